Source: an optimization exercise on an open RTL-to-GDS flow (aim: small area). Production flows keep margins and buffers that such runs may drop. The RTL was checked by simulation tests, not by an equivalence proof against the original design. Order is by start time. A run may have started before the one above it ended, and the first run may already hold edits. Some runs may be left out. An edit can pass the tests and still lose a function that they never use.

===== design/flow/run.sh =====
#!/bin/bash
# synth_recipe.tcl (not shown) runs the flow's synth.tcl, then flattens the netlist and writes it again
# the make line also repeats each setting of config.mk as NAME=value (left out here)
make -C /OpenROAD-flow-scripts/flow DESIGN_CONFIG=/design/flow/config.mk WORK_HOME=/design/flow/orfs CLKGATE_MAP_FILE= SYNTH_SCRIPT=/design/flow/synth_recipe.tcl finish

===== design/flow/constraint.sdc =====
create_clock -name core_clock -period 6.5 [get_ports {sys_clk}]
set_input_delay 1.3000 -clock core_clock [delete_from_list [all_inputs] [get_ports {sys_clk}]]
set_output_delay 1.3000 -clock core_clock [all_outputs]
set_load 0.01 [all_outputs]

===== design/flow/design.v =====
module apb_slave (
	input  wire sys_clk,
	input  wire sys_rst_n,
	input  wire tim_psel,
	input  wire tim_penable,
	input  wire tim_pwrite,
	output wire tim_pready,
	output wire wr_en,
	output wire rd_en
);
	reg  apb_access;
	wire apb_access_pre;
	assign wr_en          = tim_pready  & tim_pwrite;
	assign rd_en          = tim_pready  & ~tim_pwrite;
	assign tim_pready     = apb_access  & tim_penable;
	assign apb_access_pre = tim_penable & tim_psel;
	always @(posedge sys_clk, negedge sys_rst_n) begin
		if (!sys_rst_n) begin
			apb_access <= 1'b0;
		end else begin
			apb_access <= apb_access_pre;
		end
	end
endmodule
module counter (
	input  wire sys_clk,
	input  wire sys_rst_n,
	input  wire timer_en,
	input  wire div_en,
	input  wire [3:0]  div_val,
	input  wire [63:0] cnt_tdr,
	input  wire cnt_tdr_en,
	input  wire cnt_clr,
	input  wire timer_en_nedge,
	input  wire halt_en,
	output reg  [63:0] count,
	output reg  cnt_update
);
	reg  [63:0] cnt_pre;
	wire cnt_en;
	wire pulse;
	reg  [7:0]  sub_cnt;
	wire [7:0]  sub_cnt_pre;
	reg  [7:0]  sub_cnt_cmp;
	wire sub_cnt_clr;
	wire sub_cnt_en;
	assign cnt_en = ~halt_en && timer_en && (!div_en || (div_val==0) || pulse );
	always @(posedge sys_clk, negedge sys_rst_n) begin
		if (!sys_rst_n) begin
			cnt_update <= 1'b0;
		end else begin
			cnt_update <= cnt_en;
		end
	end
	always @(*) begin
		if( ((cnt_clr & cnt_en) | timer_en_nedge) & (~halt_en) ) begin
			cnt_pre = 64'h0;
		end else begin
			if (cnt_tdr_en) begin
				cnt_pre = cnt_tdr;
			end else begin
				if (cnt_en) begin
					cnt_pre = count + 1;
				end else begin
					cnt_pre = count;
				end
			end
		end
	end
	always @(posedge sys_clk, negedge sys_rst_n) begin
		if (!sys_rst_n) begin
			count <= 64'b0;
		end else begin
			count <= cnt_pre;
		end
	end
	always @(*) begin
		case (div_val)
			4'h0: sub_cnt_cmp = 8'd0;
			4'h2: sub_cnt_cmp = 8'd3;
			4'h3: sub_cnt_cmp = 8'd7;
			4'h4: sub_cnt_cmp = 8'd15;
			4'h5: sub_cnt_cmp = 8'd31;
			4'h6: sub_cnt_cmp = 8'd63;
			4'h7: sub_cnt_cmp = 8'd127;
			4'h8: sub_cnt_cmp = 8'd255;
			default: sub_cnt_cmp = 8'd1;
		endcase
	end
	assign pulse       = sub_cnt == sub_cnt_cmp;
	assign sub_cnt_pre = sub_cnt_clr ? 8'h0 : sub_cnt_en ? sub_cnt+1 : sub_cnt;
	assign sub_cnt_clr = ~halt_en & (~timer_en | ~div_en | pulse);
	assign sub_cnt_en  = ~halt_en & timer_en & div_en & (div_val!=0);
	always @(posedge sys_clk, negedge sys_rst_n) begin
		if (!sys_rst_n) begin
			sub_cnt <= 8'b0;
		end else begin
			sub_cnt <= sub_cnt_pre;
		end
	end
endmodule
module register (
	input  wire sys_clk,
	input  wire sys_rst_n,
	input  wire wr_en,
	input  wire rd_en,
	input  wire [11:0] tim_paddr,
	input  wire [31:0] tim_pwdata,
	input  wire [3:0]  tim_pstrb,
	output reg  [31:0] tim_prdata,
	output wire tim_pslverr,
	output wire tim_int,
	input  wire dbg_mode,
	input  wire cnt_update,
	input  wire [63:0] count,
	output wire timer_en,
	output wire div_en,
	output wire [3:0]  div_val,
	output wire [63:0] cnt_tdr,
	output wire cnt_tdr_en,
	output wire cnt_clr,
	output wire timer_en_nedge,
	output wire halt_en
);
	reg  [31:0] TCR_reg;
	reg  [31:0] TDR0_reg;
	reg  [31:0] TDR1_reg;
	reg  [31:0] TCMP0_reg;
	reg  [31:0] TCMP1_reg;
	reg  [31:0] TIER_reg;
	reg  [31:0] TISR_reg;
	reg  [31:0] THCSR_reg;
	wire [5:0]  TCR_pre;
	reg  [31:0] TDR0_pre;
	reg  [31:0] TDR1_pre;
	wire [31:0] TCMP0_pre;
	wire [31:0] TCMP1_pre;
	wire THCSR_pre;
	wire TIER_pre;
	wire TISR_pre;
	wire TCR_sel0;
	wire TCR_sel1;
	wire TDR0_sel;
	wire TDR1_sel;
	wire TCMP0_sel;
	wire TCMP1_sel;
	wire TIER_sel;
	wire TISR_clr;
	wire TISR_set;
	wire THCSR_sel;
	wire prohibit_err;
	wire div_en_err;
	wire div_val_err;
	reg  timer_en_next;
	function [31:0] strobe_merge;
		input [3:0]  pstrb;
		input [31:0] pwdata;
		input [31:0] data_reg;
		reg   [31:0] mask;
		begin
			mask = {{8{pstrb[3]}},
				{8{pstrb[2]}},
				{8{pstrb[1]}},
				{8{pstrb[0]}}};
			strobe_merge = (pwdata & mask) | (data_reg & (~mask));
		end
	endfunction
	assign timer_en    = TCR_reg[0];
	assign div_en      = TCR_reg[1];
	assign div_val     = TCR_reg[11:8];
	assign cnt_tdr     = {TDR1_pre,TDR0_pre};
	assign cnt_tdr_en  = TDR0_sel | TDR1_sel;
	assign cnt_clr     = TISR_set;
	assign halt_en     = dbg_mode & THCSR_reg[0];
	assign tim_int     = TIER_reg[0] & TISR_reg[0];
	assign div_en_err  = TCR_sel0 & TCR_reg[0] & (TCR_reg[1] !== tim_pwdata[1]);
	assign div_val_err = TCR_sel1 & TCR_reg[0] & (TCR_reg[11:8] !== tim_pwdata[11:8]);
	assign prohibit_err= TCR_sel1 & (tim_pwdata[11:8]>4'h8);
	assign tim_pslverr = div_en_err | div_val_err | prohibit_err;
	assign TCR_sel0     = wr_en & (tim_paddr === 12'h0) & tim_pstrb[0];
	assign TCR_sel1     = wr_en & (tim_paddr === 12'h0) & tim_pstrb[1];
	assign TCR_pre[1:0] = TCR_sel0 & ~tim_pslverr ? tim_pwdata[1:0]  : TCR_reg[1:0];
	assign TCR_pre[5:2] = TCR_sel1 & ~tim_pslverr ? tim_pwdata[11:8] : TCR_reg[11:8];
	assign timer_en_nedge = timer_en_next & (~timer_en);
	always @(posedge sys_clk, negedge sys_rst_n) begin
		if (!sys_rst_n) begin
			timer_en_next <= 1'b0;
		end else begin
			timer_en_next <= timer_en;
		end
	end
	assign TDR0_sel = wr_en & (tim_paddr === 12'h4);
	always @(*) begin
		if(TDR0_sel) begin
			TDR0_pre = strobe_merge(tim_pstrb,tim_pwdata,TDR0_reg);
		end else begin
			if (timer_en_nedge) begin
				TDR0_pre = 32'h0;
			end else begin
				if (cnt_update) begin
					TDR0_pre = count[31:0];
				end else begin
					TDR0_pre = TDR0_reg;
				end
			end
		end
	end
	assign TDR1_sel  = wr_en & (tim_paddr === 12'h8);
	always @(*) begin
		if(TDR1_sel) begin
			TDR1_pre = strobe_merge(tim_pstrb,tim_pwdata,TDR1_reg);
		end else begin
			if (timer_en_nedge) begin
				TDR1_pre = 32'h0;
			end else begin
				if (cnt_update) begin
					TDR1_pre = count[63:32];
				end else begin
					TDR1_pre = TDR1_reg;
				end
			end
		end
	end
	assign TCMP0_sel = wr_en & (tim_paddr === 12'hC);
	assign TCMP0_pre = TCMP0_sel ? strobe_merge(tim_pstrb,tim_pwdata,TCMP0_reg) : TCMP0_reg;
	assign TCMP1_sel = wr_en & (tim_paddr === 12'h10);
	assign TCMP1_pre = TCMP1_sel ? strobe_merge(tim_pstrb,tim_pwdata,TCMP1_reg) : TCMP1_reg;
	assign TIER_sel  = wr_en & tim_pstrb[0] & (tim_paddr === 12'h14);
	assign TIER_pre  = TIER_sel ? tim_pwdata[0] : TIER_reg[0];
	assign TISR_clr  = wr_en & tim_pstrb[0] & tim_pwdata[0] & (tim_paddr === 12'h18);
	assign TISR_set  = count === {TCMP1_reg,TCMP0_reg};
	assign TISR_pre  = TISR_clr ? 1'b0 : ( TISR_set ? 1'b1 : TISR_reg[0]);
	assign THCSR_sel    = wr_en & tim_pstrb[0] & (tim_paddr === 12'h1C);
	assign THCSR_pre    = THCSR_sel ? tim_pwdata[0] : THCSR_reg[0];
	always @(*) begin
		if (rd_en) begin
			case (tim_paddr)
				12'h00: tim_prdata = TCR_reg;
				12'h04: tim_prdata = TDR0_reg;
				12'h08: tim_prdata = TDR1_reg;
				12'h0C: tim_prdata = TCMP0_reg;
				12'h10: tim_prdata = TCMP1_reg;
				12'h14: tim_prdata = TIER_reg;
				12'h18: tim_prdata = TISR_reg;
				12'h1C: tim_prdata = THCSR_reg;
				default: tim_prdata = 32'h0;
			endcase
		end else begin
			tim_prdata = 32'h0;
		end
	end
	always @(posedge sys_clk, negedge sys_rst_n) begin
		if (!sys_rst_n) begin
			TCR_reg <= 32'h0000_0100;
		end else begin
			TCR_reg[1:0]  <= TCR_pre[1:0];
			TCR_reg[11:8] <= TCR_pre[5:2];
		end
	end
	always @(posedge sys_clk, negedge sys_rst_n) begin
		if (!sys_rst_n) begin
			TDR0_reg <= 32'h0;
		end else begin
			TDR0_reg <= TDR0_pre;
		end
	end
	always @(posedge sys_clk, negedge sys_rst_n) begin
		if (!sys_rst_n) begin
			TDR1_reg <= 32'h0;
		end else begin
			TDR1_reg <= TDR1_pre;
		end
	end
	always @(posedge sys_clk, negedge sys_rst_n) begin
		if (!sys_rst_n) begin
			TCMP0_reg <= 32'hFFFF_FFFF;
		end else begin
			TCMP0_reg <= TCMP0_pre;
		end
	end
	always @(posedge sys_clk, negedge sys_rst_n) begin
		if (!sys_rst_n) begin
			TCMP1_reg <= 32'hFFFF_FFFF;
		end else begin
			TCMP1_reg <= TCMP1_pre;
		end
	end
	always @(posedge sys_clk, negedge sys_rst_n) begin
		if (!sys_rst_n) begin
			TIER_reg <= 32'h0;
		end else begin
			TIER_reg[0] <= TIER_pre;
		end
	end
	always @(posedge sys_clk, negedge sys_rst_n) begin
		if (!sys_rst_n) begin
			TISR_reg <= 32'h0;
		end else begin
			TISR_reg[0] <= TISR_pre;
		end
	end
	always @(posedge sys_clk, negedge sys_rst_n) begin
		if (!sys_rst_n) begin
			THCSR_reg <= 32'h0;
		end else begin
			THCSR_reg[0] <= THCSR_pre;
			THCSR_reg[1] <= dbg_mode & THCSR_reg[0];
		end
	end
endmodule
module timer_top (
	input  wire sys_clk,
	input  wire sys_rst_n,
	input  wire tim_psel,
	input  wire tim_penable,
	input  wire tim_pwrite,
	input  wire [11:0] tim_paddr,
	input  wire [31:0] tim_pwdata,
	input  wire [3:0]  tim_pstrb,
	output wire [31:0] tim_prdata,
	output wire tim_pslverr,
	output wire tim_pready,
	output wire tim_int,
	input  wire dbg_mode
);
	wire wr_en;
	wire rd_en;
	wire timer_en;
	wire div_en;
	wire [3:0]  div_val;
	wire [63:0] cnt_tdr;
	wire cnt_tdr_en;
	wire cnt_clr;
	wire timer_en_nedge;
	wire [63:0] count;
	wire cnt_update;
	wire halt_en;
	apb_slave apb_slave_u(
		.sys_clk        (sys_clk        ),
		.sys_rst_n      (sys_rst_n      ),
		.tim_psel       (tim_psel       ),
		.tim_penable    (tim_penable    ),
		.tim_pwrite     (tim_pwrite     ),
		.tim_pready     (tim_pready     ),
		.wr_en          (wr_en          ),
		.rd_en          (rd_en          )
	);	
	register register_u (
		.sys_clk        (sys_clk        ),
		.sys_rst_n      (sys_rst_n      ),
		.wr_en          (wr_en          ),
		.rd_en          (rd_en          ),
		.tim_paddr      (tim_paddr      ),
		.tim_pwdata     (tim_pwdata     ),
		.tim_prdata     (tim_prdata     ),
		.tim_pstrb      (tim_pstrb      ),
		.tim_pslverr    (tim_pslverr    ),
		.tim_int        (tim_int        ),
		.dbg_mode       (dbg_mode       ),
		.timer_en       (timer_en       ),
		.div_en         (div_en         ),
		.div_val        (div_val        ),
		.cnt_tdr        (cnt_tdr        ),
		.cnt_tdr_en     (cnt_tdr_en     ),	
		.cnt_clr        (cnt_clr        ),
		.timer_en_nedge (timer_en_nedge ),
		.count          (count          ),
		.cnt_update     (cnt_update     ),
		.halt_en        (halt_en        )
	);
	counter counter_u (
		.sys_clk        (sys_clk        ),
		.sys_rst_n      (sys_rst_n      ),
		.timer_en       (timer_en       ),
		.div_en         (div_en         ),
		.div_val        (div_val        ),
		.cnt_tdr        (cnt_tdr        ),
		.cnt_tdr_en     (cnt_tdr_en     ),	
		.timer_en_nedge (timer_en_nedge ),
		.cnt_clr        (cnt_clr        ),
		.count          (count          ),
		.cnt_update     (cnt_update     ),
		.halt_en        (halt_en        )
	);
endmodule

===== design/flow/config.mk =====
export PLATFORM = sky130hd
export DESIGN_NAME = timer_top
export DESIGN_NICKNAME = timer_top
export VERILOG_FILES = /design/flow/design.v
export SDC_FILE = /design/flow/constraint.sdc
export NUM_CORES = 4
export LEC_CHECK = 0
export CAP_MARGIN = 20
export CORE_MARGIN = 2
export CORE_UTILIZATION = 40
export PLACE_DENSITY = 0.6
export SLEW_MARGIN = 20

==> summary.txt, run 1 <==
- Status: complete, no violations
- Arrival @ worst endpoint: 4.35 ns
- First-pass GRT wire length: approximately 65000 microns
- Worst path bufs/invs: 2
- Synth top area share: 27.8%
- CP required: 5.20 ns
- DR WL met2: between 15000 and 20000 microns
- WL met3: 2740 microns
- Clock sinks: ~210
- Fin. max-slew vios: 0
- Num rows: 66
- Min-Delay Startpoint: register_u.TIER_reg[0]
- Hold Crit Depth: 1
- Asr flop ratio synth: between 90% and 100%
- Syn Std Cell Area: 13300 sq um
- Beginning of the critical path: tim_paddr[7]
- Hold Vio Cnt, Final: 0
- Min Tclk post-route: 5.65 ns
- Detail Route Antenna Nets: 0
- FF-to-FF setup slack: ~2.5 ns
- Port bufs: a little under 90
- Setup violations, final: 0
- Synth Register Bits: roughly 210
- RSZ-0062 raised after global routing: no
- Yosys Warn Count: 3
- Initial Util: 40.7%
- Cell family with most CP delay: simple AND/OR/NAND/NOR gates
- R2R cell count: 8
- MaxCap Viol Count: 0
- Chip height: 186 microns
- Top cell type by total area after synthesis: dfrtp_1
- TritonRoute pass-1 iters: 5
- CTS Buf Count: 25
- Clock Pin Slew Worst Setup and Hold Paths: 0.06 ns
- Final worst path period share: 86.9%
- DRC errors left: 0
- Critical Setup Path Class: input port to output port
- Most used cell, CP: clkdlybuf4s50_1
- Worst path max stage delay: 0.95 ns
- Min-delay worst type: flip-flop to flip-flop
- Vias: 10581
- Initial antenna violation count: 0
- I/O pin count: slightly below 90
- Number of diodes: 0
- Relative slew slack: 27.4%
- Gr ovfl total: 0
- Setup crit end kind: output port
- Post-DP HPWL: 26800 microns
- Hold path endpoint: register_u.TIER_reg[0]
- Setup Fix Bufs, Post-CTS: 0
- Main synth FF type: dfrtp_1
- Avg Inst Size Synth: around 10 sq um
- Total Routing Usage GR: 23.4%
- FMAX: 177 MHz
- Routed vias/inst: 5.86
- Fill count: roughly 3100
- Clk latency of the worst-skew pair: 0.53 ns
- Maximum fanout along the worst path: 32
- Synth cell types: 68
- Final Wtd Congestion: 0.833
- Largest net degree at the start of global routing: approximately 140
- Max H-tree Level: 1
- Core Box Area: 32700 sq um
- Synth area leaders: dfrtp_1, dfstp_2, mux2_2
- Count leader, synth: dfrtp_1
- Layout Nets: 1403
- Top Layer Used: met4
- R2r endpoint: counter_u.count[12]
- Footprint of the multi-input gates: 7490 sq um
- Final setup TNS: 0 ns
- EDFF count, synth: 0
- Post-Synthesis Cells: 1310
- M1 wire length: 18800 microns
- Root Buffer: clkbuf_16
- Die width: 186 microns
- Wire per inst: approximately 23 microns
- Max Clock Skew: 0.0125 ns
- CTS tree: done
- Max clock buf depth: 3
- Initial detailed-routing violation count: 920
- Post-Route WL: between 40000 and 50000 microns
- Syn_nets: 1366
- Crit path max-delay cell type: or3b_2
- Cell Chain, Critical Path: clkdlybuf4s50_1, nor4_1, nand3_1, or3b_2, a21oi_1, clkdlybuf4s50_1
- Full die area: 34800 sq um
- CTS hold repair buffers: 0
- Layout cell share with drive strength beyond 1: between 20% and 30%
- Number of global-route vias before repair: about 10000
- Actual slew at the worst max-slew pin: approximately 1.1 ns
- Area growth from synthesis to layout: 15.4%
- Most frequent cells after synthesis: dfrtp_1, a21oi_1, mux2_2
- Startpoint Class: input port
- Register area: 5410 sq um
- CTS resizes: 0
- Sequential share of the synthesized area: around two fifths
==> worst max-delay path by stage <==
stage | end | slack (ns) | depth (start not counted)
final | tim_prdata[21] | 0.85 | 6
after global routing | tim_prdata[22] | 0.55 | 6
after global placement | tim_prdata[29] | 0.96 | 6
after detailed placement | tim_prdata[22] | 0.86 | 6
after floorplan | tim_prdata[25] | 2.09 | 6
after CTS | tim_prdata[22] | 0.84 | 6
==> cell families (layout without fill, tap and decap cells) <==
family                   after synthesis  count (layout)  synth area share (%)
XOR/XNOR                             138             138                  9.07
AO/OA/AOI/OAI                        294             294                  13.8
AND/OR/NAND/NOR                      342             342                  15.2
buffers and inverters                111             165                  3.63
flip-flops                           213             213                  40.6
adder cells (fa/ha/maj)                2               2                 0.188
multiplexers                         210             210                  17.4
==> worst register-to-register path: cells and delay by family, from the launching register on <==
kind | cells | cell delay [ns]
buffers and inverters | 1 | 0.49
XOR/XNOR | 1 | 0.20
flip-flops | 1 | 0.56
AND/OR/NAND/NOR | 4 | 1.86
AO/OA/AOI/OAI | 2 | 0.75
==> layout by cell type, fill, tap and decap left out, types with 6 or more instances in the layout <==
| master | count |
|---|---|
| inv_1 | 10 |
| a21oi_1 | 109 |
| and4_1 | 6 |
| clkbuf_8 | 9 |
| nand2_1 | 54 |
| mux2_1 | 27 |
| dfstp_2 | 65 |
| xnor2_1 | 58 |
| nor4_2 | 18 |
| o21ai_0 | 45 |
| mux2i_1 | 70 |
| clkbuf_1 | 8 |
| clkbuf_16 | 25 |
| a211oi_1 | 35 |
| and2_1 | 6 |
| nor3_2 | 19 |
| nor3_1 | 14 |
| nand4_1 | 12 |
| mux2_2 | 109 |
| buf_4 | 18 |
| nor2_1 | 78 |
| nor4_1 | 24 |
| o21ai_1 | 15 |
| a211oi_2 | 6 |
| nor3b_1 | 7 |
| a22oi_1 | 57 |
| xor2_1 | 80 |
| and3_1 | 15 |
| nand3_1 | 54 |
| dfrtp_1 | 147 |
| clkdlybuf4s50_1 | 87 |
==> stage by stage <==
stage / setup slack (ns) / std cells / area (sq um) / hold WS [ns] / util, %
after detailed placement: 0.860 / 1761 / 14500 / 0.510 / 44.5
final: 0.853 / 1806 / 15400 / 0.522 / 47.0
after floorplan: 2.09 / 1310 / 13300 / 0.352 / -
after CTS: 0.841 / 1805 / 15400 / 0.524 / 47.0
after global placement: 0.961 / 1761 / 14500 / 0.506 / 44.5
after global routing: 0.555 / 1806 / 15400 / 0.546 / 47.0
==> layout make-up <==
class                   instances  share of cell area [%]
well taps                     442                    3.60
clock inverters                 2                   0.228
flip-flops and latches        213                    35.2
multi-input cells             986                    48.7
repair buffers                108                    6.87
clock buffers                  42                    5.07
inverters                      13                   0.317
==> routing by layer <==
layer | vias to the layer above | GRT usage, %
met5 | - | 0
met4 | 0 | 5.65
met3 | 49 | 4.44
met2 | 330 | 36.8
met1 | 5309 | 33.3
li1 | 4893 | -
Power of run 1 is not shown: the default activity estimate is doubtful for this run.
==> inputs of run 2 (changes only) <==
==> design/flow/design.v (replaced) <==
module timer_top (
	input  wire sys_clk,
	input  wire sys_rst_n,
	input  wire tim_psel,
	input  wire tim_penable,
	input  wire tim_pwrite,
	input  wire [11:0] tim_paddr,
	input  wire [31:0] tim_pwdata,
	input  wire [3:0]  tim_pstrb,
	output wire [31:0] tim_prdata,
	output wire tim_pslverr,
	output wire tim_pready,
	output wire tim_int,
	input  wire dbg_mode
);
	reg         apb_access;
	reg         timer_en, div_en;
	reg  [3:0]  div_val;
	reg         timer_en_prev;
	reg         cnt_update;
	reg  [7:0]  sub_cnt;
	reg  [63:0] r;
	reg         inc, z, y;
	reg  [63:0] tcmp;
	reg         tier, tisr, halt_req, halt_ack;
	assign tim_pready = apb_access & tim_penable;
	wire wr_en  = tim_pready & tim_pwrite;
	wire a_ok   = (tim_paddr[11:5] == 7'd0) & (tim_paddr[1:0] == 2'd0);
	wire [2:0] idx = tim_paddr[4:2];
	wire wsel   = wr_en & a_ok;
	wire tcr_w  = wsel & (idx == 3'd0);
	wire tdr0_w = wsel & (idx == 3'd1);
	wire tdr1_w = wsel & (idx == 3'd2);
	wire cmp0_w = wsel & (idx == 3'd3);
	wire cmp1_w = wsel & (idx == 3'd4);
	wire tier_w = wsel & (idx == 3'd5) & tim_pstrb[0];
	wire tisr_w = wsel & (idx == 3'd6) & tim_pstrb[0];
	wire hcsr_w = wsel & (idx == 3'd7) & tim_pstrb[0];
	wire tdr_w  = tdr0_w | tdr1_w;
	wire [31:0] mask = {{8{tim_pstrb[3]}}, {8{tim_pstrb[2]}}, {8{tim_pstrb[1]}}, {8{tim_pstrb[0]}}};
	wire tcr_w0 = tcr_w & tim_pstrb[0];
	wire tcr_w1 = tcr_w & tim_pstrb[1];
	assign tim_pslverr = (tcr_w0 & timer_en & (div_en != tim_pwdata[1])) |
	                     (tcr_w1 & ((timer_en & (div_val != tim_pwdata[11:8])) | (tim_pwdata[11:8] > 4'h8)));
	always @(posedge sys_clk, negedge sys_rst_n) begin
		if (!sys_rst_n) begin
			apb_access    <= 1'b0;
			timer_en      <= 1'b0;
			div_en        <= 1'b0;
			div_val       <= 4'h1;
			timer_en_prev <= 1'b0;
			tier          <= 1'b0;
			halt_req      <= 1'b0;
			halt_ack      <= 1'b0;
		end else begin
			apb_access    <= tim_penable & tim_psel;
			timer_en_prev <= timer_en;
			if (tcr_w0 & ~tim_pslverr) begin
				timer_en <= tim_pwdata[0];
				div_en   <= tim_pwdata[1];
			end
			if (tcr_w1 & ~tim_pslverr)
				div_val  <= tim_pwdata[11:8];
			if (tier_w)
				tier <= tim_pwdata[0];
			if (hcsr_w)
				halt_req <= tim_pwdata[0];
			halt_ack <= dbg_mode & halt_req;
		end
	end
	wire halt  = dbg_mode & halt_req;
	wire nedge = timer_en_prev & ~timer_en;
	reg [7:0] sub_cmp;
	always @(*) begin
		case (div_val)
			4'h0: sub_cmp = 8'd0;
			4'h2: sub_cmp = 8'd3;
			4'h3: sub_cmp = 8'd7;
			4'h4: sub_cmp = 8'd15;
			4'h5: sub_cmp = 8'd31;
			4'h6: sub_cmp = 8'd63;
			4'h7: sub_cmp = 8'd127;
			4'h8: sub_cmp = 8'd255;
			default: sub_cmp = 8'd1;
		endcase
	end
	wire pulse  = sub_cnt == sub_cmp;
	wire cnt_en = ~halt & timer_en & (~div_en | (div_val == 4'h0) | pulse);
	always @(posedge sys_clk, negedge sys_rst_n) begin
		if (!sys_rst_n)
			sub_cnt <= 8'h0;
		else if (~halt) begin
			if (~timer_en | ~div_en | pulse)
				sub_cnt <= 8'h0;
			else if (div_val != 4'h0)
				sub_cnt <= sub_cnt + 8'd1;
		end
	end
	wire [63:0] s    = r + {63'b0, inc};
	wire [63:0] cnt  = z ? {63'b0, inc} : s;
	wire [63:0] tdr  = y ? 64'b0 : r;
	wire match = cnt == tcmp;
	wire clr   = (match & cnt_en) | (nedge & ~halt);
	wire [31:0] tn0 = tdr0_w ? ((tim_pwdata & mask) | (tdr[31:0] & ~mask)) :
	                  nedge ? 32'h0 : cnt_update ? cnt[31:0] : tdr[31:0];
	wire [31:0] tn1 = tdr1_w ? ((tim_pwdata & mask) | (tdr[63:32] & ~mask)) :
	                  nedge ? 32'h0 : cnt_update ? cnt[63:32] : tdr[63:32];
	always @(posedge sys_clk, negedge sys_rst_n) begin
		if (!sys_rst_n) begin
			r          <= 64'h0;
			inc        <= 1'b0;
			z          <= 1'b0;
			y          <= 1'b0;
			cnt_update <= 1'b0;
		end else begin
			cnt_update <= cnt_en;
			if (clr | tdr_w)
				r <= {tn1, tn0};
			else if (nedge | cnt_update)
				r <= cnt;
			inc <= ~clr & ~tdr_w & cnt_en;
			z   <= clr | (z & ~tdr_w & ~cnt_update & ~nedge);
			y   <= ~clr & ~tdr_w & (nedge | (y & ~cnt_update));
		end
	end
	always @(posedge sys_clk, negedge sys_rst_n) begin
		if (!sys_rst_n) begin
			tcmp <= 64'hFFFF_FFFF_FFFF_FFFF;
			tisr <= 1'b0;
		end else begin
			if (cmp0_w)
				tcmp[31:0]  <= (tim_pwdata & mask) | (tcmp[31:0] & ~mask);
			if (cmp1_w)
				tcmp[63:32] <= (tim_pwdata & mask) | (tcmp[63:32] & ~mask);
			if (tisr_w & tim_pwdata[0])
				tisr <= 1'b0;
			else if (match)
				tisr <= 1'b1;
		end
	end
	assign tim_int = tier & tisr;
	reg [31:0] rdata;
	always @(*) begin
		case (idx)
			3'd0: rdata = {20'h0, div_val, 6'h0, div_en, timer_en};
			3'd1: rdata = tdr[31:0];
			3'd2: rdata = tdr[63:32];
			3'd3: rdata = tcmp[31:0];
			3'd4: rdata = tcmp[63:32];
			3'd5: rdata = {31'h0, tier};
			3'd6: rdata = {31'h0, tisr};
			default: rdata = {30'h0, halt_ack, halt_req};
		endcase
	end
	assign tim_prdata = a_ok ? rdata : 32'h0;
endmodule
==> run 2 against run 1 <==
Effect of this change: still clean on timing, DRC and antenna; die area up 3.6%; final area rose by 0.83%; worst hold slack improved by 0.042 ns; largest cell class unchanged; highest routed layer unchanged; count of clock-buffer cells in the layout is 19 lower; final cell count up 24%; synthesized cell count grew 36%; clock skew down 0.0013 ns.
==> summary.txt, run 2 <==
- Area growth from synthesis to layout: 12.3%
- FF-to-FF setup slack: 1.08 ns
- Clk latency of the worst-skew pair: ~0.45 ns
- Routed vias/inst: 6.81
- Post-Synthesis Cells: 1785
- Worst setup margin: 0.969 ns
- Synth area leaders: dfrtp_1, dfstp_2, mux2_2
- Arrival @ worst endpoint: 4.23 ns
- R2r endpoint: r[18]
- Total Routing Usage GR: approximately a third
- Final worst path period share: 85.1%
- Hold Crit Depth: 1
- Max H-tree Level: 4
- Initial antenna violation count: 0
- FMAX: 181 MHz
- Initial Util: 40.3%
- Clock Pin Slew Worst Setup and Hold Paths: approximately 0.07 ns
- Status: complete, no violations
- Relative slew slack: 25.6%
- Setup Fix Bufs, Post-CTS: 0
- Port bufs: 88
- Synth top area share: 15.8%
- Beginning of the critical path: tim_paddr[2]
- Layout cell share with drive strength beyond 1: roughly 15%
- Maximum fanout along the worst path: 19
- CTS resizes: 0
- Max clock buf depth: 2
- Commonest non-fill, non-tap cell in the layout: nand2_1
- RSZ-0062 raised after global routing: no
- Syn Std Cell Area: between 10000 and 15000 sq um
- Top cell type by total area after synthesis: dfrtp_1
- Root Buffer: clkbuf_16
- CP required: 5.20 ns
- Avg Inst Size Synth: 7.74 sq um
- Number of global-route vias before repair: between 10000 and 15000
- Syn_nets: 1843
- Wire per inst: about 27 microns
- Gr ovfl total: 0
- Final Wtd Congestion: 1.07
- I/O pin count: 89
- Detail Route Antenna Nets: 0
- Largest net degree at the start of global routing: 94
- Yosys Warn Count: 1
- Most frequent cells after synthesis: nand2_1, a21oi_1, clkbuf_1
- Actual slew at the worst max-slew pin: 1.11 ns
- Post-DP HPWL: 43500 microns
- Core Box Area: 34300 sq um
- Min-delay worst type: flip-flop to flip-flop
- TritonRoute pass-1 iters: 6
- Die width: about 190 microns
- Setup crit end kind: output port
- Layout Nets: 1821
- Synth Register Bits: 152
- Min Tclk post-route: roughly 5.5 ns
- Synth cell types: ~70
- First-pass GRT wire length: 92300 microns
- Num rows: 68
- Critical Setup Path Class: input port to output port
- Asr flop ratio synth: 100%
- DRC errors left: 0
- Initial detailed-routing violation count: 2068
- EDFF count, synth: 0
- Number of diodes: 0
- Clock sinks: 152
- Setup violations, final: 0
- Full die area: 36000 sq um
- MaxCap Viol Count: 0
- Fin. max-slew vios: 0
- Hold path endpoint: halt_req
- Startpoint Class: input port
- Sequential share of the synthesized area: between 20% and 30%
- R2R cell count: 13
- Fill count: around 3500
- Max Clock Skew: 0.0112 ns
- Count leader, synth: nand2_1
- Pre-CTS WS: 1.06 ns
- Hold Vio Cnt, Final: 0
- CTS hold repair buffers: 0
- Main synth FF type: dfrtp_1
- Most frequent cells in the layout: nand2_1, a21oi_1, nor2_1
- Final setup TNS: 0 ns
- Chip height: 190 microns
- CTS tree: done
- Post-Route WL: 61000 microns
- Vias: 15191
- Min-Delay Startpoint: halt_req
- Worst r2r src: r[19]
- CTS Buf Count: 17
-- run 2: worst max-delay path by stage --
stage	slack, ns	endpoint	cells after the start
global placement	1.12	tim_prdata[23]	7
CTS	1.06	tim_prdata[6]	7
finish	0.97	tim_prdata[29]	8
detailed placement	1.06	tim_prdata[6]	7
global route	0.86	tim_prdata[29]	8
floorplan	2.28	r[55]	15
-- run 2: cells by family (layout without fill, tap and decap cells) --
logic type / after synthesis / in the layout / share of synthesized area (%)
AND/OR/NAND/NOR: 671 / 671 / 24.1
AO/OA/AOI/OAI: 517 / 517 / 23.9
buffers and inverters: 203 / 194 / 5.91
multiplexers: 159 / 159 / 12.5
flip-flops: 152 / 152 / 28.1
XOR/XNOR: 79 / 79 / 5.01
adder cells (fa/ha/maj): 4 / 4 / 0.362
-- run 2: cell type report --
type	count	area (sq um)	area share, %
Clock inverter	9	70.1	0.452
Timing Repair Buffer	137	1270	8.22
Multi-Input combinational cell	1430	9140	58.9
Inverter	25	93.8	0.605
Sequential cell	152	3890	25.1
Tap cell	455	569	3.67
Clock buffer	23	469	3.03
-- run 2: metrics by stage --
stage / utilization (%) / area (sq um) / hold slack [ns] / cells
global placement: 43.6 / 15000 / 0.530 / 2199
detailed placement: 43.6 / 15000 / 0.547 / 2199
floorplan: - / 13800 / 0.469 / 1785
CTS: 45.2 / 15500 / 0.559 / 2231
finish: 45.2 / 15500 / 0.564 / 2231
global route: 45.2 / 15500 / 0.571 / 2231
-- run 2: critical path, cell delays in order --
cell             delay, ns
clkdlybuf4s50_1       0.45
buf_4                 0.19
nor2b_1               0.37
and2_1                0.85
buf_4                 0.29
a221oi_1              0.10
nor2_1                0.12
clkdlybuf4s50_1       0.54
-- run 2: metal layers --
layer  up-vias  global-route usage [%]  wire length [microns]
met4         0                    17.1                   3220
met1      7364                    46.5                  24400
met3       188                    8.02                   7230
met2      1045                    49.7                  26100
met5         -                       0                      0
li1       6594                       -                      -
Power of run 2 is not shown: the default activity estimate is doubtful for this run.
==> inputs of run 3 (changes only) <==
--- a/design/flow/config.mk
+++ b/design/flow/config.mk
@@ -5,6 +5,7 @@
 export SDC_FILE = /design/flow/constraint.sdc
 export NUM_CORES = 4
 export LEC_CHECK = 0
+export ABC_AREA = 1
 export CAP_MARGIN = 20
 export CORE_MARGIN = 2
 export CORE_UTILIZATION = 40
==> run 3 against run 2 <==
Effect of this change: still clean on timing, DRC and antenna; setup slack improved by 0.20 ns; register-to-register slack better by 0.58 ns; first-iteration DRC count is 21% higher; clock skew is 0.0015 ns higher; critical path depth rose by 3; non-clock buffer count is 26 lower; count of clock-buffer cells in the layout shrank 5; wire length up 7.0%; sequential share of layout area is 0.65 points lower; global-route usage rose by 1.8 points; synthesized cell count up 34%; area after synthesis is 2.1% higher.
==> summary.txt, run 3 <==
- Status: complete, no violations
- Post-Route WL: between 60000 and 70000 microns
- Max H-tree Level: 4
- Die width: 192 microns
- Count leader, synth: nand2_1
- Clock Pin Slew Worst Setup and Hold Paths: 0.07 ns
- MaxCap Viol Count: 0
- Sequential share of the synthesized area: 27.6%
- Startpoint Class: input port
- Initial detailed-routing violation count: 2495
- Arrival @ worst endpoint: roughly 4 ns
- Cell Chain, Critical Path: clkdlybuf4s50_1, nor2_1, and3_1, nand2_1, inv_1, nand3_1, inv_1, nand2_1, or4_1, o41ai_1, clkdlybuf4s50_1
- Max clock buf depth: 2
- Hold Vio Cnt, Final: 0
- FF-to-FF setup slack: 1.66 ns
- Root Buffer: clkbuf_16
- First-pass GRT wire length: 97800 microns
- CTS Buf Count: 17
- Post-Synthesis Cells: 2393
- Cell family with most CP delay: buffers and inverters
- Most frequent cells in the layout: nand2_1, nor2_1, inv_1
- Vias: 17216
- Setup Fix Bufs, Post-CTS: 0
- Synth Register Bits: 152
- Worst r2r src: r[6]
- Final setup TNS: 0 ns
- Clk latency of the worst-skew pair: 0.46 ns
- Syn Std Cell Area: 14100 sq um
- Routed vias/inst: 6.01
- Fin. max-slew vios: 0
- Total Routing Usage GR: 35.8%
- TritonRoute pass-1 iters: 6
- Setup violations, final: 0
- Main synth FF type: dfrtp_1
- RSZ-0062 raised after global routing: no
- Detail Route Antenna Nets: 0
- Largest net degree at the start of global routing: approximately 100
- Layout cell share with drive strength beyond 1: 7.06%
- R2R cell count: 18
- Yosys Warn Count: 1
- Crit path max-delay cell type: clkdlybuf4s50_1
- Syn_nets: roughly 2500
- Chip height: about 190 microns
- I/O pin count: just under 90
- Initial antenna violation count: 0
- Worst path max stage delay: 0.66 ns
- Setup crit end kind: output port
- Top cell type by total area after synthesis: nand2_1
- Avg Inst Size Synth: 5.89 sq um
- DRC errors left: 0
- Wire per inst: 22.8 microns
- Final worst path period share: 82.0%
- Most frequent cells after synthesis: nand2_1, nor2_1, inv_1
- Area growth from synthesis to layout: 12.9%
- Synth top area share: 21.9%
- CTS tree: done
- Gr ovfl total: 0
- Min-delay worst type: flip-flop to flip-flop
- Initial Util: 40.7%
- CTS resizes: 0
- Synth area leaders: nand2_1, dfrtp_1, dfstp_2
- Number of diodes: 0
- CP required: 5.20 ns
- Relative slew slack: 24.6%
- Clock sinks: between 150 and 200
- Beginning of the critical path: tim_paddr[10]
- Maximum fanout along the worst path: 8
- EDFF count, synth: 0
- Number of global-route vias before repair: between 15000 and 20000
- Synth cell types: 46
- Critical path depth: 11
- Post-DP HPWL: 47900 microns
- Num rows: 68
- Full die area: 36800 sq um
- Worst path bufs/invs: 4
- Worst setup endpoint: tim_pslverr
- Commonest non-fill, non-tap cell in the layout: nand2_1
- Critical Setup Path Class: input port to output port
- FMAX: 188 MHz
- Actual slew at the worst max-slew pin: 1.13 ns
- Fill count: between 3000 and 4000
- CTS hold repair buffers: 0
- Min Tclk post-route: roughly 5.3 ns
- Asr flop ratio synth: between 90% and 100%
- Port bufs: 88
- Final Wtd Congestion: 0.988
- Layout Nets: 2454
- Max Clock Skew: 0.0127 ns
- Core Box Area: 34600 sq um
- R2r endpoint: r[49]
## run 3: stage by stage
stage / hold WS (ns) / worst slack (ns) / instances / utilization (%) / area (sq um)
2_1_floorplan: 0.413 / 2.51 / 2393 / - / 14100
3_3_place_gp: 0.489 / 1.33 / 2831 / 44.0 / 15200
3_5_place_dp: 0.495 / 1.25 / 2831 / 44.0 / 15200
4_1_cts: 0.506 / 1.21 / 2863 / 45.9 / 15900
5_1_grt: 0.531 / 0.951 / 2864 / 46.0 / 15900
6_report: 0.506 / 1.17 / 2864 / 46.0 / 15900
## run 3: worst min path at each step
stage / start / end / depth (start not counted)
after floorplan: timer_en / timer_en_prev / 0
after global placement: flip-flop / flip-flop / 2
after detailed placement: flip-flop / flip-flop / 2
after CTS: flip-flop / flip-flop / 2
after global routing: timer_en / timer_en_prev / 0
final: flip-flop / flip-flop / 2
## run 3: tightest hold or removal path, stage by stage, from the launching register on
cell and delay [ns]:
dfstp_2 0.38, nand2_1 0.05, o21ai_0 0.07
## run 3: routing by layer
| layer | GRT usage [%] | up-vias | routed length [microns] | part of all wire [%] |
|---|---|---|---|---|
| li1 | - | 7933 | - | - |
| met1 | 52.4 | 8040 | 28400 | 44 |
| met2 | 50.3 | 1119 | 26100 | 40 |
| met3 | 9.70 | 124 | 8750 | 13 |
| met4 | 11.5 | 0 | 2010 | 3.1 |
| met5 | 0 | - | 0 | 0 |
## run 3: cell type report
class	instances	area [sq um]	share of cell area, %
multi-input cells	1858	8740	54.9
clock buffers	18	439	2.76
well taps	455	569	3.58
clock inverters	14	220	1.38
inverters	256	963	6.05
repair buffers	111	1090	6.88
flip-flops and latches	152	3890	24.4
## run 3: logic make-up (layout without fill, tap and decap cells)
| family | count (synthesis) | after routing | share of synthesized area [%] |
|---|---|---|---|
| muxes | 2 | 2 | 0.142 |
| buffers and inverters | 383 | 399 | 10.6 |
| adders and majority gates | 4 | 4 | 0.355 |
| xor gates and xnor gates | 30 | 30 | 1.86 |
| AOI/OAI and AO/OA | 399 | 399 | 16.3 |
| and+or+nand+nor | 1423 | 1423 | 43.1 |
| DFF | 152 | 152 | 27.6 |
Power of run 3 is not shown: the default activity estimate is doubtful for this run.
==> inputs of run 4 (changes only) <==
--- a/design/flow/design.v
+++ b/design/flow/design.v
@@ -37,7 +37,6 @@
 	wire tisr_w = wsel & (idx == 3'd6) & tim_pstrb[0];
 	wire hcsr_w = wsel & (idx == 3'd7) & tim_pstrb[0];
 	wire tdr_w  = tdr0_w | tdr1_w;
-	wire [31:0] mask = {{8{tim_pstrb[3]}}, {8{tim_pstrb[2]}}, {8{tim_pstrb[1]}}, {8{tim_pstrb[0]}}};
 	wire tcr_w0 = tcr_w & tim_pstrb[0];
 	wire tcr_w1 = tcr_w & tim_pstrb[1];
 	assign tim_pslverr = (tcr_w0 & timer_en & (div_en != tim_pwdata[1])) |
@@ -96,15 +95,48 @@
 				sub_cnt <= sub_cnt + 8'd1;
 		end
 	end
-	wire [63:0] s    = r + {63'b0, inc};
-	wire [63:0] cnt  = z ? {63'b0, inc} : s;
-	wire [63:0] tdr  = y ? 64'b0 : r;
-	wire match = cnt == tcmp;
+	wire [7:0] allone;
+	wire [8:0] bc;
+	wire [63:0] carry;
+	genvar gb, gi;
+	generate
+		for (gb = 0; gb < 8; gb = gb + 1) begin : g_byte
+			assign allone[gb] = &r[8*gb+7:8*gb];
+			assign carry[8*gb] = bc[gb];
+			for (gi = 1; gi < 8; gi = gi + 1) begin : g_bit
+				assign carry[8*gb+gi] = carry[8*gb+gi-1] & r[8*gb+gi-1];
+			end
+		end
+		for (gb = 0; gb < 9; gb = gb + 1) begin : g_bc
+			if (gb == 0) begin : g_first
+				assign bc[gb] = inc;
+			end else begin : g_rest
+				assign bc[gb] = inc & (&allone[gb-1:0]);
+			end
+		end
+	endgenerate
+	wire [63:0] s = r ^ carry;
+	wire [63:0] cnt = z ? {63'b0, inc} : s;
+	wire match = z ? ((tcmp[63:1] == 63'd0) & (tcmp[0] == inc)) : (s == tcmp);
 	wire clr   = (match & cnt_en) | (nedge & ~halt);
-	wire [31:0] tn0 = tdr0_w ? ((tim_pwdata & mask) | (tdr[31:0] & ~mask)) :
-	                  nedge ? 32'h0 : cnt_update ? cnt[31:0] : tdr[31:0];
-	wire [31:0] tn1 = tdr1_w ? ((tim_pwdata & mask) | (tdr[63:32] & ~mask)) :
-	                  nedge ? 32'h0 : cnt_update ? cnt[63:32] : tdr[63:32];
+	wire load = clr | tdr_w;
+	wire [7:0] bw;
+	assign bw[3:0] = {4{tdr0_w}} & tim_pstrb;
+	assign bw[7:4] = {4{tdr1_w}} & tim_pstrb;
+	wire sel_cnt_nw = load ? (~nedge & cnt_update) : (nedge | cnt_update);
+	wire sel_r_nw   = load ? (~nedge & ~cnt_update & ~y) : (~nedge & ~cnt_update);
+	wire [63:0] rn;
+	generate
+		for (gb = 0; gb < 8; gb = gb + 1) begin : g_sel
+			wire wsel_b = (gb < 4) ? tdr0_w : tdr1_w;
+			wire sp = bw[gb];
+			wire sc = ~wsel_b & sel_cnt_nw;
+			wire sr = wsel_b ? (~bw[gb] & ~y) : sel_r_nw;
+			assign rn[8*gb+7:8*gb] = ({8{sp}} & tim_pwdata[8*(gb%4)+7:8*(gb%4)]) |
+			                         ({8{sc}} & cnt[8*gb+7:8*gb]) |
+			                         ({8{sr}} & r[8*gb+7:8*gb]);
+		end
+	endgenerate
 	always @(posedge sys_clk, negedge sys_rst_n) begin
 		if (!sys_rst_n) begin
 			r          <= 64'h0;
@@ -114,15 +146,13 @@
 			cnt_update <= 1'b0;
 		end else begin
 			cnt_update <= cnt_en;
-			if (clr | tdr_w)
-				r <= {tn1, tn0};
-			else if (nedge | cnt_update)
-				r <= cnt;
-			inc <= ~clr & ~tdr_w & cnt_en;
+			r   <= rn;
+			inc <= ~load & cnt_en;
 			z   <= clr | (z & ~tdr_w & ~cnt_update & ~nedge);
-			y   <= ~clr & ~tdr_w & (nedge | (y & ~cnt_update));
+			y   <= ~load & (nedge | (y & ~cnt_update));
 		end
 	end
+	wire [31:0] mask = {{8{tim_pstrb[3]}}, {8{tim_pstrb[2]}}, {8{tim_pstrb[1]}}, {8{tim_pstrb[0]}}};
 	always @(posedge sys_clk, negedge sys_rst_n) begin
 		if (!sys_rst_n) begin
 			tcmp <= 64'hFFFF_FFFF_FFFF_FFFF;
@@ -139,18 +169,18 @@
 		end
 	end
 	assign tim_int = tier & tisr;
-	reg [31:0] rdata;
-	always @(*) begin
-		case (idx)
-			3'd0: rdata = {20'h0, div_val, 6'h0, div_en, timer_en};
-			3'd1: rdata = tdr[31:0];
-			3'd2: rdata = tdr[63:32];
-			3'd3: rdata = tcmp[31:0];
-			3'd4: rdata = tcmp[63:32];
-			3'd5: rdata = {31'h0, tier};
-			3'd6: rdata = {31'h0, tisr};
-			default: rdata = {30'h0, halt_ack, halt_req};
-		endcase
-	end
-	assign tim_prdata = a_ok ? rdata : 32'h0;
+	wire rs_tdr0 = a_ok & (idx == 3'd1) & ~y;
+	wire rs_tdr1 = a_ok & (idx == 3'd2) & ~y;
+	wire rs_cmp0 = a_ok & (idx == 3'd3);
+	wire rs_cmp1 = a_ok & (idx == 3'd4);
+	wire rs_tcr  = a_ok & (idx == 3'd0);
+	wire rs_tier = a_ok & (idx == 3'd5);
+	wire rs_tisr = a_ok & (idx == 3'd6);
+	wire rs_hcsr = a_ok & (idx == 3'd7);
+	assign tim_prdata = ({32{rs_tdr0}} & r[31:0]) | ({32{rs_tdr1}} & r[63:32]) |
+	                    ({32{rs_cmp0}} & tcmp[31:0]) | ({32{rs_cmp1}} & tcmp[63:32]) |
+	                    ({32{rs_tcr}}  & {20'h0, div_val, 6'h0, div_en, timer_en}) |
+	                    ({32{rs_tier}} & {31'h0, tier}) |
+	                    ({32{rs_tisr}} & {31'h0, tisr}) |
+	                    ({32{rs_hcsr}} & {30'h0, halt_ack, halt_req});
 endmodule
==> design/flow/config.mk (replaced) <==
export PLATFORM = sky130hd
export DESIGN_NAME = timer_top
export DESIGN_NICKNAME = timer_top
export VERILOG_FILES = /design/flow/design.v
export SDC_FILE = /design/flow/constraint.sdc
export NUM_CORES = 4
export LEC_CHECK = 0
export CAP_MARGIN = 20
export CORE_MARGIN = 2
export CORE_UTILIZATION = 65
export PLACE_DENSITY = 0.75
export SLEW_MARGIN = 20
==> run 4 against run 3 <==
Effect of this change: final area down 30%; maximum frequency down 2.0%; non-clock buffer count down 10; synthesized cell count down 60%; wire length down 52%; global-route usage up 4.6 points; critical path depth down 3; worst hold slack worse by 0.0088 ns; clock skew down 0.0014 ns; area after synthesis down 32%; highest routed layer unchanged.
==> summary.txt, run 4 <==
- Layout Nets: 1146
- Min-delay worst type: flip-flop to flip-flop
- M1 wire length: 12100 microns
- Cell Chain, Critical Path: clkdlybuf4s50_1, nor4_1, nand3_1, nor4_2, buf_4, a22oi_1, o21ai_0, clkdlybuf4s50_1
- Hold Vio Cnt, Final: 0
- R2r endpoint: r[42]
- WL met3: around 4000 microns
- Sequential share of the synthesized area: 40.8%
- Gr ovfl total: 0
- Footprint of the multi-input gates: around 5400 sq um
- Chip height: 125 microns
- R2R cell count: 22
- Final Non-Filler Cells: 1232
- Asr flop ratio synth: 100%
- Synth top area share: between 20% and 30%
- Main synth FF type: dfrtp_1
- RSZ-0062 raised after global routing: no
- Count leader, synth: nand2_1
- Port bufs: between 80 and 90
- Startpoint Class: input port
- CTS hold repair buffers: 0
- FMAX: 184 MHz
- Clk latency of the worst-skew pair: 0.43 ns
- Hold Crit Depth: 0
- Crit path max-delay cell type: clkdlybuf4s50_1
- Clock Pin Slew Worst Setup and Hold Paths: about 0.060 ns
- Actual slew at the worst max-slew pin: 1.10 ns
- Most used cell, CP: clkdlybuf4s50_1
- FF-to-FF setup slack: 1.35 ns
- Die width: 125 microns
- Top cell type by total area after synthesis: dfrtp_1
- Worst r2r src: r[19]
- Critical Setup Path Class: input port to output port
- Critical path depth: 8
- Maximum fanout along the worst path: 32
- Synth area leaders: dfrtp_1, dfstp_2, mux2_2
- Fin. max-slew vios: 0
- Number of global-route vias before repair: 8573
- Setup Fix Bufs, Post-CTS: 0
- Synth cell types: 62
- Full die area: around 16000 sq um
- Post-Synthesis Cells: 964
- Routed vias/inst: 7.24
- Status: complete, no violations
- Total Routing Usage GR: about two fifths
- Max H-tree Level: 4
- Fill count: 1002
- First-pass GRT wire length: 49200 microns
- Relative slew slack: 25.1%
- Clock sinks: approximately 150
- CP required: 5.20 ns
- CTS tree: done
- Post-Route WL: ~31000 microns
- Vias: 8915
- Top Layer Used: met4
- CTS Buf Count: 17
- WHS: 0.497 ns
- Syn_nets: 1075
- DRC errors left: 0
- Final worst path period share: 83.7%
- Final Wtd Congestion: slightly above 1
- Wire per inst: 25.5 microns
- Avg Inst Size Synth: 9.88 sq um
- Yosys Warn Count: 1
- Largest net degree at the start of global routing: 98
- Max Clock Skew: 0.0112 ns
- Worst path max stage delay: 0.58 ns
- Syn Std Cell Area: between 9000 and 10000 sq um
- Post-DP HPWL: roughly 22000 microns
- Final setup TNS: 0 ns
- Number of diodes: 0
- Root Buffer: clkbuf_16
- MaxCap Viol Count: 0
- Initial Util: between 60% and 70%
- Placed cells: 1200
- Initial antenna violation count: 0
- EDFF count, synth: 0
- Num rows: 44
- Layout cell share with drive strength beyond 1: between 10% and 20%
- Commonest non-fill, non-tap cell in the layout: nand2_1
- Detail Route Antenna Nets: 0
- Register area: between 3000 and 4000 sq um
- TritonRoute pass-1 iters: 12
- DR WL met2: 13700 microns
- Synth Register Bits: around 150
- Worst path bufs/invs: 3
- Initial detailed-routing violation count: 1659
- CTS resizes: 0
- Max clock buf depth: 2
- Min Tclk post-route: between 5 and 6 ns
- Cell family with most CP delay: buffers and inverters
- Beginning of the critical path: tim_paddr[1]
- Most frequent cells after synthesis: nand2_1, dfrtp_1, o21ai_0
- Arrival @ worst endpoint: roughly 4.1 ns
- Worst setup endpoint: tim_prdata[0]
- Most frequent cells in the layout: nand2_1, dfrtp_1, clkdlybuf4s50_1
- Core Box Area: about 14000 sq um
- Setup crit end kind: output port
- Area growth from synthesis to layout: 17.8%
- Setup violations, final: 0
- I/O pin count: 89
-- run 4: cell types whose count changed after synthesis, moves of 44 or more --
| cell | change |
|---|---|
| xor2_1 | +44 |
| mux2_2 | +69 |
| o21ai_0 | -77 |
| inv_1 | -222 |
| clkbuf_1 | -58 |
| a21oi_1 | -109 |
| ha_1 | +53 |
| a22oi_1 | +47 |
| nand2_1 | -691 |
| nor2_1 | -238 |
| nand3_1 | -88 |
| nand4_1 | -148 |
-- run 4: metal layers --
layer,vias to the layer above,track usage [%]
met5,-,0
li1,3775,-
met2,716,58.5
met4,0,19.7
met3,138,10.6
met1,4286,56.5
-- run 4: worst min-delay path by stage --
stage | startpoint | endpoint
after floorplan | timer_en | timer_en_prev
after global placement | timer_en | timer_en_prev
after detailed placement | timer_en | timer_en_prev
after CTS | timer_en | timer_en_prev
after global routing | timer_en | timer_en_prev
final | timer_en | timer_en_prev
-- run 4: cell type report --
class                           count  area share [%]
Timing Repair Buffer              101            8.74
Clock inverter                     14            1.84
Tap cell                          184            2.05
Inverter                           15           0.502
Multi-Input combinational cell    748            48.4
Sequential cell                   152            34.6
Clock buffer                       18            3.83
-- run 4: kinds of logic after synthesis --
family,count (synthesis),synth area share (%)
buffers and inverters,64,2.64
AO/OA/AOI/OAI,215,16.2
multiplexers,72,8.48
XOR/XNOR,86,7.91
adder cells (fa/ha/maj),57,7.49
flip-flops,152,40.8
AND/OR/NAND/NOR,318,16.5
-- run 4: stage by stage --
stage | utilization, % | area [sq um] | worst slack [ns]
CTS | 77.7 | 11200 | 1.08
finish | 77.7 | 11200 | 1.06
global route | 77.7 | 11200 | 0.898
global placement | 73.3 | 10600 | 1.08
floorplan | - | 9520 | 2.26
detailed placement | 73.3 | 10600 | 1.09
Power of run 4 is not shown: the default activity estimate is doubtful for this run.
==> inputs of run 5 (changes only) <==
--- a/design/flow/config.mk
+++ b/design/flow/config.mk
@@ -7,6 +7,6 @@
 export LEC_CHECK = 0
 export CAP_MARGIN = 20
 export CORE_MARGIN = 2
-export CORE_UTILIZATION = 65
-export PLACE_DENSITY = 0.75
+export CORE_UTILIZATION = 40
+export PLACE_DENSITY = 0.6
 export SLEW_MARGIN = 20
==> run 5 against run 4 <==
Effect of this change: final cell count increased by 11%; worst hold slack worse by 0.0037 ns; non-clock buffer count is 1 lower; sequential share of layout area fell by 0.33 points; final area is 0.95% higher; area after synthesis unchanged; flip-flop and latch count is the same; highest routed layer unchanged; maximum frequency up 0.28%.
==> summary.txt, run 5 <==
- Status: complete, no violations
- Min-delay worst type: flip-flop to flip-flop
- Layout Nets: ~1100
- Avg Inst Size Synth: 9.88 sq um
- Root Buffer: clkbuf_16
- Max H-tree Level: 4
- First-pass GRT wire length: 50100 microns
- I/O pin count: 89
- Post-Synthesis Cells: 964
- Hold Crit Depth: 0
- Gr ovfl total: 0
- Relative slew slack: 28.3%
- Total Routing Usage GR: 26.8%
- Yosys Warn Count: 1
- RSZ-0062 raised after global routing: no
- MaxCap Viol Count: 0
- Initial detailed-routing violation count: 989
- Detail Route Antenna Nets: 0
- Asr flop ratio synth: 100%
- Count leader, synth: nand2_1
- Full die area: 25100 sq um
- Core Box Area: 23400 sq um
- Chip height: 158 microns
- Synth Register Bits: 152
- Min-Delay Startpoint: timer_en
- Final worst path period share: between 80% and 90%
- Fill count: around 2200
- FMAX: 184 MHz
- Startpoint Class: input port
- Synth cell types: 62
- Register area: 3880 sq um
- Setup crit end kind: output port
- CTS resizes: 0
- Synth top area share: 22.9%
- Commonest non-fill, non-tap cell in the layout: nand2_1
- Number of global-route vias before repair: 8293
- Wire per inst: between 20 and 25 microns
- Max Clock Skew: about 0.018 ns
- CTS Buf Count: 17
- Num rows: 56
- Largest net degree at the start of global routing: 88
- Footprint of the multi-input gates: 5430 sq um
- Maximum fanout along the worst path: 32
- Die width: 158 microns
- TritonRoute pass-1 iters: 6
- DRC errors left: 0
- CP required: 5.20 ns
- Hold Vio Cnt, Final: 0
- Actual slew at the worst max-slew pin: roughly 1.1 ns
- Post-Route WL: 32200 microns
- R2r endpoint: r[45]
- Final Wtd Congestion: 0.950
- Syn Std Cell Area: 9520 sq um
- Sequential share of the synthesized area: 40.8%
- Layout cell share with drive strength beyond 1: 18.7%
- Min Tclk post-route: ~5.4 ns
- Clk latency of the worst-skew pair: around 0.44 ns
- Clock Pin Slew Worst Setup and Hold Paths: 0.05 ns
- Critical Setup Path Class: input port to output port
- R2R cell count: 21
- Top cell type by total area after synthesis: dfrtp_1
- Arrival @ worst endpoint: 4.13 ns
- Hold path endpoint: timer_en_prev
- Setup Fix Bufs, Post-CTS: 0
- Final setup TNS: 0 ns
- CTS tree: done
- Most frequent cells in the layout: nand2_1, dfrtp_1, clkdlybuf4s50_1
- EDFF count, synth: 0
- Main synth FF type: dfrtp_1
- Fin. max-slew vios: 0
- Initial Util: between 40% and 50%
- Most frequent cells after synthesis: nand2_1, dfrtp_1, o21ai_0
- Max clock buf depth: 2
- Synth area leaders: dfrtp_1, dfstp_2, mux2_2
- Initial antenna violation count: 1
- Clock sinks: 152
- Beginning of the critical path: tim_paddr[1]
- FF-to-FF setup slack: 1.42 ns
- Port bufs: 88
- Vias: 8431
- Routed vias/inst: 6.17
- Post-DP HPWL: roughly 23000 microns
- Setup violations, final: 0
- Worst r2r src: inc
- CTS hold repair buffers: 0
- Area growth from synthesis to layout: 18.9%
- Syn_nets: about 1100
[run 5: cell counts after synthesis]
No cell type changed its count.
[run 5: stage by stage]
step / std cells / hold WS (ns) / util (%) / instance area (sq um) / setup WS [ns]
6_report: 1367 / 0.493 / 48.4 / 11300 / 1.07
5_1_grt: 1366 / 0.512 / 48.4 / 11300 / 0.773
2_1_floorplan: 964 / 0.435 / - / 9520 / 2.26
3_5_place_dp: 1334 / 0.478 / 45.9 / 10700 / 1.03
4_1_cts: 1366 / 0.491 / 48.3 / 11300 / 1.02
3_3_place_gp: 1334 / 0.482 / 45.9 / 10700 / 1.04
[run 5: cell families (layout without fill, tap and decap cells)]
logic type	after synthesis	in the layout	synth area share, %
AND/OR/NAND/NOR	318	318	16.5
AO/OA/AOI/OAI	215	215	16.2
flip-flops	152	152	40.8
XOR/XNOR	86	86	7.91
multiplexers	72	72	8.48
buffers and inverters	64	147	2.64
adder cells (fa/ha/maj)	57	57	7.49
other	0	1	0
[run 5: worst max-delay path, cell delays in order]
cell             delay [ns]
clkdlybuf4s50_1        0.39
nor4_1                 0.37
nand3_1                0.41
nor4_2                 0.32
buf_4                  0.43
a22oi_1                0.17
o21ai_0                0.15
clkdlybuf4s50_1        0.58
[run 5: worst max-delay path by stage]
stage / endpoint / slack [ns] / depth (start not counted)
2_1_floorplan: tim_prdata[0] / 2.26 / 6
4_1_cts: tim_prdata[1] / 1.02 / 8
3_5_place_dp: tim_prdata[1] / 1.03 / 8
6_report: tim_prdata[1] / 1.07 / 8
5_1_grt: tim_prdata[5] / 0.77 / 8
3_3_place_gp: tim_prdata[1] / 1.04 / 8
[run 5: area by class of cell]
cell class,count,area share (%)
clock buffers,20,4.03
flip-flops and latches,152,34.3
diodes,1,0.0221
repair buffers,100,8.59
multi-input cells,748,48.0
clock inverters,12,1.03
well taps,319,3.53
inverters,15,0.497
[run 5: routing by layer]
metal	vias up	wire length, microns	GRT usage [%]
li1	3772	-	-
met1	4160	14200	38.3
met2	427	14100	38.8
met3	72	2680	5.66
met4	0	1200	12.3
met5	-	0	0
Power of run 5 is not shown: the default activity estimate is doubtful for this run.
==> inputs of run 6 (changes only) <==
--- a/design/flow/design.v
+++ b/design/flow/design.v
@@ -21,7 +21,7 @@
 	reg  [7:0]  sub_cnt;
 	reg  [63:0] r;
 	reg         inc, z, y;
-	reg  [63:0] tcmp;
+	reg  [63:0] tcmp_n;    
 	reg         tier, tisr, halt_req, halt_ack;
 	assign tim_pready = apb_access & tim_penable;
 	wire wr_en  = tim_pready & tim_pwrite;
@@ -69,29 +69,24 @@
 	end
 	wire halt  = dbg_mode & halt_req;
 	wire nedge = timer_en_prev & ~timer_en;
-	reg [7:0] sub_cmp;
-	always @(*) begin
-		case (div_val)
-			4'h0: sub_cmp = 8'd0;
-			4'h2: sub_cmp = 8'd3;
-			4'h3: sub_cmp = 8'd7;
-			4'h4: sub_cmp = 8'd15;
-			4'h5: sub_cmp = 8'd31;
-			4'h6: sub_cmp = 8'd63;
-			4'h7: sub_cmp = 8'd127;
-			4'h8: sub_cmp = 8'd255;
-			default: sub_cmp = 8'd1;
-		endcase
-	end
+	wire [7:0] sub_cmp;
+	assign sub_cmp[0] = div_val[3] | div_val[2] | div_val[1] | div_val[0];
+	assign sub_cmp[1] = div_val[3] | div_val[2] | div_val[1];
+	assign sub_cmp[2] = div_val[3] | div_val[2] | (div_val[1] & div_val[0]);
+	assign sub_cmp[3] = div_val[3] | div_val[2];
+	assign sub_cmp[4] = div_val[3] | (div_val[2] & (div_val[1] | div_val[0]));
+	assign sub_cmp[5] = div_val[3] | (div_val[2] & div_val[1]);
+	assign sub_cmp[6] = div_val[3] | (div_val[2] & div_val[1] & div_val[0]);
+	assign sub_cmp[7] = div_val[3];
 	wire pulse  = sub_cnt == sub_cmp;
-	wire cnt_en = ~halt & timer_en & (~div_en | (div_val == 4'h0) | pulse);
+	wire cnt_en = ~halt & timer_en & (~div_en | ~sub_cmp[0] | pulse);
 	always @(posedge sys_clk, negedge sys_rst_n) begin
 		if (!sys_rst_n)
 			sub_cnt <= 8'h0;
 		else if (~halt) begin
 			if (~timer_en | ~div_en | pulse)
 				sub_cnt <= 8'h0;
-			else if (div_val != 4'h0)
+			else if (sub_cmp[0])
 				sub_cnt <= sub_cnt + 8'd1;
 		end
 	end
@@ -117,7 +112,7 @@
 	endgenerate
 	wire [63:0] s = r ^ carry;
 	wire [63:0] cnt = z ? {63'b0, inc} : s;
-	wire match = z ? ((tcmp[63:1] == 63'd0) & (tcmp[0] == inc)) : (s == tcmp);
+	wire match = z ? ((&tcmp_n[63:1]) & (tcmp_n[0] != inc)) : ((s ^ tcmp_n) == 64'hFFFF_FFFF_FFFF_FFFF);
 	wire clr   = (match & cnt_en) | (nedge & ~halt);
 	wire load = clr | tdr_w;
 	wire [7:0] bw;
@@ -155,19 +150,26 @@
 	wire [31:0] mask = {{8{tim_pstrb[3]}}, {8{tim_pstrb[2]}}, {8{tim_pstrb[1]}}, {8{tim_pstrb[0]}}};
 	always @(posedge sys_clk, negedge sys_rst_n) begin
 		if (!sys_rst_n) begin
-			tcmp <= 64'hFFFF_FFFF_FFFF_FFFF;
 			tisr <= 1'b0;
 		end else begin
-			if (cmp0_w)
-				tcmp[31:0]  <= (tim_pwdata & mask) | (tcmp[31:0] & ~mask);
-			if (cmp1_w)
-				tcmp[63:32] <= (tim_pwdata & mask) | (tcmp[63:32] & ~mask);
 			if (tisr_w & tim_pwdata[0])
 				tisr <= 1'b0;
 			else if (match)
 				tisr <= 1'b1;
 		end
 	end
+	genvar gc;
+	generate
+		for (gc = 0; gc < 8; gc = gc + 1) begin : g_cmp
+			wire we = ((gc < 4) ? cmp0_w : cmp1_w) & tim_pstrb[gc % 4];
+			always @(posedge sys_clk, negedge sys_rst_n) begin
+				if (!sys_rst_n)
+					tcmp_n[8*gc+7:8*gc] <= 8'h0;
+				else if (we)
+					tcmp_n[8*gc+7:8*gc] <= ~tim_pwdata[8*(gc%4)+7:8*(gc%4)];
+			end
+		end
+	endgenerate
 	assign tim_int = tier & tisr;
 	wire rs_tdr0 = a_ok & (idx == 3'd1) & ~y;
 	wire rs_tdr1 = a_ok & (idx == 3'd2) & ~y;
@@ -178,7 +180,7 @@
 	wire rs_tisr = a_ok & (idx == 3'd6);
 	wire rs_hcsr = a_ok & (idx == 3'd7);
 	assign tim_prdata = ({32{rs_tdr0}} & r[31:0]) | ({32{rs_tdr1}} & r[63:32]) |
-	                    ({32{rs_cmp0}} & tcmp[31:0]) | ({32{rs_cmp1}} & tcmp[63:32]) |
+	                    ({32{rs_cmp0}} & ~tcmp_n[31:0]) | ({32{rs_cmp1}} & ~tcmp_n[63:32]) |
 	                    ({32{rs_tcr}}  & {20'h0, div_val, 6'h0, div_en, timer_en}) |
 	                    ({32{rs_tier}} & {31'h0, tier}) |
 	                    ({32{rs_tisr}} & {31'h0, tisr}) |
==> design/flow/flow/run.sh (new file) <==
#!/bin/bash
# Standard ORFS layout (standard.sh) with these changes:
#  - synthesis maps with flow/abc_map.script, an area-oriented ABC script, in place
#    of ORFS's speed script (same synthesis script otherwise, same registers)
#  - the port buffers that global placement inserts are buf_1 cells
#  - CTS inserts no dummy loads and uses the buffers named in CTS_BUFS
set -euo pipefail
W=$PWD
CTS_BUFS="-buf_list sky130_fd_sc_hd__clkbuf_8"
rm -rf "$W/scripts"
cp -r "$FLOW_HOME/scripts" "$W/scripts"
cp "$W/flow/abc_map.script" "$W/scripts/abc_speed.script"
bash standard.sh SCRIPTS_DIR="$W/scripts" synth > synth.log 2>&1
export BUFFER_PORTS_ARGS="-buffer_cell sky130_fd_sc_hd__buf_1"
export CTS_ARGS="-sink_clustering_enable -repair_clock_nets -dont_use_dummy_load $CTS_BUFS"
bash standard.sh finish > layout.log 2>&1
==> design/flow/flow/abc_map.script (new file) <==
&get -n
&st
&syn2
&dch -f
&nf -R 1000 -p
&put
topo
stime -c
==> design/flow/standard.sh (new file) <==
#!/bin/bash
# synth_recipe.tcl (not shown) runs the flow's synth.tcl, then flattens the netlist and writes it again
# the make line also repeats each setting of config.mk as NAME=value (left out here)
make -C /OpenROAD-flow-scripts/flow DESIGN_CONFIG=/design/flow/config.mk WORK_HOME=/design/flow/orfs CLKGATE_MAP_FILE= SYNTH_SCRIPT=/design/flow/synth_recipe.tcl "${@:-finish}"
removed: design/flow/run.sh
==> run 6 against run 5 <==
Effect of this change: final cell count grew 0.44%; setup slack got worse by 0.64 ns; sequential share of layout area rose by 4.1 points; die area decreased by 7.6%.
==> summary.txt, run 6 <==
- Fill count: 2163
- Startpoint Class: flip-flop
- Max Clock Skew: 0.0318 ns
- CP required: 6.84 ns
- Top cell type by total area after synthesis: dfrtp_1
- Layout cell share with drive strength beyond 1: under 10%
- Min Tclk post-route: 6.07 ns
- Setup violations, final: 0
- Worst setup margin: 0.435 ns
- Post-Route WL: 29100 microns
- Detail Route Antenna Nets: 0
- First-pass GRT wire length: 45800 microns
- Full die area: 23100 sq um
- Synth top area share: roughly 43%
- Avg Inst Size Synth: 9.06 sq um
- FMAX: 165 MHz
- Max clock buf depth: 2
- DRC errors left: 0
- Core Box Area: roughly 22000 sq um
- Initial Util: between 40% and 50%
- Setup crit end kind: flip-flop
- Maximum fanout along the worst path: 21
- Gr ovfl total: 0
- CTS hold repair buffers: 0
- Number of diodes: 0
- Clk latency of the worst-skew pair: 0.46 ns
- TritonRoute pass-1 iters: 6
- EDFF count, synth: 0
- I/O pin count: 89
- Initial detailed-routing violation count: 677
- MaxCap Viol Count: 0
- Routed vias/inst: 5.89
- Main synth FF type: dfrtp_1
- Actual slew at the worst max-slew pin: between 0.9 and 1 ns
- Largest regs: r: 64 flops, tcmp_n: 64 flops, sub_cnt: 8 flops
- Min-delay worst type: flip-flop to flip-flop
- Chip height: 152 microns
- Post-DP HPWL: between 20000 and 25000 microns
- Final Wtd Congestion: 0.913
- Asr flop ratio synth: 100%
- Critical Setup Path Class: flip-flop to flip-flop
- Number of global-route vias before repair: 8003
- Port bufs: 88
- Pre-CTS WS: 0.00986 ns
- Most frequent cells in the layout: nand2_1, dfrtp_1, o21ai_0
- Yosys Warn Count: 1
- Clock Pin Slew Worst Setup and Hold Paths: 0.08 ns
- Initial antenna violation count: 0
- Synth Register Bits: 152
- Final worst path period share: 93.3%
- Syn_nets: around 1100
- CTS tree: done
- Syn Std Cell Area: around 8800 sq um
- Relative slew slack: roughly 34%
- Status: complete, no violations
- Synth area leaders: dfrtp_1, nand2_1, ha_1
- Clock sinks: between 150 and 200
- Commonest non-fill, non-tap cell in the layout: nand2_1
- Sequential share of the synthesized area: 43.4%
- Root Buffer: clkbuf_8
- Arrival @ worst endpoint: 6.41 ns
- RSZ-0062 raised after global routing: no
- Fin. max-slew vios: 0
- CTS Buf Count: 17
- Synth cell types: 38
- Num rows: 54
- Layout Nets: about 1200
- Largest net degree at the start of global routing: 87
- Most frequent cells after synthesis: nand2_1, dfrtp_1, o21ai_0
- Wire per inst: 21.2 microns
- Vias: 8082
- Total Routing Usage GR: ~25%
- Die width: 152 microns
- Final setup TNS: 0 ns
- Max H-tree Level: 4
- Area growth from synthesis to layout: 13.0%
- Count leader, synth: nand2_1
- Post-Synthesis Cells: 969
- Hold Vio Cnt, Final: 0
==> run 6: changes by cell type after synthesis, moves of 37 or more <==
| cell | before | now |
|---|---|---|
| mux2_2 | 69 | 0 |
| nand2_1 | 130 | 233 |
| clkbuf_1 | 37 | 0 |
| o21ai_0 | 71 | 110 |
| dfstp_2 | 65 | 1 |
| dfrtp_1 | 87 | 151 |
==> run 6: worst max-delay path, stage by stage (launching register included) <==
cell,delay (ns)
dfrtp_1,0.40
nand3_1,0.12
nor3_2,0.24
nand2_1,0.11
or3_1,0.40
or3_1,0.44
nor3_2,0.28
nor3b_4,0.28
ha_1,0.19
ha_1,0.17
ha_1,0.17
ha_1,0.15
ha_1,0.14
ha_1,0.17
ha_1,0.25
xnor2_1,0.15
nor4_1,0.24
buf_4,0.16
nand4_1,0.08
nor4_1,0.25
a31oi_1,0.19
o21ai_0,0.22
nand2b_1,0.19
a21o_1,0.22
nor3_2,0.07
buf_4,0.26
a22oi_1,0.31
nand2_1,0.09
==> run 6: timing repair <==
item / in CTS / in global routing
pin swaps: 0 / 2
setup buffers: 0 / 1
setup endpoints to repair: 4 / 64
resized for setup: 1 / 5
==> run 6: path summary, 6_finish.rpt <==
| check | start | to | slack (ns) | depth (start not counted) |
|---|---|---|---|---|
| setup / recovery | r[5] | r[55] | 0.43 | 27 |
| hold / removal | sub_cnt[7] | sub_cnt[7] | 0.51 | 1 |
| setup reg to reg | r[5] | r[55] | 0.43 | 27 |
| hold reg to reg | sub_cnt[7] | sub_cnt[7] | 0.51 | 1 |
| max in group asynchronous | sys_rst_n | r[34] | 4.45 | 2 |
| min in group asynchronous | sys_rst_n | tcmp_n[23] | 1.01 | 1 |
==> run 6: layer usage <==
metal	vias up	share of wire [%]	track usage [%]
met4	0	2.6	8.77
met1	3891	46	36.3
met5	-	0	0
met2	331	45	38.7
met3	47	6.9	4.91
li1	3813	-	-
==> run 6: cell families after synthesis <==
| family | share of synthesized area (%) |
|---|---|
| flops | 43.4 |
| compound gates | 18.3 |
| mux | 1.14 |
| xor+xnor | 7.68 |
| buf+inv | 0.470 |
| simple gates | 20.9 |
| fa+ha+maj | 8.13 |
==> run 6: metrics by stage <==
stage	std cells	area (sq um)	hold WS, ns	utilization [%]
after CTS	1372	9880	0.513	45.5
final	1373	9920	0.515	45.7
after global placement	1355	9640	0.496	44.4
after global routing	1373	9920	0.541	45.7
after floorplan	969	8780	0.467	-
after detailed placement	1355	9640	0.499	44.4
==> run 6: area by class of cell <==
type                       count  area [sq um]  share of cell area (%)
sequential                   152          3800                    38.4
clock buffer                  17           234                    2.36
timing repair buffer         107           502                    5.06
inverter                      11          41.3                   0.416
multi-input combinational    806          4980                    50.3
tap                          280           350                    3.53
Power of run 6 is not shown: the default activity estimate is doubtful for this run.
==> inputs of run 7 (changes only) <==
==> design/flow/flow/abc_map.script (replaced) <==
&get -n
&st
&dc2
&syn2
&dc2
&dch -f
&nf -R 1000 -p
&put
topo
stime -c
==> run 7 against run 6 <==
Effect of this change: final area decreased by 2.3%; clock skew grew 0.0018 ns; setup slack better by 0.21 ns; wire length rose by 6.8%.
==> summary.txt, run 7 <==
- Post-Route WL: 31000 microns
- Routed vias/inst: between 6 and 7
- Setup Fix Bufs, Post-CTS: 0
- Initial detailed-routing violation count: roughly 750
- Actual slew at the worst max-slew pin: 1.06 ns
- Cell family with most CP delay: simple AND/OR/NAND/NOR gates
- Hold Crit Depth: 0
- Die width: 150 microns
- Asr flop ratio synth: 100%
- Worst path max stage delay: 0.41 ns
- Critical path depth: 29
- Synth cell types: 46
- Synth top area share: 44.3%
- Cell Area, Placed: roughly 9400 sq um
- Root Buffer: clkbuf_8
- Port bufs: just under 90
- Top cell type by total area after synthesis: dfrtp_1
- Number of global-route vias before repair: 7867
- Count leader, synth: nand2_1
- CTS tree: done
- Startpoint Class: flip-flop
- R2R cell count: 29
- Fill count: 2110
- Core Box Area: 21000 sq um
- Hold path endpoint: timer_en_prev
- Max clock buf depth: 2
- TritonRoute pass-1 iters: 9
- Detail Route Antenna Nets: 0
- Syn_nets: between 1000 and 1500
- Maximum fanout along the worst path: 8
- Initial Util: 40.7%
- Sequential share of the synthesized area: 44.6%
- Largest regs: r: 64 flops, tcmp_n: 64 flops, sub_cnt: 8 flops
- Min-Delay Startpoint: timer_en
- Max Clock Skew: 0.0335 ns
- Most frequent cells in the layout: nand2_1, dfrtp_1, buf_1
- Clk latency of the worst-skew pair: 0.47 ns
- Synth area leaders: dfrtp_1, ha_1, nand2_1
- Total Routing Usage GR: 28.5%
- CP required: slightly below 7 ns
- Util after Layout: 46.2%
- FF-to-FF setup slack: 0.64 ns
- Avg Inst Size Synth: 9.45 sq um
- Final worst path period share: between 90% and 100%
- Yosys Warn Count: 1
- Arrival @ worst endpoint: 6.19 ns
- CTS Buf Count: 17
- I/O pin count: 89
- First-pass GRT wire length: 48100 microns
- Largest net degree at the start of global routing: 58
- Num rows: 53
- Crit path max-delay cell type: dfrtp_1
- Worst path bufs/invs: 1
- Most used cell, CP: ha_1
- FMAX: 171 MHz
- Post-Synthesis Cells: 903
- Worst r2r src: r[5]
- Area growth from synthesis to layout: 13.5%
- Chip height: about 150 microns
- Relative slew slack: 29.3%
- Most frequent cells after synthesis: nand2_1, dfrtp_1, nor2_1
- Final Wtd Congestion: 0.971
- Hold Vio Cnt, Final: 0
- Vias: 8183
- Number of diodes: 0
- DRC errors left: 0
- Clock sinks: 152
- Setup crit end kind: flip-flop
- Post-DP HPWL: 23200 microns
- R2r endpoint: r[40]
- Layout Nets: 1139
- Layout cell share with drive strength beyond 1: 5.07%
- Fin. max-slew vios: 0
- Syn Std Cell Area: 8540 sq um
- Status: complete, no violations
- Wire per inst: 23.8 microns
- MaxCap Viol Count: 0
- Main synth FF type: dfrtp_1
- Gr ovfl total: 0
- Min-delay worst type: flip-flop to flip-flop
- Max H-tree Level: 4
- Synth Register Bits: between 150 and 200
- Min Tclk post-route: 5.86 ns
- Final instance area: 9690 sq um
- RSZ-0062 raised after global routing: no
- EDFF count, synth: 0
- Commonest non-fill, non-tap cell in the layout: nand2_1
- Initial antenna violation count: 0
- Clock Pin Slew Worst Setup and Hold Paths: ~0.08 ns
- Setup violations, final: 0
- Full die area: 22500 sq um
- Critical Setup Path Class: flip-flop to flip-flop
==> run 7: changes by cell type in the layout (fill, tap and decap cells not counted), moves of 21 or more <==
cell	change
xnor2_1	-22
o22ai_1	+36
a21oi_1	+30
nor2_1	+28
o21ai_0	-67
nand2_1	-79
a221o_1	+30
clkinv_1	+21
a222oi_1	+25
==> run 7: worst max path at each step <==
| stage | end | start |
|---|---|---|
| floorplan | r[40] | r[6] |
| global placement | r[55] | r[5] |
| detailed placement | r[55] | r[5] |
| CTS | r[60] | r[5] |
| global route | r[19] | r[5] |
| finish | r[40] | r[5] |
==> run 7: what timing repair did <==
item                                   CTS  global route
resized for setup                        5             9
cloned                                   0             0
hold buffers                             0             0
setup endpoints to repair               30            64
endpoints found under the hold margin    0             0
==> run 7: metrics by stage <==
| stage | hold WS (ns) | std cells | setup slack [ns] | TNS, ns |
|---|---|---|---|---|
| floorplan | 0.457 | 903 | 0.636 | 0 |
| global placement | 0.509 | 1282 | 0.150 | 0 |
| detailed placement | 0.509 | 1282 | -0.121 | -1.72 |
| CTS | 0.525 | 1299 | 0.105 | 0 |
| global route | 0.544 | 1301 | 0.0355 | 0 |
| finish | 0.524 | 1301 | 0.643 | 0 |
==> run 7: cell type report <==
cell class | instances | area [sq um] | area share [%]
Inverter | 32 | 120 | 1.24
Tap cell | 275 | 344 | 3.55
Clock buffer | 17 | 234 | 2.41
Timing Repair Buffer | 106 | 494 | 5.10
Multi-Input combinational cell | 719 | 4690 | 48.4
Sequential cell | 152 | 3800 | 39.3
==> run 7: logic make-up (layout without fill, tap and decap cells) <==
group | count (synthesis) | after routing | share of synthesized area, %
simple gates | 342 | 342 | 18.0
compound gates | 272 | 272 | 22.6
xor+xnor | 41 | 41 | 4.21
buf+inv | 32 | 155 | 1.41
mux | 7 | 7 | 0.909
fa+ha+maj | 57 | 57 | 8.35
flops | 152 | 152 | 44.6
==> run 7: metal layers <==
layer | vias to the layer above | GRT usage [%] | wire length (microns)
li1 | 3717 | - | -
met1 | 4033 | 40.3 | 13500
met2 | 386 | 45.3 | 14600
met5 | - | 0 | 0
met3 | 47 | 3.91 | 2270
met4 | 0 | 9.10 | 701
Power of run 7 is not shown: the default activity estimate is doubtful for this run.
==> inputs of run 8 (changes only) <==
--- a/design/flow/flow/run.sh
+++ b/design/flow/flow/run.sh
@@ -6,7 +6,7 @@
 #  - CTS inserts no dummy loads and uses the buffers named in CTS_BUFS
 set -euo pipefail
 W=$PWD
-CTS_BUFS="-buf_list sky130_fd_sc_hd__clkbuf_8"
+CTS_BUFS="-buf_list \"sky130_fd_sc_hd__clkbuf_2 sky130_fd_sc_hd__clkbuf_4 sky130_fd_sc_hd__clkbuf_8\""
 rm -rf "$W/scripts"
 cp -r "$FLOW_HOME/scripts" "$W/scripts"
 cp "$W/flow/abc_map.script" "$W/scripts/abc_speed.script"
==> run 8 against run 7 <==
Effect of this change: critical endpoint unchanged; critical path type unchanged; global-route usage did not move; highest routed layer unchanged; count of clock-buffer cells in the layout did not move; first-iteration DRC count did not move; still clean; core utilization did not move.
==> summary.txt, run 8 <==
- CTS Buf Count: 17
- Most frequent cells in the layout: nand2_1, dfrtp_1, buf_1
- Die width: 150 microns
- Status: complete, no violations
- Max H-tree Level: 4
- RSZ-0062 raised after global routing: no
- Layout Nets: 1139
- Cell family with most CP delay: simple AND/OR/NAND/NOR gates
- FMAX: 171 MHz
- Arrival @ worst endpoint: 6.19 ns
- Hold path endpoint: timer_en_prev
- Met3 track demand over resource: under 10%
- Maximum fanout along the worst path: 8
- Setup Fix Bufs, Post-CTS: 0
- Root Buffer: clkbuf_8
- Layout cell share with drive strength beyond 1: just over 5%
- Initial antenna violation count: 0
- Chip height: approximately 150 microns
- Critical Setup Path Class: flip-flop to flip-flop
- Post-DP HPWL: 23200 microns
- Crit path max-delay cell type: dfrtp_1
- Simple-gate area share of the yosys netlist: 18.0%
- Critical path depth: 29
- Avg Inst Size Synth: 9.45 sq um
- Clock Pin Slew Worst Setup and Hold Paths: 0.08 ns
- Vias: between 8000 and 9000
- Initial Util: 40.7%
- DRC errors left: 0
- Gr ovfl total: 0
- Asr flop ratio synth: 100%
- Startpoint Class: flip-flop
- Complex-gate fraction of the synthesized area: 22.6%
- Placed cells: 1282
- Post-synthesis adder-cell area fraction: 8.35%
- Worst path max stage delay: 0.41 ns
- Full die area: between 20000 and 25000 sq um
- Port bufs: 88
- Syn_nets: 1014
- Global routing met1 resource utilization: between 40% and 50%
- Largest net degree at the start of global routing: 58
- Routed vias/inst: 6.29
- Clk latency of the worst-skew pair: about 0.47 ns
- Sequential share of the synthesized area: 44.6%
- Synth cell types: 46
- Wire per inst: about 24 microns
- Setup violations, final: 0
- Final worst path period share: 90.1%
- Post-Route WL: 31000 microns
- Relative slew slack: around 29%
- Fin. max-slew vios: 0
- Most frequent cells after synthesis: nand2_1, dfrtp_1, nor2_1
- Final Non-Filler Cells: approximately 1300
- Detail Route Antenna Nets: 0
- Count leader, synth: nand2_1
- Cell Area, Placed: approximately 9400 sq um
- Hold Vio Cnt, Final: 0
- EDFF count, synth: 0
- Yosys Warn Count: 1
- Total Routing Usage GR: 28.5%
- Max Clock Skew: 0.0335 ns
- Min-delay worst type: flip-flop to flip-flop
- Largest regs: r: 64 flops, tcmp_n: 64 flops, sub_cnt: 8 flops
- Final setup TNS: 0 ns
- Mux cell area share after synthesis: 0.909%
- Worst path bufs/invs: 1
- CP required: ~6.8 ns
- Synth area leaders: dfrtp_1, ha_1, nand2_1
- First-pass GRT wire length: 48100 microns
- Fill count: 2110
- Most used cell, CP: ha_1
- Num rows: 53
- R2r endpoint: r[40]
- Syn Std Cell Area: between 8000 and 9000 sq um
- Met2 usage: 45.3%
- Final instance area: between 9000 and 10000 sq um
- Number of diodes: 0
- R2R cell count: 29
- TritonRoute pass-1 iters: 9
- Hold Crit Depth: 0
- Core Box Area: 21000 sq um
- Busiest grt layer: met2
- Largest family of logic cells by synthesized area: compound AO/OA/AOI/OAI gates
- Xor and xnor fraction of the mapped netlist area: 4.21%
- Max clock buf depth: 2
- Initial detailed-routing violation count: approximately 750
- Synth Register Bits: 152
- Min-Delay Startpoint: timer_en
- Clock sinks: about 150
- CTS tree: done
- Top cell type by total area after synthesis: dfrtp_1
- Synth top area share: 44.3%
- Commonest non-fill, non-tap cell in the layout: nand2_1
- Main synth FF type: dfrtp_1
- MaxCap Viol Count: 0
- Setup crit end kind: flip-flop
- Min Tclk post-route: 5.86 ns
- Actual slew at the worst max-slew pin: 1.06 ns
- Area growth from synthesis to layout: 13.5%
- Worst r2r src: r[5]
- I/O pin count: 89
- Post-Synthesis Cells: about 900
- Final Wtd Congestion: 0.971
- FF-to-FF setup slack: about 0.64 ns
- Number of global-route vias before repair: a little under 8000
[run 8: cell counts after synthesis]
No cell type changed its count.
[run 8: stage by stage]
| step | hold WS, ns | utilization [%] | setup slack (ns) |
|---|---|---|---|
| 2_1_floorplan | 0.457 | - | 0.636 |
| 3_3_place_gp | 0.509 | 44.8 | 0.150 |
| 3_5_place_dp | 0.509 | 44.8 | -0.121 |
| 4_1_cts | 0.525 | 46.0 | 0.105 |
| 5_1_grt | 0.544 | 46.2 | 0.0355 |
| 6_report | 0.524 | 46.2 | 0.643 |
[run 8: cells by family after synthesis]
kind of cell	after synthesis
AO/OA/AOI/OAI	272
XOR/XNOR	41
adder cells (fa/ha/maj)	57
buffers and inverters	32
flip-flops	152
multiplexers	7
AND/OR/NAND/NOR	342
[run 8: final cells by class]
type	count	area [sq um]	area share, %
Tap cell	275	344	3.55
Sequential cell	152	3800	39.3
Inverter	32	120	1.24
Timing Repair Buffer	106	494	5.10
Clock buffer	17	234	2.41
Multi-Input combinational cell	719	4690	48.4
[run 8: worst max path at each step]
stage	to	slack (ns)	startpoint
final	r[40]	0.64	r[5]
after global routing	r[19]	0.04	r[5]
after CTS	r[60]	0.11	r[5]
after detailed placement	r[55]	-0.12	r[5]
after global placement	r[55]	0.15	r[5]
after floorplan	r[40]	0.64	r[6]
[run 8: routing by layer]
layer	up-vias	share of wire, %
met4	0	2.3
met1	4033	43
met3	47	7.3
met2	386	47
li1	3717	-
met5	-	0
[run 8: what timing repair did]
| item | in CTS | in global routing |
|---|---|---|
| endpoints found under the setup margin | 30 | 64 |
| hold buffers | 0 | 0 |
| gates resized for setup | 5 | 9 |
| pin swaps | 0 | 0 |
Power of run 8 is not shown: the default activity estimate is doubtful for this run.
==> inputs of run 9 (changes only) <==
--- a/design/flow/flow/run.sh
+++ b/design/flow/flow/run.sh
@@ -6,7 +6,7 @@
 #  - CTS inserts no dummy loads and uses the buffers named in CTS_BUFS
 set -euo pipefail
 W=$PWD
-CTS_BUFS="-buf_list \"sky130_fd_sc_hd__clkbuf_2 sky130_fd_sc_hd__clkbuf_4 sky130_fd_sc_hd__clkbuf_8\""
+CTS_BUFS="-buf_list sky130_fd_sc_hd__clkbuf_8"
 rm -rf "$W/scripts"
 cp -r "$FLOW_HOME/scripts" "$W/scripts"
 cp "$W/flow/abc_map.script" "$W/scripts/abc_speed.script"
--- a/design/flow/config.mk
+++ b/design/flow/config.mk
@@ -5,8 +5,8 @@
 export SDC_FILE = /design/flow/constraint.sdc
 export NUM_CORES = 4
 export LEC_CHECK = 0
-export CAP_MARGIN = 20
+export CAP_MARGIN = 0
 export CORE_MARGIN = 2
 export CORE_UTILIZATION = 40
 export PLACE_DENSITY = 0.6
-export SLEW_MARGIN = 20
+export SLEW_MARGIN = 0
==> run 9 against run 8 <==
Effect of this change: still clean; worst hold slack improved by 0.0015 ns; die area unchanged; count of clock-buffer cells in the layout unchanged; via count about the same; wire length about the same; clock skew decreased by 0.0012 ns; flip-flop and latch count unchanged; critical path depth unchanged; register-to-register slack got worse by 0.03 ns.
==> summary.txt, run 9 <==
- Complex-gate fraction of the synthesized area: 22.6%
- CP required: around 6.9 ns
- R2r endpoint: r[47]
- Initial antenna violation count: 0
- Post-Synthesis Cells: 903
- FMAX: between 150 and 200 MHz
- Chip height: ~150 microns
- Full die area: 22500 sq um
- WHS: 0.526 ns
- Worst r2r src: r[14]
- Total Routing Usage GR: 28.5%
- Setup crit end kind: flip-flop
- Actual slew at the worst max-slew pin: 1.15 ns
- Min Tclk post-route: 5.89 ns
- FF-to-FF setup slack: approximately 0.61 ns
- Count leader, synth: nand2_1
- Gr ovfl total: 0
- Max clock buf depth: 2
- Fin. max-slew vios: 0
- Root Buffer: clkbuf_8
- Main synth FF type: dfrtp_1
- Most used cell, CP: ha_1
- DRC errors left: 0
- Max H-tree Level: 4
- Post-DP HPWL: 23200 microns
- EDFF count, synth: 0
- Number of global-route vias before repair: about 7900
- RSZ-0062 raised after global routing: no
- Crit path max-delay cell type: dfrtp_1
- Core Box Area: around 21000 sq um
- CTS tree: done
- Detail Route Antenna Nets: 0
- Synth cell types: 46
- Clock sinks: 152
- Hold Vio Cnt, Final: 0
- First-pass GRT wire length: 48100 microns
- Min-delay worst type: flip-flop to flip-flop
- I/O pin count: 89
- Status: complete, no violations
- Layout cell share with drive strength beyond 1: 4.88%
- Largest family of logic cells by synthesized area: compound AO/OA/AOI/OAI gates
- Synth area leaders: dfrtp_1, ha_1, nand2_1
- Xor and xnor fraction of the mapped netlist area: 4.21%
- Post-Route WL: between 30000 and 40000 microns
- Relative slew slack: 23.0%
- Synth top area share: 44.3%
- TritonRoute pass-1 iters: 7
- Die width: about 150 microns
- Clock Pin Slew Worst Setup and Hold Paths: about 0.090 ns
- Post-synthesis adder-cell area fraction: 8.35%
- Setup violations, final: 0
- Final worst path period share: 90.6%
- Initial Util: 40.7%
- Number of diodes: 0
- Avg Inst Size Synth: 9.45 sq um
- MaxCap Viol Count: 0
- Beginning of the critical path: r[14]
- Initial detailed-routing violation count: approximately 800
- Syn_nets: 1014
- Worst setup endpoint: r[47]
- CTS hold repair buffers: 0
- Wire per inst: 23.9 microns
- Vias: ~8200
- Most frequent cells in the layout: nand2_1, dfrtp_1, buf_1
- Area growth from synthesis to layout: 13.5%
- Sequential share of the synthesized area: 44.6%
- Max Clock Skew: roughly 0.032 ns
- Most frequent cells after synthesis: nand2_1, dfrtp_1, nor2_1
- Num rows: 53
- Commonest non-fill, non-tap cell in the layout: nand2_1
- Routed vias/inst: approximately 6.3
- Arrival @ worst endpoint: approximately 6.2 ns
- Largest net degree at the start of global routing: 58
- Startpoint Class: flip-flop
- Clk latency of the worst-skew pair: 0.47 ns
- Mux cell area share after synthesis: 0.909%
- Asr flop ratio synth: 100%
- Critical Setup Path Class: flip-flop to flip-flop
- Port bufs: 88
- Synth Register Bits: approximately 150
- Worst path max stage delay: 0.44 ns
- R2R cell count: 29
- Largest regs: r: 64 flops, tcmp_n: 64 flops, sub_cnt: 8 flops
- Util after Layout: between 40% and 50%
- Simple-gate area share of the yosys netlist: 18.0%
- Top cell type by total area after synthesis: dfrtp_1
- CTS Buf Count: 17
- Final Wtd Congestion: about 0.97
- Maximum fanout along the worst path: 8
- Yosys Warn Count: 1
- Layout Nets: 1138
- Syn Std Cell Area: around 8500 sq um
-- run 9: changes by cell type in the layout (fill, tap and decap cells not counted), sizes merged --
cell  change
buf       -1
-- run 9: kinds of logic (layout without fill, tap and decap cells) --
logic type	Yosys count	in the layout
XOR/XNOR	41	41
AND/OR/NAND/NOR	342	342
buffers and inverters	32	154
flip-flops	152	152
adder cells (fa/ha/maj)	57	57
multiplexers	7	7
AO/OA/AOI/OAI	272	272
-- run 9: critical path: cells and delay by family (launching register included) --
family / cells / cell delay [ns]
xor+xnor: 1 / 0.17
simple gates: 14 / 2.59
compound gates: 6 / 1.31
buf+inv: 1 / 0.12
fa+ha+maj: 7 / 1.15
flops: 1 / 0.44
-- run 9: repair_timing --
action,in CTS,in global routing
gates resized for setup,5,9
setup endpoints to repair,30,64
pin swaps,0,1
setup buffers,0,1
-- run 9: layout make-up --
class / count / area, sq um
clock buffers: 17 / 234
fillers: 2108 / 11300
inverters: 32 / 120
multi-input cells: 719 / 4690
flip-flops and latches: 152 / 3800
well taps: 275 / 344
repair buffers: 105 / 499
-- run 9: stage by stage --
stage	cells	area [sq um]	setup slack [ns]	setup TNS [ns]
3_3_place_gp	1282	9390	0.150	0
3_5_place_dp	1282	9390	-0.121	-1.72
4_1_cts	1299	9640	0.105	0
5_1_grt	1300	9690	0.0116	0
2_1_floorplan	903	8540	0.636	0
6_report	1300	9690	0.614	0
-- run 9: worst min-delay path by stage --
stage / cells after the start / to / startpoint / slack (ns)
final: 0 / timer_en_prev / timer_en / 0.53
after CTS: 0 / timer_en_prev / timer_en / 0.52
after detailed placement: 0 / timer_en_prev / timer_en / 0.51
after global placement: 0 / timer_en_prev / timer_en / 0.51
after floorplan: 0 / timer_en_prev / timer_en / 0.46
after global routing: 1 / halt_req / halt_req / 0.54
-- run 9: metal layers --
layer / routed length [microns] / global-route usage, %
met2: 14500 / 45.3
met1: 13500 / 40.3
met3: 2250 / 3.91
met5: 0 / 0
met4: 771 / 9.10
Power of run 9 is not shown: the default activity estimate is doubtful for this run.
==> inputs of run 10 (changes only) <==
--- a/design/flow/flow/run.sh
+++ b/design/flow/flow/run.sh
@@ -6,7 +6,7 @@
 #  - CTS inserts no dummy loads and uses the buffers named in CTS_BUFS
 set -euo pipefail
 W=$PWD
-CTS_BUFS="-buf_list sky130_fd_sc_hd__clkbuf_8"
+CTS_BUFS="-buf_list sky130_fd_sc_hd__clkbuf_8 -sink_clustering_size 25 -sink_clustering_max_diameter 100"
 rm -rf "$W/scripts"
 cp -r "$FLOW_HOME/scripts" "$W/scripts"
 cp "$W/flow/abc_map.script" "$W/scripts/abc_speed.script"
--- a/design/flow/config.mk
+++ b/design/flow/config.mk
@@ -5,8 +5,8 @@
 export SDC_FILE = /design/flow/constraint.sdc
 export NUM_CORES = 4
 export LEC_CHECK = 0
-export CAP_MARGIN = 0
+export CAP_MARGIN = 20
 export CORE_MARGIN = 2
 export CORE_UTILIZATION = 40
 export PLACE_DENSITY = 0.6
-export SLEW_MARGIN = 0
+export SLEW_MARGIN = 20
==> run 10 against run 9 <==
Effect of this change: register-to-register slack gained 0.03 ns; highest routed layer unchanged; flip-flop and latch count is the same; largest cell class unchanged; critical endpoint is now r[40]; final cell count about the same; maximum frequency up 0.49%; first-iteration DRC count fell by 7.5%; critical path depth stayed put; setup slack better by 0.029 ns; still clean.
==> summary.txt, run 10 <==
- FF-to-FF setup slack: around 0.64 ns
- Setup Fix Bufs, Post-CTS: 0
- Detail Route Antenna Nets: 0
- Post-Synthesis Cells: ~900
- Asr flop ratio synth: 100%
- Hold Crit Depth: 0
- Synth top area share: roughly 44%
- Avg Inst Size Synth: 9.45 sq um
- CTS Buf Count: 17
- Min Tclk post-route: a little under 6 ns
- Wire per inst: 23.8 microns
- Most frequent cells after synthesis: nand2_1, dfrtp_1, nor2_1
- Hold path endpoint: timer_en_prev
- Global routing met1 resource utilization: 40.3%
- FMAX: ~170 MHz
- CTS tree: done
- Layout cell share with drive strength beyond 1: approximately 5%
- Sequential share of the synthesized area: 44.6%
- Initial antenna violation count: 0
- Count leader, synth: nand2_1
- Synth Register Bits: 152
- Min-Delay Startpoint: timer_en
- Largest regs: r: 64 flops, tcmp_n: 64 flops, sub_cnt: 8 flops
- I/O pin count: 89
- Core Box Area: about 21000 sq um
- Synth cell types: 46
- Max clock buf depth: 2
- Main synth FF type: dfrtp_1
- Number of global-route vias before repair: 7867
- Syn Std Cell Area: 8540 sq um
- Setup crit end kind: flip-flop
- MaxCap Viol Count: 0
- Busiest grt layer: met2
- Worst r2r src: r[5]
- Worst path max stage delay: 0.41 ns
- Placed cells: between 1000 and 1500
- Post-Route WL: 31000 microns
- Met3 track demand over resource: 3.91%
- Fill count: 2110
- Num rows: 53
- Most frequent cells in the layout: nand2_1, dfrtp_1, buf_1
- Largest net degree at the start of global routing: 58
- Clock sinks: between 150 and 200
- Yosys Warn Count: 1
- R2r endpoint: r[40]
- Synth area leaders: dfrtp_1, ha_1, nand2_1
- Actual slew at the worst max-slew pin: 1.06 ns
- CTS hold repair buffers: 0
- Worst path bufs/invs: 1
- Layout Nets: ~1100
- RSZ-0062 raised after global routing: no
- WHS: 0.524 ns
- Initial Util: 40.7%
- Clock Pin Slew Worst Setup and Hold Paths: 0.08 ns
- Area growth from synthesis to layout: 13.5%
- Final worst path period share: 90.1%
- Max Clock Skew: 0.0335 ns
- Critical Setup Path Class: flip-flop to flip-flop
- First-pass GRT wire length: 48100 microns
- Port bufs: 88
- Final Wtd Congestion: slightly below 1
- Die width: 150 microns
- Pre-CTS WS: -0.121 ns
- Startpoint Class: flip-flop
- Min-delay worst type: flip-flop to flip-flop
- Vias: 8183
- Post-DP HPWL: 23200 microns
- R2R cell count: 29
- Cell family with most CP delay: simple AND/OR/NAND/NOR gates
- Most used cell, CP: ha_1
- Relative slew slack: 29.3%
- Number of diodes: 0
- Max H-tree Level: 4
- Top cell type by total area after synthesis: dfrtp_1
- Full die area: 22500 sq um
- TritonRoute pass-1 iters: 9
- CP required: 6.83 ns
- Gr ovfl total: 0
- Arrival @ worst endpoint: 6.19 ns
- Root Buffer: clkbuf_8
- EDFF count, synth: 0
- DRC errors left: 0
- Total Routing Usage GR: 28.5%
- Initial detailed-routing violation count: about 750
- Commonest non-fill, non-tap cell in the layout: nand2_1
- Status: complete, no violations
- Worst setup margin: 0.643 ns
- Met2 usage: approximately 45%
- Setup violations, final: 0
- Routed vias/inst: 6.29
- Chip height: 150 microns
- Syn_nets: between 1000 and 1500
- Clk latency of the worst-skew pair: about 0.47 ns
- Hold Vio Cnt, Final: 0
- Fin. max-slew vios: 0
- Crit path max-delay cell type: dfrtp_1
- Maximum fanout along the worst path: 8
- Final Non-Filler Cells: 1301
-- run 10: cell counts after synthesis --
No cell type changed its count.
-- run 10: stage by stage --
stage	setup TNS (ns)	util, %	area (sq um)
6_report	0	46.2	9690
5_1_grt	0	46.2	9690
4_1_cts	0	46.0	9640
3_5_place_dp	-1.72	44.8	9390
3_3_place_gp	0	44.8	9390
2_1_floorplan	0	-	8540
-- run 10: final cells by class --
cell class                      count  area [sq um]  share of cell area [%]
Timing Repair Buffer              106           494                    5.10
Inverter                           32           120                    1.24
Multi-Input combinational cell    719          4690                    48.4
Tap cell                          275           344                    3.55
Sequential cell                   152          3800                    39.3
Clock buffer                       17           234                    2.41
-- run 10: worst max-delay path by stage --
stage / slack [ns] / endpoint / from / depth (start not counted)
6_report: 0.64 / r[40] / r[5] / 29
4_1_cts: 0.11 / r[60] / r[5] / 28
5_1_grt: 0.04 / r[19] / r[5] / 30
3_3_place_gp: 0.15 / r[55] / r[5] / 29
3_5_place_dp: -0.12 / r[55] / r[5] / 29
2_1_floorplan: 0.64 / r[40] / r[6] / 27
-- run 10: repair_timing --
action | in CTS | in global routing
gates resized for setup | 5 | 9
cloned | 0 | 0
endpoints found under the setup margin | 30 | 64
-- run 10: routing by layer --
metal | wire (microns) | part of all wire [%]
met4 | 701 | 2.3
met2 | 14600 | 47
met1 | 13500 | 43
met3 | 2270 | 7.3
met5 | 0 | 0
-- run 10: cell families (layout without fill, tap and decap cells) --
group | Yosys count | count (layout) | synth area share, %
fa+ha+maj | 57 | 57 | 8.35
simple gates | 342 | 342 | 18.0
flops | 152 | 152 | 44.6
mux | 7 | 7 | 0.909
buf+inv | 32 | 155 | 1.41
xor+xnor | 41 | 41 | 4.21
compound gates | 272 | 272 | 22.6
Power of run 10 is not shown: the default activity estimate is doubtful for this run.
==> inputs of run 11 (changes only) <==
--- a/design/flow/flow/run.sh
+++ b/design/flow/flow/run.sh
@@ -6,7 +6,7 @@
 #  - CTS inserts no dummy loads and uses the buffers named in CTS_BUFS
 set -euo pipefail
 W=$PWD
-CTS_BUFS="-buf_list sky130_fd_sc_hd__clkbuf_8 -sink_clustering_size 25 -sink_clustering_max_diameter 100"
+CTS_BUFS="-buf_list sky130_fd_sc_hd__clkbuf_16 -sink_clustering_size 30 -sink_clustering_max_diameter 120"
 rm -rf "$W/scripts"
 cp -r "$FLOW_HOME/scripts" "$W/scripts"
 cp "$W/flow/abc_map.script" "$W/scripts/abc_speed.script"
==> run 11 against run 10 <==
Effect of this change: still clean; die area did not move; synthesized cell count did not move; register-to-register slack worse by 0.05 ns; wire length fell by 0.18%; critical path type unchanged.
==> summary.txt, run 11 <==
- Status: complete, no violations
- Pre-CTS WS: -0.121 ns
- Routed vias/inst: 6.28
- Top cell type by total area after synthesis: dfrtp_1
- Die width: 150 microns
- Footprint of the multi-input gates: 4690 sq um
- RSZ-0062 raised after global routing: no
- Post-DP HPWL: 23200 microns
- Max clock buf depth: 2
- Clk latency of the worst-skew pair: between 0.4 and 0.5 ns
- Critical Setup Path Class: flip-flop to flip-flop
- Final Non-Filler Cells: ~1300
- Initial detailed-routing violation count: 847
- Port bufs: 88
- Startpoint Class: flip-flop
- Synth area leaders: dfrtp_1, ha_1, nand2_1
- Syn Std Cell Area: 8540 sq um
- Final Wtd Congestion: 0.971
- Fin. max-slew vios: 0
- Detail Route Antenna Nets: 0
- Synth cell types: 46
- Post-Synthesis Cells: approximately 900
- Chip height: 150 microns
- Most used cell, CP: ha_1
- Wire per inst: roughly 24 microns
- Asr flop ratio synth: 100%
- Most frequent cells in the layout: nand2_1, dfrtp_1, buf_1
- Synth Register Bits: 152
- Setup Fix Bufs, Post-CTS: 0
- CP required: 6.81 ns
- Worst setup margin: 0.597 ns
- Post-Route WL: between 30000 and 40000 microns
- MaxCap Viol Count: 0
- Layout cell share with drive strength beyond 1: 4.97%
- FMAX: around 170 MHz
- Largest net degree at the start of global routing: a little under 60
- CTS Buf Count: 17
- Most frequent cells after synthesis: nand2_1, dfrtp_1, nor2_1
- Yosys Warn Count: 1
- Hold path endpoint: tier
- Clock sinks: around 150
- R2r endpoint: r[47]
- DRC errors left: 0
- CTS tree: done
- Commonest non-fill, non-tap cell in the layout: nand2_1
- FF-to-FF setup slack: 0.60 ns
- Min-delay worst type: flip-flop to flip-flop
- Number of global-route vias before repair: about 7900
- Maximum fanout along the worst path: 8
- Max H-tree Level: 4
- Root Buffer: clkbuf_16
- Crit path max-delay cell type: dfrtp_1
- Full die area: 22500 sq um
- Sequential share of the synthesized area: between 40% and 50%
- Setup violations, final: 0
- Worst path max stage delay: 0.41 ns
- Number of diodes: 0
- Setup crit end kind: flip-flop
- Largest regs: r: 64 flops, tcmp_n: 64 flops, sub_cnt: 8 flops
- Core Box Area: approximately 21000 sq um
- Initial antenna violation count: 0
- Gr ovfl total: 0
- Area growth from synthesis to layout: 15.7%
- Hold Crit Depth: 1
- Num rows: 53
- First-pass GRT wire length: 48000 microns
- Avg Inst Size Synth: 9.45 sq um
- Hold Vio Cnt, Final: 0
- Actual slew at the worst max-slew pin: around 1.0 ns
- TritonRoute pass-1 iters: 8
- Clock Pin Slew Worst Setup and Hold Paths: approximately 0.070 ns
- Min-Delay Startpoint: tier
- Vias: 8168
- Layout Nets: around 1100
- Placed cells: 1282
- Arrival @ worst endpoint: 6.21 ns
- R2R cell count: 29
- Worst r2r src: r[5]
- Min Tclk post-route: slightly below 6 ns
- Main synth FF type: dfrtp_1
- Max Clock Skew: 0.0209 ns
- Syn_nets: approximately 1000
- EDFF count, synth: 0
- Initial Util: 40.7%
- Fill count: about 2100
- Relative slew slack: roughly 30%
- Count leader, synth: nand2_1
- I/O pin count: 89
- Register area: 3800 sq um
- Synth top area share: 44.3%
- Final worst path period share: about 90%
- Total Routing Usage GR: 28.4%
- Beginning of the critical path: r[5]
-- run 11: cell counts after synthesis --
Identical to the previous run, type by type.
-- run 11: per-stage QoR --
step	hold slack (ns)	util [%]	area (sq um)	setup TNS [ns]
global route	0.539	47.1	9880	0
finish	0.521	47.1	9880	0
global placement	0.509	44.8	9390	0
detailed placement	0.509	44.8	9390	-1.72
floorplan	0.457	-	8540	0
CTS	0.521	46.9	9830	0
-- run 11: layer usage --
layer | part of all wire, % | vias up | wire, microns | GRT usage, %
met1 | 44 | 3974 | 13500 | 40.2
met3 | 7.3 | 56 | 2260 | 4.67
met5 | 0 | - | 0 | 0
li1 | - | 3730 | - | -
met2 | 46 | 408 | 14400 | 45.1
met4 | 2.6 | 0 | 790 | 8.44
-- run 11: worst max path at each step --
stage	endpoint	slack, ns
final	r[47]	0.60
after floorplan	r[40]	0.64
after CTS	r[60]	0.12
after global routing	r[19]	0.003
after detailed placement	r[55]	-0.12
after global placement	r[55]	0.15
-- run 11: kinds of logic (layout without fill, tap and decap cells) --
group           after synthesis  count (layout)  share of synthesized area [%]
fa+ha+maj                    57              57                           8.35
buf+inv                      32             155                           1.41
flops                       152             152                           44.6
mux                           7               7                          0.909
simple gates                342             342                           18.0
compound gates              272             272                           22.6
xor+xnor                     41              41                           4.21
-- run 11: final cells by class --
cell class | instances | area share, %
flip-flops and latches | 152 | 38.5
clock buffers | 17 | 4.31
repair buffers | 106 | 5.00
multi-input cells | 719 | 47.5
well taps | 275 | 3.48
inverters | 32 | 1.22
-- run 11: timing repair --
action,in CTS,in global routing
endpoints found under the setup margin,30,64
hold buffers,0,0
gates resized for setup,5,8
-- run 11: critical path: cells and delay by family, from the launching register on --
kind | cells | cell delay [ns]
fa+ha+maj | 7 | 1.14
simple gates | 14 | 2.69
buf+inv | 1 | 0.10
compound gates | 6 | 1.29
xor+xnor | 1 | 0.17
flops | 1 | 0.41
Power of run 11 is not shown: the default activity estimate is doubtful for this run.
==> inputs of run 12 (changes only) <==
--- a/design/flow/flow/run.sh
+++ b/design/flow/flow/run.sh
@@ -6,7 +6,7 @@
 #  - CTS inserts no dummy loads and uses the buffers named in CTS_BUFS
 set -euo pipefail
 W=$PWD
-CTS_BUFS="-buf_list sky130_fd_sc_hd__clkbuf_16 -sink_clustering_size 30 -sink_clustering_max_diameter 120"
+CTS_BUFS="-buf_list sky130_fd_sc_hd__clkbuf_16 -sink_buffer_max_cap_derate 0.1"
 rm -rf "$W/scripts"
 cp -r "$FLOW_HOME/scripts" "$W/scripts"
 cp "$W/flow/abc_map.script" "$W/scripts/abc_speed.script"
==> run 12 against run 11 <==
Effect of this change: final cell count unchanged; global-route usage unchanged; critical path depth unchanged; synthesized cell count unchanged; final area unchanged; largest cell class unchanged; first-iteration DRC count unchanged; sequential share of layout area is the same; count of clock-buffer cells in the layout unchanged; worst hold slack is the same; critical endpoint unchanged; still clean on timing, DRC and antenna.
==> summary.txt, run 12 <==
- Number of global-route vias before repair: between 7000 and 8000
- Layout cell share with drive strength beyond 1: under 10%
- Sequential share of the synthesized area: 44.6%
- Arrival @ worst endpoint: 6.21 ns
- Status: complete, no violations
- Hold Crit Depth: 1
- Vias: just over 8000
- Most frequent cells in the layout: nand2_1, dfrtp_1, buf_1
- Fin. max-slew vios: 0
- Total Routing Usage GR: 28.4%
- Final Wtd Congestion: just under 1
- Num rows: 53
- Clk latency of the worst-skew pair: 0.43 ns
- FMAX: 169 MHz
- Worst path bufs/invs: 1
- Hold path endpoint: tier
- MaxCap Viol Count: 0
- FF-to-FF setup slack: about 0.60 ns
- Number of diodes: 0
- First-pass GRT wire length: 48000 microns
- Post-DP HPWL: 23200 microns
- Post-Synthesis Cells: 903
- Root Buffer: clkbuf_16
- Cell family with most CP delay: simple AND/OR/NAND/NOR gates
- Setup violations, final: 0
- Largest family of logic cells by synthesized area: compound AO/OA/AOI/OAI gates
- Synth top area share: approximately 44%
- Actual slew at the worst max-slew pin: 1.05 ns
- Clock sinks: 152
- CP required: 6.81 ns
- Final worst path period share: 90.8%
- Most frequent cells after synthesis: nand2_1, dfrtp_1, nor2_1
- Chip height: 150 microns
- Critical Setup Path Class: flip-flop to flip-flop
- Post-Route WL: 31000 microns
- Post-synthesis adder-cell area fraction: around 8.4%
- RSZ-0062 raised after global routing: no
- Port bufs: 88
- Synth area leaders: dfrtp_1, ha_1, nand2_1
- Simple-gate area share of the yosys netlist: between 15 and 20%
- Count leader, synth: nand2_1
- Most used cell, CP: ha_1
- Initial Util: roughly two fifths
- EDFF count, synth: 0
- TritonRoute pass-1 iters: 8
- Main synth FF type: dfrtp_1
- Initial detailed-routing violation count: 847
- Clock Pin Slew Worst Setup and Hold Paths: 0.07 ns
- Largest net degree at the start of global routing: 58
- Largest regs: r: 64 flops, tcmp_n: 64 flops, sub_cnt: 8 flops
- Routed vias/inst: about 6.3
- Syn_nets: 1014
- R2R cell count: 29
- Maximum fanout along the worst path: 8
- Setup Fix Bufs, Post-CTS: 0
- Worst r2r src: r[5]
- Max H-tree Level: 4
- Max clock buf depth: 2
- Min Tclk post-route: 5.90 ns
- Complex-gate fraction of the synthesized area: 22.6%
- CTS tree: done
- Startpoint Class: flip-flop
- Worst setup margin: 0.597 ns
- Die width: 150 microns
- Yosys Warn Count: 1
- Min-Delay Startpoint: tier
- Synth Register Bits: 152
- CTS hold repair buffers: 0
- Mux cell area share after synthesis: 0.909%
- Gr ovfl total: 0
- Avg Inst Size Synth: 9.45 sq um
- Syn Std Cell Area: 8540 sq um
- Wire per inst: 23.8 microns
- Top cell type by total area after synthesis: dfrtp_1
- Worst path max stage delay: 0.41 ns
- Commonest non-fill, non-tap cell in the layout: nand2_1
- Beginning of the critical path: r[5]
- Setup crit end kind: flip-flop
- R2r endpoint: r[47]
- Max Clock Skew: 0.0209 ns
- Hold Vio Cnt, Final: 0
- Min-delay worst type: flip-flop to flip-flop
- Relative slew slack: 29.9%
- I/O pin count: 89
- Full die area: 22500 sq um
- Core Box Area: roughly 21000 sq um
- Area growth from synthesis to layout: 15.7%
- Pre-CTS WS: -0.121 ns
- Asr flop ratio synth: 100%
- Synth cell types: 46
- Crit path max-delay cell type: dfrtp_1
- Xor and xnor fraction of the mapped netlist area: 4.21%
- DRC errors left: 0
- Layout Nets: approximately 1100
- Initial antenna violation count: 0
- CTS Buf Count: 17
- Detail Route Antenna Nets: 0
## run 12: layout make-up
cell class | count | area, sq um
clock buffer | 17 | 425
fill | 2095 | 11100
inverter | 32 | 120
multi-input combinational | 719 | 4690
sequential | 152 | 3800
tap | 275 | 344
timing repair buffer | 106 | 494
## run 12: kinds of logic (layout without fill, tap and decap cells)
logic type / after synthesis / in the layout
adders and majority gates: 57 / 57
buffers and inverters: 32 / 155
AOI/OAI and AO/OA: 272 / 272
muxes: 7 / 7
and+or+nand+nor: 342 / 342
DFF: 152 / 152
xor gates and xnor gates: 41 / 41
## run 12: worst max path at each step
stage                        to  cells past startpoint  slack [ns]
after global placement    r[55]                     29        0.15
after floorplan           r[40]                     27        0.64
final                     r[47]                     29        0.60
after CTS                 r[60]                     28        0.12
after global routing      r[19]                     30       0.003
after detailed placement  r[55]                     29       -0.12
## run 12: stage by stage
step / instance area [sq um] / utilization, % / cells / hold WS [ns] / TNS [ns]
2_1_floorplan: 8540 / - / 903 / 0.457 / 0
3_5_place_dp: 9390 / 44.8 / 1282 / 0.509 / -1.72
5_1_grt: 9880 / 47.1 / 1301 / 0.539 / 0
6_report: 9880 / 47.1 / 1301 / 0.521 / 0
3_3_place_gp: 9390 / 44.8 / 1282 / 0.509 / 0
4_1_cts: 9830 / 46.9 / 1299 / 0.521 / 0
## run 12: timing repair
item	4_1_cts	5_1_grt
setup endpoints to repair	30	64
pin swaps	0	0
resized for setup	5	8
## run 12: routing by layer
layer	share of wire, %	up-vias	GRT usage (%)
met5	0	-	0
met4	2.6	0	8.44
met1	44	3974	40.2
met2	46	408	45.1
met3	7.3	56	4.67
li1	-	3730	-
Power of run 12 is not shown: the default activity estimate is doubtful for this run.
==> inputs of run 13 (changes only) <==
--- a/design/flow/flow/run.sh
+++ b/design/flow/flow/run.sh
@@ -6,7 +6,7 @@
 #  - CTS inserts no dummy loads and uses the buffers named in CTS_BUFS
 set -euo pipefail
 W=$PWD
-CTS_BUFS="-buf_list sky130_fd_sc_hd__clkbuf_16 -sink_buffer_max_cap_derate 0.1"
+CTS_BUFS="-buf_list sky130_fd_sc_hd__clkbuf_8 -sink_buffer_max_cap_derate 0.05"
 rm -rf "$W/scripts"
 cp -r "$FLOW_HOME/scripts" "$W/scripts"
 cp "$W/flow/abc_map.script" "$W/scripts/abc_speed.script"
==> run 13 against run 12 <==
Effect of this change: still clean on timing, DRC and antenna; via count rose by 0.18%; synthesized cell count unchanged; wire length rose by 0.18%; die area unchanged; sequential share of layout area up 0.74 points; largest cell class unchanged.
==> summary.txt, run 13 <==
- Status: complete, no violations
- Most frequent cells after synthesis: nand2_1, dfrtp_1, nor2_1
- CTS Buf Count: 17
- Min-delay worst type: flip-flop to flip-flop
- Initial Util: between 40% and 50%
- Simple-gate area share of the yosys netlist: 18.0%
- Num rows: 53
- Full die area: 22500 sq um
- Clock sinks: about 150
- Setup violations, final: 0
- Maximum fanout along the worst path: 8
- Final Non-Filler Cells: between 1000 and 1500
- Relative slew slack: 29.3%
- Wire per inst: 23.8 microns
- Number of global-route vias before repair: 7867
- Total Routing Usage GR: 28.5%
- Final setup TNS: 0 ns
- Synth Register Bits: 152
- Max H-tree Level: 4
- CTS tree: done
- Fill count: 2110
- First-pass GRT wire length: 48100 microns
- Largest family of logic cells by synthesized area: compound AO/OA/AOI/OAI gates
- Main synth FF type: dfrtp_1
- Largest net degree at the start of global routing: a little under 60
- Post-synthesis adder-cell area fraction: 8.35%
- Arrival @ worst endpoint: between 6 and 7 ns
- Post-DP HPWL: 23200 microns
- Vias: 8183
- Final Wtd Congestion: 0.971
- Complex-gate fraction of the synthesized area: 22.6%
- Most used cell, CP: ha_1
- Synth area leaders: dfrtp_1, ha_1, nand2_1
- Top cell type by total area after synthesis: dfrtp_1
- Worst path max stage delay: 0.41 ns
- Xor and xnor fraction of the mapped netlist area: 4.21%
- Count leader, synth: nand2_1
- Post-Route WL: 31000 microns
- Clk latency of the worst-skew pair: 0.47 ns
- Avg Inst Size Synth: 9.45 sq um
- Port bufs: 88
- FF-to-FF setup slack: approximately 0.64 ns
- FMAX: roughly 170 MHz
- RSZ-0062 raised after global routing: no
- Core Box Area: 21000 sq um
- Post-Synthesis Cells: 903
- Asr flop ratio synth: 100%
- Syn_nets: just over 1000
- Sequential share of the synthesized area: 44.6%
- Final worst path period share: 90.1%
- Setup Fix Bufs, Post-CTS: 0
- Initial antenna violation count: 0
- Mux cell area share after synthesis: 0.909%
- Largest regs: r: 64 flops, tcmp_n: 64 flops, sub_cnt: 8 flops
- Max clock buf depth: 2
- Layout cell share with drive strength beyond 1: 5.07%
- Placed cells: 1282
- TritonRoute pass-1 iters: 9
- R2R cell count: 29
- Gr ovfl total: 0
- Syn Std Cell Area: 8540 sq um
- Most frequent cells in the layout: nand2_1, dfrtp_1, buf_1
- Setup crit end kind: flip-flop
- Die width: 150 microns
- I/O pin count: 89
- DRC errors left: 0
- Worst r2r src: r[5]
- Synth cell types: 46
- Clock Pin Slew Worst Setup and Hold Paths: around 0.080 ns
- Initial detailed-routing violation count: 754
- Detail Route Antenna Nets: 0
- Hold Vio Cnt, Final: 0
- Beginning of the critical path: r[5]
- Worst setup endpoint: r[40]
- EDFF count, synth: 0
- Crit path max-delay cell type: dfrtp_1
- CP required: 6.83 ns
- Startpoint Class: flip-flop
- R2r endpoint: r[40]
- WHS: 0.524 ns
- Critical Setup Path Class: flip-flop to flip-flop
- Synth top area share: 44.3%
- Commonest non-fill, non-tap cell in the layout: nand2_1
- Max Clock Skew: 0.0335 ns
- Root Buffer: clkbuf_8
- Layout Nets: roughly 1100
- Min Tclk post-route: 5.86 ns
- CTS hold repair buffers: 0
- Chip height: 150 microns
- Number of diodes: 0
- Routed vias/inst: approximately 6.3
- Fin. max-slew vios: 0
- Yosys Warn Count: 1
- Area growth from synthesis to layout: 13.5%
- Actual slew at the worst max-slew pin: 1.06 ns
- MaxCap Viol Count: 0
-- run 13: routing by layer --
layer  share of wire [%]  global-route usage, %
met1                  43                   40.3
met4                 2.3                   9.10
met3                 7.3                   3.91
met5                   0                      0
met2                  47                   45.3
-- run 13: critical path: cells and delay by family, from the launching register on --
family / cells / cell delay [ns]
compound gates: 6 / 1.26
xor+xnor: 1 / 0.17
fa+ha+maj: 7 / 1.15
buf+inv: 1 / 0.10
flops: 1 / 0.41
simple gates: 14 / 2.64
-- run 13: layout make-up --
class                      count  area, sq um  share of cell area, %
clock buffer                  17          234                   2.41
inverter                      32          120                   1.24
multi-input combinational    719         4690                   48.4
sequential                   152         3800                   39.3
tap                          275          344                   3.55
timing repair buffer         106          494                   5.10
-- run 13: cells by family after synthesis --
logic type      Yosys count
fa+ha+maj                57
mux                       7
xor+xnor                 41
buf+inv                  32
compound gates          272
flops                   152
simple gates            342
-- run 13: worst min-delay path by stage --
stage / startpoint / to / slack, ns / depth (start not counted)
finish: timer_en / timer_en_prev / 0.52 / 0
global route: halt_req / halt_req / 0.54 / 1
CTS: timer_en / timer_en_prev / 0.52 / 0
detailed placement: timer_en / timer_en_prev / 0.51 / 0
global placement: timer_en / timer_en_prev / 0.51 / 0
floorplan: timer_en / timer_en_prev / 0.46 / 0
-- run 13: through the flow --
stage	setup slack, ns	util, %	area [sq um]
detailed placement	-0.121	44.8	9390
floorplan	0.636	-	8540
finish	0.643	46.2	9690
global placement	0.150	44.8	9390
global route	0.0355	46.2	9690
CTS	0.105	46.0	9640
-- run 13: repair_timing --
item,CTS,global route
resized for setup,5,9
cloned,0,0
endpoints found under the setup margin,30,64
Power of run 13 is not shown: the default activity estimate is doubtful for this run.
==> inputs of run 14 (changes only) <==
--- a/design/flow/design.v
+++ b/design/flow/design.v
@@ -69,8 +69,8 @@
 	end
 	wire halt  = dbg_mode & halt_req;
 	wire nedge = timer_en_prev & ~timer_en;
-	wire [7:0] sub_cmp;
-	assign sub_cmp[0] = div_val[3] | div_val[2] | div_val[1] | div_val[0];
+	wire div_nz = |div_val;
+	wire [7:1] sub_cmp;
 	assign sub_cmp[1] = div_val[3] | div_val[2] | div_val[1];
 	assign sub_cmp[2] = div_val[3] | div_val[2] | (div_val[1] & div_val[0]);
 	assign sub_cmp[3] = div_val[3] | div_val[2];
@@ -78,15 +78,15 @@
 	assign sub_cmp[5] = div_val[3] | (div_val[2] & div_val[1]);
 	assign sub_cmp[6] = div_val[3] | (div_val[2] & div_val[1] & div_val[0]);
 	assign sub_cmp[7] = div_val[3];
-	wire pulse  = sub_cnt == sub_cmp;
-	wire cnt_en = ~halt & timer_en & (~div_en | ~sub_cmp[0] | pulse);
+	wire pulse  = sub_cnt[0] & (sub_cnt[7:1] == sub_cmp);
+	wire cnt_en = ~halt & timer_en & (~div_en | ~div_nz | pulse);
 	always @(posedge sys_clk, negedge sys_rst_n) begin
 		if (!sys_rst_n)
 			sub_cnt <= 8'h0;
 		else if (~halt) begin
-			if (~timer_en | ~div_en | pulse)
+			if (~timer_en | ~div_en | (pulse & div_nz))
 				sub_cnt <= 8'h0;
-			else if (sub_cmp[0])
+			else if (div_nz)
 				sub_cnt <= sub_cnt + 8'd1;
 		end
 	end
--- a/design/flow/flow/run.sh
+++ b/design/flow/flow/run.sh
@@ -6,7 +6,7 @@
 #  - CTS inserts no dummy loads and uses the buffers named in CTS_BUFS
 set -euo pipefail
 W=$PWD
-CTS_BUFS="-buf_list sky130_fd_sc_hd__clkbuf_8 -sink_buffer_max_cap_derate 0.05"
+CTS_BUFS="-buf_list sky130_fd_sc_hd__clkbuf_8"
 rm -rf "$W/scripts"
 cp -r "$FLOW_HOME/scripts" "$W/scripts"
 cp "$W/flow/abc_map.script" "$W/scripts/abc_speed.script"
==> run 14 against run 13 <==
Effect of this change: area after synthesis is 0.25% lower; maximum frequency is 3.9% lower; via count is 1.8% lower; critical path depth is 2 lower; first-iteration DRC count is 17% higher; die area is 0.24% lower; final cell count is 0.85% lower; setup slack worse by 0.24 ns; register-to-register slack worse by 0.24 ns; critical endpoint is now r[23]; largest cell class unchanged; highest routed layer unchanged.
==> summary.txt, run 14 <==
- Min-delay worst type: flip-flop to flip-flop
- CTS hold repair buffers: 0
- Placed cells: 1272
- Synth area leaders: dfrtp_1, ha_1, nand2_1
- Gr ovfl total: 0
- Arrival @ worst endpoint: 6.43 ns
- Wire per inst: 22.7 microns
- Synth top area share: between 40% and 50%
- Initial antenna violation count: 0
- Layout Nets: 1128
- Syn_nets: between 1000 and 1500
- Max clock buf depth: 2
- Chip height: 150 microns
- Clock sinks: 152
- Root Buffer: clkbuf_8
- DRC errors left: 0
- Full die area: approximately 22000 sq um
- Min Tclk post-route: 6.10 ns
- Final worst path period share: 93.8%
- Top cell type by total area after synthesis: dfrtp_1
- Crit path max-delay cell type: dfrtp_1
- Actual slew at the worst max-slew pin: 0.965 ns
- Initial detailed-routing violation count: 883
- Final instance area: 9610 sq um
- Synth cell types: 46
- Hold Vio Cnt, Final: 0
- First-pass GRT wire length: 46300 microns
- TritonRoute pass-1 iters: 9
- Relative slew slack: between 30% and 40%
- Post-Synthesis Cells: 898
- Post-Route WL: 29300 microns
- EDFF count, synth: 0
- Worst path bufs/invs: 2
- Largest net degree at the start of global routing: 55
- Most frequent cells after synthesis: dfrtp_1, nand2_1, nor2_1
- Count leader, synth: dfrtp_1
- Avg Inst Size Synth: 9.48 sq um
- FF-to-FF setup slack: between 0.4 and 0.5 ns
- Max H-tree Level: 4
- Fin. max-slew vios: 0
- CTS Buf Count: 17
- Cell Area, Placed: slightly above 9000 sq um
- Number of global-route vias before repair: 7953
- Layout cell share with drive strength beyond 1: 4.93%
- FMAX: 164 MHz
- Area growth from synthesis to layout: 12.8%
- Routed vias/inst: between 6 and 7
- Final Non-Filler Cells: 1290
- Synth Register Bits: around 150
- Commonest non-fill, non-tap cell in the layout: dfrtp_1
- Cell family with most CP delay: simple AND/OR/NAND/NOR gates
- Max Clock Skew: 0.0380 ns
- Core Box Area: roughly 21000 sq um
- Clock Pin Slew Worst Setup and Hold Paths: 0.08 ns
- Initial Util: between 40% and 50%
- Critical Setup Path Class: flip-flop to flip-flop
- Startpoint Class: flip-flop
- Status: complete, no violations
- Sequential share of the synthesized area: approximately 45%
- Syn Std Cell Area: 8520 sq um
- RSZ-0062 raised after global routing: no
- Number of diodes: 0
- I/O pin count: 89
- Main synth FF type: dfrtp_1
- Num rows: 53
- MaxCap Viol Count: 0
- Setup crit end kind: flip-flop
- Most frequent cells in the layout: dfrtp_1, nand2_1, buf_1
- CTS tree: done
- Die width: 150 microns
- Worst path max stage delay: 0.41 ns
- Final setup TNS: 0 ns
- Clk latency of the worst-skew pair: 0.48 ns
- CP required: 6.83 ns
- Yosys Warn Count: 1
- Port bufs: 88
- Most used cell, CP: ha_1
- Largest regs: r: 64 flops, tcmp_n: 64 flops, sub_cnt: 8 flops
- Maximum fanout along the worst path: 13
- Total Routing Usage GR: 27.1%
- Asr flop ratio synth: 100%
- Final Wtd Congestion: approximately 1
- Post-DP HPWL: 21900 microns
- Fill count: approximately 2100
- Vias: 8034
- Setup violations, final: 0
- Detail Route Antenna Nets: 0
[run 14: cell types whose count changed after synthesis, moves of 4 or more]
cell and delta:
nand2_1 -7, nand3_1 -7, nor3_1 +7, a21oi_1 +4, nand3b_1 +4
[run 14: timing repair]
item	CTS	global route
setup endpoints to repair	0	64
buffers inserted	0	1
resized for setup	0	15
[run 14: metal layers]
metal	part of all wire [%]	track usage (%)	vias up
li1	-	-	3700
met1	43	37.8	3875
met2	45	42.2	400
met3	8.7	5.09	59
met4	3.0	9.72	0
met5	0	0	-
[run 14: kinds of logic after synthesis]
group           after synthesis  synth area share [%]
compound gates              269                  22.2
xor+xnor                     40                  4.11
fa+ha+maj                    57                  8.37
buf+inv                      33                  1.45
flops                       152                  44.7
mux                           9                  1.16
simple gates                338                  18.0
[run 14: worst paths after layout]
path	startpoint	end	cells after the start
worst max-delay path	r[5]	r[23]	27
worst min-delay path	timer_en	timer_en_prev	0
worst max register to register	r[5]	r[23]	27
worst min register to register	timer_en	timer_en_prev	0
max in group asynchronous	sys_rst_n	r[40]	2
min in group asynchronous	sys_rst_n	r[60]	1
[run 14: final cells by class]
| type | instances | area (sq um) | area share [%] |
|---|---|---|---|
| clock buffers | 17 | 234 | 2.44 |
| inverters | 33 | 124 | 1.29 |
| multi-input cells | 713 | 4670 | 48.7 |
| flip-flops and latches | 152 | 3800 | 39.6 |
| well taps | 275 | 344 | 3.58 |
| repair buffers | 100 | 424 | 4.42 |
[run 14: through the flow]
stage	hold WS [ns]	worst slack (ns)	utilization (%)
floorplan	0.441	0.763	-
global placement	0.491	0.356	44.4
detailed placement	0.508	0.100	44.4
CTS	0.527	0.0275	45.5
global route	0.551	0.0119	45.8
finish	0.532	0.403	45.8
Power of run 14 is not shown: the default activity estimate is doubtful for this run.
==> inputs of run 15 (changes only) <==
==> design/flow/flow/abc_map.script (replaced) <==
&get -n
&st
&dc2
&syn2
&dc2
&dch -f
&nf -R 1000 -p
&put
buffer -c
topo
stime -c
upsize -c
dnsize -c
==> run 15 against run 14 <==
Effect of this change: maximum frequency increased by 0.42%; still clean on timing, DRC and antenna; flip-flop and latch count unchanged; final cell count increased by 0.31%; non-clock buffer count decreased by 1; setup slack improved by 0.025 ns; area after synthesis increased by 3.2%; largest cell class unchanged; die area increased by 3.1%; register-to-register slack improved by 0.03 ns; final area about the same; global-route usage decreased by 0.88 points; sequential share of layout area about the same; critical path type unchanged; wire length increased by 3.0%.
==> summary.txt, run 15 <==
- Worst path bufs/invs: 1
- Synth top area share: 43.0%
- Port bufs: 88
- Largest regs: r: 64 flops, tcmp_n: 64 flops, sub_cnt: 8 flops
- Worst r2r src: r[6]
- Min Tclk post-route: 6.07 ns
- Clock Pin Slew Worst Setup and Hold Paths: roughly 0.070 ns
- Area growth from synthesis to layout: 9.33%
- Yosys Warn Count: 1
- EDFF count, synth: 0
- Number of global-route vias before repair: 7870
- FMAX: 165 MHz
- Root Buffer: clkbuf_8
- Routed vias/inst: a little over 6
- Status: complete, no violations
- Full die area: 23200 sq um
- CTS hold repair buffers: 0
- Arrival @ worst endpoint: 6.47 ns
- Worst setup margin: 0.429 ns
- Startpoint Class: flip-flop
- Clock sinks: 152
- Worst setup endpoint: r[15]
- Relative slew slack: 33.3%
- Clk latency of the worst-skew pair: 0.48 ns
- Post-Route WL: 30200 microns
- DRC errors left: 0
- Syn_nets: roughly 1100
- Final Non-Filler Cells: 1294
- Max Clock Skew: ~0.028 ns
- Crit path max-delay cell type: nor3_1
- Maximum fanout along the worst path: 16
- Hold Vio Cnt, Final: 0
- CTS Buf Count: 17
- Commonest non-fill, non-tap cell in the layout: dfrtp_1
- Synth area leaders: dfrtp_1, ha_1, nand2_1
- Initial antenna violation count: 0
- CTS resizes: 0
- Beginning of the critical path: r[6]
- Worst path max stage delay: approximately 0.46 ns
- Critical path depth: 27
- RSZ-0062 raised after global routing: no
- Asr flop ratio synth: 100%
- Die width: 152 microns
- First-pass GRT wire length: ~47000 microns
- Final Wtd Congestion: 0.984
- R2r endpoint: r[15]
- Syn Std Cell Area: roughly 9000 sq um
- Sequential share of the synthesized area: 43.3%
- Max H-tree Level: 4
- Number of diodes: 0
- Main synth FF type: dfrtp_1
- Post-Synthesis Cells: 941
- Initial Util: 40.5%
- Avg Inst Size Synth: approximately 9.3 sq um
- Final setup TNS: 0 ns
- Setup violations, final: 0
- Synth cell types: 57
- Most frequent cells after synthesis: dfrtp_1, nand2_1, nor2_1
- Final worst path period share: 93.4%
- TritonRoute pass-1 iters: 8
- Cell family with most CP delay: simple AND/OR/NAND/NOR gates
- FF-to-FF setup slack: about 0.43 ns
- Num rows: 54
- R2R cell count: 27
- Layout Nets: 1127
- Wire per inst: 23.3 microns
- Initial detailed-routing violation count: around 1000
- Synth Register Bits: 152
- Chip height: about 150 microns
- Gr ovfl total: 0
- MaxCap Viol Count: 0
- Top cell type by total area after synthesis: dfrtp_1
- Actual slew at the worst max-slew pin: 0.997 ns
- Vias: 8070
- Critical Setup Path Class: flip-flop to flip-flop
- Layout cell share with drive strength beyond 1: 5.62%
- Most frequent cells in the layout: dfrtp_1, nand2_1, buf_1
- CP required: between 6 and 7 ns
- Core Box Area: between 20000 and 25000 sq um
- Post-DP HPWL: roughly 23000 microns
- CTS tree: done
- Largest net degree at the start of global routing: a little under 70
- Hold Crit Depth: 2
- Min-delay worst type: flip-flop to flip-flop
- Placed cells: 1277
- Total Routing Usage GR: 26.2%
- Count leader, synth: dfrtp_1
- Max clock buf depth: 2
- Detail Route Antenna Nets: 0
- Setup crit end kind: flip-flop
- I/O pin count: 89
- Pre-CTS WS: 0.284 ns
- Fin. max-slew vios: 0
- Fill count: 2171
- Setup Fix Bufs, Post-CTS: 0
- Most used cell, CP: ha_1
## run 15: cell types whose count changed after synthesis, moves of 6 or more
cell | previous run | this run
clkbuf_1 | 0 | 33
nor2_2 | 0 | 6
mux2_2 | 0 | 7
clkinv_1 | 33 | 0
inv_1 | 0 | 33
and2_1 | 0 | 13
and2_0 | 13 | 0
nor2_1 | 79 | 73
mux2_1 | 7 | 0
## run 15: final cells by class
type | instances | area (sq um) | share of cell area (%)
repair buffers | 99 | 417 | 4.34
clock buffers | 17 | 234 | 2.44
multi-input cells | 713 | 4670 | 48.7
well taps | 280 | 350 | 3.65
flip-flops and latches | 152 | 3800 | 39.6
inverters | 33 | 124 | 1.29
## run 15: tightest hold or removal path: stages (launching register included)
cell	delay [ns]
dfrtp_1	0.38
a222oi_1	0.08
inv_1	0.05
## run 15: worst min-delay path by stage
stage                  start       endpoint  slack (ns)
global placement        tier           tier        0.51
CTS                    r[62]          r[62]        0.54
floorplan           timer_en  timer_en_prev        0.45
finish                 r[62]          r[62]        0.54
global route           r[62]          r[62]        0.57
detailed placement     r[56]          r[56]        0.52
## run 15: through the flow
stage	hold slack, ns	util (%)	area (sq um)
after global routing	0.565	44.3	9600
final	0.537	44.3	9600
after floorplan	0.455	-	8780
after detailed placement	0.520	43.2	9360
after CTS	0.538	44.2	9590
after global placement	0.513	43.2	9360
## run 15: cells by family after synthesis
group           after synthesis  synth area share, %
xor+xnor                     40                 3.99
simple gates                338                 17.8
flops                       152                 43.3
mux                           9                 1.13
compound gates              269                 21.9
buf+inv                      76                 3.70
fa+ha+maj                    57                 8.12
## run 15: per-layer routing
layer | vias up | wire (microns) | global-route usage [%]
li1 | 3676 | - | -
met1 | 3918 | 13400 | 37.7
met2 | 419 | 13500 | 39.4
met3 | 57 | 2500 | 5.46
met4 | 0 | 799 | 9.43
met5 | - | 0 | 0
Power of run 15 is not shown: the default activity estimate is doubtful for this run.
==> inputs of run 16 (changes only) <==
==> design/flow/flow/abc_map.script (replaced) <==
&get -n
&st
&dc2
&syn2
&dc2
&dch -f
&nf -R 1000 -p
&put
topo
stime -c
--- a/design/flow/config.mk
+++ b/design/flow/config.mk
@@ -7,6 +7,6 @@
 export LEC_CHECK = 0
 export CAP_MARGIN = 20
 export CORE_MARGIN = 2
-export CORE_UTILIZATION = 40
-export PLACE_DENSITY = 0.6
+export CORE_UTILIZATION = 60
+export PLACE_DENSITY = 0.7
 export SLEW_MARGIN = 20
==> run 16 against run 15 <==
Effect of this change: maximum frequency decreased by 3.2%; worst hold slack got worse by 0.019 ns; wire length down 3.2%; first-iteration DRC count up 38%; setup slack got worse by 0.20 ns; synthesized cell count shrank 4.6%; register-to-register slack got worse by 0.20 ns; count of clock-buffer cells in the layout unchanged; final cell count shrank 7.9%; die area is 35% lower; largest cell class unchanged.
==> summary.txt, run 16 <==
- Initial detailed-routing violation count: approximately 1400
- Port bufs: between 80 and 90
- Actual slew at the worst max-slew pin: ~1.1 ns
- Startpoint Class: flip-flop
- Full die area: 15200 sq um
- Initial Util: 61.3%
- Synth top area share: 44.4%
- Main synth FF type: dfrtp_1
- Clk latency of the worst-skew pair: 0.47 ns
- EDFF count, synth: 0
- DRC errors left: 0
- Asr flop ratio synth: 100%
- Final Wtd Congestion: 1.03
- Vias: 8503
- Layout cell share with drive strength beyond 1: 4.35%
- Crit path max-delay cell type: dfrtp_1
- First-pass GRT wire length: 45000 microns
- Gr ovfl total: 0
- Synth area leaders: dfrtp_1, ha_1, nand2_1
- Worst path bufs/invs: 1
- Most frequent cells after synthesis: dfrtp_1, nand2_1, nor2_1
- Detail Route Antenna Nets: 0
- CTS Buf Count: 17
- Status: complete, no violations
- Most frequent cells in the layout: dfrtp_1, nand2_1, buf_1
- Arrival @ worst endpoint: 6.60 ns
- Max H-tree Level: 4
- TritonRoute pass-1 iters: 7
- Total Routing Usage GR: 39.7%
- Min-delay worst type: flip-flop to flip-flop
- Relative slew slack: just under 30%
- Core Box Area: between 10000 and 15000 sq um
- Layout Nets: 1125
- Commonest non-fill, non-tap cell in the layout: dfrtp_1
- Cell family with most CP delay: simple AND/OR/NAND/NOR gates
- Maximum fanout along the worst path: 8
- Critical Setup Path Class: flip-flop to flip-flop
- Syn Std Cell Area: about 8500 sq um
- Sequential share of the synthesized area: 44.7%
- Chip height: 123 microns
- Avg Inst Size Synth: approximately 9.5 sq um
- Fin. max-slew vios: 0
- Syn_nets: 1009
- Clock Pin Slew Worst Setup and Hold Paths: approximately 0.080 ns
- Setup Fix Bufs, Post-CTS: 0
- Setup violations, final: 0
- Area growth from synthesis to layout: 10.9%
- MaxCap Viol Count: 0
- Die width: 123 microns
- Max clock buf depth: 2
- Hold Vio Cnt, Final: 0
- Initial antenna violation count: 0
- Num rows: 43
- Post-DP HPWL: 21100 microns
- Clock sinks: 152
- Post-Route WL: around 29000 microns
- CTS tree: done
- Max Clock Skew: 0.0266 ns
- Synth cell types: 46
- Worst path max stage delay: 0.42 ns
- CP required: 6.83 ns
- Root Buffer: clkbuf_8
- Largest regs: r: 64 flops, tcmp_n: 64 flops, sub_cnt: 8 flops
- Yosys Warn Count: 1
- FMAX: 159 MHz
- I/O pin count: 89
- Top cell type by total area after synthesis: dfrtp_1
- Post-Synthesis Cells: 898
- Synth Register Bits: 152
- Most used cell, CP: ha_1
- Number of diodes: 0
- Largest net degree at the start of global routing: 69
- Final setup TNS: 0 ns
- RSZ-0062 raised after global routing: no
- Setup crit end kind: flip-flop
- Number of global-route vias before repair: 8312
- Wire per inst: about 25 microns
- Count leader, synth: dfrtp_1
- Final worst path period share: 96.5%
- Min Tclk post-route: ~6.3 ns
- Routed vias/inst: 7.13
==> run 16: cell count changes in the layout (fill, tap and decap cells not counted), moves of 7 or more <==
cell | previous run | this run
and2_0 | 0 | 13
clkinv_1 | 0 | 33
inv_1 | 33 | 0
and2_1 | 13 | 0
mux2_1 | 0 | 7
mux2_2 | 7 | 0
==> run 16: final cells by class <==
type                            count  area (sq um)
Tap cell                          180           225
Timing Repair Buffer               97           402
Multi-Input combinational cell    713          4660
Clock buffer                       17           234
Sequential cell                   152          3800
Inverter                           33           124
Fill cell                        1172          4430
==> run 16: cell families after synthesis <==
kind of cell / share of synthesized area, %
and+or+nand+nor: 18.0
AOI/OAI and AO/OA: 22.2
DFF: 44.7
adders and majority gates: 8.37
xor gates and xnor gates: 4.11
buffers and inverters: 1.45
muxes: 1.16
==> run 16: worst register-to-register path, cell delays in order, from the launching register on <==
cell and delay [ns]:
dfrtp_1 0.42, nand3_1 0.11, nor3_1 0.33, nand2_1 0.18
nor3_1 0.35, nand2_1 0.13, nor3_1 0.31, nor3b_2 0.34
nor3b_1 0.24, ha_1 0.19, ha_1 0.15, ha_1 0.15
ha_1 0.14, ha_1 0.14, ha_1 0.14, ha_1 0.25
xnor2_1 0.19, nor4_2 0.38, nand4_1 0.16, nor3_1 0.17
a31oi_1 0.18, o21ai_0 0.24, nand2b_2 0.22, nand2_1 0.12
o21ai_2 0.17, nor2_1 0.23, a222oi_1 0.37, clkinv_1 0.13
==> run 16: final timing paths <==
check	cells after the start	start	slack (ns)	to
worst max register to register	27	r[5]	0.23	r[49]
worst min-delay path	1	tier	0.52	tier
worst max-delay path	27	r[5]	0.23	r[49]
max in group asynchronous	2	sys_rst_n	4.14	div_val[2]
min in group asynchronous	1	sys_rst_n	1.00	tcmp_n[25]
worst min register to register	1	tier	0.52	tier
==> run 16: metal layers <==
layer | up-vias | track usage, % | share of wire, %
met1 | 4066 | 52.1 | 38
met4 | 0 | 20.6 | 5.6
met5 | - | 0 | 0
met2 | 610 | 61.9 | 46
met3 | 140 | 8.49 | 11
li1 | 3687 | - | -
==> run 16: repair_timing <==
| item | CTS | global route |
|---|---|---|
| hold buffers | 0 | 0 |
| gates resized for setup | 0 | 13 |
| setup endpoints to repair | 0 | 64 |
| endpoints found under the hold margin | 0 | 0 |
==> run 16: per-stage QoR <==
stage | util (%) | hold slack (ns) | worst slack (ns) | std cells | instance area [sq um]
detailed placement | 66.1 | 0.502 | 0.0828 | 1174 | 9170
CTS | 67.7 | 0.517 | 0.0141 | 1191 | 9400
global route | 68.1 | 0.532 | 0.0586 | 1192 | 9450
finish | 68.1 | 0.518 | 0.230 | 1192 | 9450
global placement | 66.1 | 0.481 | 0.490 | 1174 | 9170
floorplan | - | 0.441 | 0.763 | 898 | 8520
Power of run 16 is not shown: the default activity estimate is doubtful for this run.

separate check: timing with driven ports:
How much do the figures lean on ideal ports? The routed layouts below were timed once more, with nothing changed but the port constraints. Step 1 (the two cells are an assumption about what drives the block):
set clk [get_ports {sys_clk}]
set_driving_cell -lib_cell sky130_fd_sc_hd__clkbuf_16 $clk
set_driving_cell -lib_cell sky130_fd_sc_hd__buf_2 [delete_from_list [all_inputs] $clk]
Step 2 times the ports against the registers' clock, not the clock port: input delays grow and output delays shrink by t, the midpoint of the rising clock arrivals with the driver on. a / b / c = ideal ports / drivers / drivers and shift; a / b = the first two.
run	shift t [ns]	slack for setup (ns)	worst hold slack (ns)	latest minus earliest clock arrival (ns)	cell pins on the clock port's net
run 1	0.577	0.853 / 0.824 / 0.824	0.522 / 0.522 / 0.522	0.012 / 0.013	1
run 2	0.502	0.969 / 0.943 / 0.943	0.564 / 0.564 / 0.564	0.012 / 0.011	1
run 3	0.510	1.169 / 1.149 / 1.149	0.506 / 0.506 / 0.506	0.013 / 0.012	1
run 4	0.474	1.059 / 1.036 / 1.036	0.497 / 0.497 / 0.497	0.011 / 0.011	1
run 5	0.480	1.075 / 1.053 / 1.053	0.493 / 0.493 / 0.493	0.019 / 0.019	1
run 6	0.492	0.435 / 0.435 / 0.435	0.515 / 0.515 / 0.515	0.032 / 0.032	1
run 7	0.499	0.643 / 0.643 / 0.643	0.524 / 0.524 / 0.524	0.033 / 0.034	1
run 8	0.499	0.643 / 0.643 / 0.643	0.524 / 0.524 / 0.524	0.033 / 0.034	1
run 9	0.496	0.614 / 0.614 / 0.614	0.526 / 0.526 / 0.526	0.033 / 0.032	1
run 10	0.499	0.643 / 0.643 / 0.643	0.524 / 0.524 / 0.524	0.033 / 0.034	1
run 11	0.468	0.597 / 0.597 / 0.597	0.521 / 0.521 / 0.521	0.020 / 0.021	1
run 12	0.468	0.597 / 0.597 / 0.597	0.521 / 0.521 / 0.521	0.020 / 0.021	1
run 13	0.499	0.643 / 0.643 / 0.643	0.524 / 0.524 / 0.524	0.033 / 0.034	1
run 14	0.507	0.403 / 0.403 / 0.403	0.532 / 0.532 / 0.532	0.038 / 0.038	1
run 15	0.518	0.429 / 0.429 / 0.429	0.537 / 0.537 / 0.537	0.029 / 0.029	1
run 16	0.495	0.230 / 0.230 / 0.230	0.518 / 0.518 / 0.518	0.026 / 0.027	1
After both steps setup and hold are still met in every run listed. The setup slack of run 1, which loses most, moves by -0.029 ns with the drivers and by -0.029 ns with both steps.
